Source: an optimization exercise on an open RTL-to-GDS flow (aim: small area). Production flows keep margins and buffers that such runs may drop.
Where RTL was checked, it was by simulation tests only, not by an equivalence proof against the original.
Order is by start time. A run may have started before the one above it ended, and the first run may already hold edits.
Some runs may be left out. An edit can pass the tests and still lose a function that they never use.
For runs 1 to 7, only the layout was checked, not whether the RTL still works.
In runs 11 to 15 the design's own scripts or RTL, not TritonCTS, make the clock network.
The flow treats the clock pin as an ideal source. Dropping or thinning the clock tree relies on that and would not hold on a real chip.
Power figures rest on the tool's default switching activity, not on a simulated workload.

**flow/config.mk**
```make
export PLATFORM = sky130hd
export DESIGN_NAME = kitchenTimer
export DESIGN_NICKNAME = kitchenTimer
export VERILOG_FILES = /design/flow/design.v
export SDC_FILE = /design/flow/constraint.sdc
export NUM_CORES = 4
export LEC_CHECK = 0
export CAP_MARGIN = 20
export CORE_MARGIN = 2
export CORE_UTILIZATION = 40
export SLEW_MARGIN = 20
```
**flow/constraint.sdc**
```tcl
create_clock -name core_clock -period 10.0 [get_ports {CLK}]
set_input_delay 2.0000 -clock core_clock [delete_from_list [all_inputs] [get_ports {CLK}]]
set_output_delay 2.0000 -clock core_clock [all_outputs]
set_load 0.01 [all_outputs]
```
**flow/design.v**
```verilog
module kitchenTimer
#(	
	parameter			VAL_ONE_SEC	= 18'h3B9AC,
	parameter			VAL_HALF_SEC	= 17'h1DCD5,
	parameter			VAL_DEBOUNCE	= 13'h1000,
	parameter			STATE_CLEAR	= 2'b11,
	parameter			STATE_START	= 2'b01,
	parameter			MIL_SEC		= 17'hF4,
	parameter			MICRO_SEC	= 17'h18,
	parameter			LIGHT_UP	= 1'b1,
	parameter			LIGHT_DOWN	= 1'b0,
	parameter			SEQUENCE_DIG_1	= 2'd0,
	parameter			SEQUENCE_DIG_2	= 2'd1,
	parameter			SEQUENCE_DIG_3	= 2'd2,
	parameter			SEQUENCE_DIG_4	= 2'd3,
	parameter			HALF_KHZ	= 16'h4C4
)
(
	M_INPUT,		 
	S_INPUT,		 
	START,			 
	STOP,			 
	UP_DOWN,		 
	CLK,			 
	RES,			 
	DIG_1,			 
	DIG_2,			 
	DIG_3,			 
	DIG_4,			 
	LIGHT_SEG,		 
	DP,			 
	ARM			 
);
input			M_INPUT;
input			S_INPUT;
input			STOP;
input			UP_DOWN;
input			CLK;
input			START;
input			RES;
output			DIG_1;
output			DIG_2;
output			DIG_3;
output			DIG_4;
output		[6:0]	LIGHT_SEG;
output			ARM;
output			DP;
wire			DEBOUNCED_M_INPUT;
wire			DEBOUNCED_S_INPUT;
wire			DEBOUNCED_START;
wire			DEBOUNCED_STOP;
wire			DEBOUNCED_UP_DOWN;
wire			ONE_SEC_PULSE;
wire			HALF_SEC_PULSE;
wire			RES_X;
wire		[2:0]	UP_S_OUTPUT_HI;
wire		[3:0]	UP_S_OUTPUT_LO;
wire		[3:0]	UP_M_OUTPUT_HI;
wire		[3:0]	UP_M_OUTPUT_LO;
wire			UP_CNT_MIN_PULSE;
wire			UP_CNT_SEC_PULSE;
wire		[3:0]	DOWN_S_OUTPUT_HI;
wire		[3:0]	DOWN_S_OUTPUT_LO;
wire		[3:0]	DOWN_M_OUTPUT_HI;
wire		[3:0]	DOWN_M_OUTPUT_LO;
wire		[6:0]	DEC_M_OUTPUT_HI;
wire		[6:0]	DEC_M_OUTPUT_LO;
wire		[6:0]	DEC_S_OUTPUT_HI;
wire		[6:0]	DEC_S_OUTPUT_LO;
wire			DEBOUNCE_PULSE;
wire			KEEP_PUSHED_M_INPUT;
wire			KEEP_PUSHED_S_INPUT;
sync		sync( 
			.M_INPUT			(M_INPUT), 
			.S_INPUT			(S_INPUT), 
			.START				(START), 
			.UP_DOWN			(UP_DOWN),
			.STOP				(STOP),
			.CLK				(CLK), 
			.RES_X				(RES_X), 
			.DEBOUNCE_PULSE			(DEBOUNCE_PULSE),
			.DEBOUNCED_M_INPUT		(DEBOUNCED_M_INPUT), 
			.DEBOUNCED_S_INPUT		(DEBOUNCED_S_INPUT), 
			.DEBOUNCED_START		(DEBOUNCED_START),
			.DEBOUNCED_UP_DOWN		(DEBOUNCED_UP_DOWN),
			.DEBOUNCED_STOP			(DEBOUNCED_STOP),
			.KEEP_PUSHED_S_INPUT		(KEEP_PUSHED_S_INPUT),
			.KEEP_PUSHED_M_INPUT		(KEEP_PUSHED_M_INPUT)
		);
clockCounter #(	
			.VAL_ONE_SEC			(VAL_ONE_SEC),
			.VAL_HALF_SEC			(VAL_HALF_SEC),
			.VAL_DEBOUNCE			(VAL_DEBOUNCE),
			.STATE_CLEAR			(STATE_CLEAR),
			.STATE_START			(STATE_START)
)
clockCounter(
			.DEBOUNCED_M_INPUT		(DEBOUNCED_M_INPUT), 
			.DEBOUNCED_S_INPUT		(DEBOUNCED_S_INPUT), 
			.DEBOUNCED_START		(DEBOUNCED_START), 
			.DEBOUNCED_STOP			(DEBOUNCED_STOP),
			.DEBOUNCED_UP_DOWN		(DEBOUNCED_UP_DOWN),
			.CLK				(CLK), 
			.RES				(RES), 
			.ONE_SEC_PULSE			(ONE_SEC_PULSE), 
			.HALF_SEC_PULSE			(HALF_SEC_PULSE),
			.RES_X				(RES_X),
			.DEBOUNCE_PULSE			(DEBOUNCE_PULSE)
		);
setTime		setTime( 
			.DEBOUNCED_M_INPUT		(DEBOUNCED_M_INPUT), 
			.DEBOUNCED_S_INPUT		(DEBOUNCED_S_INPUT),
			.DEBOUNCED_UP_DOWN		(DEBOUNCED_UP_DOWN),
			.HALF_SEC_PULSE			(HALF_SEC_PULSE), 
			.CLK				(CLK), 
			.RES_X				(RES_X), 
			.S_OUTPUT_LO			(UP_S_OUTPUT_LO), 
			.S_OUTPUT_HI			(UP_S_OUTPUT_HI), 
			.M_OUTPUT_LO			(UP_M_OUTPUT_LO), 
			.M_OUTPUT_HI			(UP_M_OUTPUT_HI), 
			.COUNT_UP_MIN_PULSE		(UP_CNT_MIN_PULSE), 
			.COUNT_UP_SEC_PULSE		(UP_CNT_SEC_PULSE),
			.KEEP_PUSHED_S_INPUT		(KEEP_PUSHED_S_INPUT),
			.KEEP_PUSHED_M_INPUT		(KEEP_PUSHED_M_INPUT)
		);
downCounter	
#(
			.HALF_KHZ			(HALF_KHZ)
)
downCounter( 
			.DEBOUNCED_START		(DEBOUNCED_START), 
			.DEBOUNCED_STOP			(DEBOUNCED_STOP),
			.ONE_SEC_PULSE			(ONE_SEC_PULSE), 
			.COUNT_UP_MIN_PULSE		(UP_CNT_MIN_PULSE), 
			.COUNT_UP_SEC_PULSE		(UP_CNT_SEC_PULSE),
			.S_INPUT_LO			(UP_S_OUTPUT_LO), 
			.S_INPUT_HI			(UP_S_OUTPUT_HI), 
			.M_INPUT_HI			(UP_M_OUTPUT_HI), 
			.M_INPUT_LO			(UP_M_OUTPUT_LO), 
			.RES_X				(RES_X), 
			.CLK				(CLK), 
			.S_OUTPUT_HI			(DOWN_S_OUTPUT_HI),
			.S_OUTPUT_LO			(DOWN_S_OUTPUT_LO),
			.M_OUTPUT_HI			(DOWN_M_OUTPUT_HI),
			.M_OUTPUT_LO			(DOWN_M_OUTPUT_LO),
			.ARM				(ARM)
		);
decSevenSeg	decSevenSeg(
			.S_INPUT_LO			(DOWN_S_OUTPUT_LO),
			.S_INPUT_HI			(DOWN_S_OUTPUT_HI),
			.M_INPUT_LO			(DOWN_M_OUTPUT_LO),
			.M_INPUT_HI			(DOWN_M_OUTPUT_HI),
			.S_OUTPUT_LO			(DEC_S_OUTPUT_LO),
			.S_OUTPUT_HI			(DEC_S_OUTPUT_HI),
			.M_OUTPUT_LO			(DEC_M_OUTPUT_LO),
			.M_OUTPUT_HI			(DEC_M_OUTPUT_HI)
		);
dynamicLamp	
#(
			.MIL_SEC			(MIL_SEC),
			.MICRO_SEC			(MICRO_SEC),
			.LIGHT_UP			(LIGHT_UP),
			.LIGHT_DOWN			(LIGHT_DOWN),
			.SEQUENCE_DIG_1			(SEQUENCE_DIG_1),
			.SEQUENCE_DIG_2			(SEQUENCE_DIG_2),	
			.SEQUENCE_DIG_3			(SEQUENCE_DIG_3),		
			.SEQUENCE_DIG_4			(SEQUENCE_DIG_4)
)
dynamicLamp(
			.M_SEV_SEG_OUT_HI_FROM_DEC	( DEC_M_OUTPUT_HI ),
			.M_SEV_SEG_OUT_LO_FROM_DEC	( DEC_M_OUTPUT_LO ),
			.S_SEV_SEG_OUT_HI_FROM_DEC	( DEC_S_OUTPUT_HI ),
			.S_SEV_SEG_OUT_LO_FROM_DEC	( DEC_S_OUTPUT_LO ),
			.CLK				( CLK ),
			.RES_X				( RES_X ),
			.DIG_1				( DIG_1 ),
			.DIG_2				( DIG_2 ),
			.DIG_3				( DIG_3 ),
			.DIG_4				( DIG_4 ),
			.LIGHT_SEG			( LIGHT_SEG ),
			.DP				( DP)  
		);
endmodule
module sync(
	M_INPUT,			 
	S_INPUT,			 
	START,				 
	STOP,				 
	UP_DOWN,			 
	CLK,				 
	RES_X,				 
	DEBOUNCE_PULSE,			 
	DEBOUNCED_M_INPUT,		 
	DEBOUNCED_S_INPUT,		 
	DEBOUNCED_START,		 
	DEBOUNCED_STOP,			 
	DEBOUNCED_UP_DOWN,		 
	KEEP_PUSHED_M_INPUT,		 
	KEEP_PUSHED_S_INPUT		 
);
input		M_INPUT;
input		S_INPUT;
input		START;
input		UP_DOWN;
input		STOP;
input		CLK;
input		RES_X;
input		DEBOUNCE_PULSE;
output		DEBOUNCED_M_INPUT;
output		DEBOUNCED_S_INPUT;
output		DEBOUNCED_START;
output		DEBOUNCED_STOP;
output		DEBOUNCED_UP_DOWN;
output		KEEP_PUSHED_M_INPUT;
output		KEEP_PUSHED_S_INPUT;
reg		READ_M_INPUT;
reg		READ_S_INPUT;
reg		READ_START;
reg		READ_STOP;
reg		READ_UP_DOWN;
reg		KEEP_PUSHED_S_INPUT;
reg		KEEP_PUSHED_M_INPUT;
reg		DELAYED_READ_M_INPUT;
reg		DELAYED_READ_S_INPUT;
reg		DELAYED_READ_START;
reg		DELAYED_READ_STOP;
reg		DELAYED_READ_UP_DOWN;
wire		DEBOUNCED_INVERT_M_INPUT;
wire		DEBOUNCED_INVERT_S_INPUT;
wire		ACTIVATE_M_BUTTON;
wire		ACTIVATE_S_BUTTON;
wire	        RACE_STOP;
always @( posedge CLK or negedge RES_X) begin
	if( !RES_X ) 	
		READ_M_INPUT <= 1'b0;
	else if ( DEBOUNCE_PULSE )
		READ_M_INPUT <= M_INPUT;
end
always @( posedge CLK or negedge RES_X ) begin
	if( !RES_X )
		DELAYED_READ_M_INPUT <= 1'b0;
	else if ( DEBOUNCE_PULSE )
		DELAYED_READ_M_INPUT <= READ_M_INPUT;
end
assign DEBOUNCED_M_INPUT = ( READ_M_INPUT & ~DELAYED_READ_M_INPUT & DEBOUNCE_PULSE);
assign DEBOUNCED_INVERT_M_INPUT = ( ~READ_M_INPUT & DELAYED_READ_M_INPUT & DEBOUNCE_PULSE);
assign ACTIVATE_M_BUTTON = ( DEBOUNCED_M_INPUT | DEBOUNCED_INVERT_M_INPUT );
always @( posedge CLK or negedge RES_X ) begin
	if( !RES_X )
		KEEP_PUSHED_M_INPUT <= 1'b0;
	else if( ACTIVATE_M_BUTTON )
		KEEP_PUSHED_M_INPUT <= DEBOUNCED_M_INPUT;
end
always @( posedge CLK or negedge RES_X) begin
	if( !RES_X ) 	
		READ_S_INPUT <= 1'b0;
	else if ( DEBOUNCE_PULSE )
		READ_S_INPUT <= S_INPUT;
end
always @( posedge CLK or negedge RES_X ) begin
	if( !RES_X )
		DELAYED_READ_S_INPUT <= 1'b0;
	else if ( DEBOUNCE_PULSE )
		DELAYED_READ_S_INPUT <= READ_S_INPUT;
end
assign DEBOUNCED_S_INPUT = ( READ_S_INPUT & ~DELAYED_READ_S_INPUT & DEBOUNCE_PULSE);
assign DEBOUNCED_INVERT_S_INPUT = ( ~READ_S_INPUT & DELAYED_READ_S_INPUT & DEBOUNCE_PULSE);
assign ACTIVATE_S_BUTTON = ( DEBOUNCED_S_INPUT | DEBOUNCED_INVERT_S_INPUT );
always @( posedge CLK or negedge RES_X ) begin
	if( !RES_X )
		KEEP_PUSHED_S_INPUT <= 1'b0;
	else if( ACTIVATE_S_BUTTON )
		KEEP_PUSHED_S_INPUT<= DEBOUNCED_S_INPUT;
end
always @( posedge CLK or negedge RES_X) begin
	if( !RES_X ) 	
		READ_START <= 1'b0;
	else if ( DEBOUNCE_PULSE )
		READ_START <= START;  
end
always @( posedge CLK or negedge RES_X ) begin
	if( !RES_X )
		DELAYED_READ_START <= 1'b0;
	else if ( DEBOUNCE_PULSE )
		DELAYED_READ_START <= READ_START;
end
assign DEBOUNCED_START = ( READ_START & ~DELAYED_READ_START & DEBOUNCE_PULSE);
always @( posedge CLK or negedge RES_X) begin
	if( !RES_X ) 	
		READ_UP_DOWN <= 1'b0;
	else if ( DEBOUNCE_PULSE )
		READ_UP_DOWN <= ~UP_DOWN;
end
always @( posedge CLK or negedge RES_X ) begin
	if( !RES_X )
		DELAYED_READ_UP_DOWN <= 1'b0;
	else if ( DEBOUNCE_PULSE )
		DELAYED_READ_UP_DOWN <= READ_UP_DOWN;
end
assign DEBOUNCED_UP_DOWN = ( READ_UP_DOWN & ~DELAYED_READ_UP_DOWN & DEBOUNCE_PULSE);
assign RACE_STOP = (STOP & ~START);
always @( posedge CLK or negedge RES_X) begin
	if( !RES_X ) 	
		READ_STOP <= 1'b0;
	else if ( DEBOUNCE_PULSE )
		READ_STOP <= ~RACE_STOP;
end
always @( posedge CLK or negedge RES_X ) begin
	if( !RES_X )
		DELAYED_READ_STOP <= 1'b0;
	else if ( DEBOUNCE_PULSE )
		DELAYED_READ_STOP <= READ_STOP;
end
assign DEBOUNCED_STOP = ( READ_STOP & ~DELAYED_READ_STOP & DEBOUNCE_PULSE & ~DEBOUNCED_START);
endmodule
module clockCounter
#(
	parameter			VAL_ONE_SEC	= 18'h3B9AC,
	parameter			VAL_HALF_SEC	= 17'h1DCD5,
	parameter			VAL_DEBOUNCE	= 13'h1000,
	parameter	STATE_CLEAR	= 2'b11,
	parameter	STATE_START	= 2'b01
)
(	DEBOUNCED_M_INPUT,		 
	DEBOUNCED_S_INPUT,		 
	DEBOUNCED_START,		 
	DEBOUNCED_STOP,			 
	DEBOUNCED_UP_DOWN,		 
	CLK,				 
	RES,				 
	ONE_SEC_PULSE,			 
	HALF_SEC_PULSE,			 
	RES_X,				 
	DEBOUNCE_PULSE			 
);
input		DEBOUNCED_M_INPUT;
input		DEBOUNCED_S_INPUT;
input		DEBOUNCED_START;
input		DEBOUNCED_STOP;
input		DEBOUNCED_UP_DOWN;
input		CLK;
input		RES;
output		ONE_SEC_PULSE;
output		HALF_SEC_PULSE;
output		RES_X;
output		DEBOUNCE_PULSE;
reg	[17:0]	COUNT_ONE_SEC;
reg	[16:0]	COUNT_HALF_SEC;
reg		LATCH_START;
reg		LATCH_STOP;
wire		PUSHED_TIME_SET;
wire		CLEAR_HALF_SEC;
wire	[1:0]	ONE_SEC_COUNTER_STATE;
assign STOP_OR_START = ( DEBOUNCED_STOP | DEBOUNCED_START);
always @( posedge CLK or negedge RES_X ) begin
	if( !RES_X )
		LATCH_START <= 1'b0;
	else if ( STOP_OR_START )
		LATCH_START <= DEBOUNCED_START;
end
always @( posedge CLK or negedge RES_X ) begin
	if( !RES_X )
		LATCH_STOP <= 1'b0;
	else if ( STOP_OR_START )
		LATCH_STOP <= DEBOUNCED_STOP;
end
assign ONE_SEC_COUNTER_STATE = { ONE_SEC_PULSE, LATCH_START};
always @( posedge CLK or negedge RES_X ) begin
	if ( !RES_X )
		COUNT_ONE_SEC <= 18'd0;
	else begin
		case ( ONE_SEC_COUNTER_STATE ) 
			STATE_CLEAR	:	COUNT_ONE_SEC <= 18'd0;
			STATE_START	:	COUNT_ONE_SEC <= COUNT_ONE_SEC + 18'd1;
			default		:	COUNT_ONE_SEC <= COUNT_ONE_SEC;
		endcase
	end
end
assign	ONE_SEC_PULSE = (COUNT_ONE_SEC == VAL_ONE_SEC);
assign PUSHED_TIME_SET = ( DEBOUNCED_S_INPUT | DEBOUNCED_M_INPUT );
assign CLEAR_HALF_SEC = ( PUSHED_TIME_SET | HALF_SEC_PULSE );
always @( posedge CLK or negedge RES_X ) begin
	if ( !RES_X ) 
		COUNT_HALF_SEC <= 17'd0;
	else if( CLEAR_HALF_SEC ) 
		COUNT_HALF_SEC <=  17'd0;
	else
		COUNT_HALF_SEC <= COUNT_HALF_SEC + 17'd1;
end	
assign	HALF_SEC_PULSE = (COUNT_HALF_SEC == VAL_HALF_SEC );
assign  DEBOUNCE_PULSE = ( COUNT_HALF_SEC[12:0] ==  VAL_DEBOUNCE ) ;
assign RES_X = ~RES;
endmodule
module setTime(
	DEBOUNCED_M_INPUT,	 
	DEBOUNCED_S_INPUT,	 
	HALF_SEC_PULSE,		 
	DEBOUNCED_UP_DOWN,	 
	CLK,			 
	RES_X,			 
	M_OUTPUT_HI,		 
	M_OUTPUT_LO,		 
	S_OUTPUT_HI,		 
	S_OUTPUT_LO,		 
	COUNT_UP_MIN_PULSE,	 
	COUNT_UP_SEC_PULSE,	 
	KEEP_PUSHED_S_INPUT,	 
	KEEP_PUSHED_M_INPUT	 
);
input			DEBOUNCED_M_INPUT;
input			DEBOUNCED_S_INPUT;
input			DEBOUNCED_UP_DOWN;
input			CLK;
input			RES_X;
input			HALF_SEC_PULSE;
input			KEEP_PUSHED_S_INPUT;
input			KEEP_PUSHED_M_INPUT;
output		[3:0]	M_OUTPUT_HI;
output		[3:0]	M_OUTPUT_LO;
output		[2:0]	S_OUTPUT_HI;
output		[3:0]	S_OUTPUT_LO;
output			COUNT_UP_MIN_PULSE;
output			COUNT_UP_SEC_PULSE;
reg		[3:0]	S_OUTPUT_LO;
reg		[2:0]	S_OUTPUT_HI;
reg		[3:0]	M_OUTPUT_LO;
reg		[3:0]	M_OUTPUT_HI;
reg			COUNT_UP_MIN_PULSE;
reg			COUNT_UP_SEC_PULSE;
reg			LATCH_UP_DOWN;
wire			PUSHED_SEC_HALF_SEC;
wire			PUSHED_MIN_HALF_SEC;
wire			SEC_UP_COUNT;
wire			MIN_UP_COUNT;
wire			ROUND_UP_SEC_TENS;
wire			ROUND_DOWN_SEC_TENS;
wire			ROUND_UP_MIN_TENS;
wire			ROUND_DOWN_MIN_TENS;
always @(posedge CLK or negedge RES_X ) begin
	if ( !RES_X )
		LATCH_UP_DOWN <= 1'b0;
	else if ( DEBOUNCED_UP_DOWN)
		LATCH_UP_DOWN <= ~LATCH_UP_DOWN;
end
assign PUSHED_SEC_HALF_SEC = ( KEEP_PUSHED_S_INPUT & HALF_SEC_PULSE );
assign SEC_UP_COUNT = ( DEBOUNCED_S_INPUT | PUSHED_SEC_HALF_SEC );
always @(posedge CLK or negedge RES_X ) begin
	if( !RES_X )
		COUNT_UP_SEC_PULSE <= 1'b0;
	else
		COUNT_UP_SEC_PULSE <= SEC_UP_COUNT;
end
assign PUSHED_MIN_HALF_SEC = ( KEEP_PUSHED_M_INPUT & HALF_SEC_PULSE );
assign MIN_UP_COUNT= ( DEBOUNCED_M_INPUT | PUSHED_MIN_HALF_SEC );
always @( posedge CLK or negedge RES_X )  begin
	if( !RES_X )
		COUNT_UP_MIN_PULSE <= 1'b0;
	else
	 	COUNT_UP_MIN_PULSE <= MIN_UP_COUNT;
end
always @( posedge CLK or negedge  RES_X ) begin	
	if( !RES_X ) begin
		S_OUTPUT_LO <= 4'h0;
	end
	else if ( SEC_UP_COUNT ) begin
		if( LATCH_UP_DOWN ) begin
			if( S_OUTPUT_LO == 4'h0 )
				S_OUTPUT_LO <= 4'h9;
			else
				S_OUTPUT_LO <= S_OUTPUT_LO - 4'h1;
		end 
		else begin
			if( S_OUTPUT_LO == 4'h9 ) 
				S_OUTPUT_LO <= 4'h0;
			else 
				S_OUTPUT_LO <= S_OUTPUT_LO + 4'h1;
		end
	end	
end
assign ROUND_UP_SEC_TENS = ( S_OUTPUT_LO == 4'h9);
assign ROUND_DOWN_SEC_TENS = ( S_OUTPUT_LO == 4'h0);
always @( posedge CLK or negedge  RES_X ) begin	
	if( !RES_X ) begin
		S_OUTPUT_HI <= 3'h0;
	end
	else if ( SEC_UP_COUNT ) begin
		if( LATCH_UP_DOWN ) begin
			if( ROUND_DOWN_SEC_TENS ) begin
				if( S_OUTPUT_HI == 3'h0 )
					S_OUTPUT_HI <= 3'h5;
				else
					S_OUTPUT_HI <= S_OUTPUT_HI - 3'h1;
			end
		end 
		else begin
			if( ROUND_UP_SEC_TENS ) begin
				if( S_OUTPUT_HI == 4'h5 )
					S_OUTPUT_HI <= 3'h0;
				else
					S_OUTPUT_HI <= S_OUTPUT_HI + 3'h1;
			end
		end
	end
end
always @( posedge CLK or negedge  RES_X ) begin	
	if( !RES_X ) begin
		M_OUTPUT_LO <= 4'h0;
	end
	else if ( MIN_UP_COUNT ) begin
		if( LATCH_UP_DOWN ) begin
			if( M_OUTPUT_LO == 4'h0 )
				M_OUTPUT_LO <= 4'h9;
			else
				M_OUTPUT_LO <= M_OUTPUT_LO - 4'h1;
		end 
		else begin
			if( M_OUTPUT_LO == 4'h9 ) 
				M_OUTPUT_LO <= 4'h0;
			else 
				M_OUTPUT_LO <= M_OUTPUT_LO + 4'h1;
		end
	end	
end
assign ROUND_UP_MIN_TENS = ( M_OUTPUT_LO == 4'h9);
assign ROUND_DOWN_MIN_TENS = ( M_OUTPUT_LO == 4'h0);
always @( posedge CLK or negedge  RES_X ) begin	
	if( !RES_X ) begin
		M_OUTPUT_HI <= 4'h0;
	end
	else if ( MIN_UP_COUNT ) begin
		if( LATCH_UP_DOWN ) begin
			if( ROUND_DOWN_MIN_TENS ) begin
				if( M_OUTPUT_HI == 4'h0 )
					M_OUTPUT_HI <= 4'h9;
				else
					M_OUTPUT_HI <= M_OUTPUT_HI - 4'h1;
			end
		end 
		else begin
			if( ROUND_UP_MIN_TENS ) begin
				if( M_OUTPUT_HI == 4'h9 )
					M_OUTPUT_HI <= 4'h0;
				else
					M_OUTPUT_HI <= M_OUTPUT_HI + 4'h1;
			end
		end
	end
end
endmodule
module downCounter
#(	
	parameter			HALF_KHZ	= 16'h4C4
)
(
	DEBOUNCED_START,	 
	DEBOUNCED_STOP,		 
	ONE_SEC_PULSE,		 
	COUNT_UP_SEC_PULSE,	 
	COUNT_UP_MIN_PULSE,	 
	S_INPUT_LO,		 
	S_INPUT_HI,		 
	M_INPUT_LO,		 
	M_INPUT_HI,		 
	RES_X,			 
	CLK,			 
	S_OUTPUT_LO,		 
	S_OUTPUT_HI,		 
	M_OUTPUT_LO,		 
	M_OUTPUT_HI,		 
	ARM			 
);
input			DEBOUNCED_START;
input			DEBOUNCED_STOP;
input			ONE_SEC_PULSE;
input			COUNT_UP_SEC_PULSE;
input			COUNT_UP_MIN_PULSE;
input		[3:0]	S_INPUT_LO;
input		[2:0]	S_INPUT_HI;
input		[3:0]	M_INPUT_LO;
input		[3:0]	M_INPUT_HI;
input			RES_X;
input			CLK;
output		[3:0]	S_OUTPUT_LO;
output		[3:0]	S_OUTPUT_HI;
output		[3:0]	M_OUTPUT_LO;
output		[3:0]	M_OUTPUT_HI;
output			ARM;
reg		[3:0]	S_OUTPUT_LO;
reg		[3:0]	M_OUTPUT_LO;
reg		[3:0]	M_OUTPUT_HI;
reg			ARM;
reg			LATCH_START;
reg			LATCH_STOP;
reg		[2:0]	S_OUTPUT_HI_UNDEC;
wire			BUSY;
wire			COUNT_DOWN_PULSE;
wire			COUNT_UP_PULSE;
wire			SET_TIME_PULSE;
wire			CHANGE_TIME;
wire			CHECK_S_LO_IS_ZERO;
wire			CHECK_S_HI_IS_ZERO;
wire			CHECK_ZERO_SEC;
wire			CHECK_M_LO_IS_ZERO;
wire			CHECK_M_HI_IS_ZERO;
wire			CHECK_ZERO_MIN;
wire			ARM_SIG;
wire			ALL_ZERO;
wire			START_OR_STOP;
reg		[15:0]	ARM_WAVE;
assign START_OR_STOP = ( DEBOUNCED_START | DEBOUNCED_STOP);
always @( posedge CLK or negedge  RES_X ) begin
	if( !RES_X )
		LATCH_START <= 1'b0;
	else if( START_OR_STOP  )
		LATCH_START <= DEBOUNCED_START;
end
always @( posedge CLK or negedge  RES_X ) begin
	if( !RES_X )
		LATCH_STOP <= 1'b0;
	else if( START_OR_STOP )
		LATCH_STOP <= DEBOUNCED_STOP;
end
assign BUSY = ( LATCH_START & ~ARM_SIG & ~LATCH_STOP);
assign COUNT_DOWN_PULSE = ( ONE_SEC_PULSE  & BUSY );
assign COUNT_UP_PULSE = ( COUNT_UP_SEC_PULSE | COUNT_UP_MIN_PULSE );
assign SET_TIME_PULSE = ( ~LATCH_START & COUNT_UP_PULSE );
assign CHANGE_TIME = ( COUNT_DOWN_PULSE | SET_TIME_PULSE | LATCH_STOP );
always @( posedge CLK or negedge  RES_X ) begin
	if( !RES_X )
		S_OUTPUT_LO <= 4'h0;
	else if (LATCH_STOP) 
		S_OUTPUT_LO <= S_OUTPUT_LO;
	else begin
		if ( CHANGE_TIME ) begin
			if( BUSY ) begin
				if( CHECK_S_LO_IS_ZERO )
					S_OUTPUT_LO <= 4'h9;
				else 
					S_OUTPUT_LO <= S_OUTPUT_LO - 4'h1;
			end else 
			S_OUTPUT_LO <= S_INPUT_LO;
		end
	end 
end
assign CHECK_S_LO_IS_ZERO = ( S_OUTPUT_LO == 4'h0);
always @( posedge CLK or negedge RES_X ) begin
	if( !RES_X )
		S_OUTPUT_HI_UNDEC <= 3'h0;
	else if ( LATCH_STOP ) 
		S_OUTPUT_HI_UNDEC <= S_OUTPUT_HI;
	else begin
		if ( CHANGE_TIME ) begin
			if ( BUSY ) begin
				if( CHECK_S_LO_IS_ZERO ) begin
					if( CHECK_S_HI_IS_ZERO )
						S_OUTPUT_HI_UNDEC <= 3'h5;
					else 
						S_OUTPUT_HI_UNDEC <= S_OUTPUT_HI_UNDEC -3'h1;
				end
			end  else 
			S_OUTPUT_HI_UNDEC <= S_INPUT_HI;			
		end
	end 
end
assign 	S_OUTPUT_HI = {1'b0, S_OUTPUT_HI_UNDEC};
assign CHECK_S_HI_IS_ZERO = ( S_OUTPUT_HI_UNDEC == 3'h0);
assign CHECK_ZERO_SEC = ( CHECK_S_LO_IS_ZERO & CHECK_S_HI_IS_ZERO);
assign CHECK_M_LO_IS_ZERO = ( M_OUTPUT_LO == 4'h0);
always @( posedge CLK or negedge RES_X ) begin
	if( !RES_X )
		M_OUTPUT_LO <= 4'h0;
	else if ( LATCH_STOP )
		M_OUTPUT_LO <= M_OUTPUT_LO;
	else begin
		if( CHANGE_TIME ) begin
			if ( BUSY ) begin
				if( CHECK_ZERO_SEC ) begin
					if( CHECK_M_LO_IS_ZERO )
						M_OUTPUT_LO <= 4'h9;
					else	
						M_OUTPUT_LO <= M_OUTPUT_LO -4'h1;
				end
			end else
			M_OUTPUT_LO <= M_INPUT_LO;
		end 
	end
end
always @(posedge CLK or negedge  RES_X ) begin
	if ( !RES_X )
		M_OUTPUT_HI <= 4'h0;
	else if ( LATCH_STOP )
		M_OUTPUT_HI <= M_OUTPUT_HI;
	else begin
		if ( CHANGE_TIME ) begin
			if( BUSY ) begin
				if( CHECK_ZERO_SEC && CHECK_M_LO_IS_ZERO ) begin
					if( CHECK_M_HI_IS_ZERO )
						M_OUTPUT_HI <= 4'b0;
					else
						M_OUTPUT_HI <= M_OUTPUT_HI - 4'h1;
				end
			end else
			M_OUTPUT_HI <= M_INPUT_HI;
		end 
	end
end
assign CHECK_M_HI_IS_ZERO = ( M_OUTPUT_HI == 4'h0) ;
assign CHECK_ZERO_MIN = ( CHECK_M_LO_IS_ZERO & CHECK_M_HI_IS_ZERO);
assign ALL_ZERO = ( CHECK_ZERO_SEC & CHECK_ZERO_MIN);
assign ARM_SIG = ( ALL_ZERO & LATCH_START );
always @( posedge CLK or negedge RES_X ) begin
	if( !RES_X )
		ARM_WAVE <=  16'h0;
	else if( ARM_SIG ) begin
		if( ARM_WAVE == HALF_KHZ )
			ARM_WAVE <= 16'h0;
		else
			ARM_WAVE <= ARM_WAVE + 16'h1;
	end
end
assign INVERT_ARM_WAVE = ( ( ARM_WAVE == 16'h0) & ARM_SIG );
always @( posedge CLK or negedge RES_X ) begin
	if( !RES_X )
		ARM <= 1'b0;
	else if( INVERT_ARM_WAVE )
		ARM <= ~ARM;
end
endmodule
module decSevenSeg( 
	S_INPUT_LO,	 
	S_INPUT_HI,	 
	M_INPUT_LO,	 
	M_INPUT_HI,	 
	S_OUTPUT_LO,	 
	S_OUTPUT_HI,	 
	M_OUTPUT_LO,	 
	M_OUTPUT_HI	 
);
input		[3:0]	S_INPUT_LO;
input		[3:0]	S_INPUT_HI;
input		[3:0]	M_INPUT_LO;
input		[3:0]	M_INPUT_HI;
output		[6:0]	S_OUTPUT_LO;
output		[6:0]	S_OUTPUT_HI;
output		[6:0]	M_OUTPUT_LO;
output		[6:0]	M_OUTPUT_HI;
function [6:0] decodeSevenSeg;
	input	[3:0]	TIME_VAL;
	begin
		case ( TIME_VAL )
			4'h0	 : decodeSevenSeg = 7'b1111_110;
			4'h1	 : decodeSevenSeg = 7'b0110_000;
			4'h2	 : decodeSevenSeg = 7'b1101_101;
			4'h3	 : decodeSevenSeg = 7'b1111_001;
			4'h4	 : decodeSevenSeg = 7'b0110_011;
			4'h5	 : decodeSevenSeg = 7'b1011_011;
			4'h6	 : decodeSevenSeg = 7'b1011_111;
			4'h7	 : decodeSevenSeg = 7'b1110_010;
			4'h8	 : decodeSevenSeg = 7'b1111_111;
			4'h9	 : decodeSevenSeg = 7'b1111_011;
			4'hF	 : decodeSevenSeg = 7'b0000_000;
			default	 : decodeSevenSeg = 7'b1011_111;
		endcase
	end
endfunction
assign S_OUTPUT_LO = decodeSevenSeg(S_INPUT_LO);
assign S_OUTPUT_HI = decodeSevenSeg(S_INPUT_HI);
assign M_OUTPUT_LO = decodeSevenSeg(M_INPUT_LO);
assign M_OUTPUT_HI = decodeSevenSeg(M_INPUT_HI);
endmodule
module dynamicLamp
#(
	parameter			MIL_SEC		= 17'hF4,
	parameter			MICRO_SEC	= 17'h18,
	parameter			LIGHT_UP	= 	1'b1,
	parameter			LIGHT_DOWN	= 	1'b0,
	parameter			SEQUENCE_DIG_1	= 	2'd0,
	parameter			SEQUENCE_DIG_2	= 	2'd1,
	parameter			SEQUENCE_DIG_3	= 	2'd2,
	parameter			SEQUENCE_DIG_4	= 	2'd3
)
(
	M_SEV_SEG_OUT_HI_FROM_DEC,		 
	M_SEV_SEG_OUT_LO_FROM_DEC,		 
	S_SEV_SEG_OUT_HI_FROM_DEC,		 
	S_SEV_SEG_OUT_LO_FROM_DEC,		 
	CLK,					 
	RES_X,					 
	DIG_1,					 
	DIG_2,					 
	DIG_3,					 
	DIG_4,					 
	LIGHT_SEG,				 
	DP					 
);
input			[6:0]	M_SEV_SEG_OUT_HI_FROM_DEC;
input			[6:0]	M_SEV_SEG_OUT_LO_FROM_DEC;
input			[6:0]	S_SEV_SEG_OUT_HI_FROM_DEC;
input			[6:0]	S_SEV_SEG_OUT_LO_FROM_DEC;
input				CLK;
input				RES_X;
output				DIG_1;
output				DIG_2;
output				DIG_3;
output				DIG_4;
output			[6:0]	LIGHT_SEG;
output				DP;
reg				DIG_1;
reg				DIG_2;
reg				DIG_3;
reg				DIG_4;
reg			[6:0]	LIGHT_SEG;
reg			[16:0]	COUNT_ONE_MIL_SEC;
reg			[1:0]	LIGHT_UP_SEQUENCE;
wire				LIGHT_STATE;
reg			[6:0]	LIGHT_UP_TIME_VAL;
wire				LIGHT_UP_DIG_1;
wire				LIGHT_UP_DIG_2;
wire				LIGHT_UP_DIG_3;
wire				LIGHT_UP_DIG_4;
always @( posedge CLK or negedge RES_X ) begin
	if( !RES_X )
		COUNT_ONE_MIL_SEC <= 17'd00;
	else if ( COUNT_ONE_MIL_SEC == MIL_SEC )
		COUNT_ONE_MIL_SEC <= 17'd0;
	else
		COUNT_ONE_MIL_SEC <= COUNT_ONE_MIL_SEC + 17'h1;
end
always @( posedge CLK or negedge RES_X ) begin
	if( !RES_X )
		LIGHT_UP_SEQUENCE <= 2'b0;
	else if( COUNT_ONE_MIL_SEC == MIL_SEC )
		LIGHT_UP_SEQUENCE <= LIGHT_UP_SEQUENCE + 2'b1;
end                                        
assign LIGHT_STATE = (COUNT_ONE_MIL_SEC < MICRO_SEC )? LIGHT_DOWN : LIGHT_UP;
assign LIGHT_UP_DIG_1 = ( LIGHT_STATE & ( LIGHT_UP_SEQUENCE == SEQUENCE_DIG_1 ) );
assign LIGHT_UP_DIG_2 = ( LIGHT_STATE & ( LIGHT_UP_SEQUENCE == SEQUENCE_DIG_2 ) );
assign LIGHT_UP_DIG_3 = ( LIGHT_STATE & ( LIGHT_UP_SEQUENCE == SEQUENCE_DIG_3 ) );
assign LIGHT_UP_DIG_4 = ( LIGHT_STATE & ( LIGHT_UP_SEQUENCE == SEQUENCE_DIG_4 ) );
always @( posedge CLK or negedge RES_X ) begin
	if( !RES_X )
		DIG_1 <= 1'b0;
	else if ( LIGHT_UP_DIG_1 )
		DIG_1 <= 1'b1;
	else
		DIG_1 <= 1'b0;
end
always @( posedge CLK or negedge RES_X ) begin
	if( !RES_X )
		DIG_2 <= 1'b0;
	else if ( LIGHT_UP_DIG_2)
		DIG_2 <= 1'b1;
	else
		DIG_2 <= 1'b0;
end
always @( posedge CLK or negedge RES_X ) begin
	if( !RES_X )
		DIG_3 <= 1'b0;
	else if ( LIGHT_UP_DIG_3)
		DIG_3 <= 1'b1;
	else
		DIG_3 <= 1'b0;
end
always @( posedge CLK or negedge RES_X ) begin
	if( !RES_X )
		DIG_4 <= 1'b0;
	else if ( LIGHT_UP_DIG_4)
		DIG_4 <= 1'b1;
	else
		DIG_4 <= 1'b0;
end
always @( * ) begin
	case ( LIGHT_UP_SEQUENCE )
		SEQUENCE_DIG_1	:	LIGHT_UP_TIME_VAL = M_SEV_SEG_OUT_HI_FROM_DEC;
		SEQUENCE_DIG_2	:	LIGHT_UP_TIME_VAL = M_SEV_SEG_OUT_LO_FROM_DEC;
		SEQUENCE_DIG_3	:	LIGHT_UP_TIME_VAL = S_SEV_SEG_OUT_HI_FROM_DEC;
		SEQUENCE_DIG_4	:	LIGHT_UP_TIME_VAL = S_SEV_SEG_OUT_LO_FROM_DEC;
		default		:	LIGHT_UP_TIME_VAL = 7'b0000_000;
	endcase
end
always @( posedge CLK or negedge RES_X ) begin
	if( !RES_X )
		LIGHT_SEG <= 7'd0;
	else 
		LIGHT_SEG <= LIGHT_UP_TIME_VAL;
end
assign DP = 1'b0;
endmodule
```
**flow/run.sh**
```bash
#!/bin/bash
# synth_recipe.tcl (not shown) runs the flow's synth.tcl, then flattens the netlist and writes it again
# the make line also repeats each setting of config.mk as NAME=value (left out here)
make -C /OpenROAD-flow-scripts/flow DESIGN_CONFIG=/design/flow/config.mk WORK_HOME=/design/flow/orfs CLKGATE_MAP_FILE= SYNTH_SCRIPT=/design/flow/synth_recipe.tcl finish
```
==> results of run 1 <==
-- per-stage QoR --
| stage | util [%] | hold slack [ps] | instance area [um^2] | setup WS, ps | instances |
|---|---|---|---|---|---|
| floorplan | - | 433 | 7520 | 4560 | 823 |
| global placement | 42.3 | 458 | 7870 | 6130 | 1039 |
| detailed placement | 42.3 | 455 | 7870 | 6080 | 1039 |
| CTS | 45.8 | 472 | 8510 | 6540 | 1070 |
| global route | 45.8 | 483 | 8510 | 6340 | 1070 |
| finish | 45.8 | 470 | 8510 | 6670 | 1070 |
-- kinds of logic (layout without fill, tap and decap cells) --
kind of cell,Yosys count,count (layout),share of synthesized area [%]
adders and majority gates,37,37,6.16
DFF,129,129,42.9
and+or+nand+nor,311,311,21.8
other,1,1,0.0499
buffers and inverters,97,110,5.01
xor gates and xnor gates,60,60,6.99
AOI/OAI and AO/OA,171,171,14.7
muxes,17,17,2.38
-- final timing paths --
kind,from,to,cells past startpoint
min in group asynchronous,RES,sync.DELAYED_READ_STOP,2
hold reg to reg,dynamicLamp.COUNT_ONE_MIL_SEC[16],dynamicLamp.COUNT_ONE_MIL_SEC[16],1
hold / removal,dynamicLamp.COUNT_ONE_MIL_SEC[16],dynamicLamp.COUNT_ONE_MIL_SEC[16],1
setup reg to reg,downCounter.M_OUTPUT_LO[0],downCounter.M_OUTPUT_LO[3],7
max in group asynchronous,RES,downCounter.M_OUTPUT_HI[0],3
setup / recovery,dynamicLamp.LIGHT_SEG[1],LIGHT_SEG[1],1
-- metal layers --
metal  part of all wire, %  wire [um]  vias to the layer above  track usage, %
met5                     0          0                        -               0
met4                   1.6        248                        0            6.26
met3                   3.2        498                       20            3.02
met2                    47       7390                       79            26.8
met1                    48       7660                     2761            22.4
li1                      -          -                     2894               -
-- synthesized netlist by cell type, drive strengths merged, types with 5 or more instances --
| master | instances | share of area [%] |
|---|---|---|
| dfrtp | 129 | 43 |
| nand2 | 71 | 3.5 |
| nor2 | 59 | 2.9 |
| inv | 58 | 2.9 |
| o21ai | 57 | 3.8 |
| a21oi | 38 | 2.5 |
| ha | 37 | 6.2 |
| nand3 | 37 | 2.5 |
| clkbuf | 34 | 1.7 |
| xnor2 | 30 | 3.5 |
| xor2 | 30 | 3.5 |
| nor3 | 23 | 1.5 |
| nand4 | 18 | 1.5 |
| and3 | 13 | 1.1 |
| mux2i | 13 | 1.7 |
| nor2b | 13 | 1.1 |
| nor3b | 13 | 1.3 |
| and2 | 11 | 0.92 |
| nand2b | 10 | 0.83 |
| nor4 | 10 | 0.83 |
| a22o | 7 | 0.82 |
| a22oi | 6 | 0.60 |
| a31oi | 6 | 0.50 |
| and4 | 6 | 0.70 |
| o211ai | 6 | 0.60 |
| buf | 5 | 0.40 |
| o31ai | 5 | 0.50 |
| or4 | 5 | 0.60 |
-- cells in the final DEF (no fill, tap or decap), drive strengths merged, types with 7 or more instances in the layout --
| cell type | count |
|---|---|
| nand2b | 10 |
| xor2 | 30 |
| and3 | 13 |
| nor3b | 13 |
| mux2i | 13 |
| inv | 60 |
| a21oi | 38 |
| o21ai | 57 |
| nor2b | 13 |
| ha | 37 |
| nand4 | 18 |
| nand2 | 71 |
| clkdlybuf4s50 | 18 |
| nor2 | 59 |
| nand3 | 37 |
| dfrtp | 129 |
| nor3 | 23 |
| xnor2 | 30 |
| and2 | 11 |
| a22o | 7 |
| clkbuf | 20 |
| nor4 | 10 |
-- worst register-to-register path: stages (launching register included) --
cell      delay (ps)
dfrtp_1          430
inv_1            160
ha_1             230
nor3b_1          660
a311oi_1         350
nand4_1          300
and2_1           300
mux2_2           360
-- sequential cells by signal (all words and copies together), names as in the netlist, 2 cells and up --
name                           cells
dynamicLamp.LIGHT_UP_SEQUENCE      2
downCounter.M_OUTPUT_HI            4
clockCounter.COUNT_ONE_SEC        18
setTime.S_OUTPUT_LO                4
downCounter.S_OUTPUT_HI_UNDEC      3
setTime.M_OUTPUT_LO                4
setTime.M_OUTPUT_HI                4
dynamicLamp.LIGHT_SEG              7
dynamicLamp.COUNT_ONE_MIL_SEC     17
downCounter.ARM_WAVE              16
downCounter.M_OUTPUT_LO            4
downCounter.S_OUTPUT_LO            4
clockCounter.COUNT_HALF_SEC       17
setTime.S_OUTPUT_HI                3
-- final cells by class --
cell class / count / share of cell area [%]
flip-flops and latches: 129 / 37.9
clock inverters: 11 / 2.09
inverters: 58 / 2.62
clock buffers: 20 / 5.48
well taps: 234 / 3.44
repair buffers: 21 / 2.38
multi-input cells: 597 / 46.1
==> reports/qor.tcl, run 1 <==
set qor(via_count_of_the_first_global_routing_pass) 5445
set qor(dr.first_iter.drc_count) 350
set qor(critical_path.max_stage_delay_ps) 540
set qor(chip_height_um) 141
set qor(multi_input_area_um2) 3920
set qor(clk_pin_slew_worst_paths_ps) 60
set qor(synth.distinct_cells) 71
set qor(syn-instance-count) 823
set qor(min_period_ps) 3330
set qor(maximum_number_of_pins_on_one_net_before_global_route_repair) 73
set qor(cp_slowest_cell) {clkdlybuf4s50_1}
set qor(worst-path-buf-inv) 1
set qor(slew_violations) 0
set qor(synth-main-ff-cell) {dfrtp_1}
set qor(design.portCount) 20
set qor(cts-resized-gates) 0
set qor(synth_area_um2) 7520
set qor(die_w_um) 141
set qor(drt_pass1_iterations) 5
set qor(ys_seq_area_share_pct) 42.9
set qor(timing.critical_path.to_type) {primary output}
set qor(finClkSkew_ps) 6.83
set qor(routed_wire_length_per_instance_um) 14.8
set qor(tns_ps) 0
set qor(synth.net_count) 867
set qor(drt_drc_violations_left) 0
set qor(die_area_um2) 19900
set qor(tritoncts) {built}
set qor(root_buffer) {clkbuf_16}
set qor(worst_pin_slew_ps) 960
set qor(core.rowCount) 50
set qor(clock.fmax_mhz) 301
set qor(synth-edff-count) 0
set qor(clk_latency_worst_skew_pair_ps) 420
set qor(n_antenna_cell) 0
set qor(grt_setup_unrepaired) {false}
set qor(r2r_slack_ps) 7100
set qor(post-cts-setup-buffers) 0
set qor(avgSynthCellArea_um2) 9.13
set qor(run_status) {timing/DRC/antenna clean}
set qor(asyncSetResetFlopFracSynth_pct) 100
set qor(tritoncts_sink_count) 129
set qor(initial_antenna_violation_count) 0
set qor(tritoncts_buffers) 17
set qor(h-tree-depth) 4
set qor(report.final.setup_viol) 0
set qor(cts-root-to-sink-buffers) 2
set qor(final_nets) 868
set qor(postSynthRegisterBits) 129
set qor(yosysWarnings) 8
set qor(routed_via_density) 5.38
set qor(timing_hold_violations_final) 0
set qor(post-route-period-util_pct) 33.3
set qor(global_route.overflow_total) 0
set qor(cts-hold-fix-buffers) 0
set qor(grt_pass1_wl_um) 26800
set qor(timing.critical_path.fanout_max) 1
set qor(grtUsageTotal_pct) 16.6
set qor(worst-endpoint-arrival_ps) 1330
set qor(initial_utilization_pct) 40.5
set qor(portBuffers) 18
set qor(worstHoldPathType) {reg -> reg}
set qor(place_hpwl_um) 10600
set qor(layout.area.seq_um2) 3230
set qor(timing.critical_path.from_type) {register}
set qor(post_route_cells_drive_above_1_share_pct) 5.98
set qor(postRouteWirelength_um) 15800
set qor(timing.critical_path.required_ps) 8000
set qor(nFillCells) 1759
set qor(critPathTopFamily) {buffers and inverters}
set qor(setup_cp_type) {reg -> out}
set qor(gpl.final_weighted_congestion) 0.844
set qor(ant_nets) 0
set qor(dr_total_vias) 5754
set qor(area_delta_synth_final_pct) 13.2
set qor(core_um2) 18600
set qor(max-cap-violations) 0
set qor(crit_path_cell_trace) {clkdlybuf4s50_1}
set qor(slew_headroom_pct) 35.8
Power of run 1 is not shown: the default activity estimate is doubtful for this run.
==> run 2: changes to the inputs <==
==> flow/design.v (replaced) <==
module kitchenTimer (
	input		M_INPUT,
	input		S_INPUT,
	input		START,
	input		STOP,
	input		UP_DOWN,
	input		CLK,
	input		RES,
	output		DIG_1,
	output		DIG_2,
	output		DIG_3,
	output		DIG_4,
	output	[6:0]	LIGHT_SEG,
	output		DP,
	output		ARM
);
reg	[16:0]	hs;
wire		half = (hs & 17'h1DCD5) == 17'h1DCD5;	 
wire		dbp  = (hs[12:0] == 13'h1000);
reg	rm, dm, rs, ds, rt, dt, ru, du, rp, dp;
always @(posedge CLK or posedge RES) begin
	if (RES) begin
		rm <= 1'b0; dm <= 1'b0; rs <= 1'b0; ds <= 1'b0; rt <= 1'b0;
		dt <= 1'b0; ru <= 1'b0; du <= 1'b0; rp <= 1'b0; dp <= 1'b0;
	end else if (dbp) begin
		rm <= M_INPUT;		dm <= rm;
		rs <= S_INPUT;		ds <= rs;
		rt <= START;		dt <= rt;
		ru <= ~UP_DOWN;		du <= ru;
		rp <= ~(STOP & ~START);	dp <= rp;
	end
end
wire	deb_m     = rm & ~dm & dbp;
wire	deb_s     = rs & ~ds & dbp;
wire	deb_start = rt & ~dt & dbp;
wire	deb_ud    = ru & ~du & dbp;
wire	deb_stop  = rp & ~dp & dbp & ~deb_start;
always @(posedge CLK or posedge RES) begin
	if (RES)
		hs <= 17'd0;
	else if (deb_s | deb_m | half)
		hs <= 17'd0;
	else
		hs <= hs + 17'd1;
end
reg	ls, lt;
always @(posedge CLK or posedge RES) begin
	if (RES) begin
		ls <= 1'b0;
		lt <= 1'b0;
	end else if (deb_start | deb_stop) begin
		ls <= deb_start;
		lt <= deb_stop;
	end
end
reg	[17:0]	os;
wire		osp = (os & 18'h3B9AC) == 18'h3B9AC;	 
always @(posedge CLK or posedge RES) begin
	if (RES)
		os <= 18'd0;
	else if (ls)
		os <= osp ? 18'd0 : os + 18'd1;
end
reg	lud, ps, pm;
reg	pd;		 
always @(posedge CLK or posedge RES) begin
	if (RES) begin
		lud <= 1'b0;
		ps  <= 1'b0;
		pm  <= 1'b0;
	end else begin
		lud <= lud ^ deb_ud;
		ps  <= deb_s | (ds & half);
		pm  <= deb_m | (dm & half);
	end
end
always @(posedge CLK)
	pd <= lud;
reg	[3:0]	sl;
reg	[2:0]	sh;
reg	[3:0]	ml;
reg	[3:0]	mh;
wire	sl_z = (sl == 4'd0);
wire	sh_z = (sh == 3'd0);
wire	ml_z = (ml == 4'd0);
wire	mh_z = (mh == 4'd0);
wire	s_z  = sl_z & sh_z;
wire	all_z = s_z & ml_z & mh_z;
wire	arm_sig = all_z & ls;
wire	cd   = osp & ls & ~all_z;
wire	setm = ~ls & ~lt;
wire	dn   = ls | pd;
wire	en_sl = cd | (setm & ps);
wire	en_sh = en_sl & (dn ? sl_z : (sl == 4'd9));
wire	en_ml = (cd & s_z) | (setm & pm);
wire	en_mh = en_ml & (dn ? ml_z : (ml == 4'd9));
always @(posedge CLK or posedge RES) begin
	if (RES) begin
		sl <= 4'd0;
		sh <= 3'd0;
		ml <= 4'd0;
		mh <= 4'd0;
	end else begin
		if (en_sl)
			sl <= dn ? (sl_z ? 4'd9 : sl - 4'd1) : ((sl == 4'd9) ? 4'd0 : sl + 4'd1);
		if (en_sh)
			sh <= dn ? (sh_z ? 3'd5 : sh - 3'd1) : ((sh == 3'd5) ? 3'd0 : sh + 3'd1);
		if (en_ml)
			ml <= dn ? (ml_z ? 4'd9 : ml - 4'd1) : ((ml == 4'd9) ? 4'd0 : ml + 4'd1);
		if (en_mh)
			mh <= dn ? (mh_z ? 4'd9 : mh - 4'd1) : ((mh == 4'd9) ? 4'd0 : mh + 4'd1);
	end
end
reg	[10:0]	aw;
reg		arm;
always @(posedge CLK or posedge RES) begin
	if (RES) begin
		aw  <= 11'd0;
		arm <= 1'b0;
	end else if (arm_sig) begin
		aw  <= ((aw & 11'h4C4) == 11'h4C4) ? 11'd0 : aw + 11'd1;	 
		if (aw == 11'd0)
			arm <= ~arm;
	end
end
assign ARM = arm;
reg	[7:0]	x;
reg	[1:0]	y;
reg	[3:0]	r;
wire		xw = (x & 8'hF5) == 8'hF5;		 
wire	[1:0]	yn = y + {1'b0, xw};
reg	[3:0]	dsel;
always @(*) begin
	case (yn)
		2'd0:	 dsel = mh;
		2'd1:	 dsel = ml;
		2'd2:	 dsel = {1'b0, sh};
		default: dsel = sl;
	endcase
end
always @(posedge CLK or posedge RES) begin
	if (RES) begin
		x <= 8'd0;
		y <= 2'd0;
		r <= 4'd0;
	end else begin
		x <= xw ? 8'd1 : x + 8'd1;
		y <= yn;
		r <= ~dsel;
	end
end
wire	lit = (x >= 8'd25);
assign DIG_1 = lit & (y == 2'd0);
assign DIG_2 = lit & (y == 2'd1);
assign DIG_3 = lit & (y == 2'd2);
assign DIG_4 = lit & (y == 2'd3);
reg	[6:0]	seg;
always @(*) begin
	case (~r)
		4'h0:	 seg = 7'b1111_110;
		4'h1:	 seg = 7'b0110_000;
		4'h2:	 seg = 7'b1101_101;
		4'h3:	 seg = 7'b1111_001;
		4'h4:	 seg = 7'b0110_011;
		4'h5:	 seg = 7'b1011_011;
		4'h6:	 seg = 7'b1011_111;
		4'h7:	 seg = 7'b1110_010;
		4'h8:	 seg = 7'b1111_111;
		4'h9:	 seg = 7'b1111_011;
		4'hF:	 seg = 7'b0000_000;
		default: seg = 7'b1011_111;
	endcase
end
assign LIGHT_SEG = seg;
assign DP = 1'b0;
endmodule
==> run 2 against run 1 <==
  * Still clean
  * Non-clock buffer count fell by 1
  * Synthesized area fell by 30%
  * Hold slack got worse by 71 ps
==> reports/qor.tcl, run 2 <==
set qor(h-tree-depth) 3 ;# was 4
set qor(timing.critical_path.to) {DIG_4} ;# was LIGHT_SEG[1]
set qor(cts-root-to-sink-buffers) 2 ;# unchanged
set qor(root_buffer) {clkbuf_16} ;# unchanged
set qor(post-route-period-util_pct) 42.7 ;# was 33.3%
set qor(slew_headroom_pct) 35.8 ;# about the same
set qor(top_register) {os} ;# was clockCounter.COUNT_ONE_SEC
set qor(synth_area_um2) 5280 ;# was 7520 um^2
set qor(grt_pass1_wl_um) 17400 ;# was 26,800 um
set qor(maximum_number_of_pins_on_one_net_before_global_route_repair) 52 ;# was 73
set qor(worst_hold_path.num_cells) 0 ;# was 1
set qor(tritoncts_buffers) 9 ;# was 17
set qor(yosys.area.top_type_share_pct) 43.1 ;# was 42.9%
set qor(rr_worst_depth) 5 ;# was 7
set qor(grtUsageMet3_pct) 4.12 ;# was 3.02%
set qor(report.final.setup_viol) 0 ;# unchanged
set qor(dr_total_vias) 3990 ;# was 5,754
set qor(drt_pass1_iterations) 4 ;# was 5
set qor(worstReg2RegStart) {ls} ;# was downCounter.M_OUTPUT_LO[0]
set qor(via_count_of_the_first_global_routing_pass) 3701 ;# was 5,445
set qor(final_nets) 585 ;# was 868
set qor(final_common_cell) {dfrtp_1} ;# unchanged
set qor(grt_most_used_layer) {met2} ;# unchanged
set qor(initial_utilization_pct) 41.4 ;# was 40.5%
set qor(grt_setup_unrepaired) {false} ;# unchanged
set qor(nFillCells) 1210 ;# was 1,759
set qor(gpl.final_weighted_congestion) 0.780 ;# was 0.844
set qor(synthDominantAreaCellType) {dfrtp_1} ;# unchanged
set qor(postSynthRegisterBits) 92 ;# was 129
set qor(place_hpwl_um) 6740 ;# was 10,600 um
set qor(run_status) {timing/DRC/antenna clean} ;# unchanged
set qor(syn-instance-count) 562 ;# was 823
set qor(global_route.usage.met2_pct) 22.5 ;# was 26.8%
set qor(ys_seq_area_share_pct) 43.5 ;# was 42.9%
set qor(timing_hold_violations_final) 0 ;# unchanged
set qor(ant_nets) 0 ;# unchanged
set qor(worst_pin_slew_ps) 959 ;# was 960 ps
set qor(timing.critical_path.to_type) {primary output} ;# unchanged
set qor(asyncSetResetFlopFracSynth_pct) 98.9 ;# was 100%
set qor(die_area_um2) 14100 ;# was 19,900 um^2
set qor(worstHoldPathType) {reg -> reg} ;# unchanged
set qor(r2r_slack_ps) 7410 ;# was 7100 ps
set qor(tritoncts) {built} ;# unchanged
set qor(largest_register_ffs) 18 ;# unchanged
set qor(crit_path_cell_trace) {ha_1 > nor2_1 > a21oi_1 > or4_1 > and3_1 > clkdlybuf4s50_1} ;# was clkdlybuf4s50_1
set qor(clock.fmax_mhz) 234 ;# was 301 MHz
set qor(design.portCount) 20 ;# unchanged
set qor(timing.critical_path.from_type) {register} ;# unchanged
set qor(postRouteWirelength_um) 9870 ;# was 15,800 um
set qor(drt_drc_violations_left) 0 ;# unchanged
set qor(synth-main-ff-cell) {dfrtp_1} ;# unchanged
set qor(chip_height_um) 119 ;# was 141 um
set qor(max-cap-violations) 0 ;# unchanged
set qor(clk_latency_worst_skew_pair_ps) 350 ;# was 420 ps
set qor(tns_ps) 0 ;# unchanged
set qor(synth.distinct_cells) 71 ;# unchanged
set qor(yosysWarnings) 1 ;# was 8
set qor(critical_path.max_stage_delay_ps) 470 ;# was 540 ps
set qor(global_route.overflow_total) 0 ;# unchanged
set qor(cts-hold-fix-buffers) 0 ;# unchanged
set qor(finClkSkew_ps) 6.93 ;# was 6.83 ps
set qor(setup_cp_type) {reg -> out} ;# unchanged
set qor(core_um2) 12800 ;# was 18,600 um^2
set qor(grtUsageTotal_pct) 14.9 ;# was 16.6%
set qor(portBuffers) 18 ;# unchanged
set qor(routed_wire_length_per_instance_um) 13.3 ;# was 14.8 um
set qor(tritoncts_sink_count) 92 ;# was 129
set qor(synth.net_count) 583 ;# was 867
set qor(routed_via_density) 5.38 ;# about the same
set qor(largest_registers) {os (18), hs (17), aw (11)} ;# was clockCounter.COUNT_ONE_SEC (18), clockCounter.COUNT_HALF_SEC (17), dynamicLamp.COUNT_ONE_MIL_SEC (17)
set qor(critPathLaunch) {x[0]} ;# was dynamicLamp.LIGHT_SEG[1]
set qor(avgSynthCellArea_um2) 9.40 ;# was 9.13 um^2
set qor(synth_common_cells) {dfrtp_1 (91), nor2_1 (57), nand2_1 (53)} ;# was dfrtp_1 (129), nand2_1 (71), nor2_1 (59)
set qor(area_delta_synth_final_pct) 10.2 ;# was 13.2%
set qor(initial_antenna_violation_count) 0 ;# unchanged
set qor(post-cts-setup-buffers) 0 ;# unchanged
set qor(reg2reg_capture_point) {mh[0]} ;# was downCounter.M_OUTPUT_LO[3]
set qor(dr.first_iter.drc_count) 202 ;# was 350
set qor(timing.critical_path.required_ps) 8000 ;# about the same
set qor(most-common-layout-cells) {dfrtp_1 (91), nor2_1 (57), nand2_1 (53), o21ai_0 (45), inv_1 (24)} ;# was dfrtp_1 (129), nand2_1 (71), nor2_1 (59), inv_1 (57), o21ai_0 (57)
set qor(post_route_cells_drive_above_1_share_pct) 8.96 ;# was 5.98%
set qor(synth_most_common_cell) {dfrtp_1} ;# unchanged
set qor(synth-edff-count) 0 ;# unchanged
set qor(clk_pin_slew_worst_paths_ps) 70 ;# was 60 ps
set qor(slew_violations) 0 ;# unchanged
set qor(cell_types_with_the_largest_area_share_after_synthesis) {dfrtp_1 (43%), o21ai_0 (4.3%), nor2_1 (4.0%)} ;# was dfrtp_1 (43%), ha_1 (6.2%), o21ai_0 (3.8%)
set qor(timing.critical_path.fanout_max) 5 ;# was 1
set qor(worst-endpoint-arrival_ps) 2270 ;# was 1330 ps
set qor(die_w_um) 119 ;# was 141 um
set qor(grt_use_met1_pct) 20.3 ;# was 22.4%
set qor(cts-resized-gates) 0 ;# unchanged
set qor(min_period_ps) 4270 ;# was 3330 ps
set qor(cp_slowest_cell) {clkdlybuf4s50_1} ;# unchanged
set qor(core.rowCount) 41 ;# was 50
set qor(n_antenna_cell) 0 ;# unchanged
==> run 2: cell count changes in the layout (fill, tap and decap cells not counted), sizes merged, moves of 12 or more <==
| cell | before | now |
|---|---|---|
| ha | 37 | 14 |
| nand2 | 71 | 53 |
| xnor2 | 30 | 15 |
| nand3 | 37 | 25 |
| inv | 60 | 28 |
| dfrtp | 129 | 91 |
| a31oi | 6 | 18 |
| a21oi | 38 | 16 |
==> run 2: cells by family (layout without fill, tap and decap cells) <==
logic type | after synthesis | in the layout | synth area share [%]
buf+inv | 54 | 61 | 4.74
xor+xnor | 38 | 38 | 6.30
flops | 92 | 92 | 43.5
other cells | 1 | 1 | 0.0710
compound gates | 114 | 114 | 13.7
simple gates | 228 | 228 | 23.8
fa+ha+maj | 14 | 14 | 3.32
mux | 21 | 21 | 4.64
==> run 2: worst max-delay path, delay by kind of cell, from the launching register on <==
| kind | cells | cell delay [ps] |
|---|---|---|
| adder cells (fa/ha/maj) | 1 | 210 |
| AND/OR/NAND/NOR | 3 | 750 |
| buffers and inverters | 1 | 470 |
| flip-flops | 1 | 420 |
| AO/OA/AOI/OAI | 1 | 70 |
==> run 2: layer usage <==
metal / vias to the layer above / routed length, um
met4: 0 / 165
met2: 59 / 4460
met1: 1926 / 4950
li1: 1993 / -
met5: - / 0
met3: 12 / 301
==> run 2: per-stage QoR <==
step / area, um^2 / worst slack [ps] / hold slack (ps) / utilization [%] / cells
5_1_grt: 5820 / 5580 / 416 / 45.6 / 741
6_report: 5820 / 5730 / 398 / 45.6 / 741
3_5_place_dp: 5540 / 6100 / 387 / 43.4 / 725
3_3_place_gp: 5540 / 6130 / 380 / 43.4 / 725
2_1_floorplan: 5280 / 5640 / 365 / - / 562
4_1_cts: 5820 / 5710 / 403 / 45.6 / 741
==> run 2: worst min path at each step <==
stage / startpoint / to / slack, ps
floorplan: lud / pd / 370
global placement: lud / pd / 380
detailed placement: lud / pd / 390
CTS: lud / pd / 400
global route: lud / pd / 420
finish: lud / pd / 400
==> run 2: layout make-up <==
cell class | count | area (um^2) | area share, %
clock inverter | 7 | 57.6 | 0.989
tap | 172 | 215 | 3.70
timing repair buffer | 20 | 195 | 3.35
inverter | 25 | 95.1 | 1.63
sequential | 92 | 2300 | 39.5
clock buffer | 9 | 225 | 3.87
multi-input combinational | 416 | 2740 | 47.0
Power of run 2 is not shown: the default activity estimate is doubtful for this run.
==> run 3: changes to the inputs <==
==> flow/flow/run.sh (new file) <==
#!/bin/bash
# Standard synthesis, then an area-oriented re-mapping of its combinational
# logic (registers untouched), then the standard layout steps.
set -euo pipefail
W=$(pwd)
RES=$W/orfs/results/sky130hd/kitchenTimer/base
bash standard.sh synth > $W/log_1_standard_synth.txt 2>&1
cp $RES/1_2_yosys.v $W/std_synth.v
yosys -c $W/flow/remap.tcl > $W/log_2_remap.txt 2>&1
cp $W/remapped.v $RES/1_2_yosys.v
bash standard.sh "$@" > $W/log_3_layout.txt 2>&1
==> flow/flow/area.abc (new file) <==
strash
dc2
dc2
dc2
strash
&get -n
&dch -f
&nf -R 1000 -p
&put
==> flow/flow/remap.tcl (new file) <==
# Re-map the standard synthesis's combinational logic for area.  Flip-flops and
# tie cells are kept as they are (same instances, names and cell types).
yosys -import
set lib $::env(FLOW_HOME)/platforms/sky130hd/lib/sky130_fd_sc_hd__tt_025C_1v80.lib
set dont_use {sky130_fd_sc_hd__probe_p_8 sky130_fd_sc_hd__probec_p_8 sky130_fd_sc_hd__lpflow_bleeder_1 sky130_fd_sc_hd__lpflow_clkbufkapwr_1 sky130_fd_sc_hd__lpflow_clkbufkapwr_16 sky130_fd_sc_hd__lpflow_clkbufkapwr_2 sky130_fd_sc_hd__lpflow_clkbufkapwr_4 sky130_fd_sc_hd__lpflow_clkbufkapwr_8 sky130_fd_sc_hd__lpflow_clkinvkapwr_1 sky130_fd_sc_hd__lpflow_clkinvkapwr_16 sky130_fd_sc_hd__lpflow_clkinvkapwr_2 sky130_fd_sc_hd__lpflow_clkinvkapwr_4 sky130_fd_sc_hd__lpflow_clkinvkapwr_8 sky130_fd_sc_hd__lpflow_decapkapwr_12 sky130_fd_sc_hd__lpflow_decapkapwr_3 sky130_fd_sc_hd__lpflow_decapkapwr_4 sky130_fd_sc_hd__lpflow_decapkapwr_6 sky130_fd_sc_hd__lpflow_decapkapwr_8 sky130_fd_sc_hd__lpflow_inputiso0n_1 sky130_fd_sc_hd__lpflow_inputiso0p_1 sky130_fd_sc_hd__lpflow_inputiso1n_1 sky130_fd_sc_hd__lpflow_inputiso1p_1 sky130_fd_sc_hd__lpflow_inputisolatch_1 sky130_fd_sc_hd__lpflow_isobufsrc_1 sky130_fd_sc_hd__lpflow_isobufsrc_16 sky130_fd_sc_hd__lpflow_isobufsrc_2 sky130_fd_sc_hd__lpflow_isobufsrc_4 sky130_fd_sc_hd__lpflow_isobufsrc_8 sky130_fd_sc_hd__lpflow_isobufsrckapwr_16 sky130_fd_sc_hd__lpflow_lsbuf_lh_hl_isowell_tap_1 sky130_fd_sc_hd__lpflow_lsbuf_lh_hl_isowell_tap_2 sky130_fd_sc_hd__lpflow_lsbuf_lh_hl_isowell_tap_4 sky130_fd_sc_hd__lpflow_lsbuf_lh_isowell_4 sky130_fd_sc_hd__lpflow_lsbuf_lh_isowell_tap_1 sky130_fd_sc_hd__lpflow_lsbuf_lh_isowell_tap_2 sky130_fd_sc_hd__lpflow_lsbuf_lh_isowell_tap_4}
set du_args {}
foreach c $dont_use { lappend du_args -dont_use $c }
read_liberty -ignore_miss_func $lib
read_verilog std_synth.v
hierarchy -top $::env(FLOW_TOP)
blackbox sky130_fd_sc_hd__df* sky130_fd_sc_hd__conb_1
flatten
yosys rename -hide w:*.*
opt_clean -purge
opt_clean
abc -liberty $lib {*}$du_args -script flow/area.abc
opt_clean -purge
splitnets
opt_clean -purge
select $::env(FLOW_TOP)
write_verilog -noattr -nohex -nodec -selected remapped.v
==> flow/standard.sh (new file) <==
#!/bin/bash
# synth_recipe.tcl (not shown) runs the flow's synth.tcl, then flattens the netlist and writes it again
# the make line also repeats each setting of config.mk as NAME=value (left out here)
make -C /OpenROAD-flow-scripts/flow DESIGN_CONFIG=/design/flow/config.mk WORK_HOME=/design/flow/orfs CLKGATE_MAP_FILE= SYNTH_SCRIPT=/design/flow/synth_recipe.tcl "${@:-finish}"
removed: flow/run.sh
==> run 3 against run 2 <==
  * Still clean
  * Fmax up 3.3%
  * Count of clock-buffer cells in the layout increased by 1
  * Die area shrank 17%
  * Critical path depth shrank 2
  * Setup slack better by 140 ps
  * Critical path type unchanged
  * Critical endpoint unchanged
  * Highest routed layer unchanged
==> reports/qor.tcl, run 3 <==
set qor(run_status) {timing/DRC/antenna clean} ;# unchanged
set qor(tritoncts_buffers) 9 ;# unchanged
set qor(tritoncts) {built} ;# unchanged
set qor(finClkSkew_ps) 12.3 ;# was 6.93 ps
set qor(clk_pin_slew_worst_paths_ps) 90 ;# was 70 ps
set qor(routed_wire_length_per_instance_um) 13.2 ;# was 13.3 um
set qor(drt_pass1_iterations) 4 ;# unchanged
set qor(cts-root-to-sink-buffers) 2 ;# unchanged
set qor(die_area_um2) 11700 ;# was 14,100 um^2
set qor(final_nets) 507 ;# was 585
set qor(dr.first_iter.drc_count) 139 ;# was 202
set qor(tritoncts_sink_count) 92 ;# unchanged
set qor(grtUsageTotal_pct) 15.9 ;# was 14.9%
set qor(max-cap-violations) 0 ;# unchanged
set qor(routed_via_density) 5.50 ;# was 5.38
set qor(post-route-worst-setup-slack_ps) 5870 ;# was 5730 ps
set qor(timing.critical_path.required_ps) 8000 ;# about the same
set qor(syn-instance-count) 468 ;# was 562
set qor(slew_violations) 0 ;# unchanged
set qor(initial_antenna_violation_count) 0 ;# unchanged
set qor(final_common_cell) {dfrtp_1} ;# unchanged
set qor(worstHoldPathType) {reg -> reg} ;# unchanged
set qor(post-route-period-util_pct) 41.3 ;# was 42.7%
set qor(dr_total_vias) 3523 ;# was 3,990
set qor(placed_area_um2) 4700 ;# was 5540 um^2
set qor(global_route.overflow_total) 0 ;# unchanged
set qor(postRouteWirelength_um) 8490 ;# was 9870 um
set qor(place_hpwl_um) 5950 ;# was 6740 um
set qor(core_um2) 10400 ;# was 12,800 um^2
set qor(via_count_of_the_first_global_routing_pass) 3353 ;# was 3,701
set qor(h-tree-depth) 3 ;# unchanged
set qor(design.portCount) 20 ;# unchanged
set qor(clk_latency_worst_skew_pair_ps) 360 ;# was 350 ps
set qor(die_w_um) 108 ;# was 119 um
set qor(grt_setup_unrepaired) {false} ;# unchanged
set qor(cts-resized-gates) 0 ;# unchanged
set qor(initial_utilization_pct) 41.6 ;# was 41.4%
set qor(setup_cp_type) {reg -> out} ;# unchanged
set qor(timing.critical_path.fanout_max) 8 ;# was 5
set qor(worst-endpoint-arrival_ps) 2130 ;# was 2270 ps
set qor(most-common-layout-cells) {dfrtp_1 (91), nor2_1 (67), nand2_1 (50), a21oi_1 (42), o21ai_0 (34)} ;# was dfrtp_1 (91), nor2_1 (57), nand2_1 (53), o21ai_0 (45), inv_1 (24)
set qor(crit_path_cell_trace) {o311a_1 > nor4_1 > nor2_1 > clkdlybuf4s50_1} ;# was ha_1 > nor2_1 > a21oi_1 > or4_1 > and3_1 > clkdlybuf4s50_1
set qor(critical_path.max_stage_delay_ps) 490 ;# was 470 ps
set qor(clock.fmax_mhz) 242 ;# was 234 MHz
set qor(area_delta_synth_final_pct) 13.3 ;# was 10.2%
set qor(cellLeakagePower_nw) 2.24
set qor(grt_pass1_wl_um) 15000 ;# was 17,400 um
set qor(largest_registers) {os (18), hs (17), aw (11)} ;# unchanged
set qor(drt_drc_violations_left) 0 ;# unchanged
set qor(layout.cell_area.non_filler_um2) 4900 ;# was 5820 um^2
set qor(gpl.final_weighted_congestion) 0.817 ;# was 0.780
set qor(n_antenna_cell) 0 ;# unchanged
set qor(avgSynthCellArea_um2) 9.25 ;# was 9.40 um^2
set qor(report.final.setup_viol) 0 ;# unchanged
set qor(nFillCells) 1015 ;# was 1,210
set qor(worst_pin_slew_ps) 1010 ;# was 959 ps
set qor(maximum_number_of_pins_on_one_net_before_global_route_repair) 56 ;# was 52
set qor(largest_register_ffs) 18 ;# unchanged
set qor(power-per-cell-area_nw_per_um2) 129
set qor(cp_slowest_cell) {clkdlybuf4s50_1} ;# unchanged
set qor(preCtsSetupSlack_ps) 6230 ;# was 6100 ps
set qor(ant_nets) 0 ;# unchanged
set qor(root_buffer) {clkbuf_8} ;# was clkbuf_16
set qor(min_period_ps) 4130 ;# was 4270 ps
set qor(tns_ps) 0 ;# unchanged
set qor(top_register) {os} ;# unchanged
set qor(timing_hold_violations_final) 0 ;# unchanged
set qor(timing.critical_path.to_type) {primary output} ;# unchanged
set qor(cts-hold-fix-buffers) 0 ;# unchanged
set qor(chip_height_um) 108 ;# was 119 um
set qor(portBuffers) 18 ;# unchanged
set qor(core.rowCount) 37 ;# was 41
set qor(timing.critical_path.from_type) {register} ;# unchanged
set qor(yosysWarnings) 1 ;# unchanged
set qor(synth.net_count) 475 ;# was 583
set qor(final.hold.worst_slack_ps) 406 ;# was 398 ps
set qor(slew_headroom_pct) 32.3 ;# was 35.8%
set qor(peak_supply_drop_v) 0.0000666
set qor(synth_area_um2) 4330 ;# was 5280 um^2
set qor(total_power_w) 0.000631
set qor(post-cts-setup-buffers) 0 ;# unchanged
set qor(post_route_cells_drive_above_1_share_pct) 3.76 ;# was 8.96%
-- run 3: cell type report --
cell class | instances | area (um^2) | share of cell area, %
clock inverter | 6 | 72.6 | 1.48
multi-input combinational | 371 | 2010 | 41.1
clock buffer | 10 | 128 | 2.60
inverter | 5 | 20.0 | 0.408
sequential | 92 | 2300 | 46.8
timing repair buffer | 21 | 203 | 4.13
tap | 136 | 170 | 3.47
-- run 3: final timing paths --
path / startpoint / end / slack [ps] / depth (start not counted)
max in group asynchronous: RES / mh[3] / 6860 / 3
min in group asynchronous: RES / x[1] / 2030 / 2
min reg2reg: lud / pd / 410 / 0
min: lud / pd / 410 / 0
max: x[0] / DIG_4 / 5870 / 4
max reg2reg: os[11] / sh[2] / 7060 / 7
-- run 3: report_power, final --
| group | switching, W | internal, W | total [W] |
|---|---|---|---|
| sequential | 0.000000204 | 0.000372 | 0.000372 |
| clock | 0.000131 | 0.000118 | 0.000249 |
| combinational | 0.00000751 | 0.00000252 | 0.0000100 |
| total | 0.000139 | 0.000492 | 0.000631 |
-- run 3: routing by layer --
metal	vias to the layer above	wire length, um	GRT usage, %
met5	-	0	0
met1	1712	4120	19.9
met4	0	111	6.32
li1	1768	-	-
met3	10	218	3.25
met2	33	4040	27.1
-- run 3: worst max-delay path, delay by kind of cell, from the launching register on --
kind                   cells  cell delay [ps]
buffers and inverters      1              490
and+or+nand+nor            2              480
DFF                        1              450
AOI/OAI and AO/OA          1              360
-- run 3: stage by stage --
step	std cells	utilization, %
floorplan	468	-
global placement	625	45.2
detailed placement	625	45.2
CTS	641	47.1
global route	641	47.1
finish	641	47.1
==> run 4: changes to the inputs <==
--- a/flow/design.v
+++ b/flow/design.v
@@ -19,13 +19,22 @@
 wire		dbp  = (hs[12:0] == 13'h1000);
-reg	rm, dm, rs, ds, rt, dt, ru, du, rp, dp;
+reg	rm, rs, rt, ru, rp;
+reg	dm, ds, dt, du, dp;
 always @(posedge CLK or posedge RES) begin
 	if (RES) begin
-		rm <= 1'b0; dm <= 1'b0; rs <= 1'b0; ds <= 1'b0; rt <= 1'b0;
-		dt <= 1'b0; ru <= 1'b0; du <= 1'b0; rp <= 1'b0; dp <= 1'b0;
+		rm <= 1'b0; rs <= 1'b0; rt <= 1'b0; ru <= 1'b0; rp <= 1'b0;
 	end else if (dbp) begin
-		rm <= M_INPUT;		dm <= rm;
-		rs <= S_INPUT;		ds <= rs;
-		rt <= START;		dt <= rt;
-		ru <= ~UP_DOWN;		du <= ru;
-		rp <= ~(STOP & ~START);	dp <= rp;
+		rm <= M_INPUT;
+		rs <= S_INPUT;
+		rt <= START;
+		ru <= ~UP_DOWN;
+		rp <= ~(STOP & ~START);
+	end
+end
+always @(posedge CLK) begin
+	if (dbp) begin
+		dm <= rm;
+		ds <= rs;
+		dt <= rt;
+		du <= ru;
+		dp <= rp;
 	end
--- a/flow/flow/run.sh
+++ b/flow/flow/run.sh
@@ -2,3 +2,4 @@
 # Standard synthesis, then an area-oriented re-mapping of its combinational
-# logic (registers untouched), then the standard layout steps.
+# logic (registers untouched), then the standard layout steps with smaller
+# port buffers and clock tree settings.
 set -euo pipefail
@@ -10,2 +11,5 @@
 cp $W/remapped.v $RES/1_2_yosys.v
-bash standard.sh "$@" > $W/log_3_layout.txt 2>&1
+bash standard.sh \
+  "BUFFER_PORTS_ARGS=-buffer_cell sky130_fd_sc_hd__buf_1" \
+  "CTS_ARGS=-sink_clustering_enable -repair_clock_nets -dont_use_dummy_load -buf_list {sky130_fd_sc_hd__clkbuf_4 sky130_fd_sc_hd__clkbuf_8}" \
+  finish > $W/log_3_layout.txt 2>&1
--- a/flow/config.mk
+++ b/flow/config.mk
@@ -9,3 +9,3 @@
 export CORE_MARGIN = 2
-export CORE_UTILIZATION = 40
+export CORE_UTILIZATION = 70
 export SLEW_MARGIN = 20
==> run 4 against run 3 <==
  * The flow now stops in netlist read-in after synthesis
==> reports/qor.tcl, run 4 <==
set qor(last-stage-reached) {netlist read-in after synthesis}
set qor(error_message) {[ERROR STA-0171] /design/flow/orfs/results/sky130hd/kitchenTimer/base/1_2_yosys.v line 399, syntax error}
set qor(yosysWarnings) 1 ;# unchanged
set qor(run_status) {stopped before the end} ;# was timing/DRC/antenna clean
==> run 5: changes to the inputs <==
--- a/flow/flow/run.sh
+++ b/flow/flow/run.sh
@@ -13,3 +13,3 @@
   "BUFFER_PORTS_ARGS=-buffer_cell sky130_fd_sc_hd__buf_1" \
-  "CTS_ARGS=-sink_clustering_enable -repair_clock_nets -dont_use_dummy_load -buf_list {sky130_fd_sc_hd__clkbuf_4 sky130_fd_sc_hd__clkbuf_8}" \
+  "CTS_ARGS=-sink_clustering_enable -repair_clock_nets -dont_use_dummy_load" \
   finish > $W/log_3_layout.txt 2>&1
==> run 5 against run 4 <==
  * The flow again stops in netlist read-in after synthesis
==> reports/qor.tcl, run 5 <==
set qor(run_status) {stopped before the end} ;# unchanged
set qor(last-stage-reached) {netlist read-in after synthesis} ;# unchanged
set qor(error_message) {[ERROR STA-0171] /design/flow/orfs/results/sky130hd/kitchenTimer/base/1_2_yosys.v line 399, syntax error} ;# unchanged
set qor(yosysWarnings) 1 ;# unchanged
==> run 6: changes to the inputs <==
--- a/flow/flow/run.sh
+++ b/flow/flow/run.sh
@@ -10,2 +10,3 @@
 yosys -c $W/flow/remap.tcl > $W/log_2_remap.txt 2>&1
+if grep -qE "^\s*(reg|always)\b" $W/remapped.v; then echo "remapped netlist is not structural" >&2; exit 1; fi
 cp $W/remapped.v $RES/1_2_yosys.v
--- a/flow/flow/remap.tcl
+++ b/flow/flow/remap.tcl
@@ -10,3 +10,3 @@
 hierarchy -top $::env(FLOW_TOP)
-blackbox sky130_fd_sc_hd__df* sky130_fd_sc_hd__conb_1
+blackbox sky130_fd_sc_hd__*df* sky130_fd_sc_hd__*dl* sky130_fd_sc_hd__conb_1
 flatten
==> run 6 against run 5 <==
  * The run now finishes clean
==> reports/qor.tcl, run 6 <==
set qor(global_route.overflow_total) 0
set qor(cts-root-to-sink-buffers) 2
set qor(gpl.final_weighted_congestion) 0.795
set qor(peak_supply_drop_v) 0.000112
set qor(root_buffer) {clkbuf_8}
set qor(timing.critical_path.fanout_max) 7
set qor(portBuffers) 18
set qor(reg2reg_capture_point) {sh[2]}
set qor(drt_drc_violations_left) 0
set qor(area_delta_synth_final_pct) 7.19
set qor(tritoncts_sink_count) 92
set qor(cellLeakagePower_nw) 2.13
set qor(preCtsSetupSlack_ps) 6610
set qor(routed_via_density) 6.22
set qor(syn-instance-count) 445
set qor(die_w_um) 81.7
set qor(die_area_um2) 6680
set qor(ant_nets) 0
set qor(timing.critical_path.to_type) {primary output}
set qor(tns_ps) 0
set qor(final_nets) 483
set qor(chip_height_um) 81.7
set qor(timing.critical_path.from_type) {register}
set qor(slew_violations) 0
set qor(postRouteWirelength_um) 8210
set qor(largest_register_ffs) 18
set qor(post-route-worst-setup-slack_ps) 6190
set qor(timing.critical_path.required_ps) 8000
set qor(report.final.setup_viol) 0
set qor(cts-hold-fix-buffers) 0
set qor(avgSynthCellArea_um2) 9.51
set qor(tritoncts_buffers) 9
set qor(most-common-layout-cells) {dfrtp_1 (86), nor2_1 (62), a21oi_1 (39), nor3_1 (37), nand2_1 (37)}
set qor(dr_total_vias) 3414
set qor(layout.cell_area.non_filler_um2) 4530
set qor(final_common_cell) {dfrtp_1}
set qor(grtUsageTotal_pct) 27.0
set qor(dr.first_iter.drc_count) 225
set qor(worst_pin_slew_ps) 879
set qor(post-cts-setup-buffers) 0
set qor(maximum_number_of_pins_on_one_net_before_global_route_repair) 73
set qor(h-tree-depth) 3
set qor(slew_headroom_pct) 41.4
set qor(clk_pin_slew_worst_paths_ps) 90
set qor(total_power_w) 0.000578
set qor(clk_latency_worst_skew_pair_ps) 360
set qor(initial_utilization_pct) 71.9
set qor(run_status) {timing/DRC/antenna clean} ;# was stopped before the end
set qor(via_count_of_the_first_global_routing_pass) 3200
set qor(top_register) {os}
set qor(worst_hold_path.num_cells) 0
set qor(min_period_ps) 3810
set qor(post-route-period-util_pct) 38.1
set qor(drt_pass1_iterations) 5
set qor(setup_cp_type) {reg -> out}
set qor(timing.hold.worst_endpoint) {pd}
set qor(final.hold.worst_slack_ps) 393
set qor(clock.fmax_mhz) 263
set qor(core.rowCount) 28
set qor(placed_area_um2) 4410
set qor(synth.net_count) 452
set qor(grt_pass1_wl_um) 13900
set qor(timing_hold_violations_final) 0
set qor(yosysWarnings) 1 ;# unchanged
set qor(holdCritStartpoint) {lud}
set qor(rr_worst_depth) 6
set qor(post_route_cells_drive_above_1_share_pct) 2.74
set qor(r2r_slack_ps) 7060
set qor(grt_setup_unrepaired) {false}
set qor(synth_area_um2) 4230
set qor(place_hpwl_um) 5760
set qor(initial_antenna_violation_count) 0
set qor(finClkSkew_ps) 19.4
set qor(worst-endpoint-arrival_ps) 1810
set qor(cts-resized-gates) 0
set qor(tritoncts) {built}
set qor(largest_registers) {os (18), hs (17), aw (11)}
set qor(power-per-cell-area_nw_per_um2) 127
set qor(worstHoldPathType) {reg -> reg}
set qor(core_um2) 5890
set qor(routed_wire_length_per_instance_um) 15.0
set qor(worstReg2RegStart) {ls}
set qor(design.portCount) 20
set qor(n_antenna_cell) 0
set qor(max-cap-violations) 0
-- run 6: report_power, final --
group / internal [W] / switching [W]
registers: 0.000375 / 0.000000732
clock network: 0.0000807 / 0.000113
logic: 0.00000135 / 0.00000724
-- run 6: worst max path at each step --
stage / slack, ps / startpoint / end / depth (start not counted)
6_report: 6190 / x[0] / DIG_3 / 6
3_5_place_dp: 6610 / x[0] / DIG_3 / 6
5_1_grt: 6030 / x[0] / DIG_3 / 6
3_3_place_gp: 6700 / x[0] / DIG_3 / 6
4_1_cts: 6230 / x[0] / DIG_3 / 6
2_1_floorplan: 6570 / RES / arm / 1
-- run 6: through the flow --
step	util, %	std cells
after global placement	74.9	540
after global routing	77.0	549
after detailed placement	74.9	540
final	77.0	549
after CTS	77.0	549
after floorplan	-	445
-- run 6: metal layers --
metal / global-route usage [%] / wire (um)
met1: 35.9 / 3760
met2: 44.8 / 4030
met3: 5.27 / 319
met4: 9.17 / 103
met5: 0 / 0
-- run 6: critical path: stages, from the launching register on --
cell and delay, ps:
dfrtp_1 460, nor3_1 200, nor2_1 60, nor4_1 360, nand2b_1 200, nor2_1 50
buf_1 120
-- run 6: area by class of cell --
type,count,area [um^2]
Sequential cell,92,2320
Timing Repair Buffer,20,82.6
Multi-Input combinational cell,345,1880
Tap cell,75,93.8
Fill cell,410,1350
Inverter,8,31.3
Clock buffer,9,124
==> run 7: changes to the inputs <==
--- a/flow/flow/run.sh
+++ b/flow/flow/run.sh
@@ -14,3 +14,3 @@
   "BUFFER_PORTS_ARGS=-buffer_cell sky130_fd_sc_hd__buf_1" \
-  "CTS_ARGS=-sink_clustering_enable -repair_clock_nets -dont_use_dummy_load" \
+  "CTS_ARGS=-sink_clustering_enable -repair_clock_nets -dont_use_dummy_load -buf_list {sky130_fd_sc_hd__clkbuf_4 sky130_fd_sc_hd__clkbuf_8}" \
   finish > $W/log_3_layout.txt 2>&1
==> run 7 against run 6 <==
  * Hold slack unchanged
  * Sequential share of layout area unchanged
  * Die area is the same
  * Largest cell class unchanged
==> reports/qor.tcl, run 7 <==
set qor(run_status) {timing/DRC/antenna clean} ;# unchanged
set qor(maximum_number_of_pins_on_one_net_before_global_route_repair) 73 ;# unchanged
set qor(clock.fmax_mhz) 263 ;# unchanged
set qor(worst-endpoint-arrival_ps) 1810 ;# about the same
set qor(power-per-cell-area_nw_per_um2) 127 ;# unchanged
set qor(cp_slowest_cell) {dfrtp_1} ;# unchanged
set qor(critical_path.most_common_cell) {nor2_1} ;# unchanged
set qor(die_w_um) 81.7 ;# unchanged
set qor(via_count_of_the_first_global_routing_pass) 3200 ;# unchanged
set qor(tns_ps) 0 ;# unchanged
set qor(tritoncts_buffers) 9 ;# unchanged
set qor(slew_violations) 0 ;# unchanged
set qor(n_antenna_cell) 0 ;# unchanged
set qor(reg2reg_capture_point) {sh[2]} ;# unchanged
set qor(gpl.final_weighted_congestion) 0.795 ;# unchanged
set qor(core_um2) 5890 ;# unchanged
set qor(yosysWarnings) 1 ;# unchanged
set qor(grt_most_used_layer) {met2} ;# unchanged
set qor(initial_antenna_violation_count) 0 ;# unchanged
set qor(critPathTopFamily) {simple AND/OR/NAND/NOR gates} ;# unchanged
set qor(timing.hold.worst_endpoint) {pd} ;# unchanged
set qor(cellLeakagePower_nw) 2.13 ;# unchanged
set qor(post-route-period-util_pct) 38.1 ;# unchanged
set qor(preCtsSetupSlack_ps) 6610 ;# unchanged
set qor(dr.first_iter.drc_count) 225 ;# unchanged
set qor(avgSynthCellArea_um2) 9.51 ;# unchanged
set qor(largest_registers) {os (18), hs (17), aw (11)} ;# unchanged
set qor(initial_utilization_pct) 71.9 ;# unchanged
set qor(crit_path_cell_trace) {nor3_1 > nor2_1 > nor4_1 > nand2b_1 > nor2_1 > buf_1} ;# unchanged
set qor(worst_hold_path.num_cells) 0 ;# unchanged
set qor(holdCritStartpoint) {lud} ;# unchanged
set qor(routed_via_density) 6.22 ;# unchanged
set qor(drt_pass1_iterations) 5 ;# unchanged
set qor(ant_nets) 0 ;# unchanged
set qor(global_route.usage.met2_pct) 44.8 ;# unchanged
set qor(largest_register_ffs) 18 ;# unchanged
set qor(grt_pass1_wl_um) 13900 ;# unchanged
set qor(min_period_ps) 3810 ;# unchanged
set qor(drt_drc_violations_left) 0 ;# unchanged
set qor(setup_cp_type) {reg -> out} ;# unchanged
set qor(final_nets) 483 ;# unchanged
set qor(cts-hold-fix-buffers) 0 ;# unchanged
set qor(most-common-layout-cells) {dfrtp_1 (86), nor2_1 (62), a21oi_1 (39), nor3_1 (37), nand2_1 (37)} ;# unchanged
set qor(rr_worst_depth) 6 ;# unchanged
set qor(area_delta_synth_final_pct) 7.19 ;# unchanged
set qor(worstHoldPathType) {reg -> reg} ;# unchanged
set qor(grtUsageMet3_pct) 5.27 ;# unchanged
set qor(worstReg2RegStart) {ls} ;# unchanged
set qor(worst_pin_slew_ps) 879 ;# unchanged
set qor(clk_pin_slew_worst_paths_ps) 90 ;# about the same
set qor(postRouteWirelength_um) 8210 ;# unchanged
set qor(grtUsageTotal_pct) 27.0 ;# unchanged
set qor(die_area_um2) 6680 ;# unchanged
set qor(cts-root-to-sink-buffers) 2 ;# unchanged
set qor(slew_headroom_pct) 41.4 ;# unchanged
set qor(timing.critical_path.fanout_max) 7 ;# unchanged
set qor(timing_hold_violations_final) 0 ;# unchanged
set qor(final_common_cell) {dfrtp_1} ;# unchanged
set qor(finClkSkew_ps) 19.4 ;# unchanged
set qor(peak_supply_drop_v) 0.000112 ;# unchanged
set qor(chip_height_um) 81.7 ;# unchanged
set qor(routed_wire_length_per_instance_um) 15.0 ;# unchanged
set qor(r2r_slack_ps) 7060 ;# about the same
set qor(syn-instance-count) 445 ;# unchanged
set qor(post-cts-setup-buffers) 0 ;# unchanged
set qor(timing.critical_path.to_type) {primary output} ;# unchanged
set qor(place_hpwl_um) 5760 ;# unchanged
set qor(post-route-worst-setup-slack_ps) 6190 ;# unchanged
set qor(global_route.overflow_total) 0 ;# unchanged
set qor(grt_use_met1_pct) 35.9 ;# unchanged
set qor(portBuffers) 18 ;# unchanged
set qor(design.portCount) 20 ;# unchanged
set qor(critical_path.max_stage_delay_ps) 460 ;# about the same
set qor(dr_total_vias) 3414 ;# unchanged
set qor(synth.net_count) 452 ;# unchanged
set qor(post_route_cells_drive_above_1_share_pct) 2.74 ;# unchanged
set qor(tritoncts_sink_count) 92 ;# unchanged
set qor(cts-resized-gates) 0 ;# unchanged
set qor(root_buffer) {clkbuf_8} ;# unchanged
set qor(synth_area_um2) 4230 ;# unchanged
set qor(core.rowCount) 28 ;# unchanged
set qor(report.final.setup_viol) 0 ;# unchanged
set qor(h-tree-depth) 3 ;# unchanged
set qor(timing.critical_path.required_ps) 8000 ;# about the same
set qor(grt_setup_unrepaired) {false} ;# unchanged
set qor(max-cap-violations) 0 ;# unchanged
set qor(clk_latency_worst_skew_pair_ps) 360 ;# about the same
set qor(worst-path-buf-inv) 1 ;# unchanged
set qor(timing.critical_path.from_type) {register} ;# unchanged
set qor(tritoncts) {built} ;# unchanged
set qor(top_register) {os} ;# unchanged
==> run 7: cell counts in the layout (fill, tap and decap cells not counted) <==
No cell type changed its count.
==> run 7: per-stage QoR <==
step | hold WS [ps] | instances | instance area (um^2) | utilization (%) | power [W]
3_5_place_dp | 373 | 540 | 4410 | 74.9 | 0.000393
2_1_floorplan | 365 | 445 | 4230 | - | 0.000389
3_3_place_gp | 378 | 540 | 4410 | 74.9 | 0.000392
6_report | 393 | 549 | 4530 | 77.0 | 0.000578
5_1_grt | 405 | 549 | 4530 | 77.0 | 0.000596
4_1_cts | 390 | 549 | 4530 | 77.0 | 0.000581
==> run 7: layout make-up <==
type / instances / area [um^2]
clock buffers: 9 / 124
repair buffers: 20 / 82.6
flip-flops and latches: 92 / 2320
multi-input cells: 345 / 1880
well taps: 75 / 93.8
fillers: 410 / 1350
inverters: 8 / 31.3
==> run 7: routing by layer <==
layer / vias up / wire length, um
li1: 1677 / -
met1: 1639 / 3760
met2: 86 / 4030
met3: 12 / 319
met4: 0 / 103
met5: - / 0
==> run 7: power breakdown <==
group | internal (W) | leakage [nW] | total (W) | switching (W)
Combinational | 0.00000135 | 0.869 | 0.00000859 | 0.00000724
Clock | 0.0000807 | 0.0647 | 0.000193 | 0.000113
Sequential | 0.000375 | 1.19 | 0.000376 | 0.000000732
Total | 0.000457 | 2.13 | 0.000578 | 0.000121
==> run 7: worst max path at each step <==
| stage | startpoint | end | slack, ps | cells after the start |
|---|---|---|---|---|
| global route | x[0] | DIG_3 | 6030 | 6 |
| global placement | x[0] | DIG_3 | 6700 | 6 |
| floorplan | RES | arm | 6570 | 1 |
| CTS | x[0] | DIG_3 | 6230 | 6 |
| finish | x[0] | DIG_3 | 6190 | 6 |
| detailed placement | x[0] | DIG_3 | 6610 | 6 |
==> run 8: changes to the inputs <==
--- a/flow/design.v
+++ b/flow/design.v
@@ -91,8 +91,7 @@
 reg	[3:0]	mh;
-wire	sl_z = (sl == 4'd0);
-wire	sh_z = (sh == 3'd0);
-wire	ml_z = (ml == 4'd0);
-wire	mh_z = (mh == 4'd0);
-wire	s_z  = sl_z & sh_z;
-wire	all_z = s_z & ml_z & mh_z;
+wire	sl_z = ~|sl;
+wire	sh_z = ~|sh;
+wire	ml_z = ~|ml;
+wire	mh_z = ~|mh;
+wire	all_z = sl_z & sh_z & ml_z & mh_z;
 wire	arm_sig = all_z & ls;
@@ -101,6 +100,33 @@
 wire	dn   = ls | pd;
+wire	sl_w = dn ? sl_z : (sl[3] & sl[0]);
+wire	sh_w = dn ? sh_z : (sh[2] & sh[0]);
+wire	ml_w = dn ? ml_z : (ml[3] & ml[0]);
+wire	mh_w = dn ? mh_z : (mh[3] & mh[0]);
 wire	en_sl = cd | (setm & ps);
-wire	en_sh = en_sl & (dn ? sl_z : (sl == 4'd9));
-wire	en_ml = (cd & s_z) | (setm & pm);
-wire	en_mh = en_ml & (dn ? ml_z : (ml == 4'd9));
+wire	en_sh = en_sl & sl_w;
+wire	en_ml = (cd & sl_z & sh_z) | (setm & pm);
+wire	en_mh = en_ml & ml_w;
+function [3:0] tog10;
+	input [3:0] d;
+	input dn;
+	input w;
+	reg c1, c2, c3;
+	begin
+		c1 = d[0] ^ dn;
+		c2 = c1 & (d[1] ^ dn);
+		c3 = c2 & (d[2] ^ dn);
+		tog10 = {c3 | w, c2 & ~w, c1 & ~w, 1'b1};
+	end
+endfunction
+function [2:0] tog6;
+	input [2:0] d;
+	input dn;
+	input w;
+	reg c1, c2;
+	begin
+		c1 = d[0] ^ dn;
+		c2 = c1 & (d[1] ^ dn);
+		tog6 = {c2 | w, c1 & ~w, 1'b1};
+	end
+endfunction
 always @(posedge CLK or posedge RES) begin
@@ -112,10 +138,6 @@
 	end else begin
-		if (en_sl)
-			sl <= dn ? (sl_z ? 4'd9 : sl - 4'd1) : ((sl == 4'd9) ? 4'd0 : sl + 4'd1);
-		if (en_sh)
-			sh <= dn ? (sh_z ? 3'd5 : sh - 3'd1) : ((sh == 3'd5) ? 3'd0 : sh + 3'd1);
-		if (en_ml)
-			ml <= dn ? (ml_z ? 4'd9 : ml - 4'd1) : ((ml == 4'd9) ? 4'd0 : ml + 4'd1);
-		if (en_mh)
-			mh <= dn ? (mh_z ? 4'd9 : mh - 4'd1) : ((mh == 4'd9) ? 4'd0 : mh + 4'd1);
+		sl <= sl ^ ({4{en_sl}} & tog10(sl, dn, sl_w));
+		sh <= sh ^ ({3{en_sh}} & tog6(sh, dn, sh_w));
+		ml <= ml ^ ({4{en_ml}} & tog10(ml, dn, ml_w));
+		mh <= mh ^ ({4{en_mh}} & tog10(mh, dn, mh_w));
 	end
@@ -135,6 +157,8 @@
 assign ARM = arm;
-reg	[7:0]	x;
+localparam [7:0] X_START = 8'h07;
+reg	[7:0]	x_q;
+wire	[7:0]	x = x_q ^ X_START;
 reg	[1:0]	y;
 reg	[3:0]	r;
-wire		xw = (x & 8'hF5) == 8'hF5;		 
+wire		xw = (x & 8'hFC) == 8'hFC;		 
 wire	[1:0]	yn = y + {1'b0, xw};
@@ -151,12 +175,12 @@
 	if (RES) begin
-		x <= 8'd0;
-		y <= 2'd0;
-		r <= 4'd0;
+		x_q <= 8'd0;
+		y   <= 2'd0;
+		r   <= 4'd0;
 	end else begin
-		x <= xw ? 8'd1 : x + 8'd1;
-		y <= yn;
-		r <= ~dsel;
-	end
-end
-wire	lit = (x >= 8'd25);
+		x_q <= (xw ? 8'd8 : x + 8'd1) ^ X_START;
+		y   <= yn;
+		r   <= ~dsel;
+	end
+end
+wire	lit = |x[7:5];
 assign DIG_1 = lit & (y == 2'd0);
@@ -167,15 +191,19 @@
 always @(*) begin
-	case (~r)
-		4'h0:	 seg = 7'b1111_110;
-		4'h1:	 seg = 7'b0110_000;
-		4'h2:	 seg = 7'b1101_101;
-		4'h3:	 seg = 7'b1111_001;
-		4'h4:	 seg = 7'b0110_011;
-		4'h5:	 seg = 7'b1011_011;
-		4'h6:	 seg = 7'b1011_111;
-		4'h7:	 seg = 7'b1110_010;
-		4'h8:	 seg = 7'b1111_111;
-		4'h9:	 seg = 7'b1111_011;
-		4'hF:	 seg = 7'b0000_000;
-		default: seg = 7'b1011_111;
+	case (r)
+		4'd0:	 seg = 7'b0000000;
+		4'd1:	 seg = 7'b0001101;
+		4'd2:	 seg = 7'b0011011;
+		4'd3:	 seg = 7'b0111011;
+		4'd4:	 seg = 7'b0101001;
+		4'd5:	 seg = 7'b0101101;
+		4'd6:	 seg = 7'b1111011;	 
+		4'd7:	 seg = 7'b1111111;	 
+		4'd8:	 seg = 7'b1110010;	 
+		4'd9:	 seg = 7'b1011111;	 
+		4'd10:	 seg = 7'b1011011;	 
+		4'd11:	 seg = 7'b0110011;	 
+		4'd12:	 seg = 7'b1111001;	 
+		4'd13:	 seg = 7'b1101101;	 
+		4'd14:	 seg = 7'b0110000;	 
+		default: seg = 7'b1111110;	 
 	endcase
--- a/flow/flow/run.sh
+++ b/flow/flow/run.sh
@@ -14,3 +14,3 @@
   "BUFFER_PORTS_ARGS=-buffer_cell sky130_fd_sc_hd__buf_1" \
-  "CTS_ARGS=-sink_clustering_enable -repair_clock_nets -dont_use_dummy_load -buf_list {sky130_fd_sc_hd__clkbuf_4 sky130_fd_sc_hd__clkbuf_8}" \
+  "CTS_ARGS=-sink_clustering_enable -repair_clock_nets -dont_use_dummy_load" \
   finish > $W/log_3_layout.txt 2>&1
==> flow/flow/area0.abc (new file) <==
strash
dc2
dc2
dc2
strash
&get -n
&dch -f
&nf -R 1000 -p
&put
==> flow/flow/area1.abc (new file) <==
strash
&get -n
&deepsyn -T 30
&put
&get -n
&dch -f
&nf -R 1000 -p
&put
==> flow/flow/area2.abc (new file) <==
strash
balance -l
 resub -K 6 -l
 rewrite -l
 resub -K 6 -N 2 -l
 refactor -l
 resub -K 8 -l
 balance -l
 resub -K 8 -N 2 -l
 rewrite -l
 resub -K 10 -l
 rewrite -z -l
 resub -K 10 -N 2 -l
 balance -l
 resub -K 12 -l
 refactor -z -l
 resub -K 12 -N 2 -l
 rewrite -z -l
 balance -l
dc2
balance -l
 resub -K 6 -l
 rewrite -l
 resub -K 6 -N 2 -l
 refactor -l
 resub -K 8 -l
 balance -l
 resub -K 8 -N 2 -l
 rewrite -l
 resub -K 10 -l
 rewrite -z -l
 resub -K 10 -N 2 -l
 balance -l
 resub -K 12 -l
 refactor -z -l
 resub -K 12 -N 2 -l
 rewrite -z -l
 balance -l
dc2
&get -n
&dch -f
&nf -R 1000 -p
&put
==> flow/flow/area3.abc (new file) <==
strash
&get -n
&deepsyn -T 30 -S 2
&put
&get -n
&dch -f
&nf -R 1000 -p
&put
--- a/flow/flow/remap.tcl
+++ b/flow/flow/remap.tcl
@@ -15,3 +15,22 @@
 opt_clean
-abc -liberty $lib {*}$du_args -script flow/area.abc
+# Several ABC scripts; the smallest result is kept.
+design -save pre
+set best_area 1e12
+set best_script none
+foreach script [lsort [glob flow/area*.abc]] {
+  design -load pre
+  abc -liberty $lib {*}$du_args -script $script
+  opt_clean -purge
+  set out [tee -q -s result.string stat -liberty $lib]
+  if {[regexp {Chip area for module '\\[^']*': ([0-9.]+)} $out -> area]} {
+    puts "REMAP $script area $area"
+    if {$area < $best_area} {
+      set best_area $area
+      set best_script $script
+      design -save best
+    }
+  }
+}
+puts "REMAP best $best_script area $best_area"
+design -load best
 opt_clean -purge
--- a/flow/config.mk
+++ b/flow/config.mk
@@ -9,3 +9,4 @@
 export CORE_MARGIN = 2
-export CORE_UTILIZATION = 70
+export CORE_UTILIZATION = 88
+export PLACE_DENSITY = 0.92
 export SLEW_MARGIN = 20
removed: flow/flow/area.abc
==> run 8 against run 7 <==
  * The flow now stops in global placement without I/O
  * Synthesized area decreased by 5.4%
  * Synthesized cell count decreased by 9.2%
==> reports/qor.tcl, run 8 <==
set qor(die_w_um) 71.5 ;# was 81.7 um
set qor(initial_utilization_pct) 92.0 ;# was 71.9%
set qor(run_status) {stopped before the end} ;# was timing/DRC/antenna clean
set qor(error_message) {[ERROR GPL-0301] Utilization 102.245 % exceeds 100%.}
set qor(synth_area_um2) 4000 ;# was 4230 um^2
set qor(core.rowCount) 24 ;# was 28
set qor(syn-instance-count) 404 ;# was 445
set qor(synth.net_count) 411 ;# was 452
set qor(yosysWarnings) 1 ;# unchanged
set qor(last-stage-reached) {global placement without I/O}
set qor(chip_height_um) 71.5 ;# was 81.7 um
set qor(avgSynthCellArea_um2) 9.91 ;# was 9.51 um^2
==> run 9: changes to the inputs <==
--- a/flow/config.mk
+++ b/flow/config.mk
@@ -9,4 +9,3 @@
 export CORE_MARGIN = 2
-export CORE_UTILIZATION = 88
-export PLACE_DENSITY = 0.92
+export CORE_UTILIZATION = 80
 export SLEW_MARGIN = 20
==> run 9 against run 8 <==
  * Synthesized area unchanged
  * Now clean on timing, DRC and antenna
  * Synthesized cell count unchanged
==> reports/qor.tcl, run 9 <==
set qor(global_route.overflow_total) 0
set qor(synth_area_um2) 4000 ;# unchanged
set qor(grtUsageTotal_pct) 35.1
set qor(via_count_of_the_first_global_routing_pass) 3154
set qor(slew_violations) 0
set qor(worst_hold_path.num_cells) 0
set qor(timing_hold_violations_final) 0
set qor(max-cap-violations) 0
set qor(ant_nets) 0
set qor(worstReg2RegStart) {ls}
set qor(n_antenna_cell) 0
set qor(cp_slowest_cell) {dfrtp_1}
set qor(route.top_layer_used) {met4}
set qor(gpl.final_weighted_congestion) 0.846
set qor(largest_registers) {os (18), hs (17), aw (11)}
set qor(tns_ps) 0
set qor(syn-instance-count) 404 ;# unchanged
set qor(grt_setup_unrepaired) {false}
set qor(post-route-worst-setup-slack_ps) 6380
set qor(preCtsSetupSlack_ps) 6620
set qor(worst_pin_slew_ps) 749
set qor(grt_pass1_wl_um) 14600
set qor(root_buffer) {clkbuf_8}
set qor(slew_headroom_pct) 50.0
set qor(wl_met1_um) 3420
set qor(cts-root-to-sink-buffers) 2
set qor(routed_wire_length_per_instance_um) 17.3
set qor(routed_via_density) 6.57
set qor(cts-resized-gates) 0
set qor(postRouteWirelength_um) 8640
set qor(initial_utilization_pct) 83.7 ;# was 92.0%
set qor(top_register) {os}
set qor(timing.critical_path.from_type) {register}
set qor(setup_cp_type) {reg -> reg}
set qor(finClkSkew_ps) 35.3
set qor(report.final.setup_viol) 0
set qor(most-common-layout-cells) {dfrtp_1 (86), nor2_1 (57), a21oi_1 (41), nor3_1 (36), nand2_1 (33)}
set qor(holdCritStartpoint) {lud}
set qor(die_w_um) 74.7 ;# was 71.5 um
set qor(critical_path.max_stage_delay_ps) 530
set qor(drt_drc_violations_left) 0
set qor(portBuffers) 18
set qor(tritoncts) {built}
set qor(h-tree-depth) 3
set qor(crit_path_cell_trace) {and3_1 > and3_1 > and2_0 > and3_1 > and2_0 > and3_1 > and2_0 > and3_1 > and2_0 > nand2_1 > a21boi_0 > a21oi_1 > nor2_1}
set qor(die_area_um2) 5590
set qor(post-cts-setup-buffers) 0
set qor(min_period_ps) 3620
set qor(core.rowCount) 25 ;# was 24
set qor(design.portCount) 20
set qor(core_um2) 4790
set qor(timing.hold.worst_endpoint) {pd}
set qor(timing.critical_path.to_type) {register}
set qor(tritoncts_buffers) 9
set qor(worst-path-buf-inv) 0
set qor(area_delta_synth_final_pct) 7.19
set qor(critical_path.most_common_cell) {and3_1}
set qor(post_route_cells_drive_above_1_share_pct) 2.55
set qor(synth.net_count) 411 ;# unchanged
set qor(yosysWarnings) 1 ;# unchanged
set qor(wl_met3_um) 525
set qor(place_hpwl_um) 5660
set qor(timing.critical_path.required_ps) 10280
set qor(dp_cells) 490
set qor(total_power_w) 0.000577
set qor(worst-endpoint-arrival_ps) 3900
set qor(final_common_cell) {dfrtp_1}
set qor(timing.critical_path.fanout_max) 11
set qor(tritoncts_sink_count) 92
set qor(critPathTopFamily) {simple AND/OR/NAND/NOR gates}
set qor(clk_pin_slew_worst_paths_ps) 100
set qor(cellLeakagePower_nw) 2.02
set qor(worstHoldPathType) {reg -> reg}
set qor(cts-hold-fix-buffers) 0
set qor(power-per-cell-area_nw_per_um2) 134
set qor(largest_register_ffs) 18
set qor(reg2reg_capture_point) {os[17]}
set qor(dr_total_vias) 3276
set qor(dr.first_iter.drc_count) 245
set qor(chip_height_um) 74.7 ;# was 71.5 um
set qor(post-route-period-util_pct) 36.2
set qor(run_status) {timing/DRC/antenna clean} ;# was stopped before the end
set qor(clk_latency_worst_skew_pair_ps) 370
set qor(rr_worst_depth) 13
set qor(clock.fmax_mhz) 276
set qor(final_nets) 441
set qor(final_util_pct) 89.7
set qor(layout.cells.non_filler) 499
set qor(initial_antenna_violation_count) 0
set qor(r2r_slack_ps) 6380
set qor(avgSynthCellArea_um2) 9.91 ;# unchanged
set qor(met2_wirelength_um) 4410
set qor(maximum_number_of_pins_on_one_net_before_global_route_repair) 87
set qor(drt_pass1_iterations) 5
set qor(peak_supply_drop_v) 0.000136
## run 9: metrics by stage
step	hold slack, ps	instance area (um^2)
floorplan	365	4000
global placement	378	4160
detailed placement	391	4160
CTS	420	4290
global route	428	4290
finish	430	4290
## run 9: layout make-up
class	count	area [um^2]
well taps	67	83.8
flip-flops and latches	92	2320
multi-input cells	303	1650
clock buffers	9	124
fillers	219	494
inverters	9	35.0
repair buffers	19	78.8
## run 9: how the worst max path moves through the flow
stage / cells after the start / to / start
global route: 13 / os[17] / ls
finish: 13 / os[17] / ls
floorplan: 1 / arm / RES
global placement: 13 / os[17] / ls
CTS: 13 / os[17] / ls
detailed placement: 13 / os[17] / ls
## run 9: power breakdown
group,internal [W],leakage (nW),switching (W)
Clock,0.0000808,0.0647,0.000114
Sequential,0.000374,1.18,0.000000138
Combinational,0.00000105,0.782,0.00000701
## run 9: metal layers
layer  vias up  GRT usage, %
met5         -             0
met1      1556          43.9
met4         0          17.7
li1       1509             -
met3        38          9.91
met2       173          56.8
## run 9: worst register-to-register path, cell delays in order (launching register included)
cell,delay [ps]
dfrtp_1,530
and3_1,310
and3_1,250
and2_0,290
and3_1,240
and2_0,240
and3_1,210
and2_0,250
and3_1,240
and2_0,240
nand2_1,120
a21boi_0,390
a21oi_1,120
nor2_1,110
==> run 10: changes to the inputs <==
--- a/flow/design.v
+++ b/flow/design.v
@@ -19,7 +19,8 @@
 wire		dbp  = (hs[12:0] == 13'h1000);
-reg	rm, rs, rt, ru, rp;
-reg	dm, ds, dt, du, dp;
-always @(posedge CLK or posedge RES) begin
-	if (RES) begin
-		rm <= 1'b0; rs <= 1'b0; rt <= 1'b0; ru <= 1'b0; rp <= 1'b0;
+reg	[17:0]	cnt;
+reg	rm, rs, rt, rp;
+reg	dm, ds, dt, dp;
+always @(posedge CLK or posedge RES) begin
+	if (RES) begin
+		rm <= 1'b0; rs <= 1'b0; rt <= 1'b0; rp <= 1'b0;
 	end else if (dbp) begin
@@ -28,3 +29,2 @@
 		rt <= START;
-		ru <= ~UP_DOWN;
 		rp <= ~(STOP & ~START);
@@ -37,3 +37,2 @@
 		dt <= rt;
-		du <= ru;
 		dp <= rp;
@@ -41,2 +40,8 @@
 end
+wire	lud = cnt[0];	 
+wire	ps  = cnt[1];	 
+wire	pm  = cnt[2];	 
+wire	pd  = cnt[3];	 
+wire	ru  = cnt[4];	 
+wire	du  = cnt[5];
 wire	deb_m     = rm & ~dm & dbp;
@@ -64,25 +69,3 @@
 end
-reg	[17:0]	os;
-wire		osp = (os & 18'h3B9AC) == 18'h3B9AC;	 
-always @(posedge CLK or posedge RES) begin
-	if (RES)
-		os <= 18'd0;
-	else if (ls)
-		os <= osp ? 18'd0 : os + 18'd1;
-end
-reg	lud, ps, pm;
-reg	pd;		 
-always @(posedge CLK or posedge RES) begin
-	if (RES) begin
-		lud <= 1'b0;
-		ps  <= 1'b0;
-		pm  <= 1'b0;
-	end else begin
-		lud <= lud ^ deb_ud;
-		ps  <= deb_s | (ds & half);
-		pm  <= deb_m | (dm & half);
-	end
-end
-always @(posedge CLK)
-	pd <= lud;
+wire	setm = ~ls & ~lt;
 reg	[3:0]	sl;
@@ -96,5 +79,4 @@
 wire	all_z = sl_z & sh_z & ml_z & mh_z;
-wire	arm_sig = all_z & ls;
+wire	osp  = (cnt & 18'h3B9AC) == 18'h3B9AC;	 
 wire	cd   = osp & ls & ~all_z;
-wire	setm = ~ls & ~lt;
 wire	dn   = ls | pd;
@@ -144,15 +126,29 @@
 end
-reg	[10:0]	aw;
-reg		arm;
-always @(posedge CLK or posedge RES) begin
-	if (RES) begin
-		aw  <= 11'd0;
-		arm <= 1'b0;
-	end else if (arm_sig) begin
-		aw  <= ((aw & 11'h4C4) == 11'h4C4) ? 11'd0 : aw + 11'd1;	 
-		if (aw == 11'd0)
-			arm <= ~arm;
-	end
-end
-assign ARM = arm;
+wire	awp  = (cnt & 18'h004C4) == 18'h004C4;	 
+wire	aw_z = (cnt[10:0] == 11'd0);
+always @(posedge CLK or posedge RES) begin
+	if (RES)
+		cnt <= 18'd0;
+	else if (ls) begin
+		if (all_z) begin				 
+			cnt[16:0] <= awp ? 17'd0 : cnt[16:0] + 17'd1;
+			cnt[17]   <= cnt[17] ^ aw_z;
+		end else					 
+			cnt <= osp ? 18'd0 : cnt + 18'd1;
+	end else if (~lt) begin				 
+		if (deb_start | deb_stop)
+			cnt[5:0] <= 6'd0;
+		else begin
+			cnt[0] <= lud ^ deb_ud;
+			cnt[1] <= deb_s | (ds & half);
+			cnt[2] <= deb_m | (dm & half);
+			cnt[3] <= lud;
+			if (dbp) begin
+				cnt[4] <= ~UP_DOWN;
+				cnt[5] <= ru;
+			end
+		end
+	end
+end
+assign ARM = cnt[17] & all_z & (ls | lt);
 localparam [7:0] X_START = 8'h07;
==> run 10 against run 9 <==
  * First-iteration DRC count decreased by 16%
  * Synthesized cell count decreased by 11%
  * Count of clock-buffer cells in the layout unchanged
  * Non-clock buffer count unchanged
  * Die area decreased by 12%
  * Critical path type is now reg -> out
  * Sequential share of layout area decreased by 4.2 points
  * Via count decreased by 10%
  * Hold slack improved by 31 ps
  * Register-to-register slack improved by 40 ps
  * Clock skew decreased by 15 ps
  * Design area decreased by 13%
==> reports/qor.tcl, run 10 <==
set qor(run_status) {timing/DRC/antenna clean} ;# unchanged
set qor(clk_pin_slew_worst_paths_ps) 80 ;# was 100 ps
set qor(drt_drc_violations_left) 0 ;# unchanged
set qor(report.final.setup_viol) 0 ;# unchanged
set qor(setup_cp_type) {reg -> out} ;# was reg -> reg
set qor(grt_setup_unrepaired) {false} ;# unchanged
set qor(dr_total_vias) 2944 ;# was 3,276
set qor(slew_violations) 0 ;# unchanged
set qor(design.portCount) 20 ;# unchanged
set qor(core_um2) 4260 ;# was 4790 um^2
set qor(reg2reg_capture_point) {mh[3]} ;# was os[17]
set qor(post_route_cells_drive_above_1_share_pct) 2.84 ;# was 2.55%
set qor(worst-path-buf-inv) 1 ;# was 0
set qor(largest_registers) {cnt (18), hs (17), x_q (8)} ;# was os (18), hs (17), aw (11)
set qor(dp_cells) 430 ;# was 490
set qor(h-tree-depth) 3 ;# unchanged
set qor(finClkSkew_ps) 20.7 ;# was 35.3 ps
set qor(initial_antenna_violation_count) 0 ;# unchanged
set qor(min_period_ps) 4450 ;# was 3620 ps
set qor(worst_pin_slew_ps) 848 ;# was 749 ps
set qor(worstHoldPathType) {reg -> reg} ;# unchanged
set qor(largest_register_ffs) 18 ;# unchanged
set qor(area_delta_synth_final_pct) 7.57 ;# was 7.19%
set qor(post-cts-setup-buffers) 0 ;# unchanged
set qor(drt_pass1_iterations) 4 ;# was 5
set qor(n_antenna_cell) 0 ;# unchanged
set qor(timing.critical_path.fanout_max) 6 ;# was 11
set qor(critPathTopFamily) {simple AND/OR/NAND/NOR gates} ;# unchanged
set qor(layout.cells.non_filler) 439 ;# was 499
set qor(r2r_slack_ps) 6420 ;# was 6380 ps
set qor(post-route-period-util_pct) 44.5 ;# was 36.2%
set qor(grtUsageTotal_pct) 33.2 ;# was 35.1%
set qor(synth.net_count) 366 ;# was 411
set qor(timing.critical_path.from_type) {register} ;# unchanged
set qor(die_area_um2) 4900 ;# was 5590 um^2
set qor(worst_hold_path.num_cells) 0 ;# unchanged
set qor(timing.critical_path.to_type) {primary output} ;# was register
set qor(postRouteWirelength_um) 7420 ;# was 8640 um
set qor(slew_headroom_pct) 43.4 ;# was 50.0%
set qor(via_count_of_the_first_global_routing_pass) 2910 ;# was 3,154
set qor(worst-endpoint-arrival_ps) 2450 ;# was 3900 ps
set qor(timing.critical_path.required_ps) 8000 ;# was 10,280 ps
set qor(critical_path.max_stage_delay_ps) 440 ;# was 530 ps
set qor(max-cap-violations) 0 ;# unchanged
set qor(ant_nets) 0 ;# unchanged
set qor(worstReg2RegStart) {ml[1]} ;# was ls
set qor(final_nets) 396 ;# was 441
set qor(top_register) {cnt} ;# was os
set qor(maximum_number_of_pins_on_one_net_before_global_route_repair) 71 ;# was 87
set qor(timing.hold.worst_endpoint) {dt} ;# was pd
set qor(cp_slowest_cell) {dfrtp_1} ;# unchanged
set qor(avgSynthCellArea_um2) 9.71 ;# was 9.91 um^2
set qor(gpl.final_weighted_congestion) 0.883 ;# was 0.846
set qor(tritoncts_sink_count) 74 ;# was 92
set qor(chip_height_um) 70.0 ;# was 74.7 um
set qor(cts-hold-fix-buffers) 0 ;# unchanged
set qor(initial_utilization_pct) 81.7 ;# was 83.7%
set qor(portBuffers) 18 ;# unchanged
set qor(cts-root-to-sink-buffers) 2 ;# unchanged
set qor(most-common-layout-cells) {dfrtp_1 (70), a21oi_1 (41), nor2_1 (37), nor3_1 (29), nand2_1 (24)} ;# was dfrtp_1 (86), nor2_1 (57), a21oi_1 (41), nor3_1 (36), nand2_1 (33)
set qor(core.rowCount) 24 ;# was 25
set qor(rr_worst_depth) 13 ;# unchanged
set qor(routed_wire_length_per_instance_um) 16.9 ;# was 17.3 um
set qor(clock.fmax_mhz) 224 ;# was 276 MHz
set qor(holdCritStartpoint) {rt} ;# was lud
set qor(dr.first_iter.drc_count) 206 ;# was 245
set qor(clk_latency_worst_skew_pair_ps) 340 ;# was 370 ps
set qor(place_hpwl_um) 4980 ;# was 5660 um
set qor(die_w_um) 70.0 ;# was 74.7 um
set qor(tritoncts) {built} ;# unchanged
set qor(syn-instance-count) 359 ;# was 404
set qor(timing_hold_violations_final) 0 ;# unchanged
set qor(tritoncts_buffers) 9 ;# unchanged
set qor(yosysWarnings) 1 ;# unchanged
set qor(routed_via_density) 6.71 ;# was 6.57
set qor(synth_area_um2) 3490 ;# was 4000 um^2
set qor(crit_path_cell_trace) {or3_1 > or4_1 > nor3_1 > and2_0 > and3_1 > buf_1} ;# was and3_1 > and3_1 > and2_0 > and3_1 > and2_0 > and3_1 > and2_0 > and3_1 > and2_0 > nand2_1 > a21boi_0 > a21oi_1 > nor2_1
set qor(tns_ps) 0 ;# unchanged
set qor(grt_pass1_wl_um) 12900 ;# was 14,600 um
set qor(root_buffer) {clkbuf_8} ;# unchanged
set qor(final_common_cell) {dfrtp_1} ;# unchanged
set qor(global_route.overflow_total) 0 ;# unchanged
set qor(cts-resized-gates) 0 ;# unchanged
[run 10: how the worst max path moves through the flow]
stage,start,to,slack [ps],depth (start not counted)
2_1_floorplan,ml[3],ARM,6250,5
3_3_place_gp,ml[3],ARM,5990,6
3_5_place_dp,ml[3],ARM,5920,6
4_1_cts,ml[2],ARM,5550,6
5_1_grt,ml[2],ARM,5450,6
6_report,ml[2],ARM,5550,6
[run 10: worst reg2reg max path, cell delays in order, from the launching register on]
cell and delay [ps]:
dfrtp_1 470, or3_1 180, or4_1 110, nor3_1 60, and2_0 220, or3_1 400
nor3_1 410, a22o_1 260, nand3b_1 150, or2_0 350, or3_1 380, nor2_1 200
a21oi_1 100, a31o_1 190
[run 10: area by class of cell]
class / count / area [um^2]
Multi-Input combinational cell: 275 / 1580
Clock buffer: 9 / 124
Inverter: 10 / 37.5
Timing Repair Buffer: 19 / 75.1
Fill cell: 222 / 514
Tap cell: 52 / 65.1
Sequential cell: 74 / 1870
[run 10: routing by layer]
metal / vias up / routed length, um / GRT usage (%)
met1: 1433 / 3070 / 42.0
met5: - / 0 / 0
met3: 28 / 338 / 5.92
met4: 0 / 249 / 15.4
li1: 1370 / - / -
met2: 113 / 3760 / 56.1
[run 10: stage by stage]
| step | cell area, um^2 | setup slack [ps] | hold slack, ps | utilization (%) |
|---|---|---|---|---|
| after global routing | 3750 | 5450 | 476 | 87.9 |
| after floorplan | 3490 | 6250 | 432 | - |
| after global placement | 3630 | 5990 | 436 | 85.0 |
| final | 3750 | 5550 | 462 | 87.9 |
| after CTS | 3750 | 5550 | 459 | 87.9 |
| after detailed placement | 3630 | 5920 | 441 | 85.0 |
Power of run 10 is not shown: the default activity estimate is doubtful for this run.
==> run 11: changes to the inputs <==
--- a/flow/flow/run.sh
+++ b/flow/flow/run.sh
@@ -3,3 +3,3 @@
 # logic (registers untouched), then the standard layout steps with smaller
-# port buffers and clock tree settings.
+# port buffers and a smaller clock tree (flow/clock_tree.tcl).
 set -euo pipefail
@@ -15,2 +15,3 @@
   "CTS_ARGS=-sink_clustering_enable -repair_clock_nets -dont_use_dummy_load" \
+  "POST_CTS_TCL=$W/flow/clock_tree.tcl" \
   finish > $W/log_3_layout.txt 2>&1
==> flow/flow/clock_tree.tcl (new file) <==
# Replace the clock tree that CTS built with a small one: the clock port drives
# nbuf clock buffers (bufcell), each feeding the flip-flop clock pins nearest to it.
# Sourced as POST_CTS_TCL, after CTS and before the step writes its results.
set nbuf [expr {[info exists ::env(CLK_NBUF)] ? $::env(CLK_NBUF) : 3}]
set bufcell [expr {[info exists ::env(CLK_BUF)] ? $::env(CLK_BUF) : "sky130_fd_sc_hd__clkbuf_16"}]
set block [ord::get_db_block]
set db [ord::get_db]
set clk [$block findNet CLK]
# the flip-flop clock pins
set ffpins {}
foreach inst [$block getInsts] {
  set m [$inst getMaster]
  if {[$m isSequential]} {
    foreach it [$inst getITerms] {
      if {[[$it getMTerm] getSigType] eq "CLOCK" || [[$it getMTerm] getName] eq "CLK"} { lappend ffpins $it }
    }
  }
}
puts "clock_tree: [llength $ffpins] flip-flop clock pins"
# remove what CTS inserted between the port and the pins
set old {}
foreach it $ffpins {
  set net [$it getNet]
  if {$net ne "NULL" && [$net getName] ne "CLK"} { dict set old [$net getName] $net }
}
set removed 0
proc drv_of {net} {
  foreach it [$net getITerms] { if {[$it isOutputSignal]} { return [$it getInst] } }
  return ""
}
# walk up from the leaf nets to the port, deleting buffers and nets
set todo [dict values $old]
set seen {}
while {[llength $todo]} {
  set net [lindex $todo 0]; set todo [lrange $todo 1 end]
  if {[lsearch -exact $seen [$net getName]] >= 0} continue
  lappend seen [$net getName]
  set d [drv_of $net]
  if {$d ne ""} {
    foreach it [$d getITerms] {
      if {[$it isInputSignal] && [$it getNet] ne "NULL"} {
        set in [$it getNet]
        if {[$in getName] ne "CLK"} { lappend todo $in }
      }
    }
  }
}
foreach it $ffpins { $it disconnect }
foreach name $seen {
  set net [$block findNet $name]
  set d [drv_of $net]
  if {$d ne ""} { odb::dbInst_destroy $d; incr removed }
}
foreach name $seen {
  set net [$block findNet $name]
  if {$net ne "NULL"} { odb::dbNet_destroy $net }
}
# dummy loads or other cells left on CLK besides nothing: report them
puts "clock_tree: removed $removed buffers; CLK now has [llength [$clk getITerms]] cell pins"
# group the pins by position (k-means on x, y) into nbuf groups
set pts {}
foreach it $ffpins {
  set bb [[$it getInst] getBBox]
  lappend pts [list [expr {([$bb xMin] + [$bb xMax]) / 2}] [expr {([$bb yMin] + [$bb yMax]) / 2}] $it]
}
set cents {}
set sorted [lsort -integer -index 0 $pts]
for {set k 0} {$k < $nbuf} {incr k} {
  set p [lindex $sorted [expr {int(($k + 0.5) * [llength $sorted] / $nbuf)}]]
  lappend cents [list [lindex $p 0] [lindex $p 1]]
}
for {set iter 0} {$iter < 20} {incr iter} {
  set groups {}
  for {set k 0} {$k < $nbuf} {incr k} { lappend groups {} }
  foreach p $pts {
    set best 0; set bd 1e18
    for {set k 0} {$k < $nbuf} {incr k} {
      set c [lindex $cents $k]
      set d [expr {abs([lindex $p 0] - [lindex $c 0]) + abs([lindex $p 1] - [lindex $c 1])}]
      if {$d < $bd} { set bd $d; set best $k }
    }
    lset groups $best [concat [lindex $groups $best] [list $p]]
  }
  set cents {}
  foreach g $groups {
    set sx 0; set sy 0
    foreach p $g { set sx [expr {$sx + [lindex $p 0]}]; set sy [expr {$sy + [lindex $p 1]}] }
    set n [expr {max(1, [llength $g])}]
    lappend cents [list [expr {$sx / $n}] [expr {$sy / $n}]]
  }
}
set master [$db findMaster $bufcell]
for {set k 0} {$k < $nbuf} {incr k} {
  set buf [odb::dbInst_create $block $master "clkroot_$k"]
  set net [odb::dbNet_create $block "clkroot_net_$k"]
  $net setSigType CLOCK
  [$buf findITerm A] connect $clk
  [$buf findITerm X] connect $net
  foreach p [lindex $groups $k] { [lindex $p 2] connect $net }
  set c [lindex $cents $k]
  $buf setLocation [lindex $c 0] [lindex $c 1]
  $buf setPlacementStatus PLACED
  puts "clock_tree: clkroot_$k ($bufcell) drives [llength [lindex $groups $k]] pins"
}
global_connect
detailed_placement
check_placement -verbose
estimate_parasitics -placement
set mx 0
foreach pin [all_registers -clock_pins -edge_triggered] {
  foreach edge {rise fall} { foreach an {min max} {
    set s [sta::time_sta_ui [get_property $pin slew_${an}_$edge]]
    if {$s > $mx} {set mx $s}
  } }
}
puts "clock_tree: largest flip-flop clock pin slew (placement estimate) $mx"
==> run 11 against run 10 <==
  * Synthesized area down 0.93%
  * Critical path depth shrank 1
  * Fmax rose by 12%
  * First-iteration DRC count up 67%
  * Setup slack gained 480 ps
  * Core utilization grew 1.8 points
  * Critical path type unchanged
  * Highest routed layer unchanged
==> reports/qor.tcl, run 11 <==
set qor(finClkSkew_ps) 8.69 ;# was 20.7 ps
set qor(dr.first_iter.drc_count) 345 ;# was 206
set qor(clk_pin_slew_worst_paths_ps) 100 ;# was 80 ps
set qor(global_route.overflow_total) 0 ;# unchanged
set qor(critical_path.max_stage_delay_ps) 480 ;# was 440 ps
set qor(worst_pin_slew_ps) 829 ;# was 848 ps
set qor(synth_area_um2) 3450 ;# was 3490 um^2
set qor(share_seq_of_total_power_pct) 69.4
set qor(switching_share_pct) 17.8
set qor(post_route_cells_drive_above_1_share_pct) 1.32 ;# was 2.84%
set qor(chip_height_um) 69.7 ;# was 70.0 um
set qor(routed_via_density) 6.78 ;# was 6.71
set qor(cp_slowest_cell) {dfrtp_1} ;# unchanged
set qor(run_status) {timing/DRC/antenna clean} ;# unchanged
set qor(place_hpwl_um) 4710 ;# was 4980 um
set qor(initial_antenna_violation_count) 0 ;# unchanged
set qor(die_area_um2) 4860 ;# was 4900 um^2
set qor(timing.critical_path.from_type) {register} ;# unchanged
set qor(post-route-period-util_pct) 39.7 ;# was 44.5%
set qor(worst-endpoint-arrival_ps) 1970 ;# was 2450 ps
set qor(n_antenna_cell) 0 ;# unchanged
set qor(avgSynthCellArea_um2) 9.70 ;# was 9.71 um^2
set qor(via_count_of_the_first_global_routing_pass) 2740 ;# was 2,910
set qor(timing_hold_violations_final) 0 ;# unchanged
set qor(dr_total_vias) 2901 ;# was 2,944
set qor(clock.fmax_mhz) 252 ;# was 224 MHz
set qor(ant_nets) 0 ;# unchanged
set qor(initial_utilization_pct) 84.5 ;# was 81.7%
set qor(max-cap-violations) 0 ;# unchanged
set qor(drt_pass1_iterations) 5 ;# was 4
set qor(power-per-cell-area_nw_per_um2) 119
set qor(routed_wire_length_per_instance_um) 17.7 ;# was 16.9 um
set qor(drt_drc_violations_left) 0 ;# unchanged
set qor(final_common_cell) {dfrtp_1} ;# unchanged
set qor(postRouteWirelength_um) 7580 ;# was 7420 um
set qor(timing.critical_path.required_ps) 8000 ;# about the same
set qor(syn-instance-count) 356 ;# was 359
set qor(grt_setup_unrepaired) {false} ;# unchanged
set qor(largest_register_ffs) 18 ;# unchanged
set qor(core_um2) 4090 ;# was 4260 um^2
set qor(layout.cell_area.non_filler_um2) 3670 ;# was 3750 um^2
set qor(yosysWarnings) 1 ;# unchanged
set qor(grt_pass1_wl_um) 12800 ;# was 12,900 um
set qor(worstHoldPathType) {reg -> reg} ;# unchanged
set qor(final_nets) 387 ;# was 396
set qor(setup_cp_type) {reg -> out} ;# unchanged
set qor(die_w_um) 69.7 ;# was 70.0 um
set qor(tns_ps) 0 ;# unchanged
set qor(design.portCount) 20 ;# unchanged
set qor(nFillCells) 199 ;# was 222
set qor(min_period_ps) 3970 ;# was 4450 ps
set qor(internal_power_w) 0.000358
set qor(crit_path_cell_trace) {or3_1 > nand2b_1 > nand4b_1 > nor3b_1 > buf_1} ;# was or3_1 > or4_1 > nor3_1 > and2_0 > and3_1 > buf_1
set qor(top_register) {cnt} ;# unchanged
set qor(critPathTopFamily) {simple AND/OR/NAND/NOR gates} ;# unchanged
set qor(area_delta_synth_final_pct) 6.16 ;# was 7.57%
set qor(worst-path-buf-inv) 1 ;# unchanged
set qor(peak_supply_drop_v) 0.000150
set qor(portBuffers) 18 ;# unchanged
set qor(synth.net_count) 363 ;# was 366
set qor(clkPwrFrac_pct) 29.0
set qor(clk_latency_worst_skew_pair_ps) 160 ;# was 340 ps
set qor(grtUsageTotal_pct) 32.8 ;# was 33.2%
set qor(timing.critical_path.fanout_max) 8 ;# was 6
set qor(report.final.setup_viol) 0 ;# unchanged
set qor(timing.critical_path.to_type) {primary output} ;# unchanged
set qor(maximum_number_of_pins_on_one_net_before_global_route_repair) 71 ;# unchanged
set qor(final_util_pct) 89.7 ;# was 87.9%
set qor(net-switching-power_w) 0.0000777
set qor(final.hold.worst_slack_ps) 493 ;# was 462 ps
set qor(share_comb_of_total_power_pct) 1.7
set qor(gpl.final_weighted_congestion) 0.943 ;# was 0.883
set qor(total_power_w) 0.000436
set qor(most-common-layout-cells) {dfrtp_1 (70), nor2_1 (48), nand2_1 (30), nor3_1 (29), a21oi_1 (28)} ;# was dfrtp_1 (70), a21oi_1 (41), nor2_1 (37), nor3_1 (29), nand2_1 (24)
set qor(largest_registers) {cnt (18), hs (17), x_q (8)} ;# unchanged
set qor(cellLeakagePower_nw) 1.67
set qor(placed_area_um2) 3590 ;# was 3630 um^2
set qor(slew_violations) 0 ;# unchanged
set qor(slew_headroom_pct) 44.7 ;# was 43.4%
set qor(core.rowCount) 23 ;# was 24
set qor(tritoncts_sink_count) 74 ;# unchanged
==> run 11: cell type report <==
| type | count | area, um^2 | share of cell area [%] |
|---|---|---|---|
| multi-input combinational | 274 | 1550 | 42.3 |
| sequential | 74 | 1870 | 51.1 |
| timing repair buffer | 19 | 75.1 | 2.05 |
| buffer | 3 | 75.1 | 2.05 |
| inverter | 8 | 30.0 | 0.819 |
| tap | 50 | 62.6 | 1.71 |
==> run 11: metal layers <==
metal	track usage [%]	wire length (um)	up-vias
met5	0	0	-
met4	10.0	187	0
met3	4.51	510	19
met2	55.2	3750	141
met1	45.1	3130	1416
li1	-	-	1325
==> run 11: path summary, 6_finish.rpt <==
kind / startpoint / endpoint / slack [ps] / depth (start not counted)
max in group asynchronous: RES / ml[3] / 7350 / 3
hold / removal: rm / dm / 490 / 0
hold reg to reg: rm / dm / 490 / 0
min in group asynchronous: RES / hs[15] / 2120 / 3
setup reg to reg: sl[0] / mh[3] / 6650 / 13
setup / recovery: sl[0] / ARM / 6030 / 5
==> run 11: worst register-to-register path: stages, from the launching register on <==
cell	delay [ps]
dfrtp_1	500
or3_1	200
nand2b_1	130
nand4b_1	210
nand2_1	100
or4_1	610
o21ai_0	350
and3b_1	270
nand2_1	110
nor4_1	320
nor2b_1	230
nand2_1	90
nand2_1	70
o21bai_1	60
==> run 11: metrics by stage <==
step	instances	setup WS [ps]
after global routing	428	5870
final	428	6030
after floorplan	356	6460
after global placement	425	6320
after detailed placement	425	6300
==> run 11: power by group through the flow <==
stage          sequential, W  clock (W)  combinational, W
3_5_place_dp        0.000308          0        0.00000744
3_3_place_gp        0.000308          0        0.00000717
6_report            0.000302   0.000126        0.00000720
5_1_grt             0.000302   0.000135        0.00000866
2_1_floorplan       0.000308          0        0.00000490
==> run 12: changes to the inputs <==
--- a/flow/flow/run.sh
+++ b/flow/flow/run.sh
@@ -9,5 +9,20 @@
 cp $RES/1_2_yosys.v $W/std_synth.v
-yosys -c $W/flow/remap.tcl > $W/log_2_remap.txt 2>&1
-if grep -qE "^\s*(reg|always)\b" $W/remapped.v; then echo "remapped netlist is not structural" >&2; exit 1; fi
-cp $W/remapped.v $RES/1_2_yosys.v
+# one re-mapping per ABC script, four at a time; the smallest is kept
+for s in $W/flow/area*.abc; do
+  k=$(basename $s .abc)
+  REMAP_SCRIPT=$s REMAP_OUT=$W/remapped_$k.v yosys -c $W/flow/remap.tcl > $W/log_2_remap_$k.txt 2>&1 &
+  while [ $(jobs -r | wc -l) -ge 4 ]; do sleep 1; done
+done
+wait
+best=""; best_area=""
+for s in $W/flow/area*.abc; do
+  k=$(basename $s .abc)
+  a=$(sed -n 's/^REMAP .* area \([0-9.]*\)$/\1/p' $W/log_2_remap_$k.txt | tail -1)
+  [ -n "$a" ] && [ -s $W/remapped_$k.v ] || continue
+  if grep -qE "^\s*(reg|always)\b" $W/remapped_$k.v; then continue; fi
+  if [ -z "$best" ] || awk "BEGIN{exit !($a < $best_area)}"; then best=$k; best_area=$a; fi
+done
+[ -n "$best" ] || { echo "no re-mapping succeeded" >&2; exit 1; }
+echo "re-mapping kept: $best, area $best_area" | tee $W/log_2_remap_choice.txt
+cp $W/remapped_$best.v $RES/1_2_yosys.v
 bash standard.sh \
==> flow/flow/area1.abc (replaced) <==
strash
&get -n
&deepsyn -T 30 -S 0
&put
&get -n
&dch -f
&nf -R 1000 -p
&put
==> flow/flow/area2.abc (replaced) <==
strash
&get -n
&deepsyn -T 30 -S 2
&put
&get -n
&dch -f
&nf -R 1000 -p
&put
==> flow/flow/area3.abc (replaced) <==
strash
&get -n
&deepsyn -T 60 -S 1
&put
&get -n
&dch -f
&nf -R 1000 -p
&put
==> flow/flow/area4.abc (new file) <==
strash
&get -n
&deepsyn -T 60 -S 3
&put
&get -n
&dch -f
&nf -R 1000 -p
&put
==> flow/flow/area5.abc (new file) <==
strash
&get -n
&deepsyn -T 60 -S 4
&put
&get -n
&dch -f
&nf -R 1000 -p
&put
==> flow/flow/area6.abc (new file) <==
strash
&get -n
&deepsyn -T 60 -S 7
&put
&get -n
&dch -f
&nf -R 1000 -p
&put
--- a/flow/flow/remap.tcl
+++ b/flow/flow/remap.tcl
@@ -1,2 +1,3 @@
-# Re-map the standard synthesis's combinational logic for area.  Flip-flops and
+# Re-map the standard synthesis's combinational logic for area with the ABC
+# script REMAP_SCRIPT, writing REMAP_OUT.  Flip-flops and
 # tie cells are kept as they are (same instances, names and cell types).
@@ -15,22 +16,8 @@
 opt_clean
-# Several ABC scripts; the smallest result is kept.
-design -save pre
-set best_area 1e12
-set best_script none
-foreach script [lsort [glob flow/area*.abc]] {
-  design -load pre
-  abc -liberty $lib {*}$du_args -script $script
-  opt_clean -purge
-  set out [tee -q -s result.string stat -liberty $lib]
-  if {[regexp {Chip area for module '\\[^']*': ([0-9.]+)} $out -> area]} {
-    puts "REMAP $script area $area"
-    if {$area < $best_area} {
-      set best_area $area
-      set best_script $script
-      design -save best
-    }
-  }
+abc -liberty $lib {*}$du_args -script $::env(REMAP_SCRIPT)
+opt_clean -purge
+set out [tee -q -s result.string stat -liberty $lib]
+if {[regexp {Chip area for module '\\[^']*': ([0-9.]+)} $out -> area]} {
+  puts "REMAP $::env(REMAP_SCRIPT) area $area"
 }
-puts "REMAP best $best_script area $best_area"
-design -load best
 opt_clean -purge
@@ -39,2 +26,2 @@
 select $::env(FLOW_TOP)
-write_verilog -noattr -nohex -nodec -selected remapped.v
+write_verilog -noattr -nohex -nodec -selected $::env(REMAP_OUT)
--- a/flow/config.mk
+++ b/flow/config.mk
@@ -9,3 +9,3 @@
 export CORE_MARGIN = 2
-export CORE_UTILIZATION = 80
+export CORE_UTILIZATION = 85
 export SLEW_MARGIN = 20
==> run 12 against run 11 <==
  * Hold slack worse by 11 ps
  * Critical endpoint unchanged
  * Design area up 0.41%
  * Setup slack worse by 160 ps
  * Critical path depth unchanged
  * Sequential share of layout area down 0.21 points
  * Final cell count up 0.70%
  * Wire length up 23%
  * First-iteration DRC count up 21%
  * Synthesized area up 0.33%
==> reports/qor.tcl, run 12 <==
set qor(timing.critical_path.required_ps) 8000 ;# about the same
set qor(largest_registers) {cnt (18), hs (17), x_q (8)} ;# unchanged
set qor(most-common-layout-cells) {dfrtp_1 (70), nor2_1 (43), a21oi_1 (33), nor3_1 (30), nand2_1 (28)} ;# was dfrtp_1 (70), nor2_1 (48), nand2_1 (30), nor3_1 (29), a21oi_1 (28)
set qor(portBuffers) 18 ;# unchanged
set qor(design.portCount) 20 ;# unchanged
set qor(timing.critical_path.to_type) {primary output} ;# unchanged
set qor(final_common_cell) {dfrtp_1} ;# unchanged
set qor(run_status) {timing/DRC/antenna clean} ;# unchanged
set qor(grt_pass1_wl_um) 14500 ;# was 12,800 um
set qor(drt_pass1_iterations) 5 ;# unchanged
set qor(worst_pin_slew_ps) 857 ;# was 829 ps
set qor(slew_violations) 0 ;# unchanged
set qor(synth.net_count) 366 ;# was 363
set qor(slew_headroom_pct) 42.9 ;# was 44.7%
set qor(post-route-period-util_pct) 41.3 ;# was 39.7%
set qor(worstReg2RegStart) {cnt[2]} ;# was sl[0]
set qor(critical_path.max_stage_delay_ps) 550 ;# was 480 ps
set qor(drt_drc_violations_left) 0 ;# unchanged
set qor(preCtsSetupSlack_ps) 6220 ;# was 6300 ps
set qor(worstHoldPathType) {reg -> reg} ;# unchanged
set qor(cp_slowest_cell) {or4_1} ;# was dfrtp_1
set qor(core.rowCount) 23 ;# unchanged
set qor(dr.first_iter.drc_count) 417 ;# was 345
set qor(n_antenna_cell) 0 ;# unchanged
set qor(synth_area_um2) 3460 ;# was 3450 um^2
set qor(worst-endpoint-arrival_ps) 2130 ;# was 1970 ps
set qor(post-route-worst-setup-slack_ps) 5870 ;# was 6030 ps
set qor(die_area_um2) 4600 ;# was 4860 um^2
set qor(dr_total_vias) 3179 ;# was 2,901
set qor(min_period_ps) 4130 ;# was 3970 ps
set qor(top_register) {cnt} ;# unchanged
set qor(timing.critical_path.fanout_max) 5 ;# was 8
set qor(core_um2) 3970 ;# was 4090 um^2
set qor(gpl.final_weighted_congestion) 0.903 ;# was 0.943
set qor(post_route_cells_drive_above_1_share_pct) 1.57 ;# was 1.32%
set qor(routed_wire_length_per_instance_um) 21.6 ;# was 17.7 um
set qor(holdCritStartpoint) {rt} ;# was rm
set qor(largest_register_ffs) 18 ;# unchanged
set qor(clk_pin_slew_worst_paths_ps) 100 ;# about the same
set qor(grt_setup_unrepaired) {false} ;# unchanged
set qor(critPathTopFamily) {simple AND/OR/NAND/NOR gates} ;# unchanged
set qor(clk_latency_worst_skew_pair_ps) 170 ;# was 160 ps
set qor(report.final.setup_viol) 0 ;# unchanged
set qor(avgSynthCellArea_um2) 9.65 ;# was 9.70 um^2
set qor(chip_height_um) 67.8 ;# was 69.7 um
set qor(routed_via_density) 7.38 ;# was 6.78
set qor(timing_hold_violations_final) 0 ;# unchanged
set qor(worst-path-buf-inv) 1 ;# unchanged
set qor(syn-instance-count) 359 ;# was 356
set qor(postRouteWirelength_um) 9320 ;# was 7580 um
set qor(yosysWarnings) 1 ;# unchanged
set qor(maximum_number_of_pins_on_one_net_before_global_route_repair) 71 ;# unchanged
set qor(global_route.overflow_total) 0 ;# unchanged
set qor(via_count_of_the_first_global_routing_pass) 3016 ;# was 2,740
set qor(place_hpwl_um) 5420 ;# was 4710 um
set qor(initial_antenna_violation_count) 0 ;# unchanged
set qor(initial_utilization_pct) 87.2 ;# was 84.5%
set qor(timing.critical_path.from_type) {register} ;# unchanged
set qor(crit_path_cell_trace) {or4_1 > nor2_1 > nand3_1 > nor3b_1 > buf_1} ;# was or3_1 > nand2b_1 > nand4b_1 > nor3b_1 > buf_1
set qor(setup_cp_type) {reg -> out} ;# unchanged
set qor(clock.fmax_mhz) 242 ;# was 252 MHz
set qor(tritoncts_sink_count) 74 ;# unchanged
set qor(finClkSkew_ps) 22.7 ;# was 8.69 ps
set qor(max-cap-violations) 0 ;# unchanged
set qor(die_w_um) 67.8 ;# was 69.7 um
set qor(tns_ps) 0 ;# unchanged
set qor(final_util_pct) 92.7 ;# was 89.7%
set qor(ant_nets) 0 ;# unchanged
set qor(critPathLaunch) {sh[1]} ;# was sl[0]
set qor(grtUsageTotal_pct) 43.6 ;# was 32.8%
set qor(area_delta_synth_final_pct) 6.25 ;# was 6.16%
set qor(final.hold.worst_slack_ps) 481 ;# was 493 ps
set qor(final_nets) 390 ;# was 387
==> run 12: area by class of cell <==
| class | count | area, um^2 |
|---|---|---|
| Buffer | 3 | 75.1 |
| Multi-Input combinational cell | 274 | 1560 |
| Inverter | 11 | 41.3 |
| Tap cell | 50 | 62.6 |
| Timing Repair Buffer | 19 | 75.1 |
| Fill cell | 143 | 290 |
| Sequential cell | 74 | 1870 |
==> run 12: routing by layer <==
metal | vias to the layer above | part of all wire (%) | GRT usage [%]
met3 | 77 | 8.4 | 9.38
met5 | - | 0 | 0
met1 | 1502 | 36 | 51.7
li1 | 1352 | - | -
met4 | 0 | 5.4 | 19.0
met2 | 248 | 50 | 76.7
==> run 12: through the flow <==
step,cells,cell area [um^2]
2_1_floorplan,359,3460
3_3_place_gp,428,3600
3_5_place_dp,428,3600
5_1_grt,431,3680
6_report,431,3680
==> run 12: final timing paths <==
check / to / slack [ps] / depth (start not counted)
max in group asynchronous: r[0] / 7350 / 3
worst min-delay path: dt / 480 / 0
worst max register to register: cnt[17] / 6050 / 14
worst max-delay path: ARM / 5870 / 5
worst min register to register: dt / 480 / 0
min in group asynchronous: hs[13] / 2080 / 3
Power of run 12 is not shown: the default activity estimate is doubtful for this run.
==> run 13: changes to the inputs <==
--- a/flow/config.mk
+++ b/flow/config.mk
@@ -9,3 +9,3 @@
 export CORE_MARGIN = 2
-export CORE_UTILIZATION = 85
+export CORE_UTILIZATION = 80
 export SLEW_MARGIN = 20
==> run 13 against run 12 <==
  * Register-to-register slack better by 160 ps
  * Synthesized cell count unchanged
  * Sequential share of layout area up 0.052 points
  * Synthesized area unchanged
  * Largest cell class unchanged
  * Critical endpoint unchanged
  * Clock skew down 6.4 ps
  * Design area down 0.10%
  * Fmax up 2.4%
  * Setup slack better by 95 ps
  * Wire length down 13%
==> reports/qor.tcl, run 13 <==
set qor(timing_hold_violations_final) 0 ;# unchanged
set qor(run_status) {timing/DRC/antenna clean} ;# unchanged
set qor(core_um2) 4090 ;# was 3970 um^2
set qor(timing.critical_path.to_type) {primary output} ;# unchanged
set qor(share_comb_of_total_power_pct) 1.6
set qor(area_delta_synth_final_pct) 6.14 ;# was 6.25%
set qor(dr.first_iter.drc_count) 346 ;# was 417
set qor(initial_antenna_violation_count) 0 ;# unchanged
set qor(core.rowCount) 23 ;# unchanged
set qor(maximum_number_of_pins_on_one_net_before_global_route_repair) 71 ;# unchanged
set qor(clock.fmax_mhz) 248 ;# was 242 MHz
set qor(cellLeakagePower_nw) 1.62
set qor(timing.critical_path.from_type) {register} ;# unchanged
set qor(internal_power_w) 0.000358
set qor(chip_height_um) 69.8 ;# was 67.8 um
set qor(final_common_cell) {dfrtp_1} ;# unchanged
set qor(routed_via_density) 6.90 ;# was 7.38
set qor(gpl.final_weighted_congestion) 0.868 ;# was 0.903
set qor(finClkSkew_ps) 16.3 ;# was 22.7 ps
set qor(final_util_pct) 90.0 ;# was 92.7%
set qor(grt_setup_unrepaired) {false} ;# unchanged
set qor(largest_registers) {cnt (18), hs (17), x_q (8)} ;# unchanged
set qor(via_count_of_the_first_global_routing_pass) 2902 ;# was 3,016
set qor(crit_path_cell_trace) {or4_1 > nor2_1 > nand3_1 > nor3b_1 > buf_1} ;# unchanged
set qor(top_register) {cnt} ;# unchanged
set qor(power-per-cell-area_nw_per_um2) 119
set qor(global_route.overflow_total) 0 ;# unchanged
set qor(critical_path.max_stage_delay_ps) 560 ;# was 550 ps
set qor(peak_supply_drop_v) 0.000162
set qor(grt_pass1_wl_um) 13900 ;# was 14,500 um
set qor(share_seq_of_total_power_pct) 69.2
set qor(total_power_w) 0.000436
set qor(dr_total_vias) 2972 ;# was 3,179
set qor(syn-instance-count) 359 ;# unchanged
set qor(largest_register_ffs) 18 ;# unchanged
set qor(grtUsageTotal_pct) 36.0 ;# was 43.6%
set qor(setup_cp_type) {reg -> out} ;# unchanged
set qor(design.portCount) 20 ;# unchanged
set qor(slew_headroom_pct) 28.3 ;# was 42.9%
set qor(timing.critical_path.fanout_max) 5 ;# unchanged
set qor(clk_latency_worst_skew_pair_ps) 160 ;# was 170 ps
set qor(synth.net_count) 366 ;# unchanged
set qor(clk_pin_slew_worst_paths_ps) 100 ;# about the same
set qor(place_hpwl_um) 5050 ;# was 5420 um
set qor(switching_share_pct) 18.0
set qor(drt_pass1_iterations) 5 ;# unchanged
set qor(yosysWarnings) 1 ;# unchanged
set qor(ant_nets) 0 ;# unchanged
set qor(routed_wire_length_per_instance_um) 18.8 ;# was 21.6 um
set qor(max-cap-violations) 0 ;# unchanged
set qor(most-common-layout-cells) {dfrtp_1 (70), nor2_1 (43), a21oi_1 (33), nor3_1 (30), nand2_1 (28)} ;# unchanged
set qor(slew_violations) 0 ;# unchanged
set qor(portBuffers) 18 ;# unchanged
set qor(drt_drc_violations_left) 0 ;# unchanged
set qor(clkPwrFrac_pct) 29.2
set qor(worstHoldPathType) {reg -> reg} ;# unchanged
set qor(die_w_um) 69.8 ;# was 67.8 um
set qor(tritoncts_sink_count) 74 ;# unchanged
set qor(nFillCells) 185 ;# was 143
set qor(final_nets) 390 ;# unchanged
set qor(die_area_um2) 4870 ;# was 4600 um^2
set qor(postRouteWirelength_um) 8120 ;# was 9320 um
set qor(worst_pin_slew_ps) 1070 ;# was 857 ps
set qor(min_period_ps) 4040 ;# was 4130 ps
set qor(post_route_cells_drive_above_1_share_pct) 1.31 ;# was 1.57%
set qor(report.final.setup_viol) 0 ;# unchanged
set qor(timing.critical_path.required_ps) 8000 ;# about the same
set qor(post-route-period-util_pct) 40.4 ;# was 41.3%
set qor(net-switching-power_w) 0.0000785
set qor(cp_slowest_cell) {or4_1} ;# unchanged
set qor(n_antenna_cell) 0 ;# unchanged
set qor(synth_area_um2) 3460 ;# unchanged
set qor(initial_utilization_pct) 84.8 ;# was 87.2%
set qor(avgSynthCellArea_um2) 9.65 ;# unchanged
set qor(worst-endpoint-arrival_ps) 2040 ;# was 2130 ps
set qor(tns_ps) 0 ;# unchanged
==> run 13: worst paths after layout <==
check,startpoint,to,slack (ps),depth (start not counted)
setup / recovery,sh[1],ARM,5960,5
hold / removal,rt,dt,470,0
setup reg to reg,ls,cnt[17],6210,14
hold reg to reg,rt,dt,470,0
max in group asynchronous,RES,ml[3],7370,3
min in group asynchronous,RES,x_q[1],2070,3
==> run 13: final cells by class <==
type / count / area, um^2 / share of cell area (%)
buffer: 3 / 75.1 / 2.04
inverter: 11 / 41.3 / 1.12
multi-input combinational: 274 / 1550 / 42.2
sequential: 74 / 1870 / 50.9
tap: 50 / 62.6 / 1.70
timing repair buffer: 19 / 75.1 / 2.04
==> run 13: worst max-delay path, delay by kind of cell (launching register included) <==
| kind | cells | cell delay (ps) |
|---|---|---|
| and+or+nand+nor | 4 | 1260 |
| buffers and inverters | 1 | 180 |
| DFF | 1 | 450 |
==> run 13: power by group through the flow <==
stage	clock network, W	registers, W	logic [W]
2_1_floorplan	0	0.000308	0.00000471
3_3_place_gp	0	0.000308	0.00000708
3_5_place_dp	0	0.000308	0.00000733
5_1_grt	0.000138	0.000302	0.00000836
6_report	0.000127	0.000302	0.00000702
==> run 13: metrics by stage <==
| step | setup slack (ps) | std cells | hold slack, ps | area (um^2) |
|---|---|---|---|---|
| 2_1_floorplan | 6470 | 359 | 433 | 3460 |
| 3_3_place_gp | 6290 | 428 | 437 | 3600 |
| 3_5_place_dp | 6230 | 428 | 449 | 3600 |
| 5_1_grt | 5860 | 431 | 486 | 3680 |
| 6_report | 5960 | 431 | 474 | 3680 |
==> run 13: layer usage <==
metal	share of wire [%]	track usage, %
met5	0	0
met4	3.5	13.5
met3	6.2	5.52
met2	52	63.8
met1	38	44.5
==> run 14: changes to the inputs <==
--- a/flow/design.v
+++ b/flow/design.v
@@ -126,27 +126,40 @@
 end
-wire	awp  = (cnt & 18'h004C4) == 18'h004C4;	 
-wire	aw_z = (cnt[10:0] == 11'd0);
-always @(posedge CLK or posedge RES) begin
-	if (RES)
-		cnt <= 18'd0;
-	else if (ls) begin
+wire		awp  = (cnt & 18'h004C4) == 18'h004C4;	 
+wire		aw_z = (cnt[10:0] == 11'd0);
+wire	[17:0]	inc  = cnt + 18'd1;
+reg	[17:0]	cnt_t;
+always @(*) begin
+	cnt_t = 18'd0;
+	if (ls) begin
 		if (all_z) begin				 
-			cnt[16:0] <= awp ? 17'd0 : cnt[16:0] + 17'd1;
-			cnt[17]   <= cnt[17] ^ aw_z;
+			cnt_t[16:0] = cnt[16:0] ^ (awp ? 17'd0 : inc[16:0]);
+			cnt_t[17]   = aw_z;
 		end else					 
-			cnt <= osp ? 18'd0 : cnt + 18'd1;
+			cnt_t = cnt ^ (osp ? 18'd0 : inc);
 	end else if (~lt) begin				 
 		if (deb_start | deb_stop)
-			cnt[5:0] <= 6'd0;
+			cnt_t = cnt;
 		else begin
-			cnt[0] <= lud ^ deb_ud;
-			cnt[1] <= deb_s | (ds & half);
-			cnt[2] <= deb_m | (dm & half);
-			cnt[3] <= lud;
-			if (dbp) begin
-				cnt[4] <= ~UP_DOWN;
-				cnt[5] <= ru;
-			end
+			cnt_t[0] = deb_ud;
+			cnt_t[1] = ps ^ (deb_s | (ds & half));
+			cnt_t[2] = pm ^ (deb_m | (dm & half));
+			cnt_t[3] = pd ^ lud;
+			cnt_t[4] = dbp & (ru ^ ~UP_DOWN);
+			cnt_t[5] = dbp & (du ^ ru);
+			cnt_t[17:6] = cnt[17:6];
 		end
 	end
+end
+always @(posedge CLK or posedge RES) begin
+	if (RES) begin
+		cnt[2:0] <= 3'd0;
+		cnt[4]   <= 1'b0;
+	end else begin
+		cnt[2:0] <= cnt[2:0] ^ cnt_t[2:0];
+		cnt[4]   <= cnt[4] ^ cnt_t[4];
+	end
+end
+always @(posedge CLK) begin
+	cnt[3]    <= cnt[3] ^ cnt_t[3];
+	cnt[17:5] <= cnt[17:5] ^ cnt_t[17:5];
 end
==> flow/flow/area1.abc (replaced) <==
strash
&get -n
&deepsyn -T 120 -S 0
&put
&get -n
&dch -f
&nf -R 1000 -p -F 10 -A 10 -a
&put
==> flow/flow/area2.abc (replaced) <==
strash
&get -n
&deepsyn -T 120 -S 0
&put
&get -n
&dch -f
&nf -R 1000 -p
&put
==> flow/flow/area3.abc (replaced) <==
strash
&get -n
&deepsyn -T 60 -S 1
&put
&get -n
&dch -f
&nf -R 1000 -p -F 10 -A 10 -a
&put
==> flow/flow/area4.abc (replaced) <==
strash
&get -n
&deepsyn -T 60 -S 3
&put
&get -n
&dch -f
&nf -R 1000 -p -F 10 -A 10 -a
&put
==> flow/flow/area5.abc (replaced) <==
strash
&get -n
&deepsyn -T 30 -S 0
&put
&get -n
&dch -f
&nf -R 1000 -p
&put
==> flow/flow/area6.abc (replaced) <==
strash
&get -n
&deepsyn -T 30 -S 2
&put
&get -n
&dch -f
&nf -R 1000 -p -F 10 -A 10 -a
&put
--- a/flow/flow/clock_tree.tcl
+++ b/flow/flow/clock_tree.tcl
@@ -1,6 +1,8 @@
 # Replace the clock tree that CTS built with a small one: the clock port drives
-# nbuf clock buffers (bufcell), each feeding the flip-flop clock pins nearest to it.
+# clock buffers (bufcells), each feeding its share (weights) of the flip-flop
+# clock pins, those nearest to it.
 # Sourced as POST_CTS_TCL, after CTS and before the step writes its results.
-set nbuf [expr {[info exists ::env(CLK_NBUF)] ? $::env(CLK_NBUF) : 3}]
-set bufcell [expr {[info exists ::env(CLK_BUF)] ? $::env(CLK_BUF) : "sky130_fd_sc_hd__clkbuf_16"}]
+set bufcells [expr {[info exists ::env(CLK_BUFS)] ? $::env(CLK_BUFS) : "sky130_fd_sc_hd__clkbuf_16 sky130_fd_sc_hd__clkbuf_16 sky130_fd_sc_hd__clkbuf_8"}]
+set weights [expr {[info exists ::env(CLK_WEIGHTS)] ? $::env(CLK_WEIGHTS) : "3 3 2"}]
+set nbuf [llength $bufcells]
 set block [ord::get_db_block]
@@ -71,13 +73,36 @@
 }
+# capacity of each group: its share of the pins by weight
+set wsum 0
+foreach w $weights { set wsum [expr {$wsum + $w}] }
+set caps {}
+foreach w $weights { lappend caps [expr {int(ceil(double($w) * [llength $pts] / $wsum))}] }
 for {set iter 0} {$iter < 20} {incr iter} {
+  # greedy assignment of (pin, group) pairs by distance, within capacities
+  set pairs {}
+  set i 0
+  foreach p $pts {
+    for {set k 0} {$k < $nbuf} {incr k} {
+      set c [lindex $cents $k]
+      lappend pairs [list [expr {abs([lindex $p 0] - [lindex $c 0]) + abs([lindex $p 1] - [lindex $c 1])}] $i $k]
+    }
+    incr i
+  }
+  set pairs [lsort -integer -index 0 $pairs]
+  set used {}
+  for {set k 0} {$k < $nbuf} {incr k} { lappend used 0 }
+  set assigned [lrepeat [llength $pts] -1]
+  foreach pr $pairs {
+    lassign $pr d i k
+    if {[lindex $assigned $i] >= 0} continue
+    if {[lindex $used $k] >= [lindex $caps $k]} continue
+    lset assigned $i $k
+    lset used $k [expr {[lindex $used $k] + 1}]
+  }
   set groups {}
   for {set k 0} {$k < $nbuf} {incr k} { lappend groups {} }
+  set i 0
   foreach p $pts {
-    set best 0; set bd 1e18
-    for {set k 0} {$k < $nbuf} {incr k} {
-      set c [lindex $cents $k]
-      set d [expr {abs([lindex $p 0] - [lindex $c 0]) + abs([lindex $p 1] - [lindex $c 1])}]
-      if {$d < $bd} { set bd $d; set best $k }
-    }
-    lset groups $best [concat [lindex $groups $best] [list $p]]
+    set k [lindex $assigned $i]
+    lset groups $k [concat [lindex $groups $k] [list $p]]
+    incr i
   }
@@ -91,4 +116,5 @@
 }
-set master [$db findMaster $bufcell]
 for {set k 0} {$k < $nbuf} {incr k} {
+  set bufcell [lindex $bufcells $k]
+  set master [$db findMaster $bufcell]
   set buf [odb::dbInst_create $block $master "clkroot_$k"]
==> run 14 against run 13 <==
  * Still clean on timing, DRC and antenna
  * Sequential share of layout area shrank 1.3 points
  * Setup slack better by 400 ps
  * Final cell count did not move
  * Clock skew fell by 1.0 ps
  * Fmax rose by 11%
  * Wire length shrank 0.36%
  * Critical path type unchanged
  * Critical endpoint unchanged
==> reports/qor.tcl, run 14 <==
set qor(area_delta_synth_final_pct) 6.84 ;# was 6.14%
set qor(top_register) {cnt} ;# unchanged
set qor(timing.critical_path.from_type) {register} ;# unchanged
set qor(ant_nets) 0 ;# unchanged
set qor(yosysWarnings) 1 ;# unchanged
set qor(worst-endpoint-arrival_ps) 1630 ;# was 2040 ps
set qor(drt_pass1_iterations) 5 ;# unchanged
set qor(avgSynthCellArea_um2) 9.50 ;# was 9.65 um^2
set qor(tritoncts_sink_count) 74 ;# unchanged
set qor(multi_input_area_um2) 1580 ;# was 1550 um^2
set qor(syn-instance-count) 358 ;# was 359
set qor(tns_ps) 0 ;# unchanged
set qor(setup_cp_type) {reg -> out} ;# unchanged
set qor(preCtsSetupSlack_ps) 6580 ;# was 6230 ps
set qor(rr_worst_depth) 8 ;# was 14
set qor(report.final.setup_viol) 0 ;# unchanged
set qor(core_um2) 4060 ;# was 4090 um^2
set qor(nFillCells) 185 ;# unchanged
set qor(post-route-worst-setup-slack_ps) 6370 ;# was 5960 ps
set qor(global_route.overflow_total) 0 ;# unchanged
set qor(timing.critical_path.required_ps) 8000 ;# about the same
set qor(clock.fmax_mhz) 275 ;# was 248 MHz
set qor(slew_violations) 0 ;# unchanged
set qor(post-route-period-util_pct) 36.3 ;# was 40.4%
set qor(holdCritStartpoint) {rm} ;# was rt
set qor(timing.critical_path.to_type) {primary output} ;# unchanged
set qor(largest_register_ffs) 18 ;# unchanged
set qor(post_route_cells_drive_above_1_share_pct) 2.10 ;# was 1.31%
set qor(initial_utilization_pct) 83.8 ;# was 84.8%
set qor(drt_drc_violations_left) 0 ;# unchanged
set qor(grt_pass1_wl_um) 13600 ;# was 13,900 um
set qor(synth_area_um2) 3400 ;# was 3460 um^2
set qor(final_nets) 390 ;# unchanged
set qor(die_w_um) 69.2 ;# was 69.8 um
set qor(n_antenna_cell) 0 ;# unchanged
set qor(min_period_ps) 3630 ;# was 4040 ps
set qor(core.rowCount) 23 ;# unchanged
set qor(synth.net_count) 365 ;# was 366
set qor(routed_wire_length_per_instance_um) 18.8 ;# about the same
set qor(routed_via_density) 6.99 ;# was 6.90
set qor(timing_hold_violations_final) 0 ;# unchanged
set qor(grt_setup_unrepaired) {false} ;# unchanged
set qor(worst_hold_path.num_cells) 0 ;# unchanged
set qor(via_count_of_the_first_global_routing_pass) 2921 ;# was 2,902
set qor(run_status) {timing/DRC/antenna clean} ;# unchanged
set qor(clk_latency_worst_skew_pair_ps) 170 ;# was 160 ps
set qor(dr_total_vias) 3012 ;# was 2,972
set qor(reg2reg_capture_point) {cnt[1]} ;# was cnt[17]
set qor(worst_pin_slew_ps) 724 ;# was 1070 ps
set qor(worstHoldPathType) {reg -> reg} ;# unchanged
set qor(clk_pin_slew_worst_paths_ps) 100 ;# about the same
set qor(final_common_cell) {dfrtp_1} ;# unchanged
set qor(initial_antenna_violation_count) 0 ;# unchanged
set qor(maximum_number_of_pins_on_one_net_before_global_route_repair) 37 ;# was 71
set qor(timing.critical_path.fanout_max) 5 ;# unchanged
set qor(design.portCount) 20 ;# unchanged
set qor(postRouteWirelength_um) 8090 ;# was 8120 um
set qor(finClkSkew_ps) 15.3 ;# was 16.3 ps
set qor(final.hold.worst_slack_ps) 480 ;# was 474 ps
set qor(gpl.final_weighted_congestion) 0.869 ;# was 0.868
set qor(place_hpwl_um) 5260 ;# was 5050 um
set qor(grtUsageTotal_pct) 35.1 ;# was 36.0%
set qor(dr.first_iter.drc_count) 316 ;# was 346
set qor(chip_height_um) 69.2 ;# was 69.8 um
set qor(max-cap-violations) 0 ;# unchanged
set qor(largest_registers) {cnt (18), hs (17), x_q (8)} ;# unchanged
set qor(worstReg2RegStart) {hs[10]} ;# was ls
set qor(most-common-layout-cells) {dfrtp_1 (56), nor2_1 (45), a21oi_1 (31), nand2_1 (27), nor3_1 (25)} ;# was dfrtp_1 (70), nor2_1 (43), a21oi_1 (33), nor3_1 (30), nand2_1 (28)
set qor(r2r_slack_ps) 6780 ;# was 6210 ps
set qor(slew_headroom_pct) 51.6 ;# was 28.3%
set qor(die_area_um2) 4790 ;# was 4870 um^2
set qor(portBuffers) 18 ;# unchanged
set qor(layout.area.seq_um2) 1800 ;# was 1870 um^2
set qor(timing.hold.worst_endpoint) {dm} ;# was dt
-- run 14: changes by cell type in the layout (fill, tap and decap cells not counted), sizes merged, moves of 3 or more --
| cell | before | now |
|---|---|---|
| xnor2 | 12 | 7 |
| clkinv | 10 | 7 |
| dfrtp | 70 | 56 |
| a21boi | 0 | 3 |
| dfxtp | 0 | 14 |
| nand3 | 11 | 8 |
| nor3 | 30 | 25 |
| o21ai | 11 | 20 |
-- run 14: final cells by class --
type,instances,area share [%]
Sequential cell,74,49.6
Tap cell,50,1.72
Buffer,3,1.76
Multi-Input combinational cell,276,43.5
Inverter,8,0.826
Timing Repair Buffer,20,2.62
-- run 14: per-stage QoR --
step                std cells  area, um^2  util [%]
global route              431        3630      89.6
detailed placement        428        3570      87.9
finish                    431        3630      89.6
floorplan                 358        3400         -
global placement          427        3550      87.4
-- run 14: critical path: stages, from the launching register on --
cell     delay (ps)
dfrtp_1         450
or3_1           410
nor2_1          110
nand4_1         190
nor2_1          160
buf_1           160
-- run 14: how the worst max path moves through the flow --
stage,slack [ps],start,end,depth (start not counted)
2_1_floorplan,6380,hs[10],cnt[0],10
3_3_place_gp,6600,sl[2],ARM,5
3_5_place_dp,6580,sl[2],ARM,5
5_1_grt,6210,sl[2],ARM,5
6_report,6370,sl[2],ARM,5
-- run 14: routing by layer --
layer  global-route usage [%]  up-vias  part of all wire [%]
met1                     42.8     1452                    38
li1                         -     1349                     -
met2                     63.5      176                    52
met3                     4.65       35                   6.9
met4                     13.5        0                   3.0
met5                        0        -                     0
Power of run 14 is not shown: the default activity estimate is doubtful for this run.
==> run 15: changes to the inputs <==
==> flow/flow/clock_tree.tcl: back to that of run 11 <==
==> run 15 against run 14 <==
  * Still clean on timing, DRC and antenna
  * Final cell count did not move
  * Sequential share of layout area fell by 0.15 points
  * Synthesized cell count did not move
  * Hold slack got worse by 10 ps
  * Fmax rose by 0.72%
  * Core utilization rose by 0.28 points
  * Register-to-register slack improved by 90 ps
  * Synthesized area did not move
  * Critical path depth did not move
  * Via count fell by 2.7%
  * Wire length fell by 4.1%
==> reports/qor.tcl, run 15 <==
set qor(global_route.overflow_total) 0 ;# unchanged
set qor(timing.critical_path.from_type) {register} ;# unchanged
set qor(n_antenna_cell) 0 ;# unchanged
set qor(top_register) {cnt} ;# unchanged
set qor(timing.hold.worst_endpoint) {dm} ;# unchanged
set qor(slew_headroom_pct) 52.9 ;# was 51.6%
set qor(largest_registers) {cnt (18), hs (17), x_q (8)} ;# unchanged
set qor(clk_pin_slew_worst_paths_ps) 90 ;# was 100 ps
set qor(drt_drc_violations_left) 0 ;# unchanged
set qor(drt_pass1_iterations) 5 ;# unchanged
set qor(area_delta_synth_final_pct) 7.17 ;# was 6.84%
set qor(syn-instance-count) 358 ;# unchanged
set qor(r2r_slack_ps) 6870 ;# was 6780 ps
set qor(min_period_ps) 3610 ;# was 3630 ps
set qor(synth_area_um2) 3400 ;# unchanged
set qor(synth.net_count) 365 ;# unchanged
set qor(place_hpwl_um) 5260 ;# unchanged
set qor(ant_nets) 0 ;# unchanged
set qor(post-route-worst-setup-slack_ps) 6390 ;# was 6370 ps
set qor(dr.first_iter.drc_count) 334 ;# was 316
set qor(slew_violations) 0 ;# unchanged
set qor(layout.area.seq_um2) 1800 ;# unchanged
set qor(clk_latency_worst_skew_pair_ps) 160 ;# was 170 ps
set qor(via_count_of_the_first_global_routing_pass) 2869 ;# was 2,921
set qor(worst-endpoint-arrival_ps) 1610 ;# was 1630 ps
set qor(initial_utilization_pct) 83.8 ;# unchanged
set qor(worstHoldPathType) {reg -> reg} ;# unchanged
set qor(reg2reg_capture_point) {sl[1]} ;# was cnt[1]
set qor(grt_pass1_wl_um) 13200 ;# was 13,600 um
set qor(max-cap-violations) 0 ;# unchanged
set qor(avgSynthCellArea_um2) 9.50 ;# unchanged
set qor(die_area_um2) 4790 ;# unchanged
set qor(timing.critical_path.required_ps) 8000 ;# about the same
set qor(core.rowCount) 23 ;# unchanged
set qor(nFillCells) 180 ;# was 185
set qor(postRouteWirelength_um) 7760 ;# was 8090 um
set qor(run_status) {timing/DRC/antenna clean} ;# unchanged
set qor(post_route_cells_drive_above_1_share_pct) 2.10 ;# unchanged
set qor(tritoncts_sink_count) 74 ;# unchanged
set qor(preCtsSetupSlack_ps) 6580 ;# unchanged
set qor(routed_wire_length_per_instance_um) 18.0 ;# was 18.8 um
set qor(final.hold.worst_slack_ps) 469 ;# was 480 ps
set qor(gpl.final_weighted_congestion) 0.869 ;# unchanged
set qor(worstReg2RegStart) {sl[2]} ;# was hs[10]
set qor(finClkSkew_ps) 15.5 ;# was 15.3 ps
set qor(rr_worst_depth) 12 ;# was 8
set qor(final_nets) 390 ;# unchanged
set qor(timing_hold_violations_final) 0 ;# unchanged
set qor(final_common_cell) {dfrtp_1} ;# unchanged
set qor(yosysWarnings) 1 ;# unchanged
set qor(initial_antenna_violation_count) 0 ;# unchanged
set qor(timing.critical_path.fanout_max) 5 ;# unchanged
set qor(setup_cp_type) {reg -> out} ;# unchanged
set qor(clock.fmax_mhz) 277 ;# was 275 MHz
set qor(chip_height_um) 69.2 ;# unchanged
set qor(die_w_um) 69.2 ;# unchanged
set qor(dr_total_vias) 2930 ;# was 3,012
set qor(report.final.setup_viol) 0 ;# unchanged
set qor(tns_ps) 0 ;# unchanged
set qor(grt_setup_unrepaired) {false} ;# unchanged
set qor(holdCritStartpoint) {rm} ;# unchanged
set qor(largest_register_ffs) 18 ;# unchanged
set qor(routed_via_density) 6.80 ;# was 6.99
set qor(worst_pin_slew_ps) 703 ;# was 724 ps
set qor(timing.critical_path.to_type) {primary output} ;# unchanged
set qor(multi_input_area_um2) 1580 ;# unchanged
set qor(core_um2) 4060 ;# unchanged
set qor(portBuffers) 18 ;# unchanged
set qor(most-common-layout-cells) {dfrtp_1 (56), nor2_1 (45), a21oi_1 (31), nand2_1 (27), nor3_1 (25)} ;# unchanged
set qor(maximum_number_of_pins_on_one_net_before_global_route_repair) 37 ;# unchanged
set qor(worst_hold_path.num_cells) 0 ;# unchanged
set qor(design.portCount) 20 ;# unchanged
set qor(post-route-period-util_pct) 36.1 ;# was 36.3%
set qor(grtUsageTotal_pct) 33.8 ;# was 35.1%
[run 15: worst max path at each step]
stage                      start     end  slack [ps]  cells after the start
after floorplan           hs[10]  cnt[0]        6380                     10
after global placement     sl[2]     ARM        6600                      5
after detailed placement   sl[2]     ARM        6580                      5
after global routing       sl[2]     ARM        6240                      5
final                      sl[2]     ARM        6390                      5
[run 15: stage by stage]
stage               instance area [um^2]  utilization (%)  cells
floorplan                           3400                -    358
global placement                    3550             87.4    427
detailed placement                  3570             87.9    428
global route                        3650             89.9    431
finish                              3650             89.9    431
[run 15: cell type report]
cell class,instances,share of cell area [%]
inverter,8,0.824
timing repair buffer,20,2.61
buffer,3,2.06
tap,50,1.72
multi-input combinational,276,43.4
sequential,74,49.4
[run 15: critical path: stages (launching register included)]
cell	delay, ps
dfrtp_1	440
or3_1	410
nor2_1	110
nand4_1	190
nor2_1	150
buf_1	160
[run 15: layer usage]
layer  routed length, um  share of wire, %  up-vias  global-route usage [%]
met5                   0                 0        -                       0
met4                 219               2.8        0                    11.8
met3                 456               5.9       29                    4.22
met2                4000                52      148                    61.4
met1                3080                40     1403                    41.6
li1                    -                 -     1350                       -
Power of run 15 is not shown: the default activity estimate is doubtful for this run.

==> what the ideal ports hide <==
Ports are ideal in the flow. The routed layouts listed here were re-timed in OpenROAD.
Step 1, drivers: a clkbuf_16 drives CLK and a buf_2 each remaining input, both assumed.
Step 2 also shifts input and output timing later by t, the mid clock arrival at the registers, as if the neighbouring blocks saw the same clock.
Three values: no drivers, after step 1, after step 2; two values: the first two.
run	t, ns	setup WS [ns]	hold WS [ns]
run 1	0.462	6.673 / 6.629 / 6.246	0.470 / 0.470 / 0.470
run 2	0.385	5.730 / 5.692 / 6.077	0.398 / 0.398 / 0.398
run 3	0.385	5.866 / 5.832 / 6.217	0.406 / 0.406 / 0.406
run 6	0.379	6.193 / 6.165 / 6.544	0.393 / 0.393 / 0.393
run 7	0.379	6.193 / 6.165 / 6.544	0.393 / 0.393 / 0.393
run 9	0.383	6.383 / 6.383 / 6.383	0.430 / 0.430 / 0.430
run 10	0.357	5.546 / 5.518 / 5.875	0.462 / 0.462 / 0.462
run 11	0.212	6.030 / 5.971 / 6.183	0.493 / 0.493 / 0.493
run 12	0.217	5.869 / 5.807 / 6.024	0.481 / 0.481 / 0.481
run 13	0.215	5.964 / 5.900 / 6.116	0.474 / 0.474 / 0.474
run 14	0.223	6.367 / 6.306 / 6.529	0.480 / 0.480 / 0.480
run 15	0.216	6.393 / 6.330 / 6.546	0.469 / 0.469 / 0.469
After both steps every run listed still meets setup and hold. For run 1, which loses most, drivers alone change the setup slack by -0.044 ns; drivers and shift together by -0.427 ns. Setup slack includes reset recovery checks.
